Context: an optimization exercise on an open-source flow, tuned for small area and a short achievable clock period. The choices shown serve that exercise and are no tape-out recipe.
RTL that was checked went through simulation tests only; none was proved equivalent to the original.
The runs stand in the order in which they began. Some may have run side by side, so a run need not build on the results above it, and the first need not be the original design.
The series may have gaps, and a smaller design here may also do less where the tests do not look.
For runs 5, 6, 9, 10, 19, 20, 25, 26 and 30 to 32, only the layout was checked, not whether the RTL still works.
Power figures rest on the tool's default switching activity, not on a simulated workload. The flow treats the clock pin as an ideal source, which a real chip does not have.

[design/flow/config.mk]
export PLATFORM = sky130hd
export DESIGN_NAME = shaping_v5
export DESIGN_NICKNAME = shaping_v5
export VERILOG_FILES = /design/flow/design.v
export SDC_FILE = /design/flow/constraint.sdc
export NUM_CORES = 4
export LEC_CHECK = 0
export CAP_MARGIN = 20
export CORE_MARGIN = 2
export CORE_UTILIZATION = 40
export SLEW_MARGIN = 20
[design/flow/design.v]
`timescale 1ns / 1ps
module shaping_v5(
inp,shapedout,conf,clk,count,rst
    ,r1,r2);
    input [13:0] inp;
	input [11:0] conf;
    input clk;
    input rst;
	output [13:0] shapedout;
    output[11:0] count;
    output r1;
    output r2;
    assign r1 = rst1;
    assign r2 = rst2;
    (* dont_touch = "true" *) wire signed[31:0] step0_0;
    (* dont_touch = "true" *) wire signed[31:0] step0;
    wire signed[31:0] step1;
    wire signed[31:0] step2;
    wire signed[63:0] step3;
    wire signed[63:0] step4;
    wire signed[63:0] step5;
    wire signed[63:0] step6;
    wire signed[63:0] step7;
    wire [1:0] sel;
    wire [4:0] m3;
    wire [4:0] tau;
    assign tau = conf[4:0];
    assign m3 = conf[9:5];
    assign sel = conf[11:10]; 
    reg [13:0] temp0;
	reg signed[31:0] temp1;
	reg signed[31:0] temp2;
	(* dont_touch = "true" *)reg signed[63:0] temp3;
	(* dont_touch = "true" *)reg signed[63:0] temp4;
	(* dont_touch = "true" *)reg signed[63:0] temp5;
	(* dont_touch = "true" *)reg signed[63:0] temp6;
	(* dont_touch = "true" *)reg signed[63:0] temp7;
	reg signed[63:0] temp8;
    reg signed[31:0]  data3;
    reg signed[31:0]  data4;
    reg [11:0] cnt;
    reg rst1;
    reg rst2;
    reg rst3;
    reg rst4;
    reg rst5;
    reg rst6;
    reg rst7;
    parameter k = 100;
    parameter l = 200;
	parameter TAUMAX = 8'hff;
    localparam depth = $clog2(k+1)-1;
    reg [14*(k+l+k+1)-1:0] dline;
    wire signed[31:0] data_k   = {{18{dline[14*k+13]}},dline[14*k+:14]};
    wire signed[31:0] data_kl  = {{18{dline[14*(k+l)+13]}},dline[14*(k+l)+:14]};
    wire signed[31:0] data_klk = {{18{dline[14*(k+l+k)+13]}},dline[14*(k+l+k)+:14]};
    integer i;
    always @(posedge clk)begin
    if(rst)
        cnt <= 12'h001;
    else if(|cnt)
            cnt <= cnt+1;
        else
            cnt <= 12'h000;
    end
    always@(posedge clk)begin
        temp0 <= inp;
    end
    always @(posedge clk)begin
        if(rst)
            rst1 <=1;
        else if(rst1 & cnt<k+l+k+1)
            rst1 <=1;
        else
            rst1 <=12'h000;
    end
    always @(posedge clk)begin
        if(rst)
            rst2 <=1;
        else if(rst1 & cnt<k+l+k+2)
            rst2 <=1;
        else
            rst2 <=12'h000;
    end
    always @(posedge clk)begin
        if(rst)
            rst3 <=1;
        else if(rst1 & cnt<k+l+k+3)
            rst3 <=1;
        else
            rst3 <=12'h000;
    end
    always @(posedge clk)begin
        if(rst)
            rst4 <=1;
        else if(rst1 & cnt<k+l+k+4)
            rst4 <=1;
        else
            rst4 <=12'h000;
    end
    always @(posedge clk)begin
        if(rst)
            rst5 <=1;
        else if(rst1 & cnt<k+l+k+5)
            rst5 <=1;
        else
            rst5 <=12'h000;
    end
    always @(posedge clk)begin
        if(rst)
            rst6 <=1;
        else if(rst1 & cnt<k+l+k+6)
            rst6 <=1;
        else
            rst6 <=12'h000;
    end
     always @(posedge clk)begin
        if(rst)
            rst7 <=1;
        else if(rst1 & cnt<k+l+k+7)
            rst7 <=1;
        else
            rst7 <=12'h000;
    end
    always @(posedge clk)begin
        dline <= {dline[14*(k+l+k)-1:0],step0[13:0]};
     end
	always @(posedge clk)begin
	   if(rst2)
	        temp1 <=  32'h0000_0000;
	   else 
			temp1 <= step1;
	end
	always @(posedge clk)begin
	   if(rst2)
			temp2 <=  32'h0000_0000;
	   else 
			temp2 <= step2;
	end
	always @(posedge clk)begin
	   if(rst3)
			temp3 <=  64'h0000_0000_0000_0000;
	   else 
			temp3 <= step3;
	end
	always @(posedge clk)begin
	   if(rst4)begin
			temp4 <=  64'h0000_0000_0000_0000;
	   end else begin
			temp4 <= step4;
	   end
	end
	always @(posedge clk)begin
	   if(rst5)
			temp5 <=  64'h0000_0000_0000_0000;
	   else
			case(tau)
			5'h00:temp5<=step4;				 
			5'h01:temp5<=temp3+step4;		 
			5'h02:temp5<=temp3+(step4>>>1);	 
			5'h03:temp5<=temp3+(step4>>>2);	 
			5'h04:temp5<=temp3+(step4>>>3);	 
			5'h05:temp5<=temp3+(step4>>>4);	 
			5'h06:temp5<=temp3+(step4>>>5);	 
			5'h07:temp5<=temp3+(step4>>>6);	 
			5'h08:temp5<=temp3+(step4>>>7);	 
			5'h09:temp5<=temp3+(step4>>>8);	 
			5'h0a:temp5<=temp3+(step4>>>9);	 
			5'h0b:temp5<=temp3+(step4>>>10);	 
			5'h0c:temp5<=temp3+(step4>>>11);	 
			5'h0d:temp5<=temp3+(step4>>>12);	 
			5'h0e:temp5<=temp3+(step4>>>13);	 
			5'h0f:temp5<=temp3+(step4>>>14);				 
			5'h10:temp5<=temp3+(step4>>>15);				 
			5'h11:temp5<=temp3+(step4>>>16);		 
			5'h12:temp5<=temp3+(step4>>>17);	 
			5'h13:temp5<=temp3+(step4>>>18);	 
			5'h14:temp5<=temp3+(step4>>>19);	 
			5'h15:temp5<=temp3+(step4>>>20);	 
			5'h16:temp5<=temp3+(step4>>>21);	 
			5'h17:temp5<=temp3+(step4>>>22);	 
			5'h18:temp5<=temp3+(step4>>>23);	 
			5'h19:temp5<=temp3+(step4>>>24);	 
			5'h1a:temp5<=temp3+(step4>>>25);	 
			5'h1b:temp5<=temp3+(step4>>>26);	 
			5'h1c:temp5<=temp3+(step4>>>27);	 
			5'h1d:temp5<=temp3+(step4>>>28);	 
			5'h1e:temp5<=temp3+(step4>>>29);	 
			5'h1f:temp5<=temp3;				 
			endcase
	end
	always @(posedge clk)begin
	   if(rst6)
			temp6 <=  64'h0000_0000_0000_0000;
	   else 
		    temp6 <= step6;
	end
	always @(posedge clk)begin
	   if(rst7)begin
			temp7 <=  64'h0000_0000_0000_0000;
	   end else begin
	   case(m3)
	   5'h00:temp7 <= step7;    
	   5'h01:temp7 <= step7>>>1;
	   5'h02:temp7 <= step7>>>2;
	   5'h03:temp7 <= step7>>>3;
	   5'h04:temp7 <= step7>>>4;
	   5'h05:temp7 <= step7>>>5;
	   5'h06:temp7 <= step7>>>6;
	   5'h07:temp7 <= step7>>>7;
	   5'h08:temp7 <= step7>>>8;
	   5'h09:temp7 <= step7>>>9;
	   5'h0a:temp7 <= step7>>>10;
	   5'h0b:temp7 <= step7>>>11;
	   5'h0c:temp7 <= step7>>>12;
	   5'h0d:temp7 <= step7>>>13;
	   5'h0e:temp7 <= step7>>>14;
	   5'h0f:temp7 <= step7>>>15;
	   5'h10:temp7 <= step7>>>16;
	   5'h11:temp7 <= step7>>>17;
	   5'h12:temp7 <= step7>>>18;
	   5'h13:temp7 <= step7>>>19;
	   5'h14:temp7 <= step7>>>20;
	   5'h15:temp7 <= step7>>>21;
	   5'h16:temp7 <= step7>>>22;
	   5'h17:temp7 <= step7>>>23;
	   5'h18:temp7 <= step7>>>24;
	   5'h19:temp7 <= step7>>>25;
	   5'h1a:temp7 <= step7>>>26;
	   5'h1b:temp7 <= step7>>>27;
	   5'h1c:temp7 <= step7>>>28;
	   5'h1d:temp7 <= step7>>>29;
	   5'h1e:temp7 <= step7>>>30;
	   5'h1f:temp7 <= step7>>>31;
	   endcase
	   end
	end
    assign step0_0 = {{19{inp[13]}},inp[12:0]};
    assign step0 =step0_0;
    assign step1 = step0 - data_k;          
    assign step2 = data_kl - data_klk;  
    assign step3 = {{49{temp1[15]}},temp1[14:0]} - {{49{temp2[15]}},temp2[14:0]};            
    assign step4 = temp3 + temp4;            
    assign step5 = temp5;
    assign step6 = temp6 + temp5;
    assign step7 = sel[1]? (sel[0]? temp6:step5):(sel[0]? temp3:{{51{inp[13]}},inp[12:0]}); 
	assign shapedout = temp7[13:0];
    assign count = cnt;
endmodule
[design/flow/constraint.sdc]
create_clock -name core_clock -period 11.0 [get_ports {clk}]
set_input_delay 2.2000 -clock core_clock [delete_from_list [all_inputs] [get_ports {clk}]]
set_output_delay 2.2000 -clock core_clock [all_outputs]
set_load 0.01 [all_outputs]
[design/flow/run.sh]
#!/bin/bash
# synth_recipe.tcl (not shown) runs the flow's synth.tcl, then flattens the netlist and writes it again
# the make line also repeats each setting of config.mk as NAME=value (left out here)
make -C /OpenROAD-flow-scripts/flow DESIGN_CONFIG=/design/flow/config.mk WORK_HOME=/design/flow/orfs CLKGATE_MAP_FILE= SYNTH_SCRIPT=/design/flow/synth_recipe.tcl finish
==> out/metrics.csv, run 1 <==
metric;value;unit
setup_viol;0;
power_leakage;86.5;nW
nNetsFinal;16900;
hold_viol_final;0;
pin_count;56;
setup_ws;0.840;ns
rsz0062_at_grt;no;
grt_pass1_wl;1080000;µm
outcome;timing/DRC/antenna clean;
cts_hold_buf;0;
ys.flop_type;dfxtp_1;
synth_area;177000;µm²
vias;129000;
cpMaxStageDelayCell;a21oi_1;
required;12.00;ns
dieWidth;669;µm
critical_path_class;flip-flop to flip-flop;
final_cell_mix;dfxtp_1, buf_4, a21oi_1, nor2_1, o21ai_0;
slew_headroom;7.50;%
drt_iter0_drc;17700;
path_max_fanout;15;
min_period;10.16;ns
die_h;669;µm
cap_violations;0;
drc_errors;0;
ys_seq_area_share;66.1;%
post-route-util;48.0;%
core_area;441000;µm²
first_pass_iters;10;
numCtsBuffers;528;
num_rows;244;
drive_gt1_share;14.7;%
dieArea;448000;µm²
synth_edf_count;0;
postCtsSetupBuffers;0;
cts_buffer_depth;4;
fin_tns_setup;0;ns
synth_cells;14900;
finalInstanceArea;212000;µm²
area_delta_synth_final;19.7;%
first_global_vias;119000;
highest_layer;met5;
dp.cells;21600;
cts_root_buf;clkbuf_16;
arrival;11.16;ns
wire_per_inst;36.2;µm
grt_usage;35.5;%
endpoint_kind;flip-flop;
yosysWarnings;1;
grt_max_degree;112;
layout_commonest_cell;dfxtp_1;
h-tree-depth;6;
async_reset_ff_share;0;%
avgViaCountPerCell;5.70;
timing.fmax;98.4;MHz
place_congestion;1.18;
fin_cells;22600;
cts_tree;done;
cpMostUsedCell;buf_4;
period_share;92.4;%
slowest_delay;0.82;ns
tightest_slew;1.38;ns
overflow;0;
dpl_cell_area;194000;µm²
wl_met1;341000;µm
pre_cts_slack;0.580;ns
cts.sinks;5847;
wl_met2;300000;µm
routed-wl-met3;91900;µm
finalClockSkew;0.131;ns
min_path_type;flip-flop to flip-flop;
clk_latency;1.11;ns
synth.distinct_cells;113;
cp-start-kind;flip-flop;
final_antenna_net_count;0;
dp_hpwl;611000;µm
p_per_area;189;nW/µm²
ys_ff_latch;5847;
vdd_drop_max;0.174;mV
syn_nets;15600;
avgSynthCellArea;11.9;µm²
antenna_found_initial;143;
wirelength;818000;µm
portBuffers;55;
path_clk_slew;0.07;ns
drv_slew;0;
start_util;40.1;%
cts-resized-gates;0;
path summary, 6_finish.rpt:
check,from,endpoint,slack (ns),depth (start not counted)
min reg2reg,dline[390],dline[404],0.23,0
min,dline[390],dline[404],0.23,0
max reg2reg,temp3[0],temp5[38],0.84,30
max,temp3[0],temp5[38],0.84,30
logic make-up after synthesis:
| group | synth area share (%) |
|---|---|
| adder cells (fa/ha/maj) | 5.12 |
| multiplexers | 0.992 |
| flip-flops | 66.1 |
| AO/OA/AOI/OAI | 13.7 |
| AND/OR/NAND/NOR | 7.43 |
| XOR/XNOR | 5.02 |
| buffers and inverters | 1.62 |
through the flow:
step                      hold WS [ns]  power (W)
after CTS                        0.239     0.0406
after global routing             0.258     0.0415
after detailed placement         0.312     0.0222
final                            0.230     0.0401
after floorplan                  0.310     0.0219
after global placement           0.309     0.0222
cell type report:
cell class	count	area, µm²
Sequential cell	5847	117000
Inverter	231	867
Clock buffer	732	15100
Fill cell	39700	229000
Multi-Input combinational cell	8330	58600
Clock inverter	197	2730
Timing Repair Buffer	1257	10100
Tap cell	5904	7390
Antenna cell	94	235
synth_stat cells (108+ instances only):
cell type | instances | area share (%)
nor3_1 | 270 | 0.76
dfxtp_1 | 5847 | 66
a211oi_1 | 146 | 0.62
nand3_1 | 215 | 0.61
inv_1 | 226 | 0.48
a21o_1 | 285 | 1.2
mux2i_1 | 110 | 0.62
a31oi_1 | 141 | 0.50
o22ai_1 | 263 | 0.93
o21a_1 | 138 | 0.58
a21oi_1 | 865 | 2.4
xor2_1 | 424 | 2.1
o21ai_0 | 765 | 2.2
nand2_1 | 719 | 1.5
nor2_1 | 770 | 1.6
ha_1 | 671 | 4.7
nand2b_1 | 108 | 0.38
nand4_1 | 153 | 0.54
a22oi_1 | 231 | 0.98
clkbuf_1 | 381 | 0.81
a221oi_1 | 119 | 0.59
xnor2_1 | 592 | 2.9
power breakdown:
part	switching (W)	total (W)	internal (W)	leakage [nW]
clock network	0.00793	0.0184	0.0104	8.70
registers	0.0000345	0.0213	0.0213	47.3
logic	0.000325	0.000404	0.0000787	30.5
layer usage:
layer,global-route usage (%),vias up
met5,0.244,-
met1,46.5,62600
met3,13.0,2565
met4,30.5,44
met2,45.5,8304
li1,-,55300
worst max-delay path, delay by kind of cell, from the launching register on:
family | cells | cell delay [ns]
DFF | 1 | 0.32
buffers and inverters | 5 | 1.06
AOI/OAI and AO/OA | 14 | 5.19
adders and majority gates | 3 | 1.34
muxes | 1 | 0.48
and+or+nand+nor | 6 | 1.34
xor gates and xnor gates | 1 | 0.39
registers in the layout, indices dropped and copies added, names as in the netlist:
name / flops
dline: 5614
temp4: 64
temp5: 45
temp6: 45
temp3: 16
temp1: 15
temp2: 15
temp7: 14
cnt: 12
rst1: 1
rst2: 1
rst3: 1
rst4: 1
rst5: 1
rst6: 1
rst7: 1
==> inputs of run 2 (changes only) <==
==> design/flow/design.v (replaced) <==
`timescale 1ns / 1ps
module shaping_v5(
inp,shapedout,conf,clk,count,rst
    ,r1,r2);
    input [13:0] inp;
    input [11:0] conf;
    input clk;
    input rst;
    output [13:0] shapedout;
    output [11:0] count;
    output r1;
    output r2;
    parameter k = 100;
    parameter l = 200;
    localparam N = k+l+k+2;           
    wire [4:0] tau = conf[4:0];
    wire [4:0] m3  = conf[9:5];
    wire [1:0] sel = conf[11:10];
    reg [11:0] cnt;
    reg rst1;
    reg rst2;      
    reg rst2d;     
    reg [14*N-1:0] dline;
    reg signed [15:0] temp3;
    reg signed [22:0] temp4;
    reg signed [22:0] tmpS;
    reg signed [15:0] tmpT;
    reg signed [44:0] temp6;
    reg [13:0] temp7;
    always @(posedge clk) begin
        if (rst)
            cnt <= 12'h001;
        else if (|cnt)
            cnt <= cnt + 1'b1;
        else
            cnt <= 12'h000;
    end
    always @(posedge clk) begin
        rst1  <= rst | (rst1 & (cnt < k+l+k+1));
        rst2  <= rst | rst1;
        rst2d <= rst2;
    end
    always @(posedge clk)
        dline <= {dline[14*(N-1)-1:0], inp};
    wire signed [15:0] d0   = {{2{dline[13]}}, dline[13:0]};
    wire signed [15:0] dk   = {{2{dline[14*(k+1)+13]}}, dline[14*(k+1)+:14]};
    wire signed [15:0] dkl  = {{2{dline[14*(k+l+1)+13]}}, dline[14*(k+l+1)+:14]};
    wire signed [15:0] dklk = {{2{dline[14*(k+l+k+1)+13]}}, dline[14*(k+l+k+1)+:14]};
    wire signed [22:0] step4 = temp4 + {{7{temp3[15]}}, temp3};
    wire signed [23:0] w4 = {step4, 1'b0};
    wire signed [23:0] w4s = w4 >>> tau;
    wire signed [22:0] temp5 = tmpS + {{7{tmpT[15]}}, tmpT};
    always @(posedge clk) begin
        if (rst2 | rst2d)
            temp3 <= 16'sd0;
        else
            temp3 <= (d0 - dk) - (dkl - dklk);
    end
    always @(posedge clk) begin
        if (rst2) begin
            temp4 <= 23'sd0;
            tmpS  <= 23'sd0;
            tmpT  <= 16'sd0;
            temp6 <= 45'sd0;
        end else begin
            temp4 <= step4;
            if (tau == 5'd0)
                tmpS <= step4;
            else if (tau == 5'd31)
                tmpS <= 23'sd0;
            else
                tmpS <= w4s[22:0];
            tmpT  <= (tau == 5'd0) ? 16'sd0 : temp3;
            temp6 <= temp6 + {{22{temp5[22]}}, temp5};
        end
    end
    wire signed [13:0] inps = inp;
    wire signed [13:0] sh0 = inps >>> m3;
    wire signed [15:0] sh1 = temp3 >>> m3;
    wire signed [22:0] sh2 = temp5 >>> m3;
    wire signed [44:0] sh3 = temp6 >>> m3;
    always @(posedge clk) begin
        if (rst2)
            temp7 <= 14'd0;
        else
            case (sel)
            2'd0: temp7 <= sh0;
            2'd1: temp7 <= sh1[13:0];
            2'd2: temp7 <= sh2[13:0];
            default: temp7 <= sh3[13:0];
            endcase
    end
    assign shapedout = temp7;
    assign count = cnt;
    assign r1 = rst1;
    assign r2 = rst2;
endmodule
==> run 2 against run 1 <==
Compared with the run above: still clean on timing, DRC and antenna; clock power barely moved; register-to-register slack gained 4.3 ns; critical path depth decreased by 9; largest cell class unchanged; core utilization shrank 0.42 points; clock-buffer cell count is 20 higher; flip-flop and latch count decreased by 67; sequential share of layout area is 21 points higher; routed wire length is 77% lower.
==> out/metrics.csv, run 2 <==
metric;value;unit;change
outcome;timing/DRC/antenna clean;;
wire_per_inst;14.8;µm;-59%
path_clk_slew;0.07;ns;about the same
power.switching;0.00780;W;-5.9%
cts_tree;done;;
yosys.area.top_type_share;90.9;%;+25 points
grt_pass1_wl;299000;µm;-72%
top_regs;dline: 5628 flops, temp6: 45 flops;;
crit_chain;ha_1 > fa_1 > a21o_1 > a32o_1 > a211o_1 > a21oi_1 > nand2_1 > xnor2_2 > buf_4 > ha_1 > a21o_1 > a21o_1 > a21o_1 > a21o_1 > a21oi_1 > o21ai_0 > a221o_1 > o21ba_2 > a311oi_1 > xor2_1 > nor2_1;;
ys_ff_latch;5780;;-1.1%
swShare;19.7;%;-0.97 points
setup_viol;0;;unchanged
avgSynthCellArea;17.1;µm²;+44%
cts_hold_buf;0;;unchanged
synthTopCellsByCount;dfxtp_1, nor2_1, nand2_1;;
first_global_vias;53000;;-56%
cts.sinks;5780;;-1.1%
ys.flop_type;dfxtp_1;;
avgViaCountPerCell;4.00;;-30%
synth_area_leaders;dfxtp_1, ha_1, nor2_1, fa_1, a21oi_1;;
rsz0062_at_grt;no;;
first_pass_iters;5;;-5
cts-resized-gates;0;;unchanged
pin_count;56;;unchanged
vdd_drop_max;0.153;mV;-12%
synth_cells;7450;;-50%
cpMostUsedCell;a21o_1;;
place_congestion;0.786;;-34%
final_cell_mix;dfxtp_1, clkbuf_16, nor2_1, nand2_1, a21oi_1;;
clk_latency;0.98;ns;-0.13 ns
portBuffers;55;;unchanged
slew_headroom;35.8;%;+28 points
drt_iter0_drc;2269;;-87%
antenna_found_initial;13;;-91%
internal_power;0.0318;W;about the same
timing.fmax;172;MHz;+74%
synth_edf_count;0;;unchanged
drv_slew;0;;unchanged
vias;50200;;-61%
numCtsBuffers;530;;+0.38%
drc_errors;0;;unchanged
synth_area;127000;µm²;-28%
power_leakage;61.0;nW;-29%
core_area;317000;µm²;-28%
yosysWarnings;1;;unchanged
p_clk_share;46.3;%;+0.5 points
synthMostInstantiatedCell;dfxtp_1;;
synth_largest_area_cell;dfxtp_1;;
largest_register_ffs;5628;;+0.25%
period_share;53.0;%;-39 points
min_period;5.82;ns;-4.33 ns
p_per_area;262;nW/µm²;+39%
seq_power_share;53.3;%;about the same
fill_cells;26400;;-34%
dieWidth;568;µm;-15%
dp_hpwl;104000;µm;-83%
hold_start;dline[528];;
synth.distinct_cells;92;;-19%
dp.cells;11600;;-46%
multiInputGateArea;10900;µm²;-81%
p_comb_share;0.5;%;-0.5 points
ys_seq_area_share;90.9;%;+25 points
async_reset_ff_share;0;%;unchanged
required;11.78;ns;-0.22 ns
regMostFlops;dline;;
start_util;40.1;%;about the same
cpMaxStageDelayCell;a21oi_1;;
cp-startpoint;tmpS[0];;
die_h;568;µm;-15%
cp-start-kind;flip-flop;;
hold_viol_final;0;;unchanged
arrival;6.61;ns;-4.55 ns
overflow;0;;unchanged
cap_violations;0;;unchanged
drive_gt1_share;11.4;%;-3.4 points
finalClockSkew;0.0769;ns;-0.0537 ns
path_max_fanout;27;;+12
postCtsSetupBuffers;0;;unchanged
dieArea;323000;µm²;-28%
cts_buffer_depth;4;;unchanged
wirelength;185000;µm;-77%
reg2reg_from;tmpS[0];;
critical_path_class;flip-flop to flip-flop;;
num_rows;207;;-15%
area_delta_synth_final;18.6;%;
final-seq-area;116000;µm²;-1.2%
cts_root_buf;clkbuf_16;;
grt_max_degree;56;;-50%
fin_tns_setup;0;ns;unchanged
min_path_type;flip-flop to flip-flop;;
h-tree-depth;6;;unchanged
slowest_delay;0.54;ns;-0.28 ns
layout_commonest_cell;dfxtp_1;;
syn_nets;7624;;-51%
tightest_slew;0.963;ns;-0.421 ns
final_antenna_net_count;0;;unchanged
nNetsFinal;8135;;-52%
fin_cells;12600;;-44%
grt_usage;11.5;%;-24 points
endpoint_kind;flip-flop;;
run 2: changes by cell type in the layout (fill, tap and decap cells not counted), sizes merged, moves of 373 or more:
cell,previous run,this run
ha,671,114
nor2,777,209
a21oi,888,127
xnor2,592,47
o21ai,818,93
nand2,722,130
xor2,424,51
buf,1205,29
run 2: power groups by stage:
| stage | clock [W] | sequential, W | combinational, W |
|---|---|---|---|
| 6_report | 0.0183 | 0.0211 | 0.000187 |
| 3_5_place_dp | 0 | 0.0216 | 0.000194 |
| 5_1_grt | 0.0198 | 0.0211 | 0.000207 |
| 3_3_place_gp | 0 | 0.0216 | 0.000197 |
| 4_1_cts | 0.0189 | 0.0211 | 0.000195 |
| 2_1_floorplan | 0 | 0.0216 | 0.000110 |
run 2: stage by stage:
| step | worst slack (ns) | utilization, % | power, W | cell area (µm²) | hold slack, ns |
|---|---|---|---|---|---|
| after floorplan | 4.97 | - | 0.0217 | 127000 | 0.310 |
| after global placement | 4.16 | 41.9 | 0.0218 | 133000 | 0.310 |
| after detailed placement | 4.19 | 41.9 | 0.0218 | 133000 | 0.312 |
| after CTS | 5.14 | 47.6 | 0.0402 | 151000 | 0.254 |
| after global routing | 4.76 | 47.6 | 0.0411 | 151000 | 0.276 |
| final | 5.18 | 47.6 | 0.0396 | 151000 | 0.265 |
run 2: metal layers:
metal	vias up	share of wire (%)	GRT usage, %
li1	25100	-	-
met1	23900	50	16.3
met2	866	41	16.8
met3	440	4.6	2.67
met4	6	3.8	5.11
met5	-	0.017	0
run 2: logic make-up after synthesis:
group                    Yosys count  synth area share, %
multiplexers                     108                 1.12
XOR/XNOR                          98                0.674
AND/OR/NAND/NOR                  597                 2.22
adder cells (fa/ha/maj)          146                 1.62
buffers and inverters            181                0.608
AO/OA/AOI/OAI                    540                 2.89
flip-flops                      5780                 90.9
run 2: critical path: cells and delay by family (launching register included):
kind,cells,cell delay [ns]
AOI/OAI and AO/OA,13,3.35
adders and majority gates,3,1.04
buffers and inverters,1,0.37
xor gates and xnor gates,2,0.36
DFF,1,0.30
and+or+nand+nor,2,0.24
run 2: area by class of cell:
class	count	area share (%)
diodes	1	0.00166
clock buffers	752	10.1
clock inverters	189	1.94
inverters	79	0.196
multi-input cells	1489	7.20
flip-flops and latches	5780	76.6
well taps	4180	3.46
repair buffers	81	0.484
run 2: worst paths after layout:
kind / cells after the start / end / slack [ns]
setup / recovery: 21 / temp6[37] / 5.18
hold / removal: 0 / dline[542] / 0.27
setup reg to reg: 21 / temp6[37] / 5.18
hold reg to reg: 0 / dline[542] / 0.27
==> inputs of run 3 (changes only) <==
--- a/design/flow/design.v
+++ b/design/flow/design.v
@@ -72,22 +72,22 @@
                 tmpS <= w4s[22:0];
             tmpT  <= (tau == 5'd0) ? 16'sd0 : temp3;
-            temp6 <= temp6 + {{22{temp5[22]}}, temp5};
+            temp6 <= temp6 + {{22{tmpS[22]}}, tmpS} + {{29{tmpT[15]}}, tmpT};
         end
     end
     wire signed [13:0] inps = inp;
-    wire signed [13:0] sh0 = inps >>> m3;
-    wire signed [15:0] sh1 = temp3 >>> m3;
-    wire signed [22:0] sh2 = temp5 >>> m3;
-    wire signed [44:0] sh3 = temp6 >>> m3;
+    reg signed [44:0] vsrc;
+    always @(*)
+        case (sel)
+        2'd0: vsrc = inps;
+        2'd1: vsrc = temp3;
+        2'd2: vsrc = temp5;
+        default: vsrc = temp6;
+        endcase
+    wire signed [44:0] vsh = vsrc >>> m3;
     always @(posedge clk) begin
         if (rst2)
             temp7 <= 14'd0;
         else
-            case (sel)
-            2'd0: temp7 <= sh0;
-            2'd1: temp7 <= sh1[13:0];
-            2'd2: temp7 <= sh2[13:0];
-            default: temp7 <= sh3[13:0];
-            endcase
+            temp7 <= vsh[13:0];
     end
     assign shapedout = temp7;
--- a/design/flow/config.mk
+++ b/design/flow/config.mk
@@ -8,4 +8,8 @@
 export CAP_MARGIN = 20
 export CORE_MARGIN = 2
-export CORE_UTILIZATION = 40
+export CORE_UTILIZATION = 55
+export CTS_BUF_LIST = sky130_fd_sc_hd__clkbuf_8
+export CTS_CLUSTER_DIAMETER = 45
+export CTS_CLUSTER_SIZE = 18
+export SETUP_SLACK_MARGIN = 5
 export SLEW_MARGIN = 20
==> run 3 against run 2 <==
Compared with the run above: core utilization rose by 14 points; largest cell class unchanged; critical path depth fell by 11; largest power group unchanged; setup slack improved by 0.79 ns; highest routed layer is now met4; design area fell by 5.8%; die area fell by 27%; hold slack got worse by 0.017 ns; still clean; cell count fell by 10%.
==> out/metrics.csv, run 3 <==
metric;value;unit;change
dp_hpwl;97500;µm;-6.3%
yosys.area.top_type_share;90.4;%;-0.49 points
portBuffers;55;;unchanged
start_util;55.2;%;+15 points
cp-start-kind;input port;;
hold_start;dline[47];;
dp.cells;10500;;-9.3%
synthMostInstantiatedCell;dfxtp_1;;
finalClockSkew;0.137;ns;+0.0603 ns
cts_tree;done;;
cts.sinks;5780;;unchanged
grt_max_degree;82;;+46%
antenna_found_initial;9;;-4
period_share;45.8;%;-7.2 points
postCtsSetupBuffers;0;;unchanged
r2r_slack;6.37;ns;+1.19 ns
min_path_type;flip-flop to flip-flop;;
nNetsFinal;8156;;+0.26%
ys_ff_latch;5780;;unchanged
final_antenna_net_count;0;;unchanged
vias;49600;;-1.2%
fin_cells;11300;;-10%
reg2reg_depth;10;;-52%
regMostFlops;dline;;
tightest_slew;1.04;ns;+0.0792 ns
grt_usage;14.6;%;+3.1 points
arrival;5.87;ns;-0.74 ns
critical_path_class;input port to flip-flop;;
hold_viol_final;0;;unchanged
path_clk_slew;0.10;ns;+0.03 ns
vdd_drop_max;0.198;mV;+30%
cts_root_buf;clkbuf_8;;
top_regs;dline: 5628 flops, temp6: 45 flops;;
hold-path-endpoint;dline[61];;
drt_iter0_drc;2332;;+2.8%
setup_ws;5.97;ns;+0.790 ns
pin_count;56;;unchanged
die_h;487;µm;-14%
avgSynthCellArea;17.1;µm²;-0.11%
synth_largest_area_cell;dfxtp_1;;
required;11.84;ns;+0.06 ns
reg2reg_from;temp3[15];;
path_max_fanout;24;;-11%
r2r-end;tmpS[3];;
final_cell_mix;dfxtp_1, clkbuf_8, nor2_1, nand2_1, inv_1;;
fin_tns_setup;0;ns;unchanged
cts_hold_buf;0;;unchanged
avgViaCountPerCell;4.39;;+9.8%
hold_depth;0;;unchanged
setup_viol;0;;unchanged
timing.fmax;199;MHz;+16%
first_pass_iters;5;;unchanged
power_leakage;57.7;nW;-5.4%
overflow;0;;unchanged
endpoint_kind;flip-flop;;
ys_seq_area_share;90.4;%;-0.49 points
wire_per_inst;15.1;µm;+2.0%
yosysWarnings;1;;unchanged
numCtsBuffers;452;;-15%
finalPower;0.0332;W;-16%
outcome;timing/DRC/antenna clean;;
synth_cells;7499;;+0.66%
slew_headroom;30.4;%;-5.4 points
ys.flop_type;dfxtp_1;;
first_global_vias;50400;;-4.7%
layout_commonest_cell;dfxtp_1;;
dieWidth;487;µm;-14%
synth_area;128000;µm²;+0.55%
dieArea;237000;µm²;-27%
area_delta_synth_final;11.0;%;
drv_slew;0;;unchanged
drc_errors;0;;unchanged
async_reset_ff_share;0;%;unchanged
core_area;232000;µm²;-27%
p_per_area;234;nW/µm²;-11%
cts_buffer_depth;4;;unchanged
clk_latency;1.09;ns;+0.11 ns
grt_pass1_wl;277000;µm;-7.4%
min_period;5.03;ns;-0.790 ns
synth_area_leaders;dfxtp_1, fa_1, ha_1, nor2_1, mux4_2;;
cts-resized-gates;0;;unchanged
h-tree-depth;5;;-1
synth_edf_count;0;;unchanged
rsz0062_at_grt;no;;
synth.distinct_cells;85;;-7.6%
cap_violations;0;;unchanged
pre_cts_slack;4.84;ns;+0.645 ns
place_congestion;0.802;;+2.0%
drive_gt1_share;10.1;%;-1.3 points
largest_register_ffs;5628;;unchanged
syn_nets;7710;;+1.1%
wirelength;170000;µm;-8.2%
num_rows;177;;-14%
synthTopCellsByCount;dfxtp_1, nor2_1, nand2_1;;
## run 3: power breakdown
group	switching, W	leakage [nW]	total (W)	internal, W
Clock	0.00648	5.10	0.0119	0.00545
Combinational	0.000124	5.80	0.000194	0.0000699
Sequential	0.0000385	46.8	0.0211	0.0210
Total	0.00665	57.7	0.0332	0.0266
## run 3: critical path, stage by stage
cell             delay, ns
clkdlybuf4s50_1       0.47
buf_4                 0.33
clkinv_1              0.38
nor2_2                0.88
a21oi_1               0.14
a41o_1                0.24
a31oi_1               0.28
nor4_1                0.10
a2111oi_0             0.63
o22ai_1               0.17
## run 3: kinds of logic after synthesis
| group | share of synthesized area [%] |
|---|---|
| mux | 1.07 |
| simple gates | 2.32 |
| flops | 90.4 |
| compound gates | 2.94 |
| fa+ha+maj | 2.23 |
| buf+inv | 0.538 |
| xor+xnor | 0.527 |
## run 3: how the worst max path moves through the flow
stage,slack (ns),end,startpoint
after global routing,5.63,temp7[4],conf[10]
after CTS,5.99,temp7[10],conf[10]
after floorplan,5.86,temp6[42],tmpT[15]
final,5.97,temp7[4],conf[10]
after detailed placement,4.84,temp7[10],conf[10]
after global placement,4.85,temp7[4],conf[10]
## run 3: through the flow
| stage | util (%) | instance area, µm² | hold WS (ns) |
|---|---|---|---|
| after CTS | 61.2 | 142000 | 0.227 |
| after global placement | 57.0 | 132000 | 0.309 |
| after global routing | 61.3 | 142000 | 0.235 |
| after detailed placement | 57.0 | 132000 | 0.312 |
| after floorplan | - | 128000 | 0.310 |
| final | 61.3 | 142000 | 0.248 |
## run 3: layer usage
metal  track usage (%)  vias up  routed length [µm]  part of all wire (%)
met2              20.0      774               66900                    39
met5                 0        -                   0                     0
met3              3.00      409                6610                   3.9
li1                  -    25000                   -                     -
met4              6.25        0                6260                   3.7
met1              22.3    23400               90300                    53
## run 3: area by class of cell
class / instances / area (µm²)
multi-input combinational: 1538 / 11700
inverter: 96 / 360
timing repair buffer: 77 / 738
fill: 17200 / 89900
tap: 3043 / 3810
clock buffer: 505 / 6950
clock inverter: 253 / 2950
antenna: 5 / 12.5
sequential: 5780 / 116000
==> inputs of run 4 (changes only) <==
==> design/flow/flow/run.sh (new file) <==
#!/bin/bash
# Standard synthesis, then the standard layout with a larger setup margin for
# timing repair (the clock period and constraints are unchanged).
set -euo pipefail
bash standard.sh synth > synth.log 2>&1
bash standard.sh SETUP_SLACK_MARGIN=7.6 finish > layout.log 2>&1
==> design/flow/standard.sh (new file) <==
#!/bin/bash
# synth_recipe.tcl (not shown) runs the flow's synth.tcl, then flattens the netlist and writes it again
# the make line also repeats each setting of config.mk as NAME=value (left out here)
make -C /OpenROAD-flow-scripts/flow DESIGN_CONFIG=/design/flow/config.mk WORK_HOME=/design/flow/orfs CLKGATE_MAP_FILE= SYNTH_SCRIPT=/design/flow/synth_recipe.tcl "${@:-finish}"
--- a/design/flow/config.mk
+++ b/design/flow/config.mk
@@ -12,4 +12,3 @@
 export CTS_CLUSTER_DIAMETER = 45
 export CTS_CLUSTER_SIZE = 18
-export SETUP_SLACK_MARGIN = 5
 export SLEW_MARGIN = 20
removed: design/flow/run.sh
==> run 4 against run 3 <==
Compared with the run above: flip-flop and latch count did not move; setup slack improved by 1.2 ns; clock skew fell by 0.022 ns; clock-buffer cell count rose by 4; hold slack improved by 0.017 ns; area after synthesis did not move; register-to-register slack improved by 0.83 ns; core utilization rose by 1.7 points; global-route usage rose by 0.43 points; sequential power barely moved; critical path type is now flip-flop to flip-flop; non-clock buffer count rose by 170; still clean; design area rose by 2.8%.
==> out/metrics.csv, run 4 <==
metric;value;unit;change
endpoint_kind;flip-flop;;
fill_cells;16800;;-2.4%
first_pass_iters;5;;unchanged
grt_max_degree;57;;-30%
start_util;55.2;%;unchanged
drive_gt1_share;16.6;%;+6.5 points
fin_tns_setup;0;ns;unchanged
pin_count;56;;unchanged
top_regs;dline: 5628 flops, temp6: 45 flops;;
regMostFlops;dline;;
final_cell_mix;dfxtp_1, clkbuf_8, nor2_1, nand2_1, buf_4;;
critical_path_class;flip-flop to flip-flop;;
setup_viol;0;;unchanged
wire_per_inst;15.4;µm;+2.0%
period_share;34.5;%;-11 points
synth.distinct_cells;85;;unchanged
vdd_drop_max;0.168;mV;-15%
rsz0062_at_grt;yes;;
cts_hold_buf;0;;unchanged
synthMostInstantiatedCell;dfxtp_1;;
p_per_area;227;nW/µm²;-3.0%
timing.fmax;263;MHz;+33%
ys.flop_type;dfxtp_1;;
drt_iter0_drc;2190;;-6.1%
drc_errors;0;;unchanged
async_reset_ff_share;0;%;unchanged
drv_slew;0;;unchanged
r2r_slack;7.20;ns;+0.83 ns
cts.sinks;5780;;unchanged
grt_pass1_wl;284000;µm;+2.9%
yosys.area.top_type_share;90.4;%;unchanged
fin_cells;11500;;+1.6%
synth_cells;7499;;unchanged
slew_headroom;32.0;%;+1.6 points
layout_commonest_cell;dfxtp_1;;
avgViaCountPerCell;4.42;;+0.53%
die_h;487;µm;unchanged
avgSynthCellArea;17.1;µm²;unchanged
ys_ff_latch;5780;;unchanged
area_delta_synth_final;14.1;%;
power_leakage;59.0;nW;+2.2%
min_path_type;flip-flop to flip-flop;;
h-tree-depth;5;;unchanged
grt_usage;15.0;%;+0.43 points
arrival;4.68;ns;-1.19 ns
path_max_fanout;2;;-92%
first_global_vias;51400;;+2.0%
clk_latency;1.02;ns;-0.07 ns
synth_area_leaders;dfxtp_1, fa_1, ha_1, nor2_1, mux4_2;;
synth_edf_count;0;;unchanged
hold_viol_final;0;;unchanged
path_clk_slew;0.10;ns;about the same
outcome;timing/DRC/antenna clean;;
vias;50700;;+2.1%
dp_hpwl;100000;µm;+2.5%
wirelength;176000;µm;+3.6%
cap_violations;0;;unchanged
num_rows;177;;unchanged
antenna_found_initial;7;;-2
dp.cells;10500;;-0.038%
synthTopCellsByCount;dfxtp_1, nor2_1, nand2_1;;
place_congestion;0.784;;-2.3%
dieArea;237000;µm²;unchanged
finalClockSkew;0.115;ns;-0.0219 ns
core_area;232000;µm²;unchanged
cts_root_buf;clkbuf_8;;
synth_largest_area_cell;dfxtp_1;;
largest_register_ffs;5628;;unchanged
syn_nets;7710;;unchanged
synth_area;128000;µm²;unchanged
portBuffers;55;;unchanged
tightest_slew;1.02;ns;-0.0267 ns
min_period;3.80;ns;-1.24 ns
nNetsFinal;8329;;+2.1%
cts_tree;done;;
cp-start-kind;flip-flop;;
yosysWarnings;1;;unchanged
numCtsBuffers;452;;unchanged
final_antenna_net_count;0;;unchanged
dieWidth;487;µm;unchanged
cts_buffer_depth;4;;unchanged
finalInstanceArea;146000;µm²;+2.8%
required;11.88;ns;+0.04 ns
dpl_cell_area;132000;µm²;+0.18%
ys_seq_area_share;90.4;%;unchanged
overflow;0;;unchanged
## run 4: cell counts after synthesis
No cell type changed its count.
## run 4: worst max-delay path, cell delays in order (launching register included)
cell	delay, ns
dfxtp_2	0.35
inv_2	0.04
fa_1	0.54
inv_2	0.05
fa_1	0.46
inv_2	0.08
ha_4	0.13
inv_2	0.03
fa_2	0.34
nor2b_2	0.15
o21ai_2	0.08
a21boi_2	0.18
o21ai_2	0.10
a21boi_2	0.20
o2111ai_2	0.20
a31oi_4	0.30
a221o_1	0.20
xnor2_1	0.12
nor2_1	0.07
## run 4: path summary, 6_finish.rpt
| path | from | to | depth (start not counted) |
|---|---|---|---|
| worst max-delay path | dline[1414] | temp3[14] | 18 |
| worst min-delay path | dline[782] | dline[796] | 0 |
| worst max register to register | dline[1414] | temp3[14] | 18 |
| worst min register to register | dline[782] | dline[796] | 0 |
## run 4: kinds of logic (layout without fill, tap and decap cells)
kind of cell | Yosys count | count (layout) | share of synthesized area (%)
buf+inv | 181 | 1109 | 0.538
other cells | 0 | 6 | 0
compound gates | 544 | 544 | 2.94
fa+ha+maj | 183 | 183 | 2.23
mux | 99 | 99 | 1.07
flops | 5780 | 5780 | 90.4
xor+xnor | 77 | 77 | 0.527
simple gates | 635 | 636 | 2.32
## run 4: layout make-up
class | count | area, µm² | share of cell area, %
multi-input cells | 1539 | 13700 | 9.40
inverters | 96 | 425 | 0.291
clock buffers | 509 | 7010 | 4.79
repair inverters | 2 | 15.0 | 0.0103
well taps | 3043 | 3810 | 2.61
clock inverters | 255 | 2770 | 1.89
repair buffers | 247 | 2440 | 1.67
diodes | 6 | 15.0 | 0.0103
flip-flops and latches | 5780 | 116000 | 79.3
## run 4: power breakdown
| group | internal, W | switching (W) |
|---|---|---|
| clock network | 0.00532 | 0.00647 |
| logic | 0.000104 | 0.000149 |
| registers | 0.0210 | 0.0000376 |
## run 4: layer usage
layer / track usage [%] / share of wire (%)
met5: 0 / 0.014
met3: 2.82 / 3.6
met2: 21.8 / 41
met4: 5.29 / 3.1
met1: 22.6 / 52
## run 4: timing repair
action	in CTS	in global routing
cloned	6	0
resized for setup	608	127
endpoints found under the setup margin	118	90
buffers inserted	134	38
pin swaps	134	138
## run 4: per-stage QoR
stage | worst slack (ns) | hold slack (ns) | total power [W] | utilization [%]
after floorplan | 6.88 | 0.310 | 0.0217 | -
after global placement | 5.20 | 0.310 | 0.0218 | 57.1
after detailed placement | 5.12 | 0.312 | 0.0218 | 57.1
after CTS | 7.07 | 0.251 | 0.0336 | 62.6
after global routing | 6.98 | 0.267 | 0.0344 | 63.0
final | 7.20 | 0.265 | 0.0331 | 63.0
==> inputs of run 5 (changes only) <==
==> design/flow/design.v (replaced) <==
`timescale 1ns / 1ps
module shaping_v5(
inp,shapedout,conf,clk,count,rst
    ,r1,r2);
    input [13:0] inp;
    input [11:0] conf;
    input clk;
    input rst;
    output [13:0] shapedout;
    output [11:0] count;
    output r1;
    output r2;
    parameter k = 100;
    parameter l = 200;
    localparam N = k+l+k+1;           
    wire [4:0] tau = conf[4:0];
    wire [4:0] m3  = conf[9:5];
    wire [1:0] sel = conf[11:10];
    reg [11:0] cnt;
    reg rst1;
    reg rst2;      
    reg rst2d;     
    reg [14*N-1:0] dline;
    reg signed [14:0] temp2;
    reg signed [15:0] temp3;
    reg signed [22:0] acc4;
    reg signed [22:0] tmpS;
    reg signed [15:0] tmpT;
    reg [22:0] t6lo;
    reg [21:0] t6hi;
    reg signed [2:0] c6;
    reg [13:0] temp7;
    always @(posedge clk) begin
        if (rst)
            cnt <= 12'h001;
        else if (|cnt)
            cnt <= cnt + 1'b1;
        else
            cnt <= 12'h000;
    end
    always @(posedge clk) begin
        rst1 <= rst | (rst1 & (cnt < k+l+k+1));
        rst2 <= rst | rst1;
        rst2d <= rst2;
    end
    always @(posedge clk)
        dline <= {dline[14*(N-1)-1:0], inp};
    wire signed [15:0] d0   = {{2{dline[13]}}, dline[13:0]};
    wire signed [15:0] dk1  = {{2{dline[14*(k+1)+13]}}, dline[14*(k+1)+:14]};
    wire signed [14:0] dkl  = {dline[14*(k+l)+13], dline[14*(k+l)+:14]};
    wire signed [14:0] dklk = {dline[14*(k+l+k)+13], dline[14*(k+l+k)+:14]};
    wire signed [23:0] w4 = {acc4, 1'b0};
    wire signed [23:0] w4s = w4 >>> tau;
    wire [24:0] lo_sum = t6lo + tmpS[22:0] + {{7{tmpT[15]}}, tmpT};
    wire [21:0] t6hi_now = t6hi + {{19{c6[2]}}, c6};
    wire signed [44:0] temp6 = {t6hi_now, t6lo};
    wire signed [22:0] temp5 = tmpS + {{7{tmpT[15]}}, tmpT};
    always @(posedge clk) begin
        if (rst2) begin
            temp2 <= 15'sd0;
            tmpS  <= 23'sd0;
            tmpT  <= 16'sd0;
            t6lo  <= 23'd0;
            t6hi  <= 22'd0;
            c6    <= 3'sd0;
        end else begin
            temp2 <= dkl - dklk;
            if (tau == 5'd0)
                tmpS <= acc4;
            else if (tau == 5'd31)
                tmpS <= 23'sd0;
            else
                tmpS <= w4s[22:0];
            tmpT  <= (tau == 5'd0) ? 16'sd0 : temp3;
            t6lo  <= lo_sum[22:0];
            t6hi  <= t6hi_now;
            c6    <= {1'b0, lo_sum[24:23]} - {2'b00, tmpS[22]} - {2'b00, tmpT[15]};
        end
    end
    always @(posedge clk) begin
        if (rst2 | rst2d) begin
            temp3 <= 16'sd0;
            acc4  <= 23'sd0;
        end else begin
            temp3 <= d0 - dk1 - {temp2[14], temp2};
            acc4  <= acc4 + {{7{d0[15]}}, d0} - {{7{dk1[15]}}, dk1} - {{8{temp2[14]}}, temp2};
        end
    end
    wire signed [13:0] inps = inp;
    reg signed [44:0] vsrc;
    always @(*)
        case (sel)
        2'd0: vsrc = inps;
        2'd1: vsrc = temp3;
        2'd2: vsrc = temp5;
        default: vsrc = temp6;
        endcase
    wire signed [44:0] vsh = vsrc >>> m3;
    always @(posedge clk) begin
        if (rst2)
            temp7 <= 14'd0;
        else
            temp7 <= vsh[13:0];
    end
    assign shapedout = temp7;
    assign count = cnt;
    assign r1 = rst1;
    assign r2 = rst2;
endmodule
--- a/design/flow/config.mk
+++ b/design/flow/config.mk
@@ -9,6 +9,6 @@
 export CORE_MARGIN = 2
 export CORE_UTILIZATION = 55
-export CTS_BUF_LIST = sky130_fd_sc_hd__clkbuf_8
-export CTS_CLUSTER_DIAMETER = 45
-export CTS_CLUSTER_SIZE = 18
+export CTS_BUF_LIST = sky130_fd_sc_hd__clkbuf_16
+export CTS_CLUSTER_DIAMETER = 55
+export CTS_CLUSTER_SIZE = 36
 export SLEW_MARGIN = 20
==> run 5 against run 4 <==
Compared with the run above: flip-flop and latch count is 4 higher; design area fell by 1.8%; via count down 4.6%; largest power group unchanged; sequential power about the same; critical endpoint is now c6[1]; power is 0.29% lower; first-iteration DRC count increased by 17%; routed wire length shrank 5.3%; still clean on timing, DRC and antenna; global-route usage decreased by 0.74 points.
==> out/metrics.csv, run 5 <==
metric;value;unit;change
wirelength;167000;µm;-5.3%
nNetsFinal;8026;;-3.6%
yosys.area.top_type_share;90.6;%;+0.25 points
regMostFlops;dline;;
syn_nets;7674;;-0.47%
final_antenna_net_count;0;;unchanged
overflow;0;;unchanged
ys_seq_area_share;90.6;%;+0.25 points
outcome;timing/DRC/antenna clean;;
cts_root_buf;clkbuf_16;;
avgSynthCellArea;17.1;µm²;+0.37%
die_h;486;µm;-0.10%
final_cell_mix;dfxtp_1, clkbuf_16, nor2_1, inv_1, nand2_1;;
min_path_type;flip-flop to flip-flop;;
period_share;37.8;%;+3.3 points
fill_cells;16800;;+0.15%
vdd_drop_max;0.184;mV;+9.4%
grt_max_degree;42;;-26%
drc_errors;0;;unchanged
grt_pass1_wl;269000;µm;-5.4%
drive_gt1_share;11.6;%;-5.1 points
wire_per_inst;15.1;µm;-1.5%
p_comb_share;1.1;%;+0.3 points
dp_hpwl;94500;µm;-5.5%
hold_viol_final;0;;unchanged
synthTopCellsByCount;dfxtp_1, nor2_1, inv_1;;
setup_viol;0;;unchanged
dieArea;236000;µm²;-0.21%
critical_path_class;flip-flop to flip-flop;;
arrival;4.94;ns;+0.26 ns
rsz0062_at_grt;yes;;
synth_cells;7456;;-0.57%
yosysWarnings;1;;unchanged
cp-start-kind;flip-flop;;
ys.flop_type;dfxtp_1;;
pre_cts_slack;4.96;ns;-0.157 ns
pin_count;56;;unchanged
p_clk_share;35.0;%;-0.6 points
portBuffers;55;;unchanged
final-seq-area;116000;µm²;about the same
place_congestion;0.797;;+1.7%
min_period;4.16;ns;+0.363 ns
required;11.78;ns;-0.10 ns
first_global_vias;48200;;-6.3%
vias;48400;;-4.6%
drt_iter0_drc;2559;;+17%
synth_area;128000;µm²;-0.21%
cts_tree;done;;
cts.sinks;5784;;+0.069%
antenna_found_initial;9;;+2
grt_usage;14.3;%;-0.74 points
path_clk_slew;0.12;ns;+0.02 ns
p_per_area;230;nW/µm²;+1.5%
start_util;55.4;%;+0.25 points
dp.cells;10500;;-0.59%
synthMostInstantiatedCell;dfxtp_1;;
synth_edf_count;0;;unchanged
first_pass_iters;5;;unchanged
area_delta_synth_final;12.3;%;
async_reset_ff_share;0;%;unchanged
power_leakage;57.6;nW;-2.4%
path_max_fanout;3;;+1
num_rows;176;;-0.56%
cts_buffer_depth;3;;-1
synth_largest_area_cell;dfxtp_1;;
dieWidth;486;µm;-0.10%
setup_ws;6.84;ns;-0.363 ns
fin_tns_setup;0;ns;unchanged
cts_hold_buf;0;;unchanged
drv_slew;0;;unchanged
synth.distinct_cells;78;;-8.2%
tightest_slew;0.827;ns;-0.188 ns
endpoint_kind;flip-flop;;
swShare;21.1;%;+1.0 points
timing.fmax;240;MHz;-8.7%
internal_power;0.0261;W;-1.5%
layout_commonest_cell;dfxtp_1;;
ys_ff_latch;5784;;+0.069%
seq_power_share;63.9;%;+0.3 points
numCtsBuffers;241;;-47%
largest_register_ffs;5614;;-0.25%
power.switching;0.00696;W;+4.7%
multiInputGateArea;12300;µm²;-10%
finalClockSkew;0.0811;ns;-0.0342 ns
avgViaCountPerCell;4.38;;-0.76%
core_area;231000;µm²;-0.66%
synth_area_leaders;dfxtp_1, ha_1, fa_1, nor2_1, mux4_2;;
cap_violations;0;;unchanged
h-tree-depth;4;;-1
fin_cells;11000;;-3.9%
slew_headroom;44.3;%;+12 points
clk_latency;0.90;ns;-0.12 ns
-- run 5: changes by cell type in the layout (fill, tap and decap cells not counted), sizes merged, moves of 13 or more --
cell      delta
buf         -54
bufinv      -24
inv         +62
clkinv      -25
and3        -14
clkinvlp    -35
nand2       -47
nand3       -19
xnor2       +13
o21ai       +39
ha          +17
clkbuf     -269
a21o        -30
o211ai      -19
-- run 5: layout make-up --
cell class              instances  share of cell area (%)
flip-flops and latches       5784                    80.8
multi-input cells            1457                    8.57
clock buffers                 241                    4.20
well taps                    3026                    2.64
clock inverters               201                    2.10
repair buffers                194                    1.36
inverters                     130                   0.356
diodes                          1                 0.00174
-- run 5: timing repair --
action | 4_1_cts | 5_1_grt
pin swaps | 80 | 77
endpoints found under the hold margin | 0 | 0
buffers inserted | 86 | 32
resized for setup | 451 | 103
setup endpoints to repair | 114 | 92
cloned | 6 | 0
-- run 5: worst paths after layout --
kind,depth (start not counted),start,endpoint,slack [ns]
min,0,dline[945],dline[959],0.28
min reg2reg,0,dline[945],dline[959],0.28
max reg2reg,19,t6lo[1],c6[1],6.84
max,19,t6lo[1],c6[1],6.84
-- run 5: per-stage QoR --
step | instance area (µm²) | utilization, % | total power [W] | hold slack [ns]
2_1_floorplan | 128000 | - | 0.0218 | 0.310
3_3_place_gp | 132000 | 57.3 | 0.0219 | 0.310
3_5_place_dp | 132000 | 57.3 | 0.0219 | 0.312
4_1_cts | 143000 | 62.0 | 0.0334 | 0.277
5_1_grt | 144000 | 62.2 | 0.0342 | 0.287
6_report | 144000 | 62.2 | 0.0330 | 0.282
-- run 5: routing by layer --
metal	global-route usage [%]	share of wire [%]	routed length, µm
met5	0	0.016	27
met4	4.67	2.8	4710
met3	2.90	4.3	7150
met2	19.5	39	64800
met1	22.6	54	90200
-- run 5: cells by family (layout without fill, tap and decap cells) --
group                      count (synthesis)  after routing  share of synthesized area (%)
and+or+nand+nor                          574            576                           2.12
xor gates and xnor gates                 101            101                          0.692
adders and majority gates                190            190                           2.25
AOI/OAI and AO/OA                        475            475                           2.44
muxes                                    115            115                           1.23
buffers and inverters                    217            766                          0.649
DFF                                     5784           5784                           90.6
other                                      0              1                              0
-- run 5: power groups by stage --
stage	registers [W]	logic [W]	clock network (W)
floorplan	0.0216	0.000208	0
global placement	0.0216	0.000283	0
detailed placement	0.0216	0.000283	0
CTS	0.0211	0.000347	0.0119
global route	0.0211	0.000402	0.0127
finish	0.0211	0.000369	0.0115
-- run 5: critical path, stage by stage (launching register included) --
cell	delay, ns
dfxtp_2	0.34
fa_1	0.58
ha_4	0.17
inv_2	0.04
fa_2	0.38
nor2b_4	0.13
o31a_1	0.17
o211ai_1	0.15
a21oi_2	0.24
nor2_4	0.09
a211oi_4	0.27
a2111oi_4	0.09
buf_6	0.15
o31ai_4	0.27
a21oi_2	0.08
o21bai_1	0.17
xnor2_1	0.11
fa_2	0.36
ha_4	0.26
nor2_1	0.03
==> inputs of run 6 (changes only) <==
--- a/design/flow/config.mk
+++ b/design/flow/config.mk
@@ -10,5 +10,5 @@
 export CORE_UTILIZATION = 55
 export CTS_BUF_LIST = sky130_fd_sc_hd__clkbuf_16
-export CTS_CLUSTER_DIAMETER = 55
-export CTS_CLUSTER_SIZE = 36
+export CTS_CLUSTER_DIAMETER = 60
+export CTS_CLUSTER_SIZE = 30
 export SLEW_MARGIN = 20
==> run 6 against run 5 <==
Compared with the run above: clock-buffer cell count shrank 6; largest power group unchanged; design area shrank 1.5%; largest cell class unchanged; fmax shrank 2.9%; still clean on timing, DRC and antenna; first-iteration DRC count shrank 6.6%; critical path type unchanged; core utilization shrank 0.93 points.
==> out/metrics.csv, run 6 <==
metric;value;unit;change
outcome;timing/DRC/antenna clean;;
fin_tns_setup;0;ns;unchanged
finalPower;0.0314;W;-4.8%
fin_hold_ws;0.286;ns;+0.00395 ns
yosys.area.top_type_share;90.6;%;unchanged
wirelength;166000;µm;-0.27%
setup_viol;0;;unchanged
synth_cells;7456;;unchanged
cp-start-kind;flip-flop;;
path_clk_slew;0.10;ns;-0.02 ns
drive_gt1_share;9.75;%;-1.8 points
internal_power;0.0253;W;-3.1%
overflow;0;;unchanged
numCtsBuffers;231;;-4.1%
h-tree-depth;4;;unchanged
endpoint_kind;flip-flop;;
hold-path-endpoint;dline[1702];;
cp.buffers_inverters;2;;unchanged
clk_latency;0.86;ns;-0.04 ns
final_cell_mix;dfxtp_1, clkbuf_16, nor2_1, inv_1, nand2_1;;
portBuffers;55;;unchanged
finalClockSkew;0.0666;ns;-0.0145 ns
timing.fmax;233;MHz;-2.9%
swShare;19.6;%;-1.4 points
grt_usage;14.2;%;-0.080 points
vdd_drop_max;0.179;mV;-3.0%
power.switching;0.00617;W;-11%
synthAdderAreaFrac;2.25;%;unchanged
multiInputGateArea;12300;µm²;-0.12%
synth_top_family_by_area;compound AO/OA/AOI/OAI gates;;
seq_power_share;67.1;%;+3.2 points
layout_commonest_cell;dfxtp_1;;
dp.cells;10500;;unchanged
reg2reg_depth;19;;unchanged
hold_depth;0;;unchanged
hold_start;dline[1688];;
die_h;486;µm;unchanged
cap_violations;0;;unchanged
fill_cells;17000;;+1.1%
vias;48000;;-0.76%
syn_nets;7674;;unchanged
cpLargestDelayFamily;adder cells;;
cts_buffer_depth;3;;unchanged
p_clk_share;31.7;%;-3.3 points
drt_iter0_drc;2390;;-6.6%
synth_area;128000;µm²;unchanged
synth.distinct_cells;78;;unchanged
fin_cells;10900;;-1.4%
period_share;39.0;%;+1.1 points
power_leakage;56.6;nW;-1.7%
synth_edf_count;0;;unchanged
core_area;231000;µm²;unchanged
tightest_slew;0.812;ns;-0.0153 ns
dieArea;236000;µm²;unchanged
cts_tree;done;;
wire_per_inst;15.3;µm;+1.1%
synthTopCellsByCount;dfxtp_1, nor2_1, inv_1;;
pin_count;56;;unchanged
path_max_fanout;3;;unchanged
cts.sinks;5784;;unchanged
antenna_found_initial;5;;-4
dp_hpwl;94500;µm;unchanged
min_period;4.29;ns;+0.126 ns
reg2reg_from;t6lo[1];;
slowest_delay;0.58;ns;about the same
avgViaCountPerCell;4.41;;+0.62%
p_per_area;222;nW/µm²;-3.4%
ys.flop_type;dfxtp_1;;
ys_seq_area_share;90.6;%;unchanged
place_congestion;0.797;;unchanged
slew_headroom;45.7;%;+1.4 points
grt_pass1_wl;269000;µm;about the same
dieWidth;486;µm;unchanged
drc_errors;0;;unchanged
synth_compound_area_share;2.44;%;unchanged
synth_area_leaders;dfxtp_1, ha_1, fa_1, nor2_1, mux4_2;;
cts_hold_buf;0;;unchanged
first_global_vias;48300;;+0.11%
final_antenna_net_count;0;;unchanged
ys_ff_latch;5784;;unchanged
area_delta_synth_final;10.7;%;
r2r-end;c6[1];;
arrival;5.02;ns;+0.08 ns
async_reset_ff_share;0;%;unchanged
yosys.area_share.simple;2.12;%;unchanged
regMostFlops;dline;;
cpMaxStageDelayCell;fa_1;;
largest_register_ffs;5614;;unchanged
nNetsFinal;8013;;-0.16%
grt_max_degree;42;;unchanged
required;11.73;ns;-0.05 ns
cts_root_buf;clkbuf_16;;
synth_mux_area_share;1.23;%;unchanged
crit_chain;fa_1 > ha_4 > inv_2 > fa_2 > nor2b_4 > o31a_1 > o211ai_1 > a21oi_2 > nor2_4 > a211oi_4 > a2111oi_4 > buf_4 > o31ai_4 > a21oi_2 > o21bai_1 > xnor2_1 > fa_2 > ha_4 > nor2_1;;
min_path_type;flip-flop to flip-flop;;
first_pass_iters;5;;unchanged
avgSynthCellArea;17.1;µm²;unchanged
rsz0062_at_grt;yes;;
r2r_slack;6.71;ns;-0.13 ns
critical_path_class;flip-flop to flip-flop;;
yosysWarnings;1;;unchanged
synthMostInstantiatedCell;dfxtp_1;;
hold_viol_final;0;;unchanged
synth-xor-area-share;0.692;%;unchanged
start_util;55.4;%;unchanged
num_rows;176;;unchanged
final-seq-area;116000;µm²;about the same
synth_largest_area_cell;dfxtp_1;;
p_comb_share;1.2;%;about the same
drv_slew;0;;unchanged
run 6: cell counts after synthesis:
Identical to the previous run, type by type.
run 6: cell families (layout without fill, tap and decap cells):
| logic type | Yosys count | in the layout |
|---|---|---|
| flip-flops | 5784 | 5784 |
| other | 0 | 2 |
| buffers and inverters | 217 | 613 |
| AO/OA/AOI/OAI | 475 | 475 |
| adder cells (fa/ha/maj) | 190 | 190 |
| AND/OR/NAND/NOR | 574 | 577 |
| XOR/XNOR | 101 | 101 |
| multiplexers | 115 | 115 |
run 6: metrics by stage:
step / setup slack (ns) / utilization (%) / cell area, µm²
detailed placement: 4.96 / 57.3 / 132000
global route: 6.54 / 61.3 / 141000
global placement: 4.97 / 57.3 / 132000
finish: 6.71 / 61.3 / 141000
CTS: 6.79 / 61.1 / 141000
floorplan: 6.48 / - / 128000
run 6: cell type report:
type                       count  share of cell area (%)
tap                         3026                    2.68
clock buffer                 235                    4.16
multi-input combinational   1458                    8.69
timing repair buffer         190                    1.44
clock inverter                58                   0.676
antenna                        2                 0.00354
inverter                     130                   0.361
sequential                  5784                    82.0
run 6: worst max-delay path by stage:
stage	start	end	slack (ns)	cells after the start
final	t6lo[1]	c6[1]	6.71	19
after global routing	t6lo[1]	c6[1]	6.54	19
after CTS	tmpS[1]	c6[1]	6.79	19
after detailed placement	conf[11]	temp7[2]	4.96	12
after global placement	conf[11]	temp7[2]	4.97	12
after floorplan	conf[10]	temp7[2]	6.48	12
run 6: metal layers:
| layer | global-route usage [%] | share of wire (%) | vias up |
|---|---|---|---|
| li1 | - | - | 24300 |
| met5 | 0 | 0 | - |
| met2 | 19.7 | 39 | 549 |
| met3 | 2.55 | 3.8 | 262 |
| met4 | 3.70 | 2.2 | 0 |
| met1 | 22.7 | 55 | 22900 |
run 6: power by group through the flow:
| stage | registers [W] | logic [W] | clock network, W |
|---|---|---|---|
| after floorplan | 0.0216 | 0.000208 | 0 |
| final | 0.0211 | 0.000379 | 0.00995 |
| after global placement | 0.0216 | 0.000283 | 0 |
| after CTS | 0.0211 | 0.000355 | 0.0103 |
| after global routing | 0.0211 | 0.000412 | 0.0111 |
| after detailed placement | 0.0216 | 0.000283 | 0 |
run 6: repair_timing:
item	in CTS	in global routing
endpoints found under the setup margin	115	94
gates cloned	8	2
pin swaps	90	70
setup buffers	86	25
gates resized for setup	480	81
==> inputs of run 7 (changes only) <==
==> design/flow/design.v: back to that of run 3 <==
==> run 7 against run 6 <==
Compared with the run above: fmax is 13% higher; flip-flop and latch count is 4 lower; design area is 1.5% higher; via count is 2.5% higher; register-to-register slack better by 0.50 ns; power is 0.42% lower; hold slack worse by 0.012 ns; first-iteration DRC count is 3.7% lower.
==> out/metrics.csv, run 7 <==
metric;value;unit;change
hold_start;dline[4200];;
dieWidth;487;µm;+0.10%
arrival;4.53;ns;-0.49 ns
largest_register_ffs;5628;;+0.25%
overflow;0;;unchanged
hold_viol_final;0;;unchanged
syn_nets;7710;;+0.47%
post-route-util;61.8;%;+0.50 points
drc_errors;0;;unchanged
cpLargestDelayFamily;compound AO/OA/AOI/OAI gates;;
avgSynthCellArea;17.1;µm²;-0.36%
power_leakage;57.5;nW;+1.6%
synth_largest_area_cell;dfxtp_1;;
p_clk_share;31.8;%;about the same
die_h;487;µm;+0.10%
synth_area;128000;µm²;+0.21%
swShare;19.6;%;-0.045 points
r2r_slack;7.22;ns;+0.50 ns
first_pass_iters;6;;+1
pin_count;56;;unchanged
synth_cells;7499;;+0.58%
path_clk_slew;0.10;ns;about the same
critical_path_class;flip-flop to flip-flop;;
antenna_found_initial;8;;+3
timing.fmax;264;MHz;+13%
multiInputGateArea;13700;µm²;+12%
cap_violations;0;;unchanged
grt_pass1_wl;278000;µm;+3.4%
wl_met1;92100;µm;+1.4%
min_path_type;flip-flop to flip-flop;;
reg2reg_depth;13;;-6
synthTopCellsByCount;dfxtp_1, nor2_1, nand2_1;;
path_max_fanout;5;;+2
cts_hold_buf;0;;unchanged
area_delta_synth_final;12.1;%;
drive_gt1_share;12.3;%;+2.5 points
num_rows;177;;+0.57%
p_per_area;218;nW/µm²;-1.9%
fin_tns_setup;0;ns;unchanged
hold_depth;0;;unchanged
cts.sinks;5780;;-0.069%
p_comb_share;0.9;%;-0.3 points
grt_usage;14.7;%;+0.53 points
grt_max_degree;37;;-12%
required;11.75;ns;+0.02 ns
power.switching;0.00613;W;-0.65%
period_share;34.4;%;-4.6 points
start_util;55.2;%;-0.25 points
h-tree-depth;4;;unchanged
fill_cells;16900;;-0.45%
yosys.area.top_type_share;90.4;%;-0.25 points
synth.distinct_cells;85;;+9.0%
synth_area_leaders;dfxtp_1, fa_1, ha_1, nor2_1, mux4_2;;
wl_met2;72300;µm;+10%
dp_hpwl;100000;µm;+5.8%
hold-path-endpoint;dline[4214];;
nNetsFinal;8133;;+1.5%
seq_power_share;67.4;%;+0.3 points
final_antenna_net_count;0;;unchanged
cts_buffer_depth;3;;unchanged
synthMostInstantiatedCell;dfxtp_1;;
yosysWarnings;1;;unchanged
setup_viol;0;;unchanged
crit_chain;buf_12 > fa_1 > ha_4 > a2111oi_4 > o21ai_1 > o21a_1 > a221o_1 > o21a_2 > o221a_4 > o211a_1 > o21a_4 > a221oi_2 > mux2_2;;
drt_iter0_drc;2302;;-3.7%
numCtsBuffers;231;;unchanged
endpoint_kind;flip-flop;;
cts_root_buf;clkbuf_16;;
ys_seq_area_share;90.4;%;-0.25 points
dieArea;237000;µm²;+0.21%
place_congestion;0.784;;-1.7%
ys.flop_type;dfxtp_1;;
synth_edf_count;0;;unchanged
r2r-end;temp6[42];;
portBuffers;55;;unchanged
slowest_delay;0.49;ns;-0.09 ns
finalClockSkew;0.105;ns;+0.0383 ns
min_period;3.78;ns;-0.504 ns
core_area;232000;µm²;+0.66%
reg2reg_from;tmpT[15];;
drv_slew;0;;unchanged
rsz0062_at_grt;yes;;
clk_latency;0.88;ns;+0.02 ns
outcome;timing/DRC/antenna clean;;
first_global_vias;49200;;+2.0%
cp.buffers_inverters;1;;-1
slew_headroom;28.7;%;-17 points
cp-start-kind;flip-flop;;
cts_tree;done;;
wirelength;174000;µm;+4.7%
vdd_drop_max;0.182;mV;+1.8%
internal_power;0.0252;W;-0.37%
final_cell_mix;dfxtp_1, clkbuf_16, nor2_1, buf_4, nand2_1;;
async_reset_ff_share;0;%;unchanged
avgViaCountPerCell;4.46;;+1.2%
layout_commonest_cell;dfxtp_1;;
top_regs;dline: 5628 flops, temp6: 45 flops;;
fin_hold_ws;0.274;ns;-0.0118 ns
wire_per_inst;15.8;µm;+3.4%
routed-wl-met3;5580;µm;-12%
cpMaxStageDelayCell;fa_1;;
vias;49200;;+2.5%
regMostFlops;dline;;
highest_layer;met5;;
tightest_slew;1.07;ns;+0.254 ns
final-seq-area;116000;µm²;about the same
ys_ff_latch;5780;;-0.069%
-- run 7: cell count changes after synthesis, sizes merged, moves of 13 or more --
| cell | change |
|---|---|
| a21o | +30 |
| nand3 | +19 |
| and3 | +14 |
| xnor2 | -13 |
| inv | -37 |
| ha | -17 |
| o211ai | +19 |
| nand2 | +47 |
| o21ai | -39 |
-- run 7: how the worst max path moves through the flow --
stage           endpoint         from  cells past startpoint  slack [ns]
2_1_floorplan   temp7[9]     conf[11]                      9        6.88
3_3_place_gp     tmpS[7]      conf[4]                      9        5.20
3_5_place_dp     tmpS[9]      conf[4]                      9        5.12
4_1_cts        temp6[42]     tmpT[15]                     13        7.17
5_1_grt        temp3[14]  dline[4214]                     18        7.02
6_report       temp6[42]     tmpT[15]                     13        7.22
-- run 7: cells by family after synthesis --
logic type,share of synthesized area [%]
buffers and inverters,0.538
adder cells (fa/ha/maj),2.23
AND/OR/NAND/NOR,2.32
multiplexers,1.07
flip-flops,90.4
XOR/XNOR,0.527
AO/OA/AOI/OAI,2.94
-- run 7: metrics by stage --
step	area, µm²	instances	worst slack, ns	total power [W]
after global placement	132000	10500	5.20	0.0218
after CTS	142000	11000	7.17	0.0317
after detailed placement	132000	10500	5.12	0.0218
after floorplan	129000	7499	6.88	0.0217
after global routing	143000	11000	7.02	0.0324
final	143000	11000	7.22	0.0313
-- run 7: area by class of cell --
cell class,instances,share of cell area [%]
clock inverters,60,0.736
diodes,5,0.00872
flip-flops and latches,5780,80.8
repair inverters,2,0.0105
multi-input cells,1539,9.58
clock buffers,231,4.03
inverters,96,0.303
repair buffers,272,1.91
well taps,3043,2.65
-- run 7: power by group through the flow --
stage / registers, W / clock network [W] / logic, W
2_1_floorplan: 0.0216 / 0 / 0.000131
3_3_place_gp: 0.0216 / 0 / 0.000198
3_5_place_dp: 0.0216 / 0 / 0.000196
4_1_cts: 0.0211 / 0.0103 / 0.000257
5_1_grt: 0.0211 / 0.0110 / 0.000292
6_report: 0.0211 / 0.00994 / 0.000272
-- run 7: what timing repair did --
action                     CTS  global route
gates resized for setup    620           145
pin swaps                  147           116
buffers inserted           147            46
setup endpoints to repair  119            91
gates cloned                 9             1
-- run 7: layer usage --
layer,up-vias,track usage [%]
met5,-,0
met4,4,4.11
met3,278,2.52
met2,520,21.7
met1,23600,22.5
li1,24800,-
-- run 7: worst reg2reg max path, delay by kind of cell, from the launching register on --
kind | cells | cell delay, ns
multiplexers | 1 | 0.36
flip-flops | 1 | 0.36
buffers and inverters | 1 | 0.14
AO/OA/AOI/OAI | 9 | 2.20
adder cells (fa/ha/maj) | 2 | 0.68
==> inputs of run 8 (changes only) <==
--- a/design/flow/flow/run.sh
+++ b/design/flow/flow/run.sh
@@ -4,3 +4,3 @@
 set -euo pipefail
 bash standard.sh synth > synth.log 2>&1
-bash standard.sh SETUP_SLACK_MARGIN=7.6 finish > layout.log 2>&1
+bash standard.sh SETUP_SLACK_MARGIN=8.2 finish > layout.log 2>&1
==> run 8 against run 7 <==
Compared with the run above: power rose by 0.73%; die area did not move; critical endpoint is now temp7[9]; highest routed layer unchanged; setup slack improved by 0.057 ns; sequential share of layout area fell by 0.68 points; routed wire length barely moved; critical path depth fell by 2; register-to-register slack improved by 0.11 ns; hold slack improved by 0.023 ns; area after synthesis did not move.
==> out/metrics.csv, run 8 <==
metric;value;unit;change
outcome;timing/DRC/antenna clean;;
core_area;232000;µm²;unchanged
power.switching;0.00618;W;+0.79%
internal_power;0.0253;W;+0.71%
drv_slew;0;;unchanged
fin_tns_setup;0;ns;unchanged
pre_cts_slack;5.14;ns;+0.0237 ns
drive_gt1_share;13.6;%;+1.4 points
synth_cells;7499;;unchanged
vdd_drop_max;0.180;mV;-1.1%
yosysWarnings;1;;unchanged
synth_area;128000;µm²;unchanged
clk_latency;0.88;ns;about the same
grt_pass1_wl;280000;µm;+0.72%
nNetsFinal;8183;;+0.61%
period_share;33.9;%;-0.52 points
p_per_area;218;nW/µm²;-0.11%
synth_largest_area_cell;dfxtp_1;;
die_h;487;µm;unchanged
area_delta_synth_final;13.0;%;
grt_usage;14.8;%;+0.055 points
grt_max_degree;41;;+11%
post-route-util;62.3;%;+0.52 points
cap_violations;0;;unchanged
avgViaCountPerCell;4.46;;about the same
ys_seq_area_share;90.4;%;unchanged
drc_errors;0;;unchanged
synth.distinct_cells;85;;unchanged
required;11.77;ns;+0.02 ns
pin_count;56;;unchanged
p_clk_share;32.2;%;+0.4 points
vias;49500;;+0.66%
dieArea;237000;µm²;unchanged
slew_headroom;28.8;%;+0.054 points
power_leakage;58.0;nW;+0.92%
setup_viol;0;;unchanged
cts_hold_buf;0;;unchanged
min_path_type;flip-flop to flip-flop;;
p_comb_share;0.9;%;about the same
cts_buffer_depth;3;;unchanged
final_antenna_net_count;0;;unchanged
regMostFlops;dline;;
h-tree-depth;4;;unchanged
ys_ff_latch;5780;;unchanged
overflow;0;;unchanged
yosys.area.top_type_share;90.4;%;unchanged
timing.fmax;268;MHz;+1.5%
tightest_slew;1.06;ns;-0.000812 ns
portBuffers;55;;unchanged
first_global_vias;49700;;+0.98%
cts_tree;done;;
fill_cells;16900;;-0.047%
drt_iter0_drc;2257;;-2.0%
finalClockSkew;0.0747;ns;-0.0302 ns
ys.flop_type;dfxtp_1;;
endpoint_kind;flip-flop;;
critical_path_class;input port to flip-flop;;
numCtsBuffers;233;;+0.87%
start_util;55.2;%;unchanged
num_rows;177;;unchanged
async_reset_ff_share;0;%;unchanged
path_clk_slew;0.09;ns;about the same
swShare;19.6;%;about the same
hold_viol_final;0;;unchanged
synth_edf_count;0;;unchanged
largest_register_ffs;5628;;unchanged
wire_per_inst;15.7;µm;-0.63%
arrival;4.50;ns;-0.03 ns
dieWidth;487;µm;unchanged
rsz0062_at_grt;yes;;
place_congestion;0.802;;+2.3%
path_max_fanout;6;;+1
top_regs;dline: 5628 flops, temp6: 45 flops;;
cp-start-kind;input port;;
cts_root_buf;clkbuf_16;;
dp_hpwl;96000;µm;-4.1%
antenna_found_initial;12;;+4
seq_power_share;66.9;%;-0.5 points
avgSynthCellArea;17.1;µm²;unchanged
synthMostInstantiatedCell;dfxtp_1;;
synth_area_leaders;dfxtp_1, fa_1, ha_1, nor2_1, mux4_2;;
syn_nets;7710;;unchanged
first_pass_iters;5;;-1
fin_cells;11100;;+0.58%
layout_commonest_cell;dfxtp_1;;
wirelength;174000;µm;about the same
synthTopCellsByCount;dfxtp_1, nor2_1, nand2_1;;
min_period;3.73;ns;-0.0572 ns
cts.sinks;5780;;unchanged
dp.cells;10500;;-0.019%
setup_ws;7.27;ns;+0.0572 ns
final_cell_mix;dfxtp_1, clkbuf_16, nor2_1, buf_4, nand2_1;;
[run 8: cell counts after synthesis]
Identical to the previous run, type by type.
[run 8: worst paths after layout]
check        cells past startpoint    endpoint  slack [ns]        from
min                              0  dline[707]        0.30  dline[693]
max reg2reg                     12   temp6[42]        7.33   temp6[15]
min reg2reg                      0  dline[707]        0.30  dline[693]
max                             11    temp7[9]        7.27    conf[10]
[run 8: layout make-up]
| type | count | area (µm²) | area share, % |
|---|---|---|---|
| diodes | 5 | 12.5 | 0.00865 |
| inverters | 96 | 427 | 0.295 |
| flip-flops and latches | 5780 | 116000 | 80.1 |
| clock buffers | 235 | 5880 | 4.06 |
| multi-input cells | 1539 | 14100 | 9.77 |
| well taps | 3043 | 3810 | 2.63 |
| repair buffers | 320 | 3390 | 2.34 |
| repair inverters | 2 | 13.8 | 0.00951 |
| clock inverters | 72 | 1150 | 0.796 |
[run 8: layer usage]
metal,global-route usage [%],vias to the layer above,wire [µm],share of wire [%]
met1,23.0,23700,93500,54
met2,21.2,564,70000,40
met3,2.57,335,5830,3.3
li1,-,24900,-,-
met5,0,-,38,0.022
met4,4.43,6,4890,2.8
[run 8: logic make-up (layout without fill, tap and decap cells)]
| kind of cell | after synthesis | after routing | share of synthesized area, % |
|---|---|---|---|
| compound gates | 544 | 544 | 2.94 |
| simple gates | 635 | 636 | 2.32 |
| mux | 99 | 99 | 1.07 |
| fa+ha+maj | 183 | 183 | 2.23 |
| other cells | 0 | 5 | 0 |
| xor+xnor | 77 | 77 | 0.527 |
| buf+inv | 181 | 725 | 0.538 |
| flops | 5780 | 5780 | 90.4 |
[run 8: repair_timing]
item,in CTS,in global routing
gates cloned,15,0
gates resized for setup,678,143
pin swaps,168,117
setup endpoints to repair,131,124
buffers inserted,181,57
[run 8: per-stage QoR]
stage	hold slack, ns	total power (W)	area (µm²)
after floorplan	0.310	0.0217	129000
after global placement	0.309	0.0218	133000
after detailed placement	0.312	0.0218	133000
after CTS	0.301	0.0319	144000
after global routing	0.299	0.0327	145000
final	0.297	0.0315	145000
[run 8: power groups by stage]
stage | logic, W | registers, W | clock network, W
2_1_floorplan | 0.000133 | 0.0216 | 0
3_3_place_gp | 0.000201 | 0.0216 | 0
3_5_place_dp | 0.000200 | 0.0216 | 0
4_1_cts | 0.000278 | 0.0211 | 0.0105
5_1_grt | 0.000315 | 0.0211 | 0.0113
6_report | 0.000295 | 0.0211 | 0.0101
[run 8: worst max-delay path, stage by stage]
cell       delay, ns
buf_12          0.12
buf_16          0.15
clkinv_16       0.06
nand2_8         0.05
or3_4           0.37
mux2i_4         0.20
nor3_2          0.08
a31o_2          0.26
mux4_2          0.51
mux2_4          0.28
a22o_1          0.19
==> inputs of run 9 (changes only) <==
--- a/design/flow/design.v
+++ b/design/flow/design.v
@@ -13,5 +13,5 @@
     parameter k = 100;
     parameter l = 200;
-    localparam N = k+l+k+2;           
+    localparam N = k+l+k+1;           
     wire [4:0] tau = conf[4:0];
     wire [4:0] m3  = conf[9:5];
@@ -23,5 +23,6 @@
     reg [14*N-1:0] dline;
     reg signed [15:0] temp3;
-    reg signed [22:0] temp4;
+    reg signed [22:0] acc4;
+    reg signed [15:0] q3;
     reg signed [22:0] tmpS;
     reg signed [15:0] tmpT;
@@ -44,34 +45,35 @@
         dline <= {dline[14*(N-1)-1:0], inp};
     wire signed [15:0] d0   = {{2{dline[13]}}, dline[13:0]};
-    wire signed [15:0] dk   = {{2{dline[14*(k+1)+13]}}, dline[14*(k+1)+:14]};
-    wire signed [15:0] dkl  = {{2{dline[14*(k+l+1)+13]}}, dline[14*(k+l+1)+:14]};
-    wire signed [15:0] dklk = {{2{dline[14*(k+l+k+1)+13]}}, dline[14*(k+l+k+1)+:14]};
-    wire signed [22:0] step4 = temp4 + {{7{temp3[15]}}, temp3};
-    wire signed [23:0] w4 = {step4, 1'b0};
+    wire signed [15:0] dk   = {{2{dline[14*k+13]}}, dline[14*k+:14]};
+    wire signed [15:0] dkl  = {{2{dline[14*(k+l)+13]}}, dline[14*(k+l)+:14]};
+    wire signed [15:0] dklk = {{2{dline[14*(k+l+k)+13]}}, dline[14*(k+l+k)+:14]};
+    wire signed [23:0] w4 = {acc4, 1'b0};
     wire signed [23:0] w4s = w4 >>> tau;
     wire signed [22:0] temp5 = tmpS + {{7{tmpT[15]}}, tmpT};
+    always @(posedge clk)
+        q3 <= dklk - dk - dkl;
     always @(posedge clk) begin
-        if (rst2 | rst2d)
+        if (rst2 | rst2d) begin
             temp3 <= 16'sd0;
-        else
-            temp3 <= (d0 - dk) - (dkl - dklk);
+            acc4  <= 23'sd0;
+        end else begin
+            temp3 <= d0 + q3;
+            acc4  <= acc4 + {{7{d0[15]}}, d0} + {{7{q3[15]}}, q3};
+        end
     end
     always @(posedge clk) begin
-        if (rst2) begin
-            temp4 <= 23'sd0;
-            tmpS  <= 23'sd0;
-            tmpT  <= 16'sd0;
+        if (tau == 5'd0)
+            tmpS <= acc4;
+        else if (tau == 5'd31)
+            tmpS <= 23'sd0;
+        else
+            tmpS <= w4s[22:0];
+        tmpT <= (tau == 5'd0) ? 16'sd0 : temp3;
+    end
+    always @(posedge clk) begin
+        if (rst2)
             temp6 <= 45'sd0;
-        end else begin
-            temp4 <= step4;
-            if (tau == 5'd0)
-                tmpS <= step4;
-            else if (tau == 5'd31)
-                tmpS <= 23'sd0;
-            else
-                tmpS <= w4s[22:0];
-            tmpT  <= (tau == 5'd0) ? 16'sd0 : temp3;
+        else
             temp6 <= temp6 + {{22{tmpS[22]}}, tmpS} + {{29{tmpT[15]}}, tmpT};
-        end
     end
     wire signed [13:0] inps = inp;
--- a/design/flow/flow/run.sh
+++ b/design/flow/flow/run.sh
@@ -4,3 +4,3 @@
 set -euo pipefail
 bash standard.sh synth > synth.log 2>&1
-bash standard.sh SETUP_SLACK_MARGIN=8.2 finish > layout.log 2>&1
+bash standard.sh SETUP_SLACK_MARGIN=7.6 finish > layout.log 2>&1
==> run 9 against run 8 <==
Compared with the run above: sequential share of layout area up 0.82 points; fmax down 3.0%; setup slack worse by 0.11 ns; global-route usage down 0.28 points; clock power about the same; area after synthesis up 0.52%; clock skew up 0.0068 ns; non-clock buffer count down 78; cell count down 0.65%; critical path type unchanged; critical endpoint is now temp7[2]; highest routed layer unchanged.
==> out/metrics.csv, run 9 <==
metric;value;unit;change
outcome;timing/DRC/antenna clean;;
rsz0062_at_grt;yes;;
internal_power;0.0253;W;-0.28%
synthTopCellsByCount;dfxtp_1, nor2_1, nand2_1;;
endpoint_kind;flip-flop;;
synth_largest_area_cell;dfxtp_1;;
cp-start-kind;input port;;
num_rows;177;;unchanged
cts_buffer_depth;3;;unchanged
drive_gt1_share;11.3;%;-2.3 points
grt_usage;14.5;%;-0.28 points
area_delta_synth_final;11.3;%;
synth_mux_area_share;1.16;%;+0.095 points
wire_per_inst;15.6;µm;-0.83%
synth_edf_count;0;;unchanged
final_antenna_net_count;0;;unchanged
arrival;4.50;ns;about the same
min_period;3.84;ns;+0.114 ns
dieArea;238000;µm²;+0.51%
finalClockSkew;0.0815;ns;+0.00684 ns
avgSynthCellArea;17.1;µm²;+0.21%
reg2reg_depth;12;;unchanged
synth_compound_area_share;3.06;%;+0.11 points
synth_area_leaders;dfxtp_1, fa_1, ha_1, nor2_1, a21oi_1;;
pre_cts_slack;5.16;ns;+0.0170 ns
yosys.area.top_type_share;89.9;%;-0.43 points
pin_count;56;;unchanged
grt_pass1_wl;275000;µm;-2.0%
die_h;488;µm;+0.26%
timing.fmax;260;MHz;-3.0%
synth.distinct_cells;100;;+18%
dpl_cell_area;133000;µm²;+0.27%
slew_headroom;37.6;%;+8.9 points
async_reset_ff_share;0;%;unchanged
cts.sinks;5782;;+0.035%
synthMostInstantiatedCell;dfxtp_1;;
cts_root_buf;clkbuf_16;;
path_clk_slew;0.10;ns;about the same
min_path_type;flip-flop to flip-flop;;
largest_register_ffs;5614;;-0.25%
reg2reg_from;tmpS[1];;
final_cell_mix;dfxtp_1, clkbuf_16, nor2_1, buf_4, nand2_1;;
clk_latency;0.87;ns;about the same
cp-startpoint;conf[10];;
synth_top_family_by_area;compound AO/OA/AOI/OAI gates;;
regMostFlops;dline;;
ys.flop_type;dfxtp_1;;
ys_seq_area_share;89.9;%;-0.43 points
first_global_vias;48800;;-1.9%
critical_path_class;input port to flip-flop;;
finalInstanceArea;143000;µm²;-0.98%
seq_power_share;67.3;%;+0.4 points
syn_nets;7756;;+0.60%
drc_errors;0;;unchanged
fin_tns_setup;0;ns;unchanged
synth_cells;7522;;+0.31%
p_comb_share;1.1;%;+0.2 points
h-tree-depth;4;;unchanged
nNetsFinal;8148;;-0.43%
required;11.66;ns;-0.11 ns
first_pass_iters;5;;unchanged
dp_hpwl;98200;µm;+2.4%
yosysWarnings;1;;unchanged
vias;49100;;-0.77%
cts_tree;done;;
p_per_area;219;nW/µm²;+0.53%
endpoint;temp7[2];;
overflow;0;;unchanged
grt_max_degree;65;;+59%
power_leakage;57.7;nW;-0.65%
top_regs;dline: 5614 flops, temp6: 45 flops;;
avgViaCountPerCell;4.46;;-0.12%
place_congestion;0.793;;-1.1%
r2r_slack;7.39;ns;+0.06 ns
path_max_fanout;6;;unchanged
numCtsBuffers;232;;-0.43%
p_clk_share;31.6;%;-0.6 points
setup_viol;0;;unchanged
power.switching;0.00611;W;-1.2%
layout_commonest_cell;dfxtp_1;;
ys_ff_latch;5782;;+0.035%
setup_ws;7.16;ns;-0.114 ns
swShare;19.5;%;-0.14 points
hold_viol_final;0;;unchanged
cap_violations;0;;unchanged
core_area;233000;µm²;+0.19%
vdd_drop_max;0.214;mV;+19%
r2r-end;temp7[0];;
dieWidth;488;µm;+0.26%
drt_iter0_drc;2470;;+9.4%
synthAdderAreaFrac;2.49;%;+0.26 points
period_share;34.9;%;+1.0 points
wirelength;172000;µm;-1.5%
synth_area;129000;µm²;+0.52%
yosys.area_share.simple;2.25;%;-0.069 points
synth-xor-area-share;0.558;%;+0.031 points
tightest_slew;0.936;ns;-0.129 ns
antenna_found_initial;8;;-4
start_util;55.3;%;+0.18 points
drv_slew;0;;unchanged
portBuffers;55;;unchanged
fill_cells;16900;;+0.041%
==> run 9: cell count changes after synthesis, moves of 12 or more <==
cell,before,now
clkbuf_1,73,53
and3_1,29,17
ha_1,107,122
nor3_1,38,52
nor2b_1,20,36
and2_1,40,15
o21ai_1,0,13
nand2_1,167,133
buf_2,2,16
a31oi_1,28,16
o21ai_0,82,94
nor2_1,207,193
==> run 9: worst max-delay path, cell delays in order <==
cell      delay, ns
buf_8          0.12
buf_12         0.14
a21o_4         0.22
or3_1          0.35
o211ai_1       0.18
buf_4          0.18
buf_12         0.11
nor4_4         0.03
a41oi_2        0.19
or4b_4         0.51
a31oi_1        0.15
o211ai_1       0.11
==> run 9: cell type report <==
type	instances	area (µm²)	area share, %
Sequential cell	5782	116000	80.9
Multi-Input combinational cell	1563	13900	9.68
Clock buffer	235	5880	4.10
Tap cell	3043	3810	2.66
Timing Repair Buffer	242	2540	1.78
Clock inverter	59	851	0.594
Inverter	91	385	0.269
Timing Repair inverter	2	16.3	0.0114
Antenna cell	3	7.51	0.00524
==> run 9: timing repair <==
item | 4_1_cts | 5_1_grt
cloned | 12 | 0
pin swaps | 95 | 85
gates resized for setup | 520 | 101
hold buffers | 0 | 0
setup buffers | 114 | 49
endpoints found under the setup margin | 120 | 82
==> run 9: worst min path at each step <==
stage                startpoint           to  slack (ns)  depth (start not counted)
floorplan            dline[986]  dline[1000]        0.31                          0
global placement    dline[1916]  dline[1930]        0.31                          0
detailed placement  dline[1169]  dline[1183]        0.31                          0
CTS                   dline[26]    dline[40]        0.26                          0
global route          dline[26]    dline[40]        0.27                          0
finish                dline[26]    dline[40]        0.28                          0
==> run 9: power by group through the flow <==
stage	Sequential, W	Combinational, W	Clock [W]
2_1_floorplan	0.0216	0.000174	0
3_3_place_gp	0.0216	0.000249	0
3_5_place_dp	0.0216	0.000248	0
4_1_cts	0.0211	0.000334	0.0103
5_1_grt	0.0211	0.000380	0.0110
6_report	0.0211	0.000354	0.00992
==> run 9: layer usage <==
layer | up-vias | global-route usage (%) | share of wire [%]
met5 | - | 0 | 0.0064
met1 | 23500 | 23.0 | 55
met2 | 553 | 20.4 | 39
li1 | 24800 | - | -
met4 | 2 | 3.93 | 2.7
met3 | 298 | 2.43 | 3.3
==> run 9: through the flow <==
stage	util [%]	hold slack, ns	instances	total power [W]
after floorplan	-	0.310	7522	0.0217
after global placement	57.2	0.310	10500	0.0218
after global routing	61.6	0.269	11000	0.0326
after CTS	61.3	0.257	11000	0.0317
after detailed placement	57.2	0.312	10500	0.0218
final	61.6	0.279	11000	0.0314
==> run 9: cell families (layout without fill, tap and decap cells) <==
| kind of cell | after synthesis | after routing |
|---|---|---|
| xor gates and xnor gates | 82 | 82 |
| DFF | 5782 | 5782 |
| AOI/OAI and AO/OA | 561 | 561 |
| and+or+nand+nor | 599 | 601 |
| buffers and inverters | 179 | 629 |
| other | 0 | 3 |
| muxes | 113 | 113 |
| adders and majority gates | 206 | 206 |
==> inputs of run 10 (changes only) <==
==> design/flow/flow/run.sh (replaced) <==
#!/bin/bash
# Standard synthesis, then the standard layout with a larger setup margin for
# timing repair and no dummy loads in clock tree synthesis (the clock period
# and constraints are unchanged).
set -euo pipefail
bash standard.sh synth > synth.log 2>&1
bash standard.sh SETUP_SLACK_MARGIN=7.6 \
  "CTS_ARGS=-sink_clustering_enable -repair_clock_nets -sink_clustering_size 30 -sink_clustering_max_diameter 60 -buf_list sky130_fd_sc_hd__clkbuf_16 -dont_use_dummy_load" \
  finish > layout.log 2>&1
==> run 10 against run 9 <==
Compared with the run above: critical path depth stayed put; area after synthesis stayed put; cell count is 0.81% lower; highest routed layer unchanged; combinational power decreased by 4%; first-iteration DRC count is 3.6% lower; power shrank 2.0%; non-clock buffer count down 25; sequential share of layout area is 0.72 points higher; still clean; die area is the same; global-route usage is 0.10 points lower; clock skew is 0.048 ns higher; clock-buffer cell count down 3.
==> out/metrics.csv, run 10 <==
metric;value;unit;change
avgViaCountPerCell;4.47;;+0.18%
arrival;4.46;ns;-0.04 ns
drc_errors;0;;unchanged
path_clk_slew;0.10;ns;about the same
h-tree-depth;4;;unchanged
first_pass_iters;5;;unchanged
drv_slew;0;;unchanged
cpMostUsedCell;o211ai_1;;
dp_hpwl;98200;µm;unchanged
overflow;0;;unchanged
fin_tns_setup;0;ns;unchanged
rsz0062_at_grt;yes;;
avgSynthCellArea;17.1;µm²;unchanged
drive_gt1_share;10.4;%;-0.92 points
layout_commonest_cell;dfxtp_1;;
min_path_type;flip-flop to flip-flop;;
wire_per_inst;15.6;µm;+0.28%
cap_violations;0;;unchanged
outcome;timing/DRC/antenna clean;;
period_share;34.8;%;-0.076 points
async_reset_ff_share;0;%;unchanged
cts_tree;done;;
synth_cells;7522;;unchanged
top_regs;dline: 5614 flops, temp6: 45 flops;;
nNetsFinal;8121;;-0.33%
timing.fmax;261;MHz;+0.22%
cts_hold_buf;0;;unchanged
crit_chain;buf_8 > buf_12 > inv_16 > a21o_4 > or3_1 > o211ai_1 > buf_4 > nor4_4 > a41oi_2 > or4b_4 > a31oi_1 > o211ai_1;;
dieWidth;488;µm;unchanged
vias;48800;;-0.63%
portBuffers;55;;unchanged
power_leakage;57.1;nW;-0.99%
multiInputGateArea;13700;µm²;-1.0%
synth_edf_count;0;;unchanged
antenna_found_initial;9;;+1
final_cell_mix;dfxtp_1, clkbuf_16, nor2_1, nand2_1, buf_4;;
num_rows;177;;unchanged
grt_pass1_wl;273000;µm;-0.73%
cpMaxStageDelayCell;or4b_4;;
cts_buffer_depth;3;;unchanged
critical_path_class;input port to flip-flop;;
path_max_fanout;7;;+1
fin_hold_ws;0.197;ns;-0.0825 ns
setup_viol;0;;unchanged
die_h;488;µm;unchanged
hold_viol_final;0;;unchanged
grt_max_degree;65;;unchanged
ys_ff_latch;5782;;unchanged
slew_headroom;38.9;%;+1.3 points
endpoint_kind;flip-flop;;
synth.distinct_cells;100;;unchanged
p_per_area;217;nW/µm²;-1.1%
slowest_delay;0.51;ns;about the same
drt_iter0_drc;2381;;-3.6%
synthMostInstantiatedCell;dfxtp_1;;
finalClockSkew;0.130;ns;+0.0482 ns
cp-start-kind;input port;;
start_util;55.3;%;unchanged
synth_area;129000;µm²;unchanged
yosys.area.top_type_share;89.9;%;unchanged
final-seq-area;116000;µm²;about the same
synth_area_leaders;dfxtp_1, fa_1, ha_1, nor2_1, a21oi_1;;
dieArea;238000;µm²;unchanged
clk_latency;0.88;ns;about the same
yosysWarnings;1;;unchanged
min_period;3.83;ns;-0.00839 ns
cp.buffers_inverters;4;;unchanged
largest_register_ffs;5614;;unchanged
tightest_slew;0.916;ns;-0.0195 ns
regMostFlops;dline;;
ys.flop_type;dfxtp_1;;
fill_cells;17000;;+0.43%
area_delta_synth_final;10.4;%;
numCtsBuffers;232;;unchanged
wirelength;171000;µm;-0.53%
final_antenna_net_count;0;;unchanged
place_congestion;0.793;;unchanged
syn_nets;7756;;unchanged
synthTopCellsByCount;dfxtp_1, nor2_1, nand2_1;;
cts.sinks;5782;;unchanged
vdd_drop_max;0.208;mV;-3.0%
first_global_vias;48500;;-0.61%
grt_usage;14.4;%;-0.10 points
required;11.63;ns;-0.03 ns
ys_seq_area_share;89.9;%;unchanged
cts_root_buf;clkbuf_16;;
cpLargestDelayFamily;compound AO/OA/AOI/OAI gates;;
core_area;233000;µm²;unchanged
synth_largest_area_cell;dfxtp_1;;
pin_count;56;;unchanged
## run 10: cell counts after synthesis
No cell type changed its count.
## run 10: cells by family after synthesis
| family | share of synthesized area (%) |
|---|---|
| and+or+nand+nor | 2.25 |
| buffers and inverters | 0.543 |
| muxes | 1.16 |
| adders and majority gates | 2.49 |
| AOI/OAI and AO/OA | 3.06 |
| DFF | 89.9 |
| xor gates and xnor gates | 0.558 |
## run 10: final cells by class
class / count / area share (%)
Clock buffer: 232 / 4.09
Timing Repair Buffer: 217 / 1.66
Antenna cell: 3 / 0.00529
Tap cell: 3043 / 2.68
Timing Repair inverter: 2 / 0.0115
Inverter: 91 / 0.264
Sequential cell: 5782 / 81.6
Multi-Input combinational cell: 1561 / 9.67
## run 10: power by group
group | total [W] | internal, W | switching, W | leakage, nW
sequential | 0.0211 | 0.0211 | 0.0000512 | 46.9
combinational | 0.000340 | 0.000152 | 0.000188 | 7.35
clock | 0.00931 | 0.00376 | 0.00555 | 2.86
## run 10: worst paths after layout
path / to / slack, ns / cells past startpoint / start
max: temp7[2] / 7.17 / 12 / conf[11]
max reg2reg: temp6[43] / 7.35 / 14 / tmpS[1]
min: dline[40] / 0.20 / 0 / dline[26]
min reg2reg: dline[40] / 0.20 / 0 / dline[26]
## run 10: per-stage QoR
| stage | setup slack (ns) | power (W) | utilization (%) | area (µm²) | instances |
|---|---|---|---|---|---|
| 5_1_grt | 7.13 | 0.0319 | 61.1 | 142000 | 10900 |
| 4_1_cts | 7.26 | 0.0311 | 60.7 | 141000 | 10900 |
| 2_1_floorplan | 6.71 | 0.0217 | - | 129000 | 7522 |
| 6_report | 7.17 | 0.0308 | 61.1 | 142000 | 10900 |
| 3_3_place_gp | 5.12 | 0.0218 | 57.2 | 133000 | 10500 |
| 3_5_place_dp | 5.16 | 0.0218 | 57.2 | 133000 | 10500 |
## run 10: metal layers
metal  vias up  global-route usage (%)  part of all wire [%]
met1     23300                    22.9                    55
met4         2                    3.84                   2.5
met2       554                    20.2                    39
met5         -                       0                0.0076
li1      24700                       -                     -
met3       312                    2.45                   3.3
## run 10: repair_timing
| action | 4_1_cts | 5_1_grt |
|---|---|---|
| pin swaps | 89 | 89 |
| endpoints found under the setup margin | 121 | 87 |
| gates resized for setup | 495 | 110 |
| cloned | 10 | 2 |
| setup buffers | 99 | 37 |
==> inputs of run 11 (changes only) <==
--- a/design/flow/design.v
+++ b/design/flow/design.v
@@ -63,17 +63,18 @@
     end
     always @(posedge clk) begin
-        if (tau == 5'd0)
-            tmpS <= acc4;
-        else if (tau == 5'd31)
-            tmpS <= 23'sd0;
-        else
-            tmpS <= w4s[22:0];
-        tmpT <= (tau == 5'd0) ? 16'sd0 : temp3;
-    end
-    always @(posedge clk) begin
-        if (rst2)
+        if (rst2) begin
+            tmpS  <= 23'sd0;
+            tmpT  <= 16'sd0;
             temp6 <= 45'sd0;
-        else
+        end else begin
+            if (tau == 5'd0)
+                tmpS <= acc4;
+            else if (tau == 5'd31)
+                tmpS <= 23'sd0;
+            else
+                tmpS <= w4s[22:0];
+            tmpT  <= (tau == 5'd0) ? 16'sd0 : temp3;
             temp6 <= temp6 + {{22{tmpS[22]}}, tmpS} + {{29{tmpT[15]}}, tmpT};
+        end
     end
     wire signed [13:0] inps = inp;
==> design/flow/flow/run.sh (replaced) <==
#!/bin/bash
# Standard synthesis, then the standard layout with a larger setup margin for
# timing repair (the clock period and constraints are unchanged).
set -euo pipefail
bash standard.sh synth > synth.log 2>&1
bash standard.sh SETUP_SLACK_MARGIN=7.6 finish > layout.log 2>&1
==> run 11 against run 10 <==
Compared with the run above: clock skew shrank 0.038 ns; critical path depth shrank 1; design area grew 0.72%; via count is essentially flat; clock power grew 8%; clock-buffer cell count grew 3; area after synthesis shrank 0.28%; core utilization grew 0.50 points; cell count grew 0.50%; critical path type unchanged; critical endpoint is now temp7[3]; largest power group unchanged.
==> out/metrics.csv, run 11 <==
metric;value;unit;change
endpoint;temp7[3];;
hold_viol_final;0;;unchanged
drv_slew;0;;unchanged
area_delta_synth_final;11.5;%;
wire_per_inst;15.7;µm;+0.52%
clk_latency;0.86;ns;-0.02 ns
dp_hpwl;97200;µm;-1.1%
synth_top_family_by_area;compound AO/OA/AOI/OAI gates;;
cap_violations;0;;unchanged
finalPower;0.0315;W;+2.4%
setup_viol;0;;unchanged
dpl_cell_area;133000;µm²;-0.18%
cpLargestDelayFamily;compound AO/OA/AOI/OAI gates;;
endpoint_kind;flip-flop;;
synth_area_leaders;dfxtp_1, fa_1, ha_1, nor2_1, mux2i_1;;
cts_buffer_depth;3;;unchanged
synth_compound_area_share;2.61;%;-0.45 points
portBuffers;55;;unchanged
grt_max_degree;57;;-12%
die_h;487;µm;-0.14%
synthAdderAreaFrac;2.50;%;+0.0070 points
power_leakage;57.6;nW;+0.88%
p_per_area;220;nW/µm²;+1.6%
nNetsFinal;8109;;-0.15%
antenna_found_initial;7;;-2
slew_headroom;48.4;%;+9.5 points
cts_tree;done;;
min_path_type;flip-flop to flip-flop;;
h-tree-depth;4;;unchanged
tightest_slew;0.773;ns;-0.143 ns
vias;48900;;+0.057%
core_area;232000;µm²;about the same
cts_hold_buf;0;;unchanged
first_global_vias;48700;;+0.45%
synth.distinct_cells;83;;-17%
cp.depth;11;;-1
arrival;4.36;ns;-0.10 ns
rsz0062_at_grt;yes;;
ys_seq_area_share;90.2;%;+0.25 points
overflow;0;;unchanged
wirelength;172000;µm;+1.0%
dieArea;237000;µm²;-0.28%
grt_usage;14.5;%;+0.072 points
drc_errors;0;;unchanged
num_rows;177;;unchanged
pre_cts_slack;5.23;ns;+0.0695 ns
cpMaxStageDelayCell;o311ai_4;;
ys.flop_type;dfxtp_1;;
yosysWarnings;1;;unchanged
period_share;33.8;%;-1.0 points
synth-xor-area-share;0.641;%;+0.083 points
numCtsBuffers;234;;+0.86%
min_period;3.72;ns;-0.112 ns
final_antenna_net_count;0;;unchanged
synth_area;128000;µm²;-0.28%
r2r_slack;7.31;ns;-0.04 ns
finalClockSkew;0.0916;ns;-0.0381 ns
setup_ws;7.28;ns;+0.112 ns
synth_mux_area_share;1.31;%;+0.15 points
final_cell_mix;dfxtp_1, clkbuf_16, nor2_1, nand2_1, buf_4;;
critical_path_class;input port to flip-flop;;
avgViaCountPerCell;4.45;;-0.44%
place_congestion;0.804;;+1.4%
avgSynthCellArea;17.1;µm²;about the same
fin_tns_setup;0;ns;unchanged
yosys.area.top_type_share;90.2;%;+0.25 points
synth_edf_count;0;;unchanged
synth_cells;7497;;-0.33%
cp-startpoint;conf[10];;
r2r-end;temp6[41];;
pin_count;56;;unchanged
outcome;timing/DRC/antenna clean;;
syn_nets;7731;;-0.32%
synth_largest_area_cell;dfxtp_1;;
crit_chain;buf_12 > buf_12 > buf_8 > a21o_4 > or3_1 > mux2_4 > and2_4 > a21o_4 > a2bb2oi_4 > o311ai_4 > a21oi_2;;
timing.fmax;269;MHz;+3.0%
required;11.65;ns;+0.02 ns
top_regs;dline: 5614 flops, temp6: 45 flops;;
drive_gt1_share;10.9;%;+0.52 points
drt_iter0_drc;2427;;+1.9%
finalInstanceArea;143000;µm²;+0.72%
cp.buffers_inverters;3;;-1
vdd_drop_max;0.185;mV;-11%
path_clk_slew;0.10;ns;about the same
grt_pass1_wl;273000;µm;+0.12%
cp-start-kind;input port;;
reg2reg_depth;14;;unchanged
synthTopCellsByCount;dfxtp_1, nor2_1, nand2_1;;
regMostFlops;dline;;
path_max_fanout;5;;-2
cts.sinks;5782;;unchanged
async_reset_ff_share;0;%;unchanged
layout_commonest_cell;dfxtp_1;;
yosys.area_share.simple;2.21;%;-0.039 points
reg2reg_from;temp6[1];;
ys_ff_latch;5782;;unchanged
synthMostInstantiatedCell;dfxtp_1;;
cts_root_buf;clkbuf_16;;
first_pass_iters;5;;unchanged
largest_register_ffs;5614;;unchanged
dieWidth;487;µm;-0.14%
slowest_delay;0.33;ns;-0.18 ns
start_util;55.2;%;-0.10 points
run 11: changes by cell type in the layout (fill, tap and decap cells not counted), sizes merged, moves of 8 or more:
cell and change:
a21o -9, a22o -12, a22oi +17, and2 +17, clkbuf +8, clkinv +36, inv +32, mux2i +13
nor2 +14, nor2b -19, o21a -9, xnor2 +8
run 11: report_power, final:
part	switching, W	internal [W]	total (W)
logic	0.000164	0.000127	0.000291
clock network	0.00596	0.00414	0.0101
registers	0.0000426	0.0210	0.0211
run 11: worst min-delay path by stage:
stage / start / endpoint / depth (start not counted) / slack [ns]
3_3_place_gp: dline[854] / dline[868] / 0 / 0.31
5_1_grt: dline[496] / dline[510] / 0 / 0.27
2_1_floorplan: dline[986] / dline[1000] / 0 / 0.31
6_report: dline[1098] / dline[1112] / 0 / 0.28
4_1_cts: dline[1321] / dline[1335] / 0 / 0.26
3_5_place_dp: dline[1322] / dline[1336] / 0 / 0.31
run 11: routing by layer:
metal	GRT usage, %	part of all wire, %	wire (µm)
met1	23.0	54	93900
met5	0	0	0
met2	20.3	40	68300
met3	2.55	3.7	6330
met4	3.90	2.3	3960
run 11: cell families after synthesis:
group	Yosys count
muxes	128
and+or+nand+nor	605
AOI/OAI and AO/OA	504
buffers and inverters	178
xor gates and xnor gates	94
adders and majority gates	206
DFF	5782
run 11: final cells by class:
class | instances | area, µm²
Sequential cell | 5782 | 116000
Fill cell | 17000 | 89200
Multi-Input combinational cell | 1540 | 13600
Clock buffer | 235 | 5880
Tap cell | 3043 | 3810
Timing Repair Buffer | 216 | 2300
Clock inverter | 66 | 1140
Inverter | 101 | 435
Antenna cell | 3 | 7.51
run 11: what timing repair did:
action / in CTS / in global routing
resized for setup: 475 / 154
setup buffers: 82 / 50
gates cloned: 10 / 4
setup endpoints to repair: 127 / 86
pin swaps: 77 / 89
run 11: through the flow:
step,hold slack (ns),utilization [%],std cells
floorplan,0.310,-,7497
global placement,0.310,57.1,10500
CTS,0.264,61.1,10900
finish,0.280,61.6,11000
detailed placement,0.312,57.1,10500
global route,0.275,61.6,11000
==> inputs of run 12 (changes only) <==
==> design/flow/flow/run.sh (replaced) <==
#!/bin/bash
# Standard synthesis, then the standard layout with a larger setup margin for
# timing repair and no dummy loads in clock tree synthesis (the clock period
# and constraints are unchanged).
set -euo pipefail
bash standard.sh synth > synth.log 2>&1
bash standard.sh SETUP_SLACK_MARGIN=7.6 \
  "CTS_ARGS=-sink_clustering_enable -repair_clock_nets -sink_clustering_size 40 -sink_clustering_max_diameter 50 -buf_list sky130_fd_sc_hd__clkbuf_16 -dont_use_dummy_load" \
  finish > layout.log 2>&1
--- a/design/flow/config.mk
+++ b/design/flow/config.mk
@@ -10,5 +10,5 @@
 export CORE_UTILIZATION = 55
 export CTS_BUF_LIST = sky130_fd_sc_hd__clkbuf_16
-export CTS_CLUSTER_DIAMETER = 60
-export CTS_CLUSTER_SIZE = 30
+export CTS_CLUSTER_DIAMETER = 50
+export CTS_CLUSTER_SIZE = 40
 export SLEW_MARGIN = 20
==> run 12 against run 11 <==
Compared with the run above: routed wire length grew 1.2%; fmax rose by 0.46%; global-route usage rose by 0.30 points; area after synthesis unchanged; sequential share of layout area is 0.92 points lower; setup slack improved by 0.017 ns; core utilization up 0.70 points; via count is 0.94% higher; largest cell class unchanged; largest power group unchanged.
==> out/metrics.csv, run 12 <==
metric;value;unit;change
cts_hold_buf;0;;unchanged
place_congestion;0.804;;unchanged
crit_chain;fa_1 > ha_4 > inv_2 > fa_2 > nor2b_4 > o2111ai_2 > and3_4 > nor3_4 > nor4_4 > or3_4 > o21ai_4 > a31oi_4 > o2bb2ai_2 > mux2_2;;
synthAdderAreaFrac;2.50;%;unchanged
top_regs;dline: 5614 flops, temp6: 45 flops;;
core_area;232000;µm²;unchanged
regMostFlops;dline;;
cp.buffers_inverters;1;;-2
yosys.area.top_type_share;90.2;%;unchanged
cpLargestDelayFamily;simple AND/OR/NAND/NOR gates;;
synth.distinct_cells;83;;unchanged
synth_cells;7497;;unchanged
die_h;487;µm;unchanged
hold_viol_final;0;;unchanged
fill_cells;16800;;-1.4%
synthTopCellsByCount;dfxtp_1, nor2_1, nand2_1;;
synth_area;128000;µm²;unchanged
hold_start;dline[5598];;
min_path_type;flip-flop to flip-flop;;
synth_mux_area_share;1.31;%;unchanged
critical_path_class;flip-flop to flip-flop;;
reg2reg_from;temp6[1];;
slew_headroom;48.7;%;+0.26 points
layout_commonest_cell;dfxtp_1;;
first_pass_iters;5;;unchanged
wirelength;175000;µm;+1.2%
synth_top_family_by_area;compound AO/OA/AOI/OAI gates;;
ys.flop_type;dfxtp_1;;
cpMaxStageDelayCell;fa_1;;
timing.fmax;270;MHz;+0.46%
cts.sinks;5782;;unchanged
setup_viol;0;;unchanged
nNetsFinal;8210;;+1.2%
cts_root_buf;clkbuf_16;;
cp-startpoint;temp6[1];;
grt_max_degree;57;;unchanged
path_clk_slew;0.11;ns;about the same
grt_pass1_wl;278000;µm;+2.0%
synth_edf_count;0;;unchanged
cts_tree;done;;
h-tree-depth;5;;+1
endpoint_kind;flip-flop;;
largest_register_ffs;5614;;unchanged
ys_seq_area_share;90.2;%;unchanged
tightest_slew;0.767;ns;-0.00668 ns
period_share;33.7;%;-0.16 points
outcome;timing/DRC/antenna clean;;
final_antenna_net_count;0;;unchanged
synth_compound_area_share;2.61;%;unchanged
yosysWarnings;1;;unchanged
overflow;0;;unchanged
slowest_delay;0.57;ns;+0.24 ns
drive_gt1_share;11.3;%;+0.33 points
required;11.73;ns;+0.08 ns
fin_hold_ws;0.228;ns;-0.0516 ns
vias;49300;;+0.94%
drv_slew;0;;unchanged
finalClockSkew;0.125;ns;+0.0333 ns
finalInstanceArea;145000;µm²;+1.1%
clk_latency;0.97;ns;+0.11 ns
min_period;3.70;ns;-0.0171 ns
rsz0062_at_grt;yes;;
vdd_drop_max;0.181;mV;-2.6%
final_cell_mix;dfxtp_1, clkbuf_16, nor2_1, nand2_1, a21oi_1;;
dpl_cell_area;133000;µm²;unchanged
cts_buffer_depth;4;;+1
synth_largest_area_cell;dfxtp_1;;
cp-start-kind;flip-flop;;
drt_iter0_drc;2469;;+1.7%
wire_per_inst;15.8;µm;+0.88%
power_leakage;58.4;nW;+1.5%
numCtsBuffers;354;;+51%
grt_usage;14.8;%;+0.30 points
area_delta_synth_final;12.7;%;
syn_nets;7731;;unchanged
avgSynthCellArea;17.1;µm²;unchanged
synth_area_leaders;dfxtp_1, fa_1, ha_1, nor2_1, mux2i_1;;
pin_count;56;;unchanged
synth-xor-area-share;0.641;%;unchanged
portBuffers;55;;unchanged
first_global_vias;49900;;+2.6%
yosys.area_share.simple;2.21;%;unchanged
arrival;4.43;ns;+0.07 ns
p_per_area;228;nW/µm²;+3.7%
dp_hpwl;97200;µm;unchanged
antenna_found_initial;6;;-1
cap_violations;0;;unchanged
fin_tns_setup;0;ns;unchanged
dieWidth;487;µm;unchanged
dieArea;237000;µm²;unchanged
avgViaCountPerCell;4.47;;+0.63%
synthMostInstantiatedCell;dfxtp_1;;
num_rows;177;;unchanged
async_reset_ff_share;0;%;unchanged
start_util;55.2;%;unchanged
drc_errors;0;;unchanged
path_max_fanout;3;;-2
ys_ff_latch;5782;;unchanged
## run 12: cell counts after synthesis
Identical to the previous run, type by type.
## run 12: logic make-up (layout without fill, tap and decap cells)
family | count (synthesis) | after routing
flip-flops | 5782 | 5782
AND/OR/NAND/NOR | 605 | 607
AO/OA/AOI/OAI | 504 | 504
adder cells (fa/ha/maj) | 206 | 206
buffers and inverters | 178 | 653
multiplexers | 128 | 128
XOR/XNOR | 94 | 94
other | 0 | 3
## run 12: worst reg2reg max path, cell delays in order, from the launching register on
cell	delay, ns
dfxtp_2	0.32
fa_1	0.57
ha_4	0.15
inv_2	0.04
fa_2	0.37
nor2b_4	0.20
o2111ai_2	0.18
and3_4	0.20
nor3_4	0.26
nor4_4	0.09
or3_4	0.39
o21ai_4	0.22
a31oi_4	0.13
o2bb2ai_2	0.16
mux2_2	0.27
## run 12: area by class of cell
cell class / count / area [µm²] / share of cell area, %
Multi-Input combinational cell: 1539 / 13500 / 9.34
Timing Repair Buffer: 198 / 2160 / 1.49
Clock buffer: 354 / 8860 / 6.12
Inverter: 101 / 433 / 0.299
Antenna cell: 3 / 7.51 / 0.00519
Sequential cell: 5782 / 116000 / 80.1
Tap cell: 3043 / 3810 / 2.63
## run 12: per-layer routing
metal	up-vias	share of wire (%)	track usage, %
met5	-	0	0
met4	0	2.9	5.05
met3	370	3.8	2.84
met2	715	40	20.6
met1	23500	54	23.0
li1	24800	-	-
## run 12: through the flow
| step | total power, W | setup WS, ns | std cells | util (%) |
|---|---|---|---|---|
| final | 0.0330 | 7.30 | 11000 | 62.3 |
| after global routing | 0.0342 | 7.21 | 11000 | 62.3 |
| after CTS | 0.0334 | 7.24 | 11000 | 61.9 |
| after detailed placement | 0.0218 | 5.23 | 10500 | 57.1 |
| after global placement | 0.0218 | 5.11 | 10500 | 57.1 |
| after floorplan | 0.0217 | 6.87 | 7497 | - |
## run 12: path summary, 6_finish.rpt
kind | slack (ns) | cells after the start | endpoint
setup / recovery | 7.30 | 14 | temp6[41]
hold / removal | 0.23 | 0 | dline[5612]
setup reg to reg | 7.30 | 14 | temp6[41]
hold reg to reg | 0.23 | 0 | dline[5612]
## run 12: repair_timing
| item | in CTS | in global routing |
|---|---|---|
| cloned | 10 | 2 |
| gates resized for setup | 461 | 138 |
| setup buffers | 79 | 36 |
| pin swaps | 74 | 69 |
| setup endpoints to repair | 125 | 98 |
## run 12: power breakdown
| group | total [W] | switching (W) | internal, W |
|---|---|---|---|
| combinational | 0.000289 | 0.000163 | 0.000126 |
| sequential | 0.0211 | 0.0000424 | 0.0211 |
| clock | 0.0116 | 0.00593 | 0.00569 |
| total | 0.0330 | 0.00614 | 0.0269 |
==> inputs of run 13 (changes only) <==
==> design/flow/flow/run.sh (replaced) <==
#!/bin/bash
# Standard synthesis, then the standard layout with a larger setup margin for
# timing repair and no dummy loads in clock tree synthesis (the clock period
# and constraints are unchanged).
set -euo pipefail
bash standard.sh synth > synth.log 2>&1
bash standard.sh SETUP_SLACK_MARGIN=7.6 \
  "CTS_ARGS=-sink_clustering_enable -repair_clock_nets -sink_clustering_size 30 -sink_clustering_max_diameter 80 -buf_list sky130_fd_sc_hd__clkbuf_16 -dont_use_dummy_load" \
  finish > layout.log 2>&1
--- a/design/flow/config.mk
+++ b/design/flow/config.mk
@@ -10,5 +10,5 @@
 export CORE_UTILIZATION = 55
 export CTS_BUF_LIST = sky130_fd_sc_hd__clkbuf_16
-export CTS_CLUSTER_DIAMETER = 50
-export CTS_CLUSTER_SIZE = 40
+export CTS_CLUSTER_DIAMETER = 80
+export CTS_CLUSTER_SIZE = 30
 export SLEW_MARGIN = 20
==> run 13 against run 12 <==
Compared with the run above: power is 7.4% lower; cell count decreased by 1.1%; setup slack got worse by 0.027 ns; largest cell class unchanged.
==> out/metrics.csv, run 13 <==
metric;value;unit;change
outcome;timing/DRC/antenna clean;;
num_rows;177;;unchanged
layout_commonest_cell;dfxtp_1;;
vdd_drop_max;0.167;mV;-7.7%
final_cell_mix;dfxtp_1, clkbuf_16, nor2_1, nand2_1, buf_4;;
cts_buffer_depth;3;;-1
pin_count;56;;unchanged
grt_pass1_wl;273000;µm;-2.1%
drc_errors;0;;unchanged
synth_edf_count;0;;unchanged
cts_hold_buf;0;;unchanged
first_global_vias;48300;;-3.2%
synthMostInstantiatedCell;dfxtp_1;;
synth.distinct_cells;83;;unchanged
dieWidth;487;µm;unchanged
ys_ff_latch;5782;;unchanged
h-tree-depth;4;;-1
largest_register_ffs;5614;;unchanged
path_max_fanout;8;;+5
async_reset_ff_share;0;%;unchanged
cp-start-kind;input port;;
yosys.area.top_type_share;90.2;%;unchanged
nNetsFinal;8089;;-1.5%
hold_viol_final;0;;unchanged
synth_largest_area_cell;dfxtp_1;;
min_period;3.73;ns;+0.0267 ns
start_util;55.2;%;unchanged
cts.sinks;5782;;unchanged
endpoint_kind;flip-flop;;
cap_violations;0;;unchanged
place_congestion;0.804;;unchanged
avgViaCountPerCell;4.45;;-0.44%
drive_gt1_share;9.97;%;-1.3 points
grt_usage;14.5;%;-0.32 points
ys.flop_type;dfxtp_1;;
overflow;0;;unchanged
yosysWarnings;1;;unchanged
slew_headroom;48.1;%;-0.60 points
period_share;33.9;%;+0.24 points
area_delta_synth_final;10.2;%;
finalClockSkew;0.138;ns;+0.0127 ns
tightest_slew;0.778;ns;+0.0118 ns
first_pass_iters;7;;+2
vias;48600;;-1.5%
core_area;232000;µm²;unchanged
arrival;4.34;ns;-0.09 ns
synth_cells;7497;;unchanged
p_per_area;216;nW/µm²;-5.3%
path_clk_slew;0.10;ns;about the same
drt_iter0_drc;2425;;-1.8%
setup_viol;0;;unchanged
regMostFlops;dline;;
syn_nets;7731;;unchanged
clk_latency;0.87;ns;-0.10 ns
synthTopCellsByCount;dfxtp_1, nor2_1, nand2_1;;
required;11.61;ns;-0.12 ns
cts_root_buf;clkbuf_16;;
wirelength;172000;µm;-1.7%
dp_hpwl;97200;µm;unchanged
grt_max_degree;57;;unchanged
timing.fmax;268;MHz;-0.72%
rsz0062_at_grt;yes;;
numCtsBuffers;224;;-37%
drv_slew;0;;unchanged
min_path_type;flip-flop to flip-flop;;
portBuffers;55;;unchanged
fill_cells;17100;;+2.1%
ys_seq_area_share;90.2;%;unchanged
avgSynthCellArea;17.1;µm²;unchanged
critical_path_class;input port to flip-flop;;
synth_area;128000;µm²;unchanged
power_leakage;56.8;nW;-2.7%
final_antenna_net_count;0;;unchanged
die_h;487;µm;unchanged
dieArea;237000;µm²;unchanged
fin_tns_setup;0;ns;unchanged
cts_tree;done;;
top_regs;dline: 5614 flops, temp6: 45 flops;;
synth_area_leaders;dfxtp_1, fa_1, ha_1, nor2_1, mux2i_1;;
antenna_found_initial;8;;+2
wire_per_inst;15.7;µm;-0.63%
fin_hold_ws;0.243;ns;+0.0151 ns
==> run 13: final timing paths <==
path	startpoint	end	slack [ns]	cells after the start
setup / recovery	conf[10]	temp7[3]	7.27	11
hold / removal	dline[359]	dline[373]	0.24	0
setup reg to reg	tmpS[1]	temp6[41]	7.34	14
hold reg to reg	dline[359]	dline[373]	0.24	0
==> run 13: timing repair <==
action,CTS,global route
endpoints found under the setup margin,126,92
pin swaps,74,81
resized for setup,459,137
cloned,9,3
setup buffers,88,36
==> run 13: final cells by class <==
cell class / count / area, µm² / share of cell area [%]
clock buffer: 224 / 5610 / 3.96
multi-input combinational: 1539 / 13500 / 9.53
timing repair buffer: 207 / 2210 / 1.56
tap: 3043 / 3810 / 2.69
inverter: 101 / 423 / 0.299
sequential: 5782 / 116000 / 81.9
antenna: 3 / 7.51 / 0.00531
==> run 13: per-layer routing <==
metal	global-route usage (%)	up-vias	routed length (µm)
met5	0	-	0
met4	4.05	0	4360
met3	2.48	286	5760
met2	20.2	534	67200
met1	23.0	23200	94200
li1	-	24500	-
==> run 13: cell families after synthesis <==
logic type,share of synthesized area [%]
buf+inv,0.537
fa+ha+maj,2.50
mux,1.31
flops,90.2
xor+xnor,0.641
simple gates,2.21
compound gates,2.61
==> run 13: where the power goes <==
part	leakage [nW]	switching, W	internal [W]
clock network	2.76	0.00554	0.00364
registers	46.9	0.0000425	0.0211
logic	7.22	0.000161	0.000124
==> run 13: worst max-delay path, stage by stage <==
cell       delay, ns
buf_12          0.10
buf_12          0.15
buf_8           0.13
a21o_4          0.19
or3_1           0.34
mux2_4          0.31
and2_4          0.17
a21o_4          0.23
a2bb2oi_4       0.18
o311ai_4        0.26
a21oi_2         0.05
==> run 13: through the flow <==
stage	instances	area (µm²)	util (%)	setup WS [ns]	total power, W
6_report	10900	141000	60.9	7.27	0.0306
5_1_grt	10900	141000	60.9	7.27	0.0317
4_1_cts	10900	141000	60.5	7.28	0.0309
3_5_place_dp	10500	133000	57.1	5.23	0.0218
3_3_place_gp	10500	133000	57.1	5.11	0.0218
2_1_floorplan	7497	129000	-	6.87	0.0217
==> inputs of run 14 (changes only) <==
==> design/flow/flow/run.sh (replaced) <==
#!/bin/bash
# Standard synthesis, then the standard layout with a larger setup margin for
# timing repair and no dummy loads in clock tree synthesis (the clock period
# and constraints are unchanged).
set -euo pipefail
bash standard.sh synth > synth.log 2>&1
bash standard.sh SETUP_SLACK_MARGIN=7.6 \
  "CTS_ARGS=-sink_clustering_enable -repair_clock_nets -sink_clustering_size 30 -sink_clustering_max_diameter 60 -buf_list sky130_fd_sc_hd__clkbuf_16 -dont_use_dummy_load" \
  finish > layout.log 2>&1
--- a/design/flow/config.mk
+++ b/design/flow/config.mk
@@ -8,7 +8,7 @@
 export CAP_MARGIN = 20
 export CORE_MARGIN = 2
-export CORE_UTILIZATION = 55
+export CORE_UTILIZATION = 70
 export CTS_BUF_LIST = sky130_fd_sc_hd__clkbuf_16
-export CTS_CLUSTER_DIAMETER = 80
+export CTS_CLUSTER_DIAMETER = 60
 export CTS_CLUSTER_SIZE = 30
 export SLEW_MARGIN = 20
==> run 14 against run 13 <==
Compared with the run above: synthesized cell count stayed put; area after synthesis did not move; the run now fails in detailed placement.
==> out/metrics.csv, run 14 <==
metric;value;unit;change
yosys.area.top_type_share;90.2;%;unchanged
synthTopCellsByCount;dfxtp_1, nor2_1, nand2_1;;
place_congestion;0.801;;-0.35%
synth_largest_area_cell;dfxtp_1;;
avgSynthCellArea;17.1;µm²;unchanged
async_reset_ff_share;0;%;unchanged
ys_ff_latch;5782;;unchanged
outcome;did not finish;;
synth_top_family_by_area;compound AO/OA/AOI/OAI gates;;
stop_stage;detailed placement;;
synth_area;128000;µm²;unchanged
yosys.area_share.simple;2.21;%;unchanged
num_rows;157;;-11%
syn_nets;7731;;unchanged
synth_compound_area_share;2.61;%;unchanged
yosysWarnings;1;;unchanged
start_util;70.3;%;+15 points
dieWidth;432;µm;-11%
toolErrorMsg;[ERROR DPL-0033] detailed placement checks failed during check placement.;;
synth.distinct_cells;83;;unchanged
ys_seq_area_share;90.2;%;unchanged
dp_hpwl;132000;µm;+36%
synth_area_leaders;dfxtp_1, fa_1, ha_1, nor2_1, mux2i_1;;
portBuffers;55;;unchanged
synthAdderAreaFrac;2.50;%;unchanged
die_h;432;µm;-11%
pin_count;56;;unchanged
synth_edf_count;0;;unchanged
synth_mux_area_share;1.31;%;unchanged
ys.flop_type;dfxtp_1;;
synthMostInstantiatedCell;dfxtp_1;;
synth_cells;7497;;unchanged
synth-xor-area-share;0.641;%;unchanged
==> run 14: cell counts after synthesis <==
Identical to the previous run, type by type.
==> run 14: logic make-up after synthesis <==
logic type / after synthesis
AOI/OAI and AO/OA: 504
xor gates and xnor gates: 94
adders and majority gates: 206
buffers and inverters: 178
DFF: 5782
muxes: 128
and+or+nand+nor: 605
==> run 14: power by group through the flow <==
stage / Clock (W) / Combinational, W / Sequential, W
2_1_floorplan: 0 / 0.000144 / 0.0216
3_3_place_gp: 0 / 0.000208 / 0.0216
==> run 14: per-stage QoR <==
step           area (µm²)  hold slack (ns)
2_1_floorplan      129000            0.310
3_3_place_gp       132000            0.310
==> run 14: how the worst min path moves through the flow <==
| stage | to | slack (ns) |
|---|---|---|
| global placement | dline[2056] | 0.31 |
| floorplan | dline[1000] | 0.31 |
==> inputs of run 15 (changes only) <==
==> design/flow/flow/run.sh (replaced) <==
#!/bin/bash
# Standard synthesis, then the standard layout with a larger setup margin for
# timing repair and no dummy loads in clock tree synthesis (the clock period
# and constraints are unchanged).
set -euo pipefail
bash standard.sh synth > synth.log 2>&1
bash standard.sh SETUP_SLACK_MARGIN=7.6 \
  "CTS_ARGS=-sink_clustering_enable -repair_clock_nets -sink_clustering_size 30 -sink_clustering_max_diameter 110 -buf_list sky130_fd_sc_hd__clkbuf_16 -dont_use_dummy_load" \
  finish > layout.log 2>&1
--- a/design/flow/config.mk
+++ b/design/flow/config.mk
@@ -8,7 +8,7 @@
 export CAP_MARGIN = 20
 export CORE_MARGIN = 2
-export CORE_UTILIZATION = 70
+export CORE_UTILIZATION = 55
 export CTS_BUF_LIST = sky130_fd_sc_hd__clkbuf_16
-export CTS_CLUSTER_DIAMETER = 60
+export CTS_CLUSTER_DIAMETER = 110
 export CTS_CLUSTER_SIZE = 30
 export SLEW_MARGIN = 20
==> run 15 against run 14 <==
Compared with the run above: the run now finishes clean; area after synthesis did not move; synthesized cell count stayed put.
==> out/metrics.csv, run 15 <==
metric;value;unit;change
dieWidth;487;µm;+13%
endpoint_kind;flip-flop;;
fin_tns_setup;0;ns;
path_clk_slew;0.10;ns;
cts_root_buf;clkbuf_16;;
period_share;33.5;%;
core_area;232000;µm²;
syn_nets;7731;;unchanged
pin_count;56;;unchanged
outcome;timing/DRC/antenna clean;;
synthMostInstantiatedCell;dfxtp_1;;
critical_path_class;input port to flip-flop;;
antenna_found_initial;7;;
highest_layer;met4;;
slowest_delay;0.55;ns;
dieArea;237000;µm²;
cap_violations;0;;
min_path_type;flip-flop to flip-flop;;
required;11.61;ns;
wire_per_inst;15.8;µm;
numCtsBuffers;216;;
avgViaCountPerCell;4.44;;
ys_ff_latch;5782;;unchanged
overflow;0;;
tightest_slew;0.755;ns;
crit_chain;buf_12 > buf_4 > buf_12 > buf_16 > a21oi_1 > a21oi_1 > buf_4 > o211a_1 > mux4_2 > or3_4 > o311ai_4 > a21oi_2;;
grt_usage;14.4;%;
h-tree-depth;4;;
power_leakage;56.9;nW;
yosysWarnings;1;;unchanged
regMostFlops;dline;;
num_rows;177;;+13%
avgSynthCellArea;17.1;µm²;unchanged
ys_seq_area_share;90.2;%;unchanged
grt_max_degree;57;;
p_per_area;215;nW/µm²;
vdd_drop_max;0.172;mV;
min_period;3.69;ns;
wl_met1;94100;µm;
hold_viol_final;0;;
path_max_fanout;12;;
arrival;4.30;ns;
die_h;487;µm;+13%
area_delta_synth_final;10.4;%;
cp.buffers_inverters;5;;
place_congestion;0.804;;+0.35%
top_regs;dline: 5614 flops, temp6: 45 flops;;
finalClockSkew;0.0987;ns;
grt_pass1_wl;272000;µm;
fill_cells;17100;;
synth.distinct_cells;83;;unchanged
cpMaxStageDelayCell;mux4_2;;
synth_largest_area_cell;dfxtp_1;;
synth_cells;7497;;unchanged
async_reset_ff_share;0;%;unchanged
largest_register_ffs;5614;;
clk_latency;0.85;ns;
final_antenna_net_count;0;;
rsz0062_at_grt;yes;;
first_pass_iters;5;;
first_global_vias;48200;;
drc_errors;0;;
cpLargestDelayFamily;buffers and inverters;;
cts_tree;done;;
routed-wl-met3;5990;µm;
synth_area;128000;µm²;unchanged
dp.cells;10500;;
nNetsFinal;8099;;
cp-start-kind;input port;;
wirelength;172000;µm;
layout_commonest_cell;dfxtp_1;;
vias;48400;;
fin_cells;10900;;
synth_area_leaders;dfxtp_1, fa_1, ha_1, nor2_1, mux2i_1;;
ys.flop_type;dfxtp_1;;
drt_iter0_drc;2471;;
final_cell_mix;dfxtp_1, clkbuf_16, nor2_1, nand2_1, buf_4;;
cts_buffer_depth;3;;
slew_headroom;49.7;%;
dp_hpwl;97200;µm;-26%
synth_edf_count;0;;unchanged
yosys.area.top_type_share;90.2;%;unchanged
timing.fmax;271;MHz;
wl_met2;68000;µm;
drive_gt1_share;10.3;%;
setup_viol;0;;
synthTopCellsByCount;dfxtp_1, nor2_1, nand2_1;;
start_util;55.2;%;-15 points
drv_slew;0;;
cts_hold_buf;0;;
cts.sinks;5782;;
portBuffers;55;;unchanged
[run 15: stage by stage]
stage | hold slack [ns] | instance area, µm² | setup WS (ns) | utilization (%) | total power [W]
after global placement | 0.310 | 133000 | 5.11 | 57.1 | 0.0218
after global routing | 0.248 | 142000 | 7.24 | 61.0 | 0.0315
final | 0.246 | 142000 | 7.31 | 61.0 | 0.0304
after detailed placement | 0.312 | 133000 | 5.23 | 57.1 | 0.0218
after floorplan | 0.310 | 129000 | 6.87 | - | 0.0217
after CTS | 0.239 | 141000 | 7.24 | 60.5 | 0.0308
[run 15: layout make-up]
| type | count | area (µm²) | share of cell area [%] |
|---|---|---|---|
| antenna | 1 | 2.50 | 0.00177 |
| clock buffer | 216 | 5410 | 3.82 |
| inverter | 101 | 423 | 0.299 |
| multi-input combinational | 1539 | 13700 | 9.65 |
| sequential | 5782 | 116000 | 81.8 |
| tap | 3043 | 3810 | 2.69 |
| timing repair buffer | 225 | 2450 | 1.73 |
[run 15: worst paths after layout]
path | start | to | slack, ns | cells after the start
setup / recovery | conf[10] | temp7[3] | 7.31 | 12
hold / removal | dline[2253] | dline[2267] | 0.25 | 0
setup reg to reg | temp6[1] | temp6[37] | 7.35 | 14
hold reg to reg | dline[2253] | dline[2267] | 0.25 | 0
[run 15: logic make-up (layout without fill, tap and decap cells)]
family / after synthesis / in the layout / synth area share (%)
AND/OR/NAND/NOR: 605 / 607 / 2.21
AO/OA/AOI/OAI: 504 / 504 / 2.61
other: 0 / 1 / 0
buffers and inverters: 178 / 542 / 0.537
multiplexers: 128 / 128 / 1.31
adder cells (fa/ha/maj): 206 / 206 / 2.50
XOR/XNOR: 94 / 94 / 0.641
flip-flops: 5782 / 5782 / 90.2
[run 15: timing repair]
action | 4_1_cts | 5_1_grt
endpoints found under the hold margin | 0 | 0
buffers inserted | 99 | 41
resized for setup | 501 | 154
pin swaps | 90 | 81
gates cloned | 9 | 5
endpoints found under the setup margin | 126 | 97
[run 15: routing by layer]
layer	global-route usage [%]	up-vias
met5	0	-
met4	3.99	0
met2	20.2	517
li1	-	24500
met3	2.48	271
met1	23.0	23100
[run 15: power breakdown]
group	switching [W]	internal, W
Sequential	0.0000422	0.0210
Combinational	0.000167	0.000135
Clock	0.00552	0.00352
==> inputs of run 16 (changes only) <==
==> design/flow/flow/run.sh (replaced) <==
#!/bin/bash
# Standard synthesis, then the standard layout with a larger setup margin for
# timing repair and no dummy loads in clock tree synthesis (the clock period
# and constraints are unchanged).
set -euo pipefail
bash standard.sh synth > synth.log 2>&1
bash standard.sh SETUP_SLACK_MARGIN=7.6 \
  "CTS_ARGS=-sink_clustering_enable -repair_clock_nets -sink_clustering_size 30 -sink_clustering_max_diameter 80 -buf_list sky130_fd_sc_hd__clkbuf_16 -dont_use_dummy_load" \
  finish > layout.log 2>&1
--- a/design/flow/config.mk
+++ b/design/flow/config.mk
@@ -8,7 +8,7 @@
 export CAP_MARGIN = 20
 export CORE_MARGIN = 2
-export CORE_UTILIZATION = 55
+export CORE_UTILIZATION = 63
 export CTS_BUF_LIST = sky130_fd_sc_hd__clkbuf_16
-export CTS_CLUSTER_DIAMETER = 110
+export CTS_CLUSTER_DIAMETER = 80
 export CTS_CLUSTER_SIZE = 30
 export SLEW_MARGIN = 20
==> run 16 against run 15 <==
Compared with the run above: core utilization is 8.7 points higher; sequential power barely moved; register-to-register slack got worse by 0.19 ns; die area is 13% lower; sequential share of layout area up 0.41 points; global-route usage increased by 2.4 points; critical path depth up 3; fmax down 4.1%; clock skew shrank 0.0048 ns; cell count shrank 3.4%; area after synthesis did not move; highest routed layer is now met5.
==> out/metrics.csv, run 16 <==
metric;value;unit;change
cts.sinks;5782;;unchanged
yosys.area_share.simple;2.21;%;unchanged
num_rows;165;;-6.8%
fin_hold_ws;0.258;ns;+0.0119 ns
vdd_drop_max;0.178;mV;+3.0%
clk_latency;0.85;ns;about the same
rsz0062_at_grt;yes;;
first_pass_iters;5;;unchanged
min_path_type;flip-flop to flip-flop;;
cts_tree;done;;
grt_usage;16.8;%;+2.4 points
outcome;timing/DRC/antenna clean;;
multiInputGateArea;13500;µm²;-1.6%
synthTopCellsByCount;dfxtp_1, nor2_1, nand2_1;;
pin_count;56;;unchanged
setup_viol;0;;unchanged
fill_cells;12900;;-25%
dp.cells;10200;;-3.5%
yosys.area.top_type_share;90.2;%;unchanged
wire_per_inst;16.6;µm;+5.0%
core_area;202000;µm²;-13%
final_cell_mix;dfxtp_1, clkbuf_16, nor2_1, nand2_1, buf_4;;
cts_root_buf;clkbuf_16;;
numCtsBuffers;220;;+1.9%
synth-xor-area-share;0.641;%;unchanged
final_antenna_net_count;0;;unchanged
avgViaCountPerCell;4.60;;+3.6%
drc_errors;0;;unchanged
grt_max_degree;50;;-12%
critical_path_class;flip-flop to flip-flop;;
p_comb_share;0.9;%;about the same
p_per_area;217;nW/µm²;+0.84%
drv_slew;0;;unchanged
power_leakage;56.9;nW;about the same
largest_register_ffs;5614;;unchanged
regMostFlops;dline;;
period_share;34.9;%;+1.4 points
tightest_slew;0.790;ns;+0.0352 ns
cap_violations;0;;unchanged
timing.fmax;260;MHz;-4.1%
h-tree-depth;4;;unchanged
swShare;18.9;%;+0.071 points
finalPower;0.0305;W;+0.32%
first_global_vias;48700;;+1.0%
finalClockSkew;0.0939;ns;-0.00480 ns
cts_hold_buf;0;;unchanged
ys.flop_type;dfxtp_1;;
internal_power;0.0248;W;+0.23%
dieWidth;455;µm;-6.5%
nNetsFinal;8097;;-0.025%
place_congestion;0.857;;+6.6%
synth.distinct_cells;83;;unchanged
dp_hpwl;96700;µm;-0.46%
overflow;0;;unchanged
dpl_cell_area;132000;µm²;-0.35%
start_util;63.4;%;+8.2 points
ys_seq_area_share;90.2;%;unchanged
drt_iter0_drc;2728;;+10%
synthAdderAreaFrac;2.50;%;unchanged
synth_area_leaders;dfxtp_1, fa_1, ha_1, nor2_1, mux2i_1;;
power.switching;0.00577;W;+0.70%
yosysWarnings;1;;unchanged
seq_power_share;69.1;%;-0.2 points
async_reset_ff_share;0;%;unchanged
endpoint_kind;flip-flop;;
path_max_fanout;3;;-9
vias;48500;;+0.12%
synth_compound_area_share;2.61;%;unchanged
required;11.66;ns;+0.05 ns
synth_largest_area_cell;dfxtp_1;;
layout_commonest_cell;dfxtp_1;;
area_delta_synth_final;9.82;%;
synth_cells;7497;;unchanged
path_clk_slew;0.10;ns;about the same
p_clk_share;30.0;%;+0.3 points
arrival;4.50;ns;+0.20 ns
top_regs;dline: 5614 flops, temp6: 45 flops;;
antenna_found_initial;10;;+3
final-seq-area;116000;µm²;about the same
min_period;3.84;ns;+0.156 ns
cp-start-kind;flip-flop;;
die_h;455;µm;-6.5%
ys_ff_latch;5782;;unchanged
fin_tns_setup;0;ns;unchanged
synth_mux_area_share;1.31;%;unchanged
fin_cells;10500;;-3.4%
synth_top_family_by_area;compound AO/OA/AOI/OAI gates;;
grt_pass1_wl;274000;µm;+0.89%
hold_viol_final;0;;unchanged
wirelength;175000;µm;+1.4%
slew_headroom;47.3;%;-2.3 points
syn_nets;7731;;unchanged
synth_area;128000;µm²;unchanged
portBuffers;55;;unchanged
synthMostInstantiatedCell;dfxtp_1;;
synth_edf_count;0;;unchanged
cts_buffer_depth;3;;unchanged
finalInstanceArea;141000;µm²;-0.52%
drive_gt1_share;9.82;%;-0.52 points
avgSynthCellArea;17.1;µm²;unchanged
dieArea;207000;µm²;-13%
-- run 16: cell counts after synthesis --
Identical to the previous run, type by type.
-- run 16: layout make-up --
class                           count  share of cell area [%]
Sequential cell                  5782                    82.2
Antenna cell                        5                 0.00888
Clock buffer                      220                    3.91
Tap cell                         2672                    2.37
Timing Repair inverter              1                 0.00799
Inverter                          101                   0.298
Multi-Input combinational cell   1538                    9.54
Timing Repair Buffer              219                    1.63
-- run 16: cells by family after synthesis --
| logic type | after synthesis |
|---|---|
| buffers and inverters | 178 |
| AO/OA/AOI/OAI | 504 |
| multiplexers | 128 |
| flip-flops | 5782 |
| AND/OR/NAND/NOR | 605 |
| XOR/XNOR | 94 |
| adder cells (fa/ha/maj) | 206 |
-- run 16: final timing paths --
| path | start | endpoint | slack, ns | cells past startpoint |
|---|---|---|---|---|
| setup reg to reg | tmpS[1] | temp6[41] | 7.16 | 15 |
| hold reg to reg | dline[1109] | dline[1123] | 0.26 | 0 |
| hold / removal | dline[1109] | dline[1123] | 0.26 | 0 |
| setup / recovery | tmpS[1] | temp6[41] | 7.16 | 15 |
-- run 16: repair_timing --
item	4_1_cts	5_1_grt
endpoints found under the setup margin	121	100
cloned	7	1
setup buffers	102	38
pin swaps	69	81
gates resized for setup	473	129
-- run 16: worst max-delay path, stage by stage, from the launching register on --
cell and delay, ns:
dfxtp_4 0.35, fa_1 0.54, ha_2 0.19, inv_2 0.04, fa_2 0.41, nor2b_4 0.14, o2111ai_2 0.13, and3_4 0.22
nor3_4 0.26, nor4_2 0.07, buf_4 0.17, or3_4 0.36, o21ai_4 0.28, a31oi_4 0.13, o2bb2ai_2 0.15, mux2_2 0.27
-- run 16: routing by layer --
metal	vias up	GRT usage (%)	share of wire [%]
li1	24500	-	-
met1	23100	25.9	52
met2	558	24.7	42
met3	299	2.98	3.7
met4	2	4.44	2.4
met5	-	0	0.0063
-- run 16: power by group through the flow --
stage                     Sequential (W)  Combinational (W)  Clock (W)
after floorplan                   0.0216           0.000144          0
after global placement            0.0216           0.000208          0
after detailed placement          0.0216           0.000207          0
after CTS                         0.0211           0.000262    0.00942
after global routing              0.0211           0.000306     0.0101
final                             0.0211           0.000285    0.00915
-- run 16: through the flow --
stage               setup WS, ns  util, %
floorplan                   6.87        -
global placement            5.39     65.4
detailed placement          5.39     65.4
CTS                         7.20     69.2
global route                7.05     69.7
finish                      7.16     69.7
==> inputs of run 17 (changes only) <==
==> design/flow/flow/run.sh (replaced) <==
#!/bin/bash
# Standard synthesis, then the standard layout with a larger setup margin for
# timing repair and no dummy loads in clock tree synthesis (the clock period
# and constraints are unchanged).
set -euo pipefail
bash standard.sh synth > synth.log 2>&1
bash standard.sh SETUP_SLACK_MARGIN=7.35 \
  "CTS_ARGS=-sink_clustering_enable -repair_clock_nets -sink_clustering_size 30 -sink_clustering_max_diameter 110 -buf_list sky130_fd_sc_hd__clkbuf_16 -dont_use_dummy_load" \
  finish > layout.log 2>&1
--- a/design/flow/config.mk
+++ b/design/flow/config.mk
@@ -8,7 +8,7 @@
 export CAP_MARGIN = 20
 export CORE_MARGIN = 2
-export CORE_UTILIZATION = 63
+export CORE_UTILIZATION = 55
 export CTS_BUF_LIST = sky130_fd_sc_hd__clkbuf_16
-export CTS_CLUSTER_DIAMETER = 80
+export CTS_CLUSTER_DIAMETER = 110
 export CTS_CLUSTER_SIZE = 30
 export SLEW_MARGIN = 20
==> run 17 against run 16 <==
Compared with the run above: still clean on timing, DRC and antenna; sequential power is essentially flat; sequential share of layout area grew 0.43 points; flip-flop and latch count is the same; cell count grew 2.9%; area after synthesis is the same; die area grew 14%; global-route usage shrank 2.3 points; setup slack gained 0.13 ns; clock-buffer cell count shrank 7; first-iteration DRC count shrank 14%; largest power group unchanged.
==> out/metrics.csv, run 17 <==
metric;value;unit;change
synth_edf_count;0;;unchanged
tightest_slew;0.879;ns;+0.0882 ns
num_rows;177;;+7.3%
nNetsFinal;8031;;-0.82%
reg2reg_from;tmpS[1];;
first_pass_iters;5;;unchanged
grt_max_degree;56;;+12%
hold_start;dline[398];;
outcome;timing/DRC/antenna clean;;
hold-path-endpoint;dline[412];;
largest_register_ffs;5614;;unchanged
rsz0062_at_grt;yes;;
dieArea;237000;µm²;+14%
synth.distinct_cells;83;;unchanged
drc_errors;0;;unchanged
synth_area;128000;µm²;unchanged
period_share;33.8;%;-1.1 points
async_reset_ff_share;0;%;unchanged
pre_cts_slack;5.37;ns;-0.0183 ns
regMostFlops;dline;;
required;11.63;ns;-0.03 ns
setup_viol;0;;unchanged
clk_latency;0.86;ns;about the same
drt_iter0_drc;2355;;-14%
top_regs;dline: 5614 flops, temp6: 45 flops;;
synth_largest_area_cell;dfxtp_1;;
slew_headroom;41.4;%;-5.9 points
fin_tns_setup;0;ns;unchanged
ys.flop_type;dfxtp_1;;
critical_path_class;input port to flip-flop;;
dp_hpwl;98900;µm;+2.3%
die_h;487;µm;+7.0%
hold_viol_final;0;;unchanged
pin_count;56;;unchanged
core_area;232000;µm²;+15%
synth_cells;7497;;unchanged
portBuffers;55;;unchanged
first_global_vias;48200;;-0.96%
final_antenna_net_count;0;;unchanged
p_per_area;216;nW/µm²;-0.14%
start_util;55.2;%;-8.2 points
syn_nets;7731;;unchanged
yosys.area.top_type_share;90.2;%;unchanged
power_leakage;56.4;nW;-0.89%
cts_root_buf;clkbuf_16;;
wirelength;170000;µm;-2.5%
place_congestion;0.773;;-9.8%
r2r_slack;7.31;ns;+0.15 ns
hold_depth;0;;unchanged
overflow;0;;unchanged
antenna_found_initial;6;;-4
drive_gt1_share;8.35;%;-1.5 points
grt_usage;14.5;%;-2.3 points
reg2reg_depth;14;;-1
area_delta_synth_final;9.25;%;
cts_buffer_depth;3;;unchanged
timing.fmax;269;MHz;+3.4%
cp-start-kind;input port;;
r2r-end;temp6[41];;
avgViaCountPerCell;4.43;;-3.7%
ys_seq_area_share;90.2;%;unchanged
ys_ff_latch;5782;;unchanged
layout_commonest_cell;dfxtp_1;;
drv_slew;0;;unchanged
wire_per_inst;15.7;µm;-5.3%
finalInstanceArea;140000;µm²;-0.52%
arrival;4.34;ns;-0.16 ns
numCtsBuffers;213;;-3.2%
cts.sinks;5782;;unchanged
dieWidth;487;µm;+7.0%
synth_area_leaders;dfxtp_1, fa_1, ha_1, nor2_1, mux2i_1;;
dp.cells;10500;;+3.7%
final_cell_mix;dfxtp_1, clkbuf_16, nor2_1, nand2_1, a21oi_1;;
dpl_cell_area;133000;µm²;+0.28%
path_clk_slew;0.11;ns;about the same
finalClockSkew;0.0989;ns;+0.00497 ns
vias;48000;;-0.88%
cts_tree;done;;
fin_cells;10800;;+2.9%
grt_pass1_wl;273000;µm;-0.56%
vdd_drop_max;0.180;mV;+1.2%
min_path_type;flip-flop to flip-flop;;
synthTopCellsByCount;dfxtp_1, nor2_1, nand2_1;;
path_max_fanout;15;;+12
avgSynthCellArea;17.1;µm²;unchanged
setup_ws;7.28;ns;+0.126 ns
cap_violations;0;;unchanged
endpoint_kind;flip-flop;;
min_period;3.72;ns;-0.126 ns
cts_hold_buf;0;;unchanged
synthMostInstantiatedCell;dfxtp_1;;
yosysWarnings;1;;unchanged
h-tree-depth;4;;unchanged
==> run 17: cell counts after synthesis <==
No cell type changed its count.
==> run 17: cells by family (layout without fill, tap and decap cells) <==
family	Yosys count	in the layout	share of synthesized area [%]
simple gates	605	606	2.21
flops	5782	5782	90.2
compound gates	504	504	2.61
fa+ha+maj	206	206	2.50
mux	128	128	1.31
buf+inv	178	475	0.537
other cells	0	6	0
xor+xnor	94	94	0.641
==> run 17: cell type report <==
class	instances	area, µm²
sequential	5782	116000
fill	17100	92100
multi-input combinational	1538	13000
clock buffer	213	5330
tap	3043	3810
timing repair buffer	161	1710
inverter	101	423
antenna	6	15.0
==> run 17: worst max-delay path by stage <==
stage | startpoint | cells past startpoint | slack [ns] | to
after global routing | tmpS[1] | 15 | 7.19 | temp6[37]
final | conf[10] | 11 | 7.28 | temp7[3]
after CTS | tmpS[0] | 16 | 7.24 | temp6[41]
after detailed placement | conf[10] | 11 | 5.37 | temp7[0]
after floorplan | conf[11] | 11 | 6.87 | temp7[10]
after global placement | conf[10] | 11 | 5.33 | temp7[0]
==> run 17: repair_timing <==
item / in CTS / in global routing
setup endpoints to repair: 115 / 54
buffers inserted: 62 / 20
gates cloned: 5 / 1
resized for setup: 326 / 128
pin swaps: 38 / 48
==> run 17: stage by stage <==
stage	utilization (%)	hold slack [ns]	power, W
2_1_floorplan	-	0.310	0.0217
3_3_place_gp	57.1	0.310	0.0218
3_5_place_dp	57.1	0.312	0.0218
4_1_cts	60.1	0.234	0.0307
5_1_grt	60.4	0.249	0.0315
6_report	60.4	0.241	0.0303
==> run 17: power breakdown <==
group          internal (W)  total [W]  switching (W)
combinational      0.000114   0.000261       0.000147
sequential           0.0211     0.0211      0.0000420
clock               0.00347    0.00897        0.00550
total                0.0246     0.0303        0.00569
==> run 17: worst max-delay path, cell delays in order <==
cell and delay (ns):
buf_8 0.11, buf_12 0.15, inv_16 0.08, nand2_8 0.09, or4_4 0.44, o2111ai_4 0.14, nor2_1 0.06, mux4_2 0.56
or3_1 0.34, o311ai_1 0.09, a21oi_1 0.07
==> run 17: routing by layer <==
metal	vias up	GRT usage [%]	routed length (µm)
li1	24400	-	-
met1	22900	22.9	93100
met2	503	20.4	67400
met3	261	2.54	5700
met4	2	3.89	4200
met5	-	0	8
==> inputs of run 18 (changes only) <==
==> design/flow/flow/run.sh (replaced) <==
#!/bin/bash
# Standard synthesis, then the standard layout with a larger setup margin for
# timing repair and no dummy loads in clock tree synthesis (the clock period
# and constraints are unchanged).
set -euo pipefail
bash standard.sh synth > synth.log 2>&1
bash standard.sh SETUP_SLACK_MARGIN=7.6 \
  "CTS_ARGS=-sink_clustering_enable -repair_clock_nets -sink_clustering_size 34 -sink_clustering_max_diameter 110 -buf_list sky130_fd_sc_hd__clkbuf_16 -dont_use_dummy_load" \
  finish > layout.log 2>&1
--- a/design/flow/config.mk
+++ b/design/flow/config.mk
@@ -11,4 +11,4 @@
 export CTS_BUF_LIST = sky130_fd_sc_hd__clkbuf_16
 export CTS_CLUSTER_DIAMETER = 110
-export CTS_CLUSTER_SIZE = 30
+export CTS_CLUSTER_SIZE = 34
 export SLEW_MARGIN = 20
==> run 18 against run 17 <==
Compared with the run above: critical endpoint is now temp7[2]; routed wire length increased by 0.21%; still clean on timing, DRC and antenna; critical path depth up 1; register-to-register slack gained 0.04 ns; fmax shrank 1.7%; design area increased by 0.32%; clock-buffer cell count shrank 19; synthesized cell count is the same; non-clock buffer count grew 42; clock skew rose by 0.029 ns; power decreased by 0.99%; via count up 0.37%.
==> out/metrics.csv, run 18 <==
metric;value;unit;change
cts_hold_buf;0;;unchanged
outcome;timing/DRC/antenna clean;;
dieArea;237000;µm²;unchanged
cts_buffer_depth;3;;unchanged
gr-max-usage-layer;met1;;
period_share;34.4;%;+0.58 points
regMostFlops;dline;;
h-tree-depth;4;;unchanged
syn_nets;7731;;unchanged
path_max_fanout;10;;-5
wirelength;171000;µm;+0.21%
synth_edf_count;0;;unchanged
pin_count;56;;unchanged
yosysWarnings;1;;unchanged
min_path_type;flip-flop to flip-flop;;
synth_area_leaders;dfxtp_1, fa_1, ha_1, nor2_1, mux2i_1;;
crit_chain;buf_12 > buf_12 > buf_6 > buf_8 > buf_4 > nand2_8 > o22ai_1 > or3_4 > mux4_2 > a21oi_2 > o221ai_2 > o21ba_2;;
synth.distinct_cells;83;;unchanged
post-route-util;60.5;%;+0.19 points
synthTopCellsByCount;dfxtp_1, nor2_1, nand2_1;;
largest_register_ffs;5614;;unchanged
start_util;55.2;%;unchanged
drt_iter0_drc;2503;;+6.3%
drv_slew;0;;unchanged
top_regs;dline: 5614 flops, temp6: 45 flops;;
min_period;3.78;ns;+0.0639 ns
critical_path_class;input port to flip-flop;;
drc_errors;0;;unchanged
place_congestion;0.804;;+4.0%
nNetsFinal;8055;;+0.30%
grt_max_degree;57;;+1.8%
ys_seq_area_share;90.2;%;unchanged
dpl_cell_area;133000;µm²;about the same
portBuffers;55;;unchanged
fill_cells;17200;;+0.55%
avgSynthCellArea;17.1;µm²;unchanged
grt_use_met1;23.0;%;+0.051 points
met3_usage;2.44;%;-0.10 points
cpMostUsedCell;buf_12;;
arrival;4.54;ns;+0.20 ns
timing.fmax;265;MHz;-1.7%
dieWidth;487;µm;unchanged
slew_headroom;49.3;%;+7.9 points
vias;48200;;+0.37%
cts_root_buf;clkbuf_16;;
first_global_vias;48000;;-0.45%
ys.flop_type;dfxtp_1;;
finalClockSkew;0.128;ns;+0.0290 ns
slowest_delay;0.58;ns;+0.02 ns
ys_ff_latch;5782;;unchanged
yosys.area.top_type_share;90.2;%;unchanged
synth_largest_area_cell;dfxtp_1;;
wire_per_inst;15.7;µm;about the same
dp_hpwl;97200;µm;-1.8%
fin_tns_setup;0;ns;unchanged
cpMaxStageDelayCell;mux4_2;;
hold_viol_final;0;;unchanged
die_h;487;µm;unchanged
overflow;0;;unchanged
use_met2;20.1;%;-0.30 points
required;11.76;ns;+0.13 ns
antenna_found_initial;7;;+1
finalInstanceArea;141000;µm²;+0.32%
first_pass_iters;5;;unchanged
numCtsBuffers;194;;-8.9%
setup_viol;0;;unchanged
cts_tree;done;;
avgViaCountPerCell;4.44;;+0.17%
core_area;232000;µm²;unchanged
cp-start-kind;input port;;
grt_usage;14.4;%;-0.076 points
vdd_drop_max;0.170;mV;-5.2%
async_reset_ff_share;0;%;unchanged
synthMostInstantiatedCell;dfxtp_1;;
cap_violations;0;;unchanged
num_rows;177;;unchanged
grt_pass1_wl;271000;µm;-0.64%
area_delta_synth_final;9.60;%;
drive_gt1_share;9.32;%;+0.97 points
layout_commonest_cell;dfxtp_1;;
multiInputGateArea;13500;µm²;+3.2%
endpoint_kind;flip-flop;;
synth_area;128000;µm²;unchanged
fin_hold_ws;0.247;ns;+0.00656 ns
cts.sinks;5782;;unchanged
path_clk_slew;0.11;ns;about the same
clk_latency;0.89;ns;+0.03 ns
synth_cells;7497;;unchanged
tightest_slew;0.760;ns;-0.119 ns
p_per_area;213;nW/µm²;-1.3%
final_cell_mix;dfxtp_1, nor2_1, clkbuf_16, nand2_1, a21oi_1;;
final-seq-area;116000;µm²;about the same
power_leakage;56.4;nW;+0.15%
rsz0062_at_grt;yes;;
final_antenna_net_count;0;;unchanged
[run 18: critical path: cells and delay by family]
family,cells,cell delay [ns]
compound gates,4,0.63
mux,1,0.58
simple gates,2,0.49
buf+inv,5,0.63
[run 18: final cells by class]
| type | count | area share [%] |
|---|---|---|
| tap | 3043 | 2.71 |
| inverter | 101 | 0.296 |
| multi-input combinational | 1539 | 9.56 |
| antenna | 4 | 0.00712 |
| sequential | 5782 | 82.4 |
| clock buffer | 194 | 3.45 |
| timing repair buffer | 203 | 1.58 |
[run 18: path summary, 6_finish.rpt]
kind | startpoint | end | slack (ns) | depth (start not counted)
setup / recovery | conf[10] | temp7[2] | 7.22 | 12
hold / removal | dline[31] | dline[45] | 0.25 | 0
setup reg to reg | tmpS[3] | temp7[2] | 7.35 | 13
hold reg to reg | dline[31] | dline[45] | 0.25 | 0
[run 18: through the flow]
step           power (W)  cells  setup WS [ns]
2_1_floorplan     0.0217   7497           6.87
3_3_place_gp      0.0218  10500           5.11
3_5_place_dp      0.0218  10500           5.23
4_1_cts           0.0303  10800           7.30
5_1_grt           0.0311  10900           7.22
6_report          0.0300  10900           7.22
[run 18: report_power, final]
group          switching, W  internal, W
Clock               0.00545      0.00319
Combinational      0.000159     0.000126
Sequential        0.0000423       0.0211
Total               0.00565       0.0244
[run 18: layer usage]
metal	vias up	wire [µm]
li1	24400	-
met1	23100	94500
met2	471	66800
met3	270	5260
met4	0	4200
met5	-	0
[run 18: repair_timing]
| action | 4_1_cts | 5_1_grt |
|---|---|---|
| pin swaps | 74 | 64 |
| buffers inserted | 86 | 35 |
| resized for setup | 482 | 106 |
| cloned | 8 | 3 |
| setup endpoints to repair | 126 | 96 |
| endpoints found under the hold margin | 0 | 0 |
[run 18: cells by family (layout without fill, tap and decap cells)]
| kind of cell | Yosys count | after routing | share of synthesized area, % |
|---|---|---|---|
| buffers and inverters | 178 | 498 | 0.537 |
| adder cells (fa/ha/maj) | 206 | 206 | 2.50 |
| XOR/XNOR | 94 | 94 | 0.641 |
| multiplexers | 128 | 128 | 1.31 |
| flip-flops | 5782 | 5782 | 90.2 |
| other | 0 | 4 | 0 |
| AO/OA/AOI/OAI | 504 | 504 | 2.61 |
| AND/OR/NAND/NOR | 605 | 607 | 2.21 |
==> inputs of run 19 (changes only) <==
--- a/design/flow/design.v
+++ b/design/flow/design.v
@@ -63,18 +63,17 @@
     end
     always @(posedge clk) begin
-        if (rst2) begin
-            tmpS  <= 23'sd0;
-            tmpT  <= 16'sd0;
+        if (tau == 5'd0)
+            tmpS <= acc4;
+        else if (tau == 5'd31)
+            tmpS <= 23'sd0;
+        else
+            tmpS <= w4s[22:0];
+        tmpT <= (tau == 5'd0) ? 16'sd0 : temp3;
+    end
+    always @(posedge clk) begin
+        if (rst2)
             temp6 <= 45'sd0;
-        end else begin
-            if (tau == 5'd0)
-                tmpS <= acc4;
-            else if (tau == 5'd31)
-                tmpS <= 23'sd0;
-            else
-                tmpS <= w4s[22:0];
-            tmpT  <= (tau == 5'd0) ? 16'sd0 : temp3;
+        else
             temp6 <= temp6 + {{22{tmpS[22]}}, tmpS} + {{29{tmpT[15]}}, tmpT};
-        end
     end
     wire signed [13:0] inps = inp;
==> design/flow/flow/run.sh (replaced) <==
#!/bin/bash
# Standard synthesis, then the standard layout with a larger setup margin for
# timing repair and no dummy loads in clock tree synthesis (the clock period
# and constraints are unchanged).
set -euo pipefail
bash standard.sh synth > synth.log 2>&1
bash standard.sh SETUP_SLACK_MARGIN=7.6 \
  "CTS_ARGS=-sink_clustering_enable -repair_clock_nets -sink_clustering_size 30 -sink_clustering_max_diameter 110 -buf_list sky130_fd_sc_hd__clkbuf_16 -dont_use_dummy_load" \
  finish > layout.log 2>&1
--- a/design/flow/config.mk
+++ b/design/flow/config.mk
@@ -11,4 +11,4 @@
 export CTS_BUF_LIST = sky130_fd_sc_hd__clkbuf_16
 export CTS_CLUSTER_DIAMETER = 110
-export CTS_CLUSTER_SIZE = 34
+export CTS_CLUSTER_SIZE = 30
 export SLEW_MARGIN = 20
==> run 19 against run 18 <==
Compared with the run above: still clean; register-to-register slack better by 0.02 ns; sequential power about the same; sequential share of layout area down 0.52 points; via count up 0.82%; clock power up 4.1%; largest cell class unchanged.
==> out/metrics.csv, run 19 <==
metric;value;unit;change
drv_slew;0;;unchanged
slowest_delay;0.53;ns;-0.05 ns
finalClockSkew;0.106;ns;-0.0221 ns
slew_headroom;38.1;%;-11 points
antenna_found_initial;9;;+2
hold_start;dline[385];;
pre_cts_slack;5.16;ns;-0.0695 ns
overflow;0;;unchanged
async_reset_ff_share;0;%;unchanged
p_per_area;215;nW/µm²;+0.71%
path_max_fanout;6;;-4
hold_depth;0;;unchanged
dieWidth;488;µm;+0.14%
reg2reg_depth;14;;+1
wire_per_inst;15.6;µm;-0.55%
top_regs;dline: 5614 flops, temp6: 45 flops;;
cts_root_buf;clkbuf_16;;
outcome;timing/DRC/antenna clean;;
cap_violations;0;;unchanged
clk_latency;0.87;ns;-0.02 ns
first_global_vias;48200;;+0.44%
nNetsFinal;8107;;+0.65%
fill_cells;17100;;-0.74%
dp_hpwl;98200;µm;+1.1%
synthMostInstantiatedCell;dfxtp_1;;
place_congestion;0.793;;-1.4%
pin_count;56;;unchanged
first_pass_iters;5;;unchanged
synthTopCellsByCount;dfxtp_1, nor2_1, nand2_1;;
avgViaCountPerCell;4.45;;+0.35%
cpMaxStageDelayCell;or4b_4;;
crit_chain;buf_12 > buf_12 > a21o_4 > buf_4 > or3_4 > a211oi_4 > a211oi_4 > and2_4 > or4b_4 > a31oi_1 > o211ai_1;;
min_period;3.93;ns;+0.154 ns
critical_path_class;input port to flip-flop;;
numCtsBuffers;214;;+10%
layout_commonest_cell;dfxtp_1;;
grt_pass1_wl;272000;µm;+0.35%
h-tree-depth;4;;unchanged
portBuffers;55;;unchanged
finalPower;0.0304;W;+1.4%
arrival;4.58;ns;+0.04 ns
syn_nets;7756;;+0.32%
grt_max_degree;65;;+14%
min_path_type;flip-flop to flip-flop;;
cp-start-kind;input port;;
ys_ff_latch;5782;;unchanged
yosysWarnings;1;;unchanged
drive_gt1_share;10.3;%;+0.93 points
ys_seq_area_share;89.9;%;-0.25 points
yosys.area.top_type_share;89.9;%;-0.25 points
cts_tree;done;;
r2r_slack;7.37;ns;+0.02 ns
power_leakage;56.8;nW;+0.68%
ys.flop_type;dfxtp_1;;
dp.cells;10500;;+0.11%
cts_buffer_depth;3;;unchanged
die_h;488;µm;+0.14%
start_util;55.3;%;+0.10 points
cp.buffers_inverters;3;;-2
period_share;35.8;%;+1.4 points
timing.fmax;254;MHz;-3.9%
hold_viol_final;0;;unchanged
core_area;233000;µm²;about the same
fin_cells;10900;;+0.47%
largest_register_ffs;5614;;unchanged
synth_largest_area_cell;dfxtp_1;;
hold-path-endpoint;dline[399];;
synth.distinct_cells;100;;+20%
grt_usage;14.4;%;-0.021 points
synth_edf_count;0;;unchanged
drc_errors;0;;unchanged
synth_cells;7522;;+0.33%
fin_tns_setup;0;ns;unchanged
vias;48600;;+0.82%
multiInputGateArea;13800;µm²;+2.4%
dieArea;238000;µm²;+0.28%
vdd_drop_max;0.163;mV;-4.2%
drt_iter0_drc;2488;;-0.60%
cp.depth;11;;-1
endpoint_kind;flip-flop;;
wirelength;171000;µm;about the same
synth_area;129000;µm²;+0.28%
final_cell_mix;dfxtp_1, clkbuf_16, nor2_1, nand2_1, buf_4;;
tightest_slew;0.929;ns;+0.169 ns
area_delta_synth_final;10.0;%;
regMostFlops;dline;;
rsz0062_at_grt;yes;;
setup_viol;0;;unchanged
final_antenna_net_count;0;;unchanged
avgSynthCellArea;17.1;µm²;about the same
setup_ws;7.07;ns;-0.154 ns
cts.sinks;5782;;unchanged
synth_area_leaders;dfxtp_1, fa_1, ha_1, nor2_1, a21oi_1;;
num_rows;177;;unchanged
reg2reg_from;temp6[1];;
path_clk_slew;0.10;ns;about the same
cpLargestDelayFamily;simple AND/OR/NAND/NOR gates;;
r2r-end;temp6[43];;
final-seq-area;116000;µm²;about the same
required;11.65;ns;-0.11 ns
-- run 19: cell types whose count changed in the layout (fill, tap and decap cells not counted), moves of 12 or more --
cell / change
and2_1: -15
clkbuf_16: +20
a22o_1: +12
a22oi_1: -12
ha_1: -13
nor2b_1: +19
nor2_1: -14
buf_4: +17
-- run 19: power breakdown --
part           internal [W]  switching [W]  leakage [nW]
Clock               0.00349        0.00550          2.64
Combinational      0.000150       0.000186          7.32
Sequential           0.0211      0.0000512          46.9
-- run 19: kinds of logic (layout without fill, tap and decap cells) --
| logic type | after synthesis | in the layout | synth area share (%) |
|---|---|---|---|
| compound gates | 561 | 561 | 3.06 |
| xor+xnor | 82 | 82 | 0.558 |
| fa+ha+maj | 206 | 206 | 2.49 |
| buf+inv | 179 | 528 | 0.543 |
| flops | 5782 | 5782 | 89.9 |
| mux | 113 | 113 | 1.16 |
| other cells | 0 | 3 | 0 |
| simple gates | 599 | 599 | 2.25 |
-- run 19: what timing repair did --
item                                    4_1_cts  5_1_grt
gates resized for setup                     494      112
setup buffers                                99       43
cloned                                        8        2
hold buffers                                  0        0
pin swaps                                    86       89
endpoints found under the setup margin      121       82
-- run 19: final cells by class --
class | count | share of cell area [%]
Multi-Input combinational cell | 1561 | 9.73
Clock buffer | 214 | 3.78
Antenna cell | 3 | 0.00530
Tap cell | 3043 | 2.69
Sequential cell | 5782 | 81.9
Timing Repair inverter | 2 | 0.0115
Inverter | 91 | 0.265
Timing Repair Buffer | 221 | 1.65
-- run 19: worst max-delay path by stage --
stage,start,end,slack (ns)
after floorplan,conf[11],temp7[2],6.71
after global placement,conf[10],temp7[3],5.12
after detailed placement,conf[10],temp7[3],5.16
after CTS,conf[11],temp7[7],7.29
after global routing,conf[11],temp7[7],7.04
final,conf[10],temp7[2],7.07
-- run 19: layer usage --
metal | part of all wire [%] | track usage [%]
met5 | 0.0076 | 0
met4 | 2.4 | 3.65
met3 | 2.9 | 2.35
met2 | 39 | 20.2
met1 | 55 | 22.9
-- run 19: stage by stage --
step / cell area (µm²) / hold WS [ns] / utilization (%)
floorplan: 129000 / 0.310 / -
global placement: 133000 / 0.310 / 57.2
detailed placement: 133000 / 0.312 / 57.2
CTS: 141000 / 0.223 / 60.5
global route: 142000 / 0.238 / 60.9
finish: 142000 / 0.240 / 60.9
==> inputs of run 20 (changes only) <==
--- a/design/flow/design.v
+++ b/design/flow/design.v
@@ -20,4 +20,5 @@
     reg rst1;
     reg rst2;      
+    reg rst7;      
     reg rst2d;     
     reg [14*N-1:0] dline;
@@ -39,6 +40,7 @@
     always @(posedge clk) begin
         rst1  <= rst | (rst1 & (cnt < k+l+k+1));
-        rst2  <= rst | rst1;
-        rst2d <= rst2;
+        rst2  <= rst | (rst1 & (cnt < k+l+k+2));
+        rst7  <= rst | (rst1 & (cnt < k+l+k+7));
+        rst2d <= rst7;
     end
     always @(posedge clk)
@@ -54,5 +56,5 @@
         q3 <= dklk - dk - dkl;
     always @(posedge clk) begin
-        if (rst2 | rst2d) begin
+        if (rst7 | rst2d) begin
             temp3 <= 16'sd0;
             acc4  <= 23'sd0;
@@ -63,17 +65,18 @@
     end
     always @(posedge clk) begin
-        if (tau == 5'd0)
-            tmpS <= acc4;
-        else if (tau == 5'd31)
-            tmpS <= 23'sd0;
-        else
-            tmpS <= w4s[22:0];
-        tmpT <= (tau == 5'd0) ? 16'sd0 : temp3;
-    end
-    always @(posedge clk) begin
-        if (rst2)
+        if (rst7) begin
+            tmpS  <= 23'sd0;
+            tmpT  <= 16'sd0;
             temp6 <= 45'sd0;
-        else
+        end else begin
+            if (tau == 5'd0)
+                tmpS <= acc4;
+            else if (tau == 5'd31)
+                tmpS <= 23'sd0;
+            else
+                tmpS <= w4s[22:0];
+            tmpT  <= (tau == 5'd0) ? 16'sd0 : temp3;
             temp6 <= temp6 + {{22{tmpS[22]}}, tmpS} + {{29{tmpT[15]}}, tmpT};
+        end
     end
     wire signed [13:0] inps = inp;
@@ -88,5 +91,5 @@
     wire signed [44:0] vsh = vsrc >>> m3;
     always @(posedge clk) begin
-        if (rst2)
+        if (rst7)
             temp7 <= 14'd0;
         else
==> run 20 against run 19 <==
Compared with the run above: flip-flop and latch count grew 1; cell count shrank 0.38%; non-clock buffer count shrank 10; critical endpoint is now temp6[43]; critical path depth grew 4; global-route usage grew 0.73 points; area after synthesis shrank 0.19%; via count shrank 0.19%; core utilization is essentially flat; power is essentially flat; setup slack lost 0.16 ns; die area shrank 0.19%; largest power group unchanged; clock-buffer cell count grew 1.
==> out/metrics.csv, run 20 <==
metric;value;unit;change
drc_errors;0;;unchanged
cts_root_buf;clkbuf_16;;
nNetsFinal;8066;;-0.51%
cts_tree;done;;
cts_buffer_depth;3;;unchanged
final-seq-area;116000;µm²;about the same
reg2reg_depth;15;;+1
hold-path-endpoint;dline[4043];;
first_global_vias;49300;;+2.3%
dpl_cell_area;133000;µm²;about the same
min_path_type;flip-flop to flip-flop;;
synth_mux_area_share;1.35;%;+0.18 points
async_reset_ff_share;0;%;unchanged
final_antenna_net_count;0;;unchanged
synth_edf_count;0;;unchanged
clk_latency;0.89;ns;+0.02 ns
timing.fmax;244;MHz;-3.9%
synth_largest_area_cell;dfxtp_1;;
slew_headroom;41.4;%;+3.3 points
pin_count;56;;unchanged
overflow;0;;unchanged
critical_path_class;flip-flop to flip-flop;;
yosysWarnings;1;;unchanged
rsz0062_at_grt;yes;;
path_clk_slew;0.10;ns;about the same
cp.buffers_inverters;2;;-1
layout_commonest_cell;dfxtp_1;;
vias;48500;;-0.19%
fill_cells;17100;;+0.16%
largest_register_ffs;5614;;unchanged
dieWidth;487;µm;about the same
avgSynthCellArea;17.1;µm²;+0.22%
h-tree-depth;4;;unchanged
finalInstanceArea;141000;µm²;-0.12%
outcome;timing/DRC/antenna clean;;
synth-xor-area-share;0.641;%;+0.083 points
synth_area_leaders;dfxtp_1, fa_1, ha_1, nor2_1, mux2i_1;;
hold_viol_final;0;;unchanged
power_leakage;56.9;nW;about the same
place_congestion;0.778;;-1.9%
start_util;55.3;%;about the same
top_regs;dline: 5614 flops, temp6: 45 flops;;
synth_compound_area_share;2.81;%;-0.24 points
post-route-util;60.9;%;about the same
synth_cells;7491;;-0.41%
drt_iter0_drc;2264;;-9.0%
dp.cells;10500;;-0.25%
hold_start;dline[4029];;
multiInputGateArea;13600;µm²;-1.5%
syn_nets;7725;;-0.40%
crit_chain;fa_1 > ha_4 > inv_2 > fa_2 > and2b_2 > o31a_1 > buf_6 > o2111ai_4 > a211oi_4 > o22ai_4 > o31ai_4 > o41ai_4 > o41a_1 > o21ai_2 > mux2_4;;
wirelength;178000;µm;+4.5%
grt_max_degree;49;;-25%
ys_seq_area_share;90.1;%;+0.19 points
path_max_fanout;3;;-3
first_pass_iters;5;;unchanged
cp-start-kind;flip-flop;;
min_period;4.09;ns;+0.160 ns
synth.distinct_cells;88;;-12%
portBuffers;55;;unchanged
die_h;487;µm;about the same
synthTopCellsByCount;dfxtp_1, nor2_1, a21oi_1;;
period_share;37.2;%;+1.5 points
fin_tns_setup;0;ns;unchanged
synthAdderAreaFrac;2.50;%;+0.0047 points
vdd_drop_max;0.177;mV;+8.7%
tightest_slew;0.873;ns;-0.0555 ns
synthMostInstantiatedCell;dfxtp_1;;
synth_top_family_by_area;compound AO/OA/AOI/OAI gates;;
required;11.70;ns;+0.05 ns
grt_pass1_wl;281000;µm;+3.4%
area_delta_synth_final;10.1;%;about the same
cap_violations;0;;unchanged
cpLargestDelayFamily;compound AO/OA/AOI/OAI gates;;
num_rows;177;;unchanged
finalClockSkew;0.126;ns;+0.0201 ns
yosys.area_share.simple;2.03;%;-0.22 points
arrival;4.79;ns;+0.21 ns
endpoint_kind;flip-flop;;
antenna_found_initial;6;;-3
setup_viol;0;;unchanged
core_area;232000;µm²;about the same
wire_per_inst;16.4;µm;+4.9%
regMostFlops;dline;;
grt_usage;15.1;%;+0.73 points
avgViaCountPerCell;4.46;;+0.19%
r2r_slack;6.91;ns;-0.46 ns
cpMaxStageDelayCell;fa_1;;
fin_hold_ws;0.210;ns;-0.0296 ns
final_cell_mix;dfxtp_1, clkbuf_16, nor2_1, nand2_1, a21oi_1;;
ys.flop_type;dfxtp_1;;
dieArea;237000;µm²;-0.19%
r2r-end;temp6[43];;
cts.sinks;5783;;+0.017%
slowest_delay;0.58;ns;+0.05 ns
numCtsBuffers;215;;+0.47%
ys_ff_latch;5783;;+0.017%
fin_cells;10900;;-0.38%
drv_slew;0;;unchanged
synth_area;128000;µm²;-0.19%
drive_gt1_share;9.92;%;-0.33 points
reg2reg_from;temp6[1];;
yosys.area.top_type_share;90.1;%;+0.19 points
dp_hpwl;104000;µm;+5.8%
hold_depth;0;;unchanged
p_per_area;215;nW/µm²;about the same
## run 20: timing repair
action,CTS,global route
setup buffers,96,27
hold buffers,0,0
resized for setup,486,113
pin swaps,86,60
gates cloned,13,0
endpoints found under the setup margin,115,92
## run 20: cell families after synthesis
logic type	Yosys count
and+or+nand+nor	560
buffers and inverters	185
adders and majority gates	206
xor gates and xnor gates	94
muxes	134
AOI/OAI and AO/OA	529
DFF	5783
## run 20: worst max-delay path by stage
stage | startpoint | end | slack (ns) | cells past startpoint
floorplan | conf[11] | temp7[9] | 6.82 | 11
global placement | conf[10] | temp7[6] | 5.34 | 11
detailed placement | conf[10] | temp7[6] | 5.39 | 11
CTS | temp6[1] | temp6[43] | 6.94 | 15
global route | temp6[1] | temp6[43] | 6.82 | 15
finish | temp6[1] | temp6[43] | 6.91 | 15
## run 20: through the flow
step | power, W | setup slack, ns
global placement | 0.0218 | 5.34
finish | 0.0304 | 6.91
floorplan | 0.0217 | 6.82
global route | 0.0315 | 6.82
detailed placement | 0.0218 | 5.39
CTS | 0.0307 | 6.94
## run 20: worst reg2reg max path: cells and delay by family (launching register included)
kind / cells / cell delay [ns]
compound gates: 8 / 1.87
fa+ha+maj: 3 / 1.04
buf+inv: 2 / 0.17
flops: 1 / 0.36
mux: 1 / 0.31
simple gates: 1 / 0.25
## run 20: power breakdown
| group | internal, W | switching (W) |
|---|---|---|
| combinational | 0.000132 | 0.000164 |
| clock | 0.00350 | 0.00551 |
| sequential | 0.0211 | 0.0000427 |
| total | 0.0247 | 0.00571 |
## run 20: layout make-up
type	instances	share of cell area (%)
Sequential cell	5783	82.0
Multi-Input combinational cell	1524	9.60
Clock buffer	215	3.80
Tap cell	3043	2.69
Timing Repair Buffer	211	1.66
Inverter	97	0.271
Antenna cell	2	0.00354
## run 20: routing by layer
metal / global-route usage, % / share of wire (%)
met3: 2.57 / 3.2
met4: 5.21 / 3.4
met5: 0 / 0.0073
met2: 22.6 / 42
met1: 22.2 / 52
==> inputs of run 21 (changes only) <==
--- a/design/flow/design.v
+++ b/design/flow/design.v
@@ -20,5 +20,4 @@
     reg rst1;
     reg rst2;      
-    reg rst7;      
     reg rst2d;     
     reg [14*N-1:0] dline;
@@ -28,5 +27,7 @@
     reg signed [22:0] tmpS;
     reg signed [15:0] tmpT;
-    reg signed [44:0] temp6;
+    reg [22:0] t6lo;
+    reg [21:0] t6hi;
+    reg signed [1:0] c6;
     reg [13:0] temp7;
     always @(posedge clk) begin
@@ -40,7 +41,6 @@
     always @(posedge clk) begin
         rst1  <= rst | (rst1 & (cnt < k+l+k+1));
-        rst2  <= rst | (rst1 & (cnt < k+l+k+2));
-        rst7  <= rst | (rst1 & (cnt < k+l+k+7));
-        rst2d <= rst7;
+        rst2  <= rst | rst1;
+        rst2d <= rst2;
     end
     always @(posedge clk)
@@ -53,8 +53,11 @@
     wire signed [23:0] w4s = w4 >>> tau;
     wire signed [22:0] temp5 = tmpS + {{7{tmpT[15]}}, tmpT};
+    wire [24:0] lo_sum = {2'b00, t6lo} + {{2{tmpS[22]}}, tmpS} + {{9{tmpT[15]}}, tmpT};
+    wire [21:0] t6hi_now = t6hi + {{20{c6[1]}}, c6};
+    wire signed [44:0] temp6 = {t6hi_now, t6lo};
     always @(posedge clk)
         q3 <= dklk - dk - dkl;
     always @(posedge clk) begin
-        if (rst7 | rst2d) begin
+        if (rst2 | rst2d) begin
             temp3 <= 16'sd0;
             acc4  <= 23'sd0;
@@ -65,8 +68,10 @@
     end
     always @(posedge clk) begin
-        if (rst7) begin
+        if (rst2) begin
             tmpS  <= 23'sd0;
             tmpT  <= 16'sd0;
-            temp6 <= 45'sd0;
+            t6lo  <= 23'd0;
+            t6hi  <= 22'd0;
+            c6    <= 2'sd0;
         end else begin
             if (tau == 5'd0)
@@ -77,5 +82,7 @@
                 tmpS <= w4s[22:0];
             tmpT  <= (tau == 5'd0) ? 16'sd0 : temp3;
-            temp6 <= temp6 + {{22{tmpS[22]}}, tmpS} + {{29{tmpT[15]}}, tmpT};
+            t6lo  <= lo_sum[22:0];
+            t6hi  <= t6hi_now;
+            c6    <= lo_sum[24:23];
         end
     end
@@ -91,5 +98,5 @@
     wire signed [44:0] vsh = vsrc >>> m3;
     always @(posedge clk) begin
-        if (rst7)
+        if (rst2)
             temp7 <= 14'd0;
         else
--- a/design/flow/flow/run.sh
+++ b/design/flow/flow/run.sh
@@ -5,5 +5,5 @@
 set -euo pipefail
 bash standard.sh synth > synth.log 2>&1
-bash standard.sh SETUP_SLACK_MARGIN=7.6 \
+bash standard.sh SETUP_SLACK_MARGIN=7.35 \
   "CTS_ARGS=-sink_clustering_enable -repair_clock_nets -sink_clustering_size 30 -sink_clustering_max_diameter 110 -buf_list sky130_fd_sc_hd__clkbuf_16 -dont_use_dummy_load" \
   finish > layout.log 2>&1
==> run 21 against run 20 <==
Compared with the run above: clock power about the same; synthesized cell count grew 0.16%; sequential power hardly changed; routed wire length down 4.1%; power down 0.13%; largest power group unchanged; setup slack better by 0.38 ns; largest cell class unchanged.
==> out/metrics.csv, run 21 <==
metric;value;unit;change
outcome;timing/DRC/antenna clean;;
synth.distinct_cells;98;;+11%
power.switching;0.00569;W;-0.39%
ys_seq_area_share;90.3;%;+0.18 points
cp-start-kind;input port;;
required;11.65;ns;-0.05 ns
area_delta_synth_final;9.25;%;
regMostFlops;dline;;
min_path_type;flip-flop to flip-flop;;
numCtsBuffers;215;;unchanged
hold_depth;0;;unchanged
grt_max_degree;55;;+12%
avgViaCountPerCell;4.44;;-0.40%
antenna_found_initial;5;;-1
syn_nets;7719;;-0.078%
grt_pass1_wl;273000;µm;-2.8%
reg2reg_from;c6[1];;
core_area;232000;µm²;unchanged
fin_cells;10800;;-0.45%
pin_count;56;;unchanged
cap_violations;0;;unchanged
die_h;487;µm;about the same
final_antenna_net_count;0;;unchanged
synth_cells;7503;;+0.16%
vdd_drop_max;0.176;mV;-0.92%
seq_power_share;69.5;%;about the same
wire_per_inst;15.8;µm;-3.6%
r2r_slack;7.43;ns;+0.52 ns
final_cell_mix;dfxtp_1, clkbuf_16, nor2_1, ha_1, nand2_1;;
path_clk_slew;0.10;ns;about the same
dpl_cell_area;132000;µm²;-0.32%
nNetsFinal;7999;;-0.83%
fill_cells;17100;;+0.13%
portBuffers;55;;unchanged
hold_viol_final;0;;unchanged
cts.sinks;5784;;+0.017%
setup_ws;7.29;ns;+0.382 ns
async_reset_ff_share;0;%;unchanged
timing.fmax;269;MHz;+10%
num_rows;177;;unchanged
dp.cells;10500;;+0.076%
path_max_fanout;4;;+1
cts_buffer_depth;3;;unchanged
largest_register_ffs;5614;;unchanged
fin_tns_setup;0;ns;unchanged
synth_area;128000;µm²;-0.18%
dieWidth;487;µm;about the same
vias;48100;;-0.85%
first_pass_iters;5;;unchanged
p_clk_share;29.6;%;about the same
min_period;3.71;ns;-0.382 ns
start_util;55.2;%;-0.099 points
setup_viol;0;;unchanged
period_share;33.7;%;-3.5 points
place_congestion;0.775;;-0.48%
layout_commonest_cell;dfxtp_1;;
grt_usage;14.5;%;-0.58 points
dp_hpwl;99000;µm;-4.8%
first_global_vias;48300;;-2.0%
ys_ff_latch;5784;;+0.017%
overflow;0;;unchanged
drive_gt1_share;8.25;%;-1.7 points
yosys.area.top_type_share;90.3;%;+0.18 points
synth_largest_area_cell;dfxtp_1;;
rsz0062_at_grt;yes;;
clk_latency;0.90;ns;about the same
wirelength;171000;µm;-4.1%
pre_cts_slack;5.33;ns;-0.0666 ns
power_leakage;55.8;nW;-1.9%
finalInstanceArea;140000;µm²;-0.93%
slew_headroom;40.0;%;-1.4 points
synth_edf_count;0;;unchanged
critical_path_class;input port to flip-flop;;
drt_iter0_drc;2080;;-8.1%
internal_power;0.0247;W;about the same
synthMostInstantiatedCell;dfxtp_1;;
yosysWarnings;1;;unchanged
endpoint_kind;flip-flop;;
tightest_slew;0.891;ns;+0.0178 ns
ys.flop_type;dfxtp_1;;
drc_errors;0;;unchanged
synthTopCellsByCount;dfxtp_1, nor2_1, ha_1;;
hold_start;dline[3702];;
p_comb_share;0.9;%;about the same
drv_slew;0;;unchanged
cts_root_buf;clkbuf_16;;
finalClockSkew;0.108;ns;-0.0176 ns
synth_area_leaders;dfxtp_1, ha_1, fa_1, nor2_1, o21ai_0;;
cts_tree;done;;
reg2reg_depth;10;;-5
p_per_area;217;nW/µm²;+0.81%
hold-path-endpoint;dline[3716];;
swShare;18.7;%;-0.048 points
cts_hold_buf;0;;unchanged
dieArea;237000;µm²;-0.18%
r2r-end;temp7[7];;
arrival;4.36;ns;-0.43 ns
avgSynthCellArea;17.1;µm²;-0.34%
h-tree-depth;4;;unchanged
==> run 21: kinds of logic after synthesis <==
family,share of synthesized area (%)
AO/OA/AOI/OAI,3.03
XOR/XNOR,0.627
buffers and inverters,0.571
AND/OR/NAND/NOR,2.24
flip-flops,90.3
multiplexers,1.02
adder cells (fa/ha/maj),2.21
==> run 21: worst max-delay path, stage by stage <==
cell             delay, ns
clkdlybuf4s50_1       0.48
inv_1                 0.07
mux4_2                0.51
mux4_2                0.53
nand2_2               0.13
a31oi_2               0.11
a2111oi_2             0.34
==> run 21: power by group through the flow <==
stage / sequential, W / combinational [W] / clock [W]
2_1_floorplan: 0.0216 / 0.000140 / 0
3_3_place_gp: 0.0216 / 0.000208 / 0
3_5_place_dp: 0.0216 / 0.000206 / 0
4_1_cts: 0.0211 / 0.000247 / 0.00936
5_1_grt: 0.0211 / 0.000283 / 0.0101
6_report: 0.0211 / 0.000263 / 0.00900
==> run 21: worst max path at each step <==
stage | endpoint | slack (ns) | cells past startpoint | from
finish | temp7[7] | 7.29 | 7 | inp[8]
global route | temp7[7] | 7.24 | 11 | c6[1]
floorplan | temp7[10] | 7.09 | 8 | conf[11]
global placement | tmpS[19] | 5.34 | 7 | conf[4]
detailed placement | tmpS[17] | 5.33 | 7 | conf[4]
CTS | temp7[7] | 7.35 | 10 | c6[1]
==> run 21: cell type report <==
| class | instances | area [µm²] | share of cell area [%] |
|---|---|---|---|
| diodes | 2 | 5.00 | 0.00357 |
| clock buffers | 215 | 5380 | 3.84 |
| inverters | 99 | 410 | 0.293 |
| multi-input cells | 1530 | 12900 | 9.22 |
| flip-flops and latches | 5784 | 116000 | 82.7 |
| well taps | 3043 | 3810 | 2.72 |
| repair buffers | 152 | 1690 | 1.21 |
| repair inverters | 1 | 5.00 | 0.00357 |
==> run 21: timing repair <==
action                     4_1_cts  5_1_grt
resized for setup              288      150
setup endpoints to repair       94       48
buffers inserted                44       24
cloned                          10        1
pin swaps                       32       56
==> run 21: layer usage <==
layer	track usage [%]	routed length [µm]	up-vias	share of wire, %
met3	2.66	6490	288	3.8
met2	20.3	67200	517	39
met4	4.46	4820	0	2.8
met1	22.8	92500	22900	54
li1	-	-	24400	-
met5	0	0	-	0
==> run 21: stage by stage <==
| stage | hold slack [ns] | util, % | total power [W] |
|---|---|---|---|
| after floorplan | 0.310 | - | 0.0217 |
| after global placement | 0.310 | 57.0 | 0.0218 |
| after detailed placement | 0.312 | 57.0 | 0.0218 |
| after CTS | 0.228 | 59.9 | 0.0307 |
| after global routing | 0.244 | 60.3 | 0.0315 |
| final | 0.230 | 60.3 | 0.0304 |
==> inputs of run 22 (changes only) <==
--- a/design/flow/flow/run.sh
+++ b/design/flow/flow/run.sh
@@ -5,5 +5,5 @@
 set -euo pipefail
 bash standard.sh synth > synth.log 2>&1
-bash standard.sh SETUP_SLACK_MARGIN=7.35 \
+bash standard.sh SETUP_SLACK_MARGIN=7.6 \
   "CTS_ARGS=-sink_clustering_enable -repair_clock_nets -sink_clustering_size 30 -sink_clustering_max_diameter 110 -buf_list sky130_fd_sc_hd__clkbuf_16 -dont_use_dummy_load" \
   finish > layout.log 2>&1
==> run 22 against run 21 <==
Compared with the run above: still clean on timing, DRC and antenna; via count is 1.3% higher; routed wire length is 1.3% higher; power is 0.20% higher; synthesized cell count stayed put; clock-buffer cell count is the same; largest power group unchanged; highest routed layer unchanged.
==> out/metrics.csv, run 22 <==
metric;value;unit;change
outcome;timing/DRC/antenna clean;;
fin_tns_setup;0;ns;unchanged
tightest_slew;0.875;ns;-0.0157 ns
start_util;55.2;%;unchanged
fill_cells;17100;;-0.41%
synth_area;128000;µm²;unchanged
wire_per_inst;15.9;µm;+0.55%
async_reset_ff_share;0;%;unchanged
ys_ff_latch;5784;;unchanged
period_share;34.0;%;+0.24 points
crit_chain;buf_12 > buf_12 > buf_8 > nor2b_4 > buf_12 > nand3b_1 > mux2i_2 > or2_4 > o221a_1 > a211oi_4 > nor4b_4 > a311o_1;;
fin_hold_ws;0.239;ns;+0.00976 ns
arrival;4.42;ns;+0.06 ns
internal_power;0.0247;W;about the same
cpMostUsedCell;buf_12;;
place_congestion;0.782;;+0.94%
synth_largest_area_cell;dfxtp_1;;
vias;48700;;+1.3%
area_delta_synth_final;10.3;%;
hold_viol_final;0;;unchanged
p_clk_share;29.7;%;about the same
portBuffers;55;;unchanged
cts_tree;done;;
path_max_fanout;7;;+3
grt_max_degree;52;;-5.5%
synth_edf_count;0;;unchanged
grt_pass1_wl;275000;µm;+0.66%
slowest_delay;0.40;ns;-0.13 ns
drive_gt1_share;10.3;%;+2.1 points
required;11.68;ns;+0.03 ns
seq_power_share;69.3;%;-0.2 points
synthMostInstantiatedCell;dfxtp_1;;
grt_usage;14.7;%;+0.13 points
cts_buffer_depth;3;;unchanged
cp.depth;12;;+5
yosys.area.top_type_share;90.3;%;unchanged
first_global_vias;48700;;+0.71%
timing.fmax;268;MHz;-0.70%
regMostFlops;dline;;
swShare;18.8;%;+0.086 points
pin_count;56;;unchanged
reg2reg_from;tmpS[1];;
cpLargestDelayFamily;simple AND/OR/NAND/NOR gates;;
r2r_slack;7.43;ns;about the same
drt_iter0_drc;2227;;+7.1%
reg2reg_depth;15;;+5
drc_errors;0;;unchanged
rsz0062_at_grt;yes;;
cts_root_buf;clkbuf_16;;
dieWidth;487;µm;unchanged
synthTopCellsByCount;dfxtp_1, nor2_1, ha_1;;
min_path_type;flip-flop to flip-flop;;
endpoint_kind;flip-flop;;
power_leakage;56.4;nW;+1.1%
largest_register_ffs;5614;;unchanged
final_cell_mix;dfxtp_1, clkbuf_16, nor2_1, buf_4, nand2_1;;
ys_seq_area_share;90.3;%;unchanged
synth_area_leaders;dfxtp_1, ha_1, fa_1, nor2_1, o21ai_0;;
path_clk_slew;0.10;ns;about the same
r2r-end;c6[0];;
h-tree-depth;4;;unchanged
nNetsFinal;8077;;+0.98%
core_area;232000;µm²;unchanged
hold-path-endpoint;dline[33];;
avgViaCountPerCell;4.47;;+0.54%
synth_cells;7503;;unchanged
slew_headroom;41.0;%;+1.1 points
overflow;0;;unchanged
setup_viol;0;;unchanged
cp-start-kind;input port;;
dp_hpwl;97500;µm;-1.5%
power.switching;0.00573;W;+0.66%
hold_start;dline[19];;
p_per_area;215;nW/µm²;-0.79%
clk_latency;0.88;ns;-0.02 ns
critical_path_class;input port to flip-flop;;
antenna_found_initial;6;;+1
hold_depth;0;;unchanged
cap_violations;0;;unchanged
finalClockSkew;0.114;ns;+0.00580 ns
avgSynthCellArea;17.1;µm²;unchanged
cp.buffers_inverters;4;;+2
syn_nets;7719;;unchanged
layout_commonest_cell;dfxtp_1;;
vdd_drop_max;0.190;mV;+7.9%
num_rows;177;;unchanged
ys.flop_type;dfxtp_1;;
cts.sinks;5784;;unchanged
numCtsBuffers;215;;unchanged
final_antenna_net_count;0;;unchanged
first_pass_iters;5;;unchanged
cts_hold_buf;0;;unchanged
synth.distinct_cells;98;;unchanged
p_comb_share;1.0;%;about the same
die_h;487;µm;unchanged
dieArea;237000;µm²;unchanged
min_period;3.74;ns;+0.0263 ns
yosysWarnings;1;;unchanged
fin_cells;10900;;+0.73%
wirelength;173000;µm;+1.3%
drv_slew;0;;unchanged
cpMaxStageDelayCell;nor4b_4;;
dp.cells;10500;;+0.0095%
run 22: cell counts after synthesis:
No cell type changed its count.
run 22: worst max-delay path by stage:
stage / slack [ns] / to / from
floorplan: 7.09 / temp7[10] / conf[11]
global placement: 5.43 / temp7[7] / conf[11]
detailed placement: 5.43 / temp7[12] / conf[11]
CTS: 7.33 / r2 / rst2
global route: 7.27 / temp7[0] / conf[10]
finish: 7.26 / temp7[0] / conf[10]
run 22: layout make-up:
| cell class | instances | area, µm² | area share, % |
|---|---|---|---|
| inverters | 99 | 420 | 0.297 |
| repair buffers | 229 | 2510 | 1.77 |
| multi-input cells | 1531 | 13400 | 9.50 |
| well taps | 3043 | 3810 | 2.69 |
| repair inverters | 1 | 7.51 | 0.00531 |
| diodes | 3 | 7.51 | 0.00531 |
| clock buffers | 215 | 5380 | 3.80 |
| flip-flops and latches | 5784 | 116000 | 81.9 |
run 22: cells by family (layout without fill, tap and decap cells):
family | Yosys count | count (layout) | share of synthesized area, %
flip-flops | 5784 | 5784 | 90.3
AND/OR/NAND/NOR | 598 | 600 | 2.24
AO/OA/AOI/OAI | 551 | 551 | 3.03
buffers and inverters | 190 | 544 | 0.571
adder cells (fa/ha/maj) | 188 | 188 | 2.21
multiplexers | 101 | 101 | 1.02
XOR/XNOR | 91 | 91 | 0.627
other | 0 | 3 | 0
run 22: worst register-to-register path: cells and delay by family (launching register included):
family,cells,cell delay (ns)
AOI/OAI and AO/OA,5,1.06
xor gates and xnor gates,1,0.14
adders and majority gates,3,1.13
buffers and inverters,2,0.24
DFF,1,0.38
and+or+nand+nor,4,0.50
run 22: timing repair:
item | CTS | global route
pin swaps | 111 | 71
setup endpoints to repair | 105 | 81
cloned | 17 | 0
setup buffers | 105 | 34
gates resized for setup | 533 | 112
run 22: power groups by stage:
stage | logic, W | clock network, W | registers, W
final | 0.000305 | 0.00902 | 0.0211
after global routing | 0.000326 | 0.0101 | 0.0211
after CTS | 0.000292 | 0.00937 | 0.0211
after detailed placement | 0.000207 | 0 | 0.0216
after global placement | 0.000209 | 0 | 0.0216
after floorplan | 0.000142 | 0 | 0.0216
run 22: layer usage:
metal | track usage [%] | routed length, µm | vias to the layer above | part of all wire (%)
li1 | - | - | 24600 | -
met1 | 22.6 | 92800 | 23300 | 54
met2 | 20.6 | 68900 | 495 | 40
met3 | 2.71 | 6300 | 312 | 3.6
met4 | 4.96 | 5250 | 0 | 3.0
met5 | 0 | 0 | - | 0
run 22: metrics by stage:
| step | utilization, % | setup slack [ns] | cell area, µm² | total power (W) |
|---|---|---|---|---|
| 4_1_cts | 60.6 | 7.33 | 141000 | 0.0308 |
| 2_1_floorplan | - | 7.09 | 129000 | 0.0217 |
| 3_5_place_dp | 57.0 | 5.43 | 133000 | 0.0218 |
| 3_3_place_gp | 57.0 | 5.43 | 133000 | 0.0218 |
| 6_report | 60.9 | 7.26 | 142000 | 0.0304 |
| 5_1_grt | 60.9 | 7.27 | 141000 | 0.0315 |
==> inputs of run 23 (changes only) <==
==> design/flow/flow/run.sh (replaced) <==
#!/bin/bash
# Standard synthesis, then the standard layout with: a larger setup margin
# for timing repair, plain buffers (buf_4) on the ports instead of delay
# cells, and no dummy loads in clock tree synthesis. The clock period and
# constraints are unchanged.
set -euo pipefail
bash standard.sh synth > synth.log 2>&1
bash standard.sh SETUP_SLACK_MARGIN=7.35 \
  "BUFFER_PORTS_ARGS=-buffer_cell sky130_fd_sc_hd__buf_4" \
  "CTS_ARGS=-sink_clustering_enable -repair_clock_nets -sink_clustering_size 30 -sink_clustering_max_diameter 110 -buf_list sky130_fd_sc_hd__clkbuf_16 -dont_use_dummy_load" \
  MATCH_CELL_FOOTPRINT=0 \
  finish > layout.log 2>&1
==> run 23 against run 22 <==
Compared with the run above: flip-flop and latch count stayed put; global-route usage shrank 0.48 points; via count fell by 0.98%.
==> out/metrics.csv, run 23 <==
metric;value;unit;change
area_delta_synth_final;8.54;%;
finalPower;0.0303;W;-0.32%
reg2reg_depth;15;;unchanged
ys_seq_area_share;90.3;%;unchanged
pin_count;56;;unchanged
hold_viol_final;0;;unchanged
swShare;18.7;%;-0.10 points
clk_latency;0.82;ns;-0.06 ns
synth_area;128000;µm²;unchanged
cts_hold_buf;0;;unchanged
grt_pass1_wl;268000;µm;-2.4%
dp_hpwl;97100;µm;-0.44%
path_max_fanout;12;;+5
antenna_found_initial;7;;+1
hold_start;dline[49];;
min_path_type;flip-flop to flip-flop;;
grt_max_degree;64;;+23%
reg2reg_from;tmpS[1];;
cap_violations;0;;unchanged
synth.distinct_cells;98;;unchanged
p_clk_share;29.7;%;about the same
synth_area_leaders;dfxtp_1, ha_1, fa_1, nor2_1, o21ai_0;;
cp-startpoint;conf[10];;
outcome;timing/DRC/antenna clean;;
path_clk_slew;0.10;ns;about the same
dieArea;237000;µm²;unchanged
min_period;3.62;ns;-0.117 ns
wl_met2;65900;µm;-4.4%
avgSynthCellArea;17.1;µm²;unchanged
die_h;487;µm;unchanged
cts_root_buf;clkbuf_16;;
slew_headroom;35.3;%;-5.8 points
multiInputGateArea;12700;µm²;-5.4%
synth_largest_area_cell;dfxtp_1;;
rsz0062_at_grt;yes;;
cpMaxStageDelayCell;a311o_2;;
dieWidth;487;µm;unchanged
synth_edf_count;0;;unchanged
syn_nets;7719;;unchanged
final-seq-area;116000;µm²;about the same
synthMostInstantiatedCell;dfxtp_1;;
drive_gt1_share;7.81;%;-2.5 points
setup_viol;0;;unchanged
synthTopCellsByCount;dfxtp_1, nor2_1, ha_1;;
place_congestion;0.769;;-1.6%
overflow;0;;unchanged
regMostFlops;dline;;
cp-start-kind;input port;;
cp.depth;10;;-2
grt_usage;14.2;%;-0.48 points
avgViaCountPerCell;4.47;;about the same
pre_cts_slack;5.84;ns;+0.406 ns
period_share;32.9;%;-1.1 points
vdd_drop_max;0.166;mV;-12%
dpl_cell_area;132000;µm²;-0.15%
cts_buffer_depth;3;;unchanged
cts_tree;done;;
power_leakage;55.5;nW;-1.6%
setup_ws;7.38;ns;+0.117 ns
p_comb_share;0.7;%;-0.3 points
ys_ff_latch;5784;;unchanged
nNetsFinal;7965;;-1.4%
final_cell_mix;dfxtp_1, clkbuf_16, nor2_1, nand2_1, buf_4;;
first_global_vias;48100;;-1.2%
cpMostUsedCell;buf_4;;
yosys.area.top_type_share;90.3;%;unchanged
finalClockSkew;0.0997;ns;-0.0144 ns
core_area;232000;µm²;unchanged
tightest_slew;0.970;ns;+0.0950 ns
wl_met1;92200;µm;-0.59%
final_antenna_net_count;0;;unchanged
synth_cells;7503;;unchanged
cts.sinks;5784;;unchanged
crit_chain;buf_16 > nand2b_4 > buf_4 > a21oi_4 > a311o_2 > o21a_2 > buf_4 > a211oi_2 > nor2_1 > o311a_1;;
timing.fmax;276;MHz;+3.2%
layout_commonest_cell;dfxtp_1;;
required;11.68;ns;about the same
start_util;55.2;%;unchanged
fill_cells;17400;;+1.7%
async_reset_ff_share;0;%;unchanged
hold_depth;0;;unchanged
fin_cells;10800;;-0.97%
portBuffers;55;;unchanged
critical_path_class;input port to flip-flop;;
first_pass_iters;5;;unchanged
arrival;4.30;ns;-0.12 ns
largest_register_ffs;5614;;unchanged
drv_slew;0;;unchanged
drt_iter0_drc;2287;;+2.7%
endpoint_kind;flip-flop;;
yosysWarnings;1;;unchanged
slowest_delay;0.39;ns;about the same
routed-wl-met3;5700;µm;-9.5%
internal_power;0.0246;W;-0.19%
h-tree-depth;4;;unchanged
seq_power_share;69.6;%;+0.3 points
fin_tns_setup;0;ns;unchanged
numCtsBuffers;215;;unchanged
wire_per_inst;15.6;µm;-1.8%
dp.cells;10500;;-0.085%
vias;48200;;-0.98%
ys.flop_type;dfxtp_1;;
num_rows;177;;unchanged
p_per_area;218;nW/µm²;+1.3%
finalInstanceArea;139000;µm²;-1.6%
cp.buffers_inverters;3;;-1
wirelength;168000;µm;-2.8%
power.switching;0.00568;W;-0.87%
cpLargestDelayFamily;compound AO/OA/AOI/OAI gates;;
drc_errors;0;;unchanged
highest_layer;met5;;
==> run 23: worst paths after layout <==
check                                 end  slack [ns]
worst max-delay path             temp7[1]        7.38
worst min-delay path            dline[63]        0.24
worst max register to register   temp7[3]        7.41
worst min register to register  dline[63]        0.24
==> run 23: area by class of cell <==
| class | count | share of cell area [%] |
|---|---|---|
| antenna | 9 | 0.0162 |
| clock buffer | 215 | 3.87 |
| inverter | 99 | 0.287 |
| multi-input combinational | 1531 | 9.13 |
| sequential | 5784 | 83.2 |
| tap | 3043 | 2.74 |
| timing repair buffer | 118 | 0.726 |
==> run 23: power groups by stage <==
stage	clock network, W	logic (W)	registers (W)
after floorplan	0	0.000142	0.0216
after global placement	0	0.000206	0.0216
after detailed placement	0	0.000205	0.0216
after CTS	0.00936	0.000213	0.0211
after global routing	0.0101	0.000247	0.0211
final	0.00900	0.000227	0.0211
==> run 23: metal layers <==
metal  vias to the layer above  GRT usage (%)
li1                      24300              -
met1                     23100           22.5
met2                       505           19.6
met3                       299           2.48
met4                         2           4.34
met5                         -              0
==> run 23: logic make-up after synthesis <==
kind of cell	after synthesis	share of synthesized area (%)
fa+ha+maj	188	2.21
buf+inv	190	0.571
xor+xnor	91	0.627
flops	5784	90.3
mux	101	1.02
compound gates	551	3.03
simple gates	598	2.24
==> run 23: metrics by stage <==
step | hold slack (ns) | utilization (%)
6_report | 0.245 | 59.9
5_1_grt | 0.241 | 59.9
4_1_cts | 0.246 | 59.5
3_5_place_dp | 0.312 | 57.0
3_3_place_gp | 0.309 | 57.0
2_1_floorplan | 0.310 | -
==> run 23: repair_timing <==
action                                 in CTS  in global routing
endpoints found under the hold margin       0                  0
pin swaps                                  17                 56
resized for setup                         101                147
cloned                                      0                  4
buffers inserted                           22                 27
setup endpoints to repair                  48                 32
==> inputs of run 24 (changes only) <==
--- a/design/flow/flow/run.sh
+++ b/design/flow/flow/run.sh
@@ -9,4 +9,3 @@
   "BUFFER_PORTS_ARGS=-buffer_cell sky130_fd_sc_hd__buf_4" \
   "CTS_ARGS=-sink_clustering_enable -repair_clock_nets -sink_clustering_size 30 -sink_clustering_max_diameter 110 -buf_list sky130_fd_sc_hd__clkbuf_16 -dont_use_dummy_load" \
-  MATCH_CELL_FOOTPRINT=0 \
   finish > layout.log 2>&1
==> run 24 against run 23 <==
Compared with the run above: still clean on timing, DRC and antenna; design area decreased by 0.21%; synthesized cell count unchanged; via count decreased by 0.32%; sequential share of layout area increased by 0.16 points; clock power about the same; global-route usage decreased by 0.23 points; clock skew decreased by 0.0076 ns; die area unchanged; routed wire length decreased by 1.5%; critical endpoint is now temp7[4]; largest power group unchanged.
==> out/metrics.csv, run 24 <==
metric;value;unit;change
hold_viol_final;0;;unchanged
required;11.70;ns;+0.02 ns
drv_slew;0;;unchanged
final_cell_mix;dfxtp_1, clkbuf_16, nor2_1, nand2_1, ha_1;;
regMostFlops;dline;;
power_leakage;55.4;nW;-0.18%
clk_latency;0.85;ns;+0.03 ns
met3_usage;2.37;%;-0.11 points
num_rows;177;;unchanged
numCtsBuffers;214;;-0.47%
setup_viol;0;;unchanged
swShare;18.7;%;-0.058 points
ys_seq_area_share;90.3;%;unchanged
synthMostInstantiatedCell;dfxtp_1;;
finalPower;0.0303;W;-0.14%
wirelength;166000;µm;-1.5%
layout_commonest_cell;dfxtp_1;;
path_max_fanout;14;;+2
seq_power_share;69.7;%;about the same
avgViaCountPerCell;4.46;;-0.16%
use_met2;19.2;%;-0.38 points
fin_tns_setup;0;ns;unchanged
period_share;32.9;%;-0.035 points
place_congestion;0.798;;+3.7%
cts_buffer_depth;3;;unchanged
rsz0062_at_grt;yes;;
pre_cts_slack;5.70;ns;-0.131 ns
critical_path_class;input port to flip-flop;;
cap_violations;0;;unchanged
endpoint_kind;flip-flop;;
drc_errors;0;;unchanged
cts_root_buf;clkbuf_16;;
synth_area;128000;µm²;unchanged
yosys.area.top_type_share;90.3;%;unchanged
fin_cells;10800;;-0.17%
final_antenna_net_count;0;;unchanged
dieArea;237000;µm²;unchanged
r2r_slack;7.43;ns;+0.02 ns
avgSynthCellArea;17.1;µm²;unchanged
hold_start;dline[674];;
arrival;4.32;ns;+0.02 ns
setup_ws;7.38;ns;+0.00384 ns
dieWidth;487;µm;unchanged
synth_largest_area_cell;dfxtp_1;;
internal_power;0.0246;W;about the same
portBuffers;55;;unchanged
ys.flop_type;dfxtp_1;;
ys_ff_latch;5784;;unchanged
vias;48100;;-0.32%
cts.sinks;5784;;unchanged
synth_edf_count;0;;unchanged
drive_gt1_share;7.42;%;-0.39 points
grt_pass1_wl;265000;µm;-1.4%
min_period;3.62;ns;-0.00384 ns
r2r-end;temp7[3];;
finalInstanceArea;139000;µm²;-0.21%
grt_usage;13.9;%;-0.23 points
p_clk_share;29.6;%;about the same
fill_cells;17400;;+0.017%
p_per_area;218;nW/µm²;about the same
overflow;0;;unchanged
wire_per_inst;15.4;µm;-1.4%
h-tree-depth;4;;unchanged
timing.fmax;276;MHz;+0.11%
dp_hpwl;96400;µm;-0.69%
gr-max-usage-layer;met1;;
cts_tree;done;;
vdd_drop_max;0.180;mV;+8.5%
slew_headroom;34.8;%;-0.41 points
core_area;232000;µm²;unchanged
antenna_found_initial;3;;-4
outcome;timing/DRC/antenna clean;;
grt_max_degree;65;;+1.6%
first_pass_iters;5;;unchanged
synth.distinct_cells;98;;unchanged
reg2reg_from;tmpS[14];;
synthTopCellsByCount;dfxtp_1, nor2_1, ha_1;;
pin_count;56;;unchanged
path_clk_slew;0.10;ns;about the same
die_h;487;µm;unchanged
min_path_type;flip-flop to flip-flop;;
async_reset_ff_share;0;%;unchanged
hold_depth;0;;unchanged
yosysWarnings;1;;unchanged
drt_iter0_drc;2375;;+3.8%
hold-path-endpoint;dline[688];;
finalClockSkew;0.0921;ns;-0.00761 ns
dpl_cell_area;132000;µm²;about the same
start_util;55.2;%;unchanged
first_global_vias;47700;;-0.70%
grt_use_met1;22.4;%;-0.085 points
area_delta_synth_final;8.32;%;
syn_nets;7719;;unchanged
p_comb_share;0.7;%;about the same
nNetsFinal;7952;;-0.16%
reg2reg_depth;12;;-3
tightest_slew;0.976;ns;+0.00619 ns
synth_area_leaders;dfxtp_1, ha_1, fa_1, nor2_1, o21ai_0;;
synth_cells;7503;;unchanged
power.switching;0.00565;W;-0.45%
largest_register_ffs;5614;;unchanged
cp-start-kind;input port;;
dp.cells;10500;;-0.038%
-- run 24: cell count changes in the layout (fill, tap and decap cells not counted), sizes merged --
cell    delta
clkinv     -1
buf       -10
o21a       -1
inv        +1
clkbuf     -2
diode      -5
-- run 24: area by class of cell --
type | count | area [µm²] | share of cell area [%]
Antenna cell | 4 | 10.0 | 0.00721
Clock buffer | 214 | 5360 | 3.86
Timing Repair Buffer | 107 | 918 | 0.661
Inverter | 99 | 387 | 0.278
Multi-Input combinational cell | 1530 | 12600 | 9.06
Sequential cell | 5784 | 116000 | 83.4
Tap cell | 3043 | 3810 | 2.74
-- run 24: cells by family (layout without fill, tap and decap cells) --
logic type | count (synthesis) | count (layout) | synth area share (%)
other | 0 | 4 | 0
multiplexers | 101 | 101 | 1.02
adder cells (fa/ha/maj) | 188 | 188 | 2.21
AND/OR/NAND/NOR | 598 | 599 | 2.24
XOR/XNOR | 91 | 91 | 0.627
buffers and inverters | 190 | 420 | 0.571
flip-flops | 5784 | 5784 | 90.3
AO/OA/AOI/OAI | 551 | 551 | 3.03
-- run 24: power by group through the flow --
stage                     Clock, W  Sequential (W)  Combinational (W)
after detailed placement         0          0.0216           0.000200
after floorplan                  0          0.0216           0.000140
after CTS                  0.00932          0.0211           0.000210
after global placement           0          0.0216           0.000201
final                      0.00897          0.0211           0.000221
after global routing        0.0101          0.0211           0.000241
-- run 24: worst max-delay path, stage by stage --
cell and delay [ns]:
buf_16 0.14, inv_6 0.14, nand2_8 0.12, o31ai_2 0.44
inv_1 0.13, mux4_2 0.51, o211ai_1 0.35, o21ai_0 0.12
o21ai_0 0.16
-- run 24: what timing repair did --
item	CTS	global route
pin swaps	17	42
resized for setup	93	124
buffers inserted	15	28
gates cloned	0	2
hold buffers	0	0
setup endpoints to repair	51	25
-- run 24: worst max path at each step --
stage                           start        end  cells after the start
after global placement        conf[5]   temp7[5]                      9
after global routing         conf[11]  temp7[11]                     10
after floorplan              conf[11]  temp7[10]                      8
after CTS                 dline[1402]     q3[14]                     13
after detailed placement      conf[5]   temp7[5]                      9
final                        conf[10]   temp7[4]                      9
-- run 24: per-stage QoR --
stage	hold slack, ns	util (%)
after CTS	0.238	59.4
after detailed placement	0.312	56.9
after global placement	0.309	56.9
after global routing	0.250	59.8
after floorplan	0.310	-
final	0.249	59.8
-- run 24: per-layer routing --
layer  wire length, µm  part of all wire [%]
met1             92200                    56
met2             64200                    39
met3              5480                   3.3
met4              3920                   2.4
met5                 0                     0
==> inputs of run 25 (changes only) <==
--- a/design/flow/design.v
+++ b/design/flow/design.v
@@ -53,9 +53,10 @@
     wire signed [23:0] w4s = w4 >>> tau;
     wire signed [22:0] temp5 = tmpS + {{7{tmpT[15]}}, tmpT};
-    wire [24:0] lo_sum = {2'b00, t6lo} + {{2{tmpS[22]}}, tmpS} + {{9{tmpT[15]}}, tmpT};
+    wire [24:0] lo_sum = {2'b00, t6lo} + {{2{temp5[22]}}, temp5};
     wire [21:0] t6hi_now = t6hi + {{20{c6[1]}}, c6};
     wire signed [44:0] temp6 = {t6hi_now, t6lo};
     always @(posedge clk)
         q3 <= dklk - dk - dkl;
+    wire signed [15:0] t3next = d0 + q3;
     always @(posedge clk) begin
         if (rst2 | rst2d) begin
@@ -63,6 +64,6 @@
             acc4  <= 23'sd0;
         end else begin
-            temp3 <= d0 + q3;
-            acc4  <= acc4 + {{7{d0[15]}}, d0} + {{7{q3[15]}}, q3};
+            temp3 <= t3next;
+            acc4  <= acc4 + {{7{t3next[15]}}, t3next};
         end
     end
--- a/design/flow/flow/run.sh
+++ b/design/flow/flow/run.sh
@@ -6,5 +6,5 @@
 set -euo pipefail
 bash standard.sh synth > synth.log 2>&1
-bash standard.sh SETUP_SLACK_MARGIN=7.35 \
+bash standard.sh SETUP_SLACK_MARGIN=7.6 \
   "BUFFER_PORTS_ARGS=-buffer_cell sky130_fd_sc_hd__buf_4" \
   "CTS_ARGS=-sink_clustering_enable -repair_clock_nets -sink_clustering_size 30 -sink_clustering_max_diameter 110 -buf_list sky130_fd_sc_hd__clkbuf_16 -dont_use_dummy_load" \
==> run 25 against run 24 <==
Compared with the run above: setup slack lost 0.41 ns; non-clock buffer count rose by 71; hold slack lost 0.0043 ns; clock-buffer cell count did not move; die area down 1.2%; highest routed layer is now met5; design area barely moved; critical endpoint is now acc4[21].
==> out/metrics.csv, run 25 <==
metric;value;unit;change
avgViaCountPerCell;4.40;;-1.3%
critical_path_class;flip-flop to flip-flop;;
path_max_fanout;3;;-11
cts.sinks;5784;;unchanged
grt_max_degree;53;;-18%
post-route-util;60.5;%;+0.73 points
ys.flop_type;dfxtp_1;;
cp.buffers_inverters;0;;-3
syn_nets;7528;;-2.5%
grt_usage;13.6;%;-0.36 points
outcome;timing/DRC/antenna clean;;
regMostFlops;dline;;
die_h;484;µm;-0.61%
overflow;0;;unchanged
cpLargestDelayFamily;compound AO/OA/AOI/OAI gates;;
pin_count;56;;unchanged
cp-start-kind;flip-flop;;
crit_chain;ha_4 > fa_2 > a21o_1 > a21oi_2 > o21bai_1 > a21oi_2 > o21bai_2 > a211oi_2 > o21bai_1 > a21oi_2 > o21ai_2 > xor2_2 > ha_4 > a21o_1 > a21o_1 > a21oi_2 > o21ai_2 > a2111oi_2 > o21bai_1 > xnor2_1 > nor2_1;;
finalPower;0.0303;W;+0.12%
nNetsFinal;7833;;-1.5%
dp_hpwl;88700;µm;-8.1%
area_delta_synth_final;9.64;%;
finalClockSkew;0.0903;ns;-0.00177 ns
yosysWarnings;1;;unchanged
grt_pass1_wl;258000;µm;-2.4%
power_leakage;55.4;nW;+0.11%
cp.depth;21;;+12
rsz0062_at_grt;yes;;
cts_root_buf;clkbuf_16;;
arrival;4.71;ns;+0.39 ns
synth.distinct_cells;76;;-22%
num_rows;176;;-0.56%
endpoint_kind;flip-flop;;
synth_area_leaders;dfxtp_1, ha_1, nor2_1, a21oi_1, xnor2_1;;
numCtsBuffers;214;;unchanged
first_pass_iters;6;;+1
fin_tns_setup;0;ns;unchanged
dieArea;234000;µm²;-1.2%
synth_cells;7356;;-2.0%
ys_ff_latch;5784;;unchanged
tightest_slew;0.806;ns;-0.171 ns
cap_violations;0;;unchanged
start_util;55.2;%;about the same
largest_register_ffs;5614;;unchanged
fin_hold_ws;0.245;ns;-0.00433 ns
final_antenna_net_count;0;;unchanged
avgSynthCellArea;17.2;µm²;+0.75%
synthTopCellsByCount;dfxtp_1, nor2_1, a21oi_1;;
cpMaxStageDelayCell;fa_2;;
p_per_area;218;nW/µm²;+0.14%
vias;47000;;-2.2%
drt_iter0_drc;2162;;-9.0%
layout_commonest_cell;dfxtp_1;;
synth_largest_area_cell;dfxtp_1;;
cts_tree;done;;
min_path_type;flip-flop to flip-flop;;
finalInstanceArea;139000;µm²;about the same
ys_seq_area_share;91.4;%;+1.1 points
hold_depth;0;;unchanged
cts_buffer_depth;3;;unchanged
cpMostUsedCell;a21oi_2;;
antenna_found_initial;3;;unchanged
async_reset_ff_share;0;%;unchanged
synthMostInstantiatedCell;dfxtp_1;;
hold_viol_final;0;;unchanged
period_share;36.6;%;+3.7 points
setup_viol;0;;unchanged
required;11.69;ns;about the same
timing.fmax;248;MHz;-10%
drv_slew;0;;unchanged
wire_per_inst;14.8;µm;-4.0%
dpl_cell_area;131000;µm²;-1.1%
vdd_drop_max;0.160;mV;-11%
wirelength;158000;µm;-4.8%
h-tree-depth;4;;unchanged
reg2reg_depth;21;;+9
clk_latency;0.86;ns;about the same
synth_edf_count;0;;unchanged
core_area;229000;µm²;-1.2%
first_global_vias;47300;;-0.96%
yosys.area.top_type_share;91.4;%;+1.1 points
drive_gt1_share;9.47;%;+2.0 points
slew_headroom;46.2;%;+11 points
portBuffers;55;;unchanged
drc_errors;0;;unchanged
min_period;4.03;ns;+0.409 ns
place_congestion;0.761;;-4.7%
synth_area;127000;µm²;-1.2%
slowest_delay;0.37;ns;-0.14 ns
path_clk_slew;0.11;ns;about the same
final_cell_mix;dfxtp_1, clkbuf_16, nor2_1, buf_4, nand2_1;;
fill_cells;17000;;-2.3%
dieWidth;484;µm;-0.61%
==> run 25: logic make-up after synthesis <==
kind of cell | share of synthesized area (%)
mux | 1.05
xor+xnor | 0.801
buf+inv | 0.508
flops | 91.4
simple gates | 1.94
compound gates | 2.75
fa+ha+maj | 1.54
==> run 25: area by class of cell <==
cell class	count	area, µm²	area share (%)
multi-input combinational	1403	11900	8.58
timing repair buffer	178	1640	1.18
tap	3026	3790	2.73
antenna	1	2.50	0.00180
inverter	80	312	0.224
sequential	5784	116000	83.4
clock buffer	214	5360	3.86
==> run 25: worst paths after layout <==
path | startpoint | endpoint | slack, ns
worst max-delay path | dline[0] | acc4[21] | 6.97
worst min-delay path | dline[1789] | dline[1803] | 0.24
worst max register to register | dline[0] | acc4[21] | 6.97
worst min register to register | dline[1789] | dline[1803] | 0.24
==> run 25: through the flow <==
step | std cells | setup slack (ns)
after global routing | 10700 | 6.70
after global placement | 10400 | 6.01
after floorplan | 7356 | 6.84
final | 10700 | 6.97
after CTS | 10700 | 6.94
after detailed placement | 10400 | 5.96
==> run 25: routing by layer <==
| layer | vias up | part of all wire (%) | GRT usage (%) |
|---|---|---|---|
| met1 | 22400 | 54 | 21.1 |
| met3 | 287 | 3.2 | 2.33 |
| li1 | 23900 | - | - |
| met2 | 490 | 40 | 19.6 |
| met4 | 2 | 2.5 | 3.68 |
| met5 | - | 0.0051 | 0 |
==> run 25: worst register-to-register path: cells and delay by family (launching register included) <==
kind	cells	cell delay [ns]
flip-flops	1	0.34
XOR/XNOR	2	0.42
AO/OA/AOI/OAI	15	2.36
adder cells (fa/ha/maj)	3	0.79
AND/OR/NAND/NOR	1	0.06
==> run 25: timing repair <==
item / in CTS / in global routing
pin swaps: 71 / 66
gates cloned: 1 / 0
hold buffers: 0 / 0
resized for setup: 265 / 109
setup buffers: 82 / 32
endpoints found under the setup margin: 78 / 75
==> run 25: power by group <==
part | total (W) | switching (W) | internal (W)
sequential | 0.0211 | 0.0000381 | 0.0211
clock | 0.00898 | 0.00549 | 0.00349
combinational | 0.000246 | 0.000144 | 0.000102
==> inputs of run 26 (changes only) <==
--- a/design/flow/design.v
+++ b/design/flow/design.v
@@ -58,5 +58,4 @@
     always @(posedge clk)
         q3 <= dklk - dk - dkl;
-    wire signed [15:0] t3next = d0 + q3;
     always @(posedge clk) begin
         if (rst2 | rst2d) begin
@@ -64,6 +63,6 @@
             acc4  <= 23'sd0;
         end else begin
-            temp3 <= t3next;
-            acc4  <= acc4 + {{7{t3next[15]}}, t3next};
+            temp3 <= d0 + q3;
+            acc4  <= acc4 + {{7{d0[15]}}, d0} + {{7{q3[15]}}, q3};
         end
     end
==> run 26 against run 25 <==
Compared with the run above: still clean on timing, DRC and antenna; register-to-register slack got worse by 0.13 ns; cell count increased by 1.1%; via count increased by 1.5%; critical endpoint is now t6lo[21]; highest routed layer is now met4.
==> out/metrics.csv, run 26 <==
metric;value;unit;change
vias;47700;;+1.5%
setup_viol;0;;unchanged
area_delta_synth_final;9.09;%;
avgSynthCellArea;17.0;µm²;-1.3%
portBuffers;55;;unchanged
start_util;55.4;%;+0.19 points
wire_per_inst;14.6;µm;-1.3%
fin_cells;10800;;+1.1%
path_clk_slew;0.10;ns;about the same
wirelength;158000;µm;-0.23%
drive_gt1_share;8.53;%;-0.94 points
synth_edf_count;0;;unchanged
dp_hpwl;87500;µm;-1.3%
vdd_drop_max;0.166;mV;+3.4%
place_congestion;0.785;;+3.2%
synthAdderAreaFrac;1.86;%;+0.32 points
cpMaxStageDelayCell;a211o_4;;
reg2reg_depth;18;;-14%
min_period;4.15;ns;+0.129 ns
crit_chain;ha_4 > fa_2 > a211oi_4 > o21bai_1 > a21oi_1 > xnor2_1 > ha_2 > or3_1 > a21oi_2 > o21ai_2 > a211o_4 > a41oi_4 > a21oi_2 > a221o_1 > o41ai_4 > buf_4 > xor2_1 > nor2_1;;
hold_viol_final;0;;unchanged
cts_tree;done;;
synth_mux_area_share;1.12;%;+0.075 points
yosys.area_share.simple;2.25;%;+0.31 points
dpl_cell_area;132000;µm²;+0.77%
period_share;37.8;%;+1.2 points
final-seq-area;116000;µm²;about the same
finalInstanceArea;139000;µm²;+0.22%
required;11.65;ns;-0.04 ns
cts_buffer_depth;3;;unchanged
synth.distinct_cells;84;;+11%
cpMostUsedCell;a21oi_2;;
endpoint_kind;flip-flop;;
ys_ff_latch;5784;;unchanged
path_max_fanout;3;;unchanged
cts_hold_buf;0;;unchanged
slowest_delay;0.39;ns;+0.02 ns
synth_area_leaders;dfxtp_1, ha_1, nor2_1, fa_1, a21oi_1;;
cp-start-kind;flip-flop;;
layout_commonest_cell;dfxtp_1;;
synthTopCellsByCount;dfxtp_1, nor2_1, nand2_1;;
regMostFlops;dline;;
synth_largest_area_cell;dfxtp_1;;
numCtsBuffers;213;;-0.47%
critical_path_class;flip-flop to flip-flop;;
grt_usage;13.4;%;-0.17 points
finalClockSkew;0.103;ns;+0.0130 ns
drt_iter0_drc;2149;;-0.60%
drc_errors;0;;unchanged
finalPower;0.0303;W;about the same
synth_compound_area_share;2.73;%;-0.016 points
ys.flop_type;dfxtp_1;;
clk_latency;0.84;ns;-0.02 ns
drv_slew;0;;unchanged
fin_tns_setup;0;ns;unchanged
async_reset_ff_share;0;%;unchanged
overflow;0;;unchanged
grt_pass1_wl;258000;µm;-0.11%
timing.fmax;241;MHz;-3.1%
tightest_slew;0.789;ns;-0.0163 ns
final_cell_mix;dfxtp_1, nor2_1, clkbuf_16, nand2_1, ha_1;;
final_antenna_net_count;0;;unchanged
h-tree-depth;4;;unchanged
synth_top_family_by_area;compound AO/OA/AOI/OAI gates;;
cts_root_buf;clkbuf_16;;
syn_nets;7698;;+2.3%
synthMostInstantiatedCell;dfxtp_1;;
fill_cells;17100;;+0.91%
antenna_found_initial;4;;+1
synth_area;128000;µm²;+0.73%
num_rows;176;;unchanged
dieWidth;486;µm;+0.36%
cap_violations;0;;unchanged
yosys.area.top_type_share;90.8;%;-0.66 points
dp.cells;10500;;+1.4%
dieArea;236000;µm²;+0.73%
outcome;timing/DRC/antenna clean;;
slew_headroom;47.2;%;+0.95 points
first_pass_iters;5;;-1
die_h;486;µm;+0.36%
grt_max_degree;54;;+1.9%
core_area;230000;µm²;+0.38%
pin_count;56;;unchanged
rsz0062_at_grt;yes;;
avgViaCountPerCell;4.42;;+0.37%
multiInputGateArea;12200;µm²;+2.8%
synth-xor-area-share;0.700;%;-0.10 points
min_path_type;flip-flop to flip-flop;;
cts.sinks;5784;;unchanged
arrival;4.80;ns;+0.09 ns
synth_cells;7505;;+2.0%
first_global_vias;47900;;+1.4%
ys_seq_area_share;90.8;%;-0.66 points
yosysWarnings;1;;unchanged
largest_register_ffs;5614;;unchanged
nNetsFinal;7968;;+1.7%
p_per_area;218;nW/µm²;-0.20%
power_leakage;55.7;nW;+0.55%
hold_depth;0;;unchanged
run 26: cell count changes in the layout (fill, tap and decap cells not counted), sizes merged, moves of 10 or more:
| cell | previous run | this run |
|---|---|---|
| a211oi | 26 | 37 |
| a21o | 35 | 50 |
| and2 | 44 | 29 |
| buf | 178 | 147 |
| fa | 19 | 41 |
| inv | 77 | 95 |
| nand2 | 111 | 139 |
| nor2 | 188 | 232 |
| nor3 | 46 | 58 |
| xnor2 | 66 | 56 |
run 26: final cells by class:
cell class | instances | share of cell area, %
tap | 3026 | 2.72
inverter | 98 | 0.280
multi-input combinational | 1525 | 8.80
sequential | 5784 | 83.3
timing repair inverter | 1 | 0.00539
clock buffer | 213 | 3.83
timing repair buffer | 152 | 1.09
antenna | 5 | 0.00899
run 26: path summary, 6_finish.rpt:
path | start | to | slack (ns)
max | tmpT[0] | t6lo[21] | 6.85
max reg2reg | tmpT[0] | t6lo[21] | 6.85
min reg2reg | dline[2084] | dline[2098] | 0.25
min | dline[2084] | dline[2098] | 0.25
run 26: what timing repair did:
item,in CTS,in global routing
setup buffers,61,22
resized for setup,191,141
pin swaps,42,64
gates cloned,2,4
endpoints found under the hold margin,0,0
setup endpoints to repair,85,79
run 26: worst max-delay path, delay by kind of cell, from the launching register on:
kind	cells	cell delay (ns)
AOI/OAI and AO/OA	10	2.13
xor gates and xnor gates	2	0.25
adders and majority gates	3	0.73
buffers and inverters	1	0.17
DFF	1	0.33
and+or+nand+nor	2	0.43
run 26: cells by family (layout without fill, tap and decap cells):
kind of cell / after synthesis / in the layout
compound gates: 531 / 531
mux: 109 / 109
flops: 5784 / 5784
fa+ha+maj: 165 / 165
xor+xnor: 102 / 102
other cells: 0 / 5
buf+inv: 196 / 464
simple gates: 618 / 618
run 26: metal layers:
| metal | GRT usage [%] | up-vias | wire, µm |
|---|---|---|---|
| li1 | - | 24300 | - |
| met1 | 21.5 | 22600 | 87600 |
| met2 | 18.3 | 534 | 60100 |
| met3 | 2.49 | 269 | 5690 |
| met4 | 3.97 | 0 | 4050 |
| met5 | 0 | - | 0 |
run 26: per-stage QoR:
step / hold slack, ns / worst slack [ns] / utilization [%]
floorplan: 0.310 / 6.79 / -
global placement: 0.310 / 5.49 / 57.2
detailed placement: 0.312 / 5.48 / 57.2
CTS: 0.248 / 6.81 / 60.0
global route: 0.255 / 6.70 / 60.4
finish: 0.253 / 6.85 / 60.4
run 26: report_power, final:
part	switching, W	total (W)	internal [W]
registers	0.0000371	0.0211	0.0211
logic	0.000155	0.000264	0.000110
clock network	0.00549	0.00897	0.00347
total	0.00568	0.0303	0.0246
==> inputs of run 27 (changes only) <==
--- a/design/flow/design.v
+++ b/design/flow/design.v
@@ -53,5 +53,5 @@
     wire signed [23:0] w4s = w4 >>> tau;
     wire signed [22:0] temp5 = tmpS + {{7{tmpT[15]}}, tmpT};
-    wire [24:0] lo_sum = {2'b00, t6lo} + {{2{temp5[22]}}, temp5};
+    wire [24:0] lo_sum = {2'b00, t6lo} + {{2{tmpS[22]}}, tmpS} + {{9{tmpT[15]}}, tmpT};
     wire [21:0] t6hi_now = t6hi + {{20{c6[1]}}, c6};
     wire signed [44:0] temp6 = {t6hi_now, t6lo};
--- a/design/flow/flow/run.sh
+++ b/design/flow/flow/run.sh
@@ -6,5 +6,5 @@
 set -euo pipefail
 bash standard.sh synth > synth.log 2>&1
-bash standard.sh SETUP_SLACK_MARGIN=7.6 \
+bash standard.sh SETUP_SLACK_MARGIN=7.9 \
   "BUFFER_PORTS_ARGS=-buffer_cell sky130_fd_sc_hd__buf_4" \
   "CTS_ARGS=-sink_clustering_enable -repair_clock_nets -sink_clustering_size 30 -sink_clustering_max_diameter 110 -buf_list sky130_fd_sc_hd__clkbuf_16 -dont_use_dummy_load" \
==> run 27 against run 26 <==
Compared with the run above: power grew 0.18%; critical path type is now input port to flip-flop; non-clock buffer count grew 50; clock skew shrank 0.014 ns; largest power group unchanged; critical path depth shrank 9; die area grew 0.50%; cell count grew 0.68%.
==> out/metrics.csv, run 27 <==
metric;value;unit;change
finalPower;0.0304;W;+0.18%
crit_chain;buf_16 > buf_4 > nand2_8 > o22ai_1 > a31oi_2 > nand3_2 > mux4_2 > o221a_1 > nor4_1;;
hold_viol_final;0;;unchanged
num_rows;177;;+0.57%
ys_seq_area_share;90.3;%;-0.46 points
synth_cells;7503;;-0.027%
synth_largest_area_cell;dfxtp_1;;
tightest_slew;1.12;ns;+0.335 ns
min_path_type;flip-flop to flip-flop;;
slew_headroom;25.0;%;-22 points
cpMaxStageDelayCell;mux4_2;;
cts_root_buf;clkbuf_16;;
portBuffers;55;;unchanged
path_clk_slew;0.10;ns;about the same
cts_buffer_depth;3;;unchanged
ys.flop_type;dfxtp_1;;
layout_commonest_cell;dfxtp_1;;
first_pass_iters;5;;unchanged
numCtsBuffers;215;;+0.94%
wire_per_inst;15.8;µm;+8.2%
core_area;232000;µm²;+0.86%
syn_nets;7719;;+0.27%
synthMostInstantiatedCell;dfxtp_1;;
wirelength;172000;µm;+8.9%
cap_violations;0;;unchanged
area_delta_synth_final;10.3;%;
nNetsFinal;8050;;+1.0%
pin_count;56;;unchanged
timing.fmax;278;MHz;+16%
synth_area;128000;µm²;+0.51%
cts.sinks;5784;;unchanged
slowest_delay;0.58;ns;+0.19 ns
place_congestion;0.777;;-0.98%
drt_iter0_drc;2348;;+9.3%
arrival;4.26;ns;-0.54 ns
yosys.area.top_type_share;90.3;%;-0.46 points
async_reset_ff_share;0;%;unchanged
drive_gt1_share;11.1;%;+2.6 points
synth_area_leaders;dfxtp_1, ha_1, fa_1, nor2_1, o21ai_0;;
p_per_area;215;nW/µm²;-1.5%
overflow;0;;unchanged
largest_register_ffs;5614;;unchanged
die_h;487;µm;+0.25%
first_global_vias;49000;;+2.2%
drc_errors;0;;unchanged
synthTopCellsByCount;dfxtp_1, nor2_1, ha_1;;
grt_max_degree;55;;+1.9%
dp_hpwl;98200;µm;+12%
dieWidth;487;µm;+0.25%
vias;48500;;+1.6%
dpl_cell_area;132000;µm²;+0.40%
yosysWarnings;1;;unchanged
period_share;32.7;%;-5.1 points
required;11.66;ns;about the same
drv_slew;0;;unchanged
endpoint_kind;flip-flop;;
start_util;55.2;%;-0.19 points
final_cell_mix;dfxtp_1, clkbuf_16, nor2_1, buf_4, nand2_1;;
synth_edf_count;0;;unchanged
cts_tree;done;;
avgSynthCellArea;17.1;µm²;+0.53%
min_period;3.60;ns;-0.558 ns
vdd_drop_max;0.179;mV;+8.1%
regMostFlops;dline;;
antenna_found_initial;4;;unchanged
rsz0062_at_grt;yes;;
critical_path_class;input port to flip-flop;;
finalClockSkew;0.0890;ns;-0.0143 ns
ys_ff_latch;5784;;unchanged
synth.distinct_cells;98;;+17%
final_antenna_net_count;0;;unchanged
h-tree-depth;4;;unchanged
grt_pass1_wl;274000;µm;+6.2%
finalInstanceArea;141000;µm²;+1.7%
cts_hold_buf;0;;unchanged
cp-start-kind;input port;;
path_max_fanout;13;;+10
power_leakage;56.2;nW;+0.83%
outcome;timing/DRC/antenna clean;;
fin_tns_setup;0;ns;unchanged
grt_usage;14.5;%;+1.1 points
avgViaCountPerCell;4.46;;+0.93%
dieArea;237000;µm²;+0.50%
post-route-util;60.9;%;+0.48 points
clk_latency;0.86;ns;+0.02 ns
setup_viol;0;;unchanged
-- run 27: changes by cell type after synthesis, sizes merged, moves of 12 or more --
cell / before / now
a21o: 50 / 37
nand2: 139 / 112
clkbuf: 83 / 69
a21oi: 137 / 97
o31ai: 7 / 19
nor2: 232 / 213
fa: 41 / 65
-- run 27: repair_timing --
action | in CTS | in global routing
gates resized for setup | 417 | 155
setup buffers | 92 | 37
cloned | 11 | 0
hold endpoints to repair | 0 | 0
pin swaps | 121 | 100
endpoints found under the setup margin | 104 | 87
-- run 27: final timing paths --
| path | startpoint | endpoint | slack, ns | cells after the start |
|---|---|---|---|---|
| max | conf[10] | temp7[10] | 7.40 | 9 |
| min | dline[192] | dline[206] | 0.25 | 0 |
| max reg2reg | tmpS[1] | c6[0] | 7.44 | 14 |
| min reg2reg | dline[192] | dline[206] | 0.25 | 0 |
-- run 27: cell families after synthesis --
logic type	count (synthesis)	synth area share, %
flip-flops	5784	90.3
AND/OR/NAND/NOR	598	2.24
AO/OA/AOI/OAI	551	3.03
buffers and inverters	190	0.571
adder cells (fa/ha/maj)	188	2.21
multiplexers	101	1.02
XOR/XNOR	91	0.627
-- run 27: critical path, delay by kind of cell --
| kind | cells | cell delay, ns |
|---|---|---|
| compound gates | 3 | 0.63 |
| mux | 1 | 0.58 |
| simple gates | 3 | 0.56 |
| buf+inv | 2 | 0.27 |
-- run 27: metrics by stage --
step                setup slack [ns]  hold slack (ns)  instances
floorplan                       7.09            0.310       7503
global placement                5.82            0.310      10500
detailed placement              5.84            0.312      10500
CTS                             7.40            0.235      10800
global route                    7.31            0.236      10900
finish                          7.40            0.251      10900
-- run 27: area by class of cell --
class	instances	area, µm²
well taps	3043	3810
repair buffers	202	2120
inverters	99	420
flip-flops and latches	5784	116000
fillers	17200	90800
multi-input cells	1532	13800
diodes	2	5.00
clock buffers	215	5380
-- run 27: routing by layer --
metal  global-route usage, %  vias to the layer above  wire length [µm]
met1                    23.0                    23200             93800
met5                       0                        -                 0
met3                    2.32                      285              5490
met4                    4.25                        0              4570
met2                    20.5                      524             67700
li1                        -                    24500                 -
-- run 27: power breakdown --
part,switching [W],internal (W)
logic,0.000164,0.000117
clock network,0.00550,0.00351
registers,0.0000387,0.0211
==> inputs of run 28 (changes only) <==
--- a/design/flow/flow/run.sh
+++ b/design/flow/flow/run.sh
@@ -6,5 +6,5 @@
 set -euo pipefail
 bash standard.sh synth > synth.log 2>&1
-bash standard.sh SETUP_SLACK_MARGIN=7.9 \
+bash standard.sh SETUP_SLACK_MARGIN=7.6 \
   "BUFFER_PORTS_ARGS=-buffer_cell sky130_fd_sc_hd__buf_4" \
   "CTS_ARGS=-sink_clustering_enable -repair_clock_nets -sink_clustering_size 30 -sink_clustering_max_diameter 110 -buf_list sky130_fd_sc_hd__clkbuf_16 -dont_use_dummy_load" \
==> run 28 against run 27 <==
Compared with the run above: still clean; via count about the same; clock-buffer cell count is 2 lower; die area is the same; global-route usage is 0.54 points lower; sequential power about the same; clock skew rose by 0.0011 ns; clock power hardly changed; register-to-register slack better by 0.13 ns; critical path depth decreased by 7; hold slack worse by 0.0010 ns; largest cell class unchanged.
==> out/metrics.csv, run 28 <==
metric;value;unit;change
outcome;timing/DRC/antenna clean;;
required;8.80;ns;-2.86 ns
antenna_found_initial;5;;+1
tightest_slew;0.884;ns;-0.240 ns
largest_register_ffs;5614;;unchanged
drv_slew;0;;unchanged
avgSynthCellArea;17.1;µm²;unchanged
power_leakage;56.0;nW;-0.24%
crit_chain;buf_12 > buf_6;;
slew_headroom;41.1;%;+16 points
arrival;1.42;ns;-2.84 ns
cts_tree;done;;
grt_pass1_wl;267000;µm;-2.5%
rsz0062_at_grt;yes;;
final-seq-area;116000;µm²;unchanged
async_reset_ff_share;0;%;unchanged
overflow;0;;unchanged
cpMaxStageDelayCell;dfxtp_4;;
yosysWarnings;1;;unchanged
synth.distinct_cells;98;;unchanged
wirelength;168000;µm;-2.3%
min_period;3.62;ns;+0.0232 ns
hold_viol_final;0;;unchanged
ys_seq_area_share;90.3;%;unchanged
fin_tns_setup;0;ns;unchanged
synthMostInstantiatedCell;dfxtp_1;;
synth_edf_count;0;;unchanged
place_congestion;0.791;;+1.8%
cts.sinks;5784;;unchanged
routed-wl-met3;5900;µm;+7.5%
ys_ff_latch;5784;;unchanged
vias;48500;;+0.087%
yosys.area.top_type_share;90.3;%;unchanged
slowest_delay;0.37;ns;-0.21 ns
first_pass_iters;5;;unchanged
synthTopCellsByCount;dfxtp_1, nor2_1, ha_1;;
synth_largest_area_cell;dfxtp_1;;
cp-start-kind;flip-flop;;
cpLargestDelayFamily;flip-flops;;
fill_cells;17200;;-0.23%
grt_usage;14.0;%;-0.54 points
multiInputGateArea;13700;µm²;-1.2%
numCtsBuffers;213;;-0.93%
critical_path_class;flip-flop to primary output;;
layout_commonest_cell;dfxtp_1;;
ys.flop_type;dfxtp_1;;
pin_count;56;;unchanged
path_clk_slew;0.11;ns;about the same
drc_errors;0;;unchanged
cts_root_buf;clkbuf_16;;
core_area;232000;µm²;unchanged
final_antenna_net_count;0;;unchanged
wl_met1;92500;µm;-1.4%
synth_area;128000;µm²;unchanged
path_max_fanout;2;;-11
num_rows;177;;unchanged
cts_buffer_depth;3;;unchanged
area_delta_synth_final;10.0;%;
dieWidth;487;µm;unchanged
p_per_area;215;nW/µm²;+0.14%
pre_cts_slack;5.81;ns;-0.0299 ns
setup_ws;7.38;ns;-0.0232 ns
avgViaCountPerCell;4.47;;+0.25%
wl_met2;65300;µm;-3.5%
die_h;487;µm;unchanged
setup_viol;0;;unchanged
highest_layer;met4;;
final_cell_mix;dfxtp_1, clkbuf_16, nor2_1, buf_4, nand2_1;;
endpoint_kind;primary output;;
cts_hold_buf;0;;unchanged
finalClockSkew;0.0901;ns;+0.00111 ns
vdd_drop_max;0.214;mV;+19%
dp_hpwl;94600;µm;-3.7%
wire_per_inst;15.4;µm;-2.1%
start_util;55.2;%;unchanged
min_path_type;flip-flop to flip-flop;;
clk_latency;0.85;ns;about the same
regMostFlops;dline;;
drt_iter0_drc;2371;;+0.98%
first_global_vias;48300;;-1.5%
drive_gt1_share;10.2;%;-0.90 points
syn_nets;7719;;unchanged
h-tree-depth;4;;unchanged
nNetsFinal;8033;;-0.21%
grt_max_degree;55;;unchanged
portBuffers;55;;unchanged
cap_violations;0;;unchanged
cp.buffers_inverters;2;;unchanged
synth_cells;7503;;unchanged
dieArea;237000;µm²;unchanged
synth_area_leaders;dfxtp_1, ha_1, fa_1, nor2_1, o21ai_0;;
period_share;32.9;%;+0.21 points
timing.fmax;276;MHz;-0.64%
-- run 28: layout make-up --
type,instances,share of cell area (%)
inverters,99,0.296
well taps,3043,2.70
clock buffers,213,3.78
multi-input cells,1532,9.70
flip-flops and latches,5784,82.2
diodes,1,0.00177
repair buffers,187,1.36
-- run 28: stage by stage --
step           area [µm²]  total power, W  hold slack (ns)  util (%)  cells
6_report           141000          0.0303            0.250      60.7  10900
5_1_grt            141000          0.0315            0.247      60.7  10900
4_1_cts            140000          0.0307            0.244      60.1  10800
3_5_place_dp       132000          0.0218            0.312      57.0  10500
3_3_place_gp       132000          0.0218            0.309      57.0  10500
2_1_floorplan      129000          0.0217            0.310         -   7503
-- run 28: what timing repair did --
item / 4_1_cts / 5_1_grt
cloned: 5 / 6
buffers inserted: 71 / 43
resized for setup: 306 / 206
pin swaps: 74 / 102
endpoints found under the setup margin: 81 / 64
-- run 28: worst paths after layout --
check             slack, ns     endpoint   startpoint  cells past startpoint
setup / recovery       7.38           r2         rst2                      2
hold reg to reg        0.25  dline[1312]  dline[1298]                      0
hold / removal         0.25  dline[1312]  dline[1298]                      0
setup reg to reg       7.57        c6[1]      tmpS[2]                     13
-- run 28: logic make-up (layout without fill, tap and decap cells) --
| logic type | count (synthesis) | count (layout) | share of synthesized area [%] |
|---|---|---|---|
| AOI/OAI and AO/OA | 551 | 552 | 3.03 |
| xor gates and xnor gates | 91 | 91 | 0.627 |
| adders and majority gates | 188 | 188 | 2.21 |
| buffers and inverters | 190 | 499 | 0.571 |
| DFF | 5784 | 5784 | 90.3 |
| muxes | 101 | 101 | 1.02 |
| other | 0 | 1 | 0 |
| and+or+nand+nor | 598 | 600 | 2.24 |
-- run 28: worst reg2reg max path, cell delays in order, from the launching register on --
cell       delay (ns)
dfxtp_4          0.38
fa_2             0.57
ha_4             0.21
a211o_4          0.36
a2111oi_4        0.37
buf_4            0.19
o211ai_1         0.14
nand3_2          0.17
o21ai_4          0.08
a221oi_4         0.27
a21boi_2         0.12
a31oi_2          0.23
xnor2_1          0.14
nor2_1           0.07
-- run 28: where the power goes --
group	total, W	switching [W]	internal [W]
registers	0.0211	0.0000379	0.0211
logic	0.000274	0.000163	0.000111
clock network	0.00897	0.00549	0.00347
-- run 28: metal layers --
metal	GRT usage, %	up-vias
met1	22.4	23300
met2	19.5	527
met4	3.71	0
met3	2.41	262
li1	-	24500
met5	0	-
==> inputs of run 29 (changes only) <==
--- a/design/flow/config.mk
+++ b/design/flow/config.mk
@@ -13,2 +13,3 @@
 export CTS_CLUSTER_SIZE = 30
 export SLEW_MARGIN = 20
+export TNS_END_PERCENT = 10
==> run 29 against run 28 <==
Compared with the run above: power about the same; area after synthesis unchanged; critical path type unchanged; sequential share of layout area is 0.92 points higher; clock skew up 0.0042 ns; global-route usage rose by 0.18 points; via count is 1.1% lower; die area did not move; still clean on timing, DRC and antenna; setup slack worse by 0.00098 ns; fmax hardly changed.
==> out/metrics.csv, run 29 <==
metric;value;unit;change
outcome;timing/DRC/antenna clean;;
timing.fmax;276;MHz;about the same
dp_hpwl;95700;µm;+1.2%
start_util;55.2;%;unchanged
final_antenna_net_count;0;;unchanged
grt_pass1_wl;269000;µm;+0.59%
cap_violations;0;;unchanged
cts.sinks;5784;;unchanged
regMostFlops;dline;;
pin_count;56;;unchanged
min_period;3.62;ns;+0.000980 ns
grt_max_degree;55;;unchanged
cp-start-kind;flip-flop;;
ys_seq_area_share;90.3;%;unchanged
synth_area;128000;µm²;unchanged
arrival;1.42;ns;about the same
cts_hold_buf;0;;unchanged
critical_path_class;flip-flop to primary output;;
drive_gt1_share;8.04;%;-2.1 points
synth_mux_area_share;1.02;%;unchanged
clk_latency;0.87;ns;+0.02 ns
yosys.area.top_type_share;90.3;%;unchanged
vdd_drop_max;0.177;mV;-17%
nNetsFinal;7970;;-0.78%
required;8.80;ns;about the same
ys_ff_latch;5784;;unchanged
largest_register_ffs;5614;;unchanged
avgViaCountPerCell;4.45;;-0.54%
cts_root_buf;clkbuf_16;;
synth_largest_area_cell;dfxtp_1;;
vias;48000;;-1.1%
drt_iter0_drc;2241;;-5.5%
slowest_delay;0.36;ns;about the same
syn_nets;7719;;unchanged
p_per_area;218;nW/µm²;+1.2%
multiInputGateArea;12900;µm²;-6.0%
period_share;32.9;%;about the same
synth_compound_area_share;3.03;%;unchanged
place_congestion;0.783;;-1.0%
cts_buffer_depth;3;;unchanged
synthTopCellsByCount;dfxtp_1, nor2_1, ha_1;;
cpMaxStageDelayCell;dfxtp_4;;
cp.buffers_inverters;2;;unchanged
cts_tree;done;;
yosysWarnings;1;;unchanged
power_leakage;55.5;nW;-0.90%
synthMostInstantiatedCell;dfxtp_1;;
finalInstanceArea;139000;µm²;-1.2%
dieWidth;487;µm;unchanged
core_area;232000;µm²;unchanged
synth_top_family_by_area;compound AO/OA/AOI/OAI gates;;
path_clk_slew;0.10;ns;about the same
portBuffers;55;;unchanged
endpoint_kind;primary output;;
dpl_cell_area;132000;µm²;about the same
grt_usage;14.2;%;+0.18 points
setup_viol;0;;unchanged
synth_area_leaders;dfxtp_1, ha_1, fa_1, nor2_1, o21ai_0;;
num_rows;177;;unchanged
synth-xor-area-share;0.627;%;unchanged
h-tree-depth;4;;unchanged
wire_per_inst;15.5;µm;+0.52%
dieArea;237000;µm²;unchanged
final_cell_mix;dfxtp_1, clkbuf_16, nor2_1, nand2_1, buf_4;;
antenna_found_initial;3;;-2
rsz0062_at_grt;yes;;
synth_edf_count;0;;unchanged
cpLargestDelayFamily;flip-flops;;
synth.distinct_cells;98;;unchanged
first_global_vias;48100;;-0.44%
drv_slew;0;;unchanged
slew_headroom;38.3;%;-2.8 points
synthAdderAreaFrac;2.21;%;unchanged
min_path_type;flip-flop to flip-flop;;
path_max_fanout;2;;unchanged
first_pass_iters;5;;unchanged
numCtsBuffers;215;;+0.94%
yosys.area_share.simple;2.24;%;unchanged
avgSynthCellArea;17.1;µm²;unchanged
overflow;0;;unchanged
finalClockSkew;0.0944;ns;+0.00425 ns
die_h;487;µm;unchanged
tightest_slew;0.917;ns;+0.0336 ns
pre_cts_slack;5.57;ns;-0.240 ns
fill_cells;17300;;+0.47%
crit_chain;buf_12 > buf_6;;
area_delta_synth_final;8.74;%;
ys.flop_type;dfxtp_1;;
final-seq-area;116000;µm²;about the same
drc_errors;0;;unchanged
wirelength;168000;µm;about the same
setup_ws;7.38;ns;-0.000980 ns
synth_cells;7503;;unchanged
fin_tns_setup;0;ns;unchanged
async_reset_ff_share;0;%;unchanged
hold_viol_final;0;;unchanged
layout_commonest_cell;dfxtp_1;;
run 29: cell counts after synthesis:
Identical to the previous run, type by type.
run 29: stage by stage:
stage / utilization, % / hold slack (ns) / total power (W) / cells
floorplan: - / 0.310 / 0.0217 / 7503
global placement: 56.9 / 0.310 / 0.0218 / 10500
detailed placement: 56.9 / 0.312 / 0.0218 / 10500
CTS: 59.8 / 0.223 / 0.0307 / 10800
global route: 60.0 / 0.239 / 0.0315 / 10800
finish: 60.0 / 0.243 / 0.0303 / 10800
run 29: cell type report:
cell class                      instances  area share (%)
Tap cell                             3043            2.73
Clock buffer                          215            3.86
Multi-Input combinational cell       1531            9.23
Antenna cell                            4         0.00718
Inverter                               99           0.279
Sequential cell                      5784            83.1
Timing Repair Buffer                  123           0.819
run 29: per-layer routing:
| layer | vias up | GRT usage [%] | share of wire (%) |
|---|---|---|---|
| met5 | - | 0 | 0 |
| li1 | 24400 | - | - |
| met1 | 22900 | 22.6 | 55 |
| met2 | 513 | 19.4 | 39 |
| met4 | 0 | 4.27 | 2.8 |
| met3 | 281 | 2.66 | 3.6 |
run 29: power by group:
| part | internal, W | switching (W) | leakage, nW |
|---|---|---|---|
| clock network | 0.00350 | 0.00551 | 2.65 |
| registers | 0.0211 | 0.0000382 | 46.9 |
| logic | 0.0000885 | 0.000146 | 6.03 |
| total | 0.0247 | 0.00570 | 55.5 |
run 29: final timing paths:
path / cells after the start / start / slack, ns / to
setup reg to reg: 15 / tmpS[1] / 7.43 / c6[0]
setup / recovery: 2 / rst2 / 7.38 / r2
hold / removal: 0 / dline[5059] / 0.24 / dline[5073]
hold reg to reg: 0 / dline[5059] / 0.24 / dline[5073]
run 29: repair_timing:
action	CTS	global route
cloned	6	0
pin swaps	56	46
endpoints found under the setup margin	78	77
setup buffers	39	13
resized for setup	204	84
run 29: worst register-to-register path: stages, from the launching register on:
cell	delay, ns
dfxtp_4	0.37
fa_1	0.49
ha_2	0.20
inv_2	0.04
fa_2	0.37
nor2b_4	0.19
o31ai_4	0.11
a2111oi_4	0.30
buf_4	0.18
nor3_2	0.05
o41a_1	0.46
nor2b_4	0.18
o31ai_4	0.09
a31oi_2	0.17
xnor2_1	0.13
nor2_1	0.06
run 29: cell families after synthesis:
| family | count (synthesis) |
|---|---|
| simple gates | 598 |
| flops | 5784 |
| fa+ha+maj | 188 |
| xor+xnor | 91 |
| compound gates | 551 |
| buf+inv | 190 |
| mux | 101 |
==> inputs of run 30 (changes only) <==
--- a/design/flow/design.v
+++ b/design/flow/design.v
@@ -20,4 +20,5 @@
     reg rst1;
     reg rst2;      
+    reg rst7;      
     reg rst2d;     
     reg [14*N-1:0] dline;
@@ -41,6 +42,7 @@
     always @(posedge clk) begin
         rst1  <= rst | (rst1 & (cnt < k+l+k+1));
-        rst2  <= rst | rst1;
-        rst2d <= rst2;
+        rst2  <= rst | (rst1 & (cnt < k+l+k+2));
+        rst7  <= rst | (rst1 & (cnt < k+l+k+7));
+        rst2d <= rst7;
     end
     always @(posedge clk)
@@ -59,5 +61,5 @@
         q3 <= dklk - dk - dkl;
     always @(posedge clk) begin
-        if (rst2 | rst2d) begin
+        if (rst7 | rst2d) begin
             temp3 <= 16'sd0;
             acc4  <= 23'sd0;
@@ -68,5 +70,5 @@
     end
     always @(posedge clk) begin
-        if (rst2) begin
+        if (rst7) begin
             tmpS  <= 23'sd0;
             tmpT  <= 16'sd0;
@@ -98,5 +100,5 @@
     wire signed [44:0] vsh = vsrc >>> m3;
     always @(posedge clk) begin
-        if (rst2)
+        if (rst7)
             temp7 <= 14'd0;
         else
--- a/design/flow/config.mk
+++ b/design/flow/config.mk
@@ -13,3 +13,2 @@
 export CTS_CLUSTER_SIZE = 30
 export SLEW_MARGIN = 20
-export TNS_END_PERCENT = 10
==> run 30 against run 29 <==
Compared with the run above: cell count is 0.27% lower; flip-flop and latch count increased by 1; routed wire length down 3.8%; first-iteration DRC count is 3.3% lower; clock skew increased by 0.010 ns; fmax fell by 8.6%.
==> out/metrics.csv, run 30 <==
metric;value;unit;change
dp_hpwl;90700;µm;-5.2%
seq_power_share;69.5;%;about the same
wirelength;161000;µm;-3.8%
place_congestion;0.766;;-2.2%
grt_max_degree;48;;-13%
swShare;18.8;%;about the same
regMostFlops;dline;;
drv_slew;0;;unchanged
vdd_drop_max;0.178;mV;+0.26%
dieWidth;486;µm;-0.20%
synth_compound_area_share;2.73;%;-0.30 points
grt_usage;13.7;%;-0.47 points
synth.distinct_cells;86;;-12%
async_reset_ff_share;0;%;unchanged
yosys.area.top_type_share;90.7;%;+0.38 points
cts_tree;done;;
vias;47500;;-1.1%
clk_latency;0.88;ns;about the same
synth_cells;7438;;-0.87%
avgSynthCellArea;17.2;µm²;+0.47%
largest_register_ffs;5614;;unchanged
cts_hold_buf;0;;unchanged
power.switching;0.00569;W;about the same
nNetsFinal;7961;;-0.11%
fill_cells;17000;;-1.2%
numCtsBuffers;215;;unchanged
synthAdderAreaFrac;2.22;%;+0.0090 points
final-seq-area;116000;µm²;about the same
wire_per_inst;15.0;µm;-3.6%
cts_root_buf;clkbuf_16;;
path_clk_slew;0.11;ns;about the same
syn_nets;7654;;-0.84%
grt_pass1_wl;262000;µm;-2.5%
synth_edf_count;0;;unchanged
drive_gt1_share;9.23;%;+1.2 points
core_area;230000;µm²;-0.85%
internal_power;0.0247;W;about the same
cts.sinks;5785;;+0.017%
cts_buffer_depth;3;;unchanged
finalPower;0.0304;W;about the same
fin_tns_setup;0;ns;unchanged
p_comb_share;0.8;%;about the same
ys_seq_area_share;90.7;%;+0.38 points
die_h;486;µm;-0.20%
multiInputGateArea;12600;µm²;-2.1%
yosys.area_share.simple;2.11;%;-0.13 points
h-tree-depth;4;;unchanged
layout_commonest_cell;dfxtp_1;;
yosysWarnings;1;;unchanged
synth_mux_area_share;1.03;%;+0.0071 points
final_cell_mix;dfxtp_1, clkbuf_16, nor2_1, nand2_1, buf_4;;
slew_headroom;38.3;%;about the same
first_pass_iters;5;;unchanged
final_antenna_net_count;0;;unchanged
p_clk_share;29.7;%;about the same
outcome;timing/DRC/antenna clean;;
portBuffers;55;;unchanged
dieArea;236000;µm²;-0.40%
power_leakage;56.1;nW;+0.94%
p_per_area;217;nW/µm²;-0.13%
setup_viol;0;;unchanged
dpl_cell_area;132000;µm²;-0.32%
hold_viol_final;0;;unchanged
drc_errors;0;;unchanged
antenna_found_initial;6;;+3
synth_area;128000;µm²;-0.40%
drt_iter0_drc;2167;;-3.3%
period_share;36.0;%;+3.1 points
synthMostInstantiatedCell;dfxtp_1;;
finalInstanceArea;140000;µm²;+0.17%
synth_largest_area_cell;dfxtp_1;;
tightest_slew;0.922;ns;+0.00435 ns
cp-start-kind;flip-flop;;
critical_path_class;flip-flop to flip-flop;;
synthTopCellsByCount;dfxtp_1, nor2_1, ha_1;;
endpoint_kind;flip-flop;;
start_util;55.4;%;+0.25 points
rsz0062_at_grt;yes;;
area_delta_synth_final;9.37;%;
synth-xor-area-share;0.686;%;+0.058 points
cap_violations;0;;unchanged
finalClockSkew;0.104;ns;+0.00999 ns
num_rows;176;;-0.56%
ys.flop_type;dfxtp_1;;
synth_area_leaders;dfxtp_1, ha_1, fa_1, nor2_1, a21oi_1;;
min_period;3.96;ns;+0.340 ns
required;11.63;ns;+2.83 ns
ys_ff_latch;5785;;+0.017%
path_max_fanout;3;;+1
overflow;0;;unchanged
synth_top_family_by_area;compound AO/OA/AOI/OAI gates;;
arrival;4.59;ns;+3.17 ns
avgViaCountPerCell;4.41;;-0.87%
first_global_vias;47700;;-0.78%
min_path_type;flip-flop to flip-flop;;
timing.fmax;252;MHz;-8.6%
pin_count;56;;unchanged
-- run 30: cell count changes in the layout (fill, tap and decap cells not counted), sizes merged, moves of 14 or more --
cell / before / now
a211oi: 46 / 32
a21oi: 97 / 121
buf: 119 / 169
xnor2: 47 / 66
-- run 30: layout make-up --
| type | instances | area share, % |
|---|---|---|
| repair buffers | 170 | 1.13 |
| flip-flops and latches | 5785 | 83.0 |
| inverters | 101 | 0.293 |
| diodes | 1 | 0.00179 |
| multi-input cells | 1472 | 9.02 |
| clock buffers | 215 | 3.85 |
| well taps | 3026 | 2.71 |
-- run 30: metrics by stage --
step | cells | setup slack, ns | hold slack (ns) | utilization, %
3_3_place_gp | 10400 | 5.77 | 0.309 | 57.2
4_1_cts | 10700 | 7.01 | 0.246 | 60.3
6_report | 10800 | 7.04 | 0.249 | 60.6
3_5_place_dp | 10400 | 5.80 | 0.312 | 57.2
5_1_grt | 10800 | 6.89 | 0.247 | 60.6
2_1_floorplan | 7438 | 7.02 | 0.310 | -
-- run 30: power by group through the flow --
stage	sequential [W]	clock [W]	combinational, W
2_1_floorplan	0.0216	0	0.000140
4_1_cts	0.0211	0.00937	0.000224
5_1_grt	0.0211	0.0101	0.000263
3_3_place_gp	0.0216	0	0.000196
3_5_place_dp	0.0216	0	0.000195
6_report	0.0211	0.00902	0.000241
-- run 30: cell families after synthesis --
kind of cell / count (synthesis)
multiplexers: 99
XOR/XNOR: 100
buffers and inverters: 182
AO/OA/AOI/OAI: 513
flip-flops: 5785
AND/OR/NAND/NOR: 571
adder cells (fa/ha/maj): 188
-- run 30: layer usage --
metal	track usage [%]	part of all wire [%]	wire length, µm	vias up
met4	4.12	2.7	4390	2
met3	2.58	3.4	5560	275
li1	-	-	-	24100
met1	21.9	55	89100	22600
met2	18.7	39	62100	464
met5	0	0.0081	13	-
-- run 30: final timing paths --
path                                start   endpoint  slack [ns]  cells after the start
worst max-delay path              tmpT[2]      c6[1]        7.04                     13
worst min-delay path            dline[36]  dline[50]        0.25                      0
worst max register to register    tmpT[2]      c6[1]        7.04                     13
worst min register to register  dline[36]  dline[50]        0.25                      0
-- run 30: critical path: stages (launching register included) --
cell	delay (ns)
dfxtp_2	0.35
fa_1	0.60
ha_4	0.22
a211o_1	0.29
o211ai_1	0.17
a21oi_4	0.16
a221o_1	0.37
a41o_1	0.24
o41ai_4	0.41
o21ai_2	0.10
or4_4	0.44
a31oi_4	0.20
xnor2_2	0.16
nor2_2	0.07
-- run 30: repair_timing --
item | in CTS | in global routing
buffers inserted | 68 | 41
setup endpoints to repair | 73 | 72
cloned | 2 | 0
pin swaps | 81 | 110
gates resized for setup | 285 | 125
==> inputs of run 31 (changes only) <==
--- a/design/flow/flow/run.sh
+++ b/design/flow/flow/run.sh
@@ -6,5 +6,5 @@
 set -euo pipefail
 bash standard.sh synth > synth.log 2>&1
-bash standard.sh SETUP_SLACK_MARGIN=7.6 \
+bash standard.sh SETUP_SLACK_MARGIN=7.35 \
   "BUFFER_PORTS_ARGS=-buffer_cell sky130_fd_sc_hd__buf_4" \
   "CTS_ARGS=-sink_clustering_enable -repair_clock_nets -sink_clustering_size 30 -sink_clustering_max_diameter 110 -buf_list sky130_fd_sc_hd__clkbuf_16 -dont_use_dummy_load" \
==> run 31 against run 30 <==
Compared with the run above: clock power is 0.6% lower; flip-flop and latch count stayed put; clock-buffer cell count is 2 lower; core utilization is 0.57 points lower; non-clock buffer count is 62 lower; cell count is 0.58% lower; global-route usage is 0.14 points higher; critical endpoint unchanged; largest cell class unchanged; highest routed layer unchanged.
==> out/metrics.csv, run 31 <==
metric;value;unit;change
critical_path_class;flip-flop to flip-flop;;
yosys.area_share.simple;2.11;%;unchanged
cts_tree;done;;
min_period;3.89;ns;-0.0753 ns
cts_hold_buf;0;;unchanged
vias;47200;;-0.56%
period_share;35.3;%;-0.68 points
synthMostInstantiatedCell;dfxtp_1;;
first_global_vias;47200;;-0.98%
async_reset_ff_share;0;%;unchanged
ys_ff_latch;5785;;unchanged
timing.fmax;257;MHz;+1.9%
ys_seq_area_share;90.7;%;unchanged
synth_largest_area_cell;dfxtp_1;;
min_path_type;flip-flop to flip-flop;;
outcome;timing/DRC/antenna clean;;
avgSynthCellArea;17.2;µm²;unchanged
cts.sinks;5785;;unchanged
synth_cells;7438;;unchanged
r2r-end;c6[1];;
layout_commonest_cell;dfxtp_1;;
synth_area_leaders;dfxtp_1, ha_1, fa_1, nor2_1, a21oi_1;;
final_antenna_net_count;0;;unchanged
syn_nets;7654;;unchanged
drt_iter0_drc;2178;;+0.51%
tightest_slew;0.909;ns;-0.0129 ns
first_pass_iters;5;;unchanged
synthAdderAreaFrac;2.22;%;unchanged
final_cell_mix;dfxtp_1, clkbuf_16, nor2_1, nand2_1, ha_1;;
dieArea;236000;µm²;unchanged
clk_latency;0.86;ns;-0.02 ns
path_max_fanout;3;;unchanged
synth_edf_count;0;;unchanged
pin_count;56;;unchanged
p_comb_share;0.7;%;about the same
cts_root_buf;clkbuf_16;;
swShare;18.7;%;-0.033 points
ys.flop_type;dfxtp_1;;
cp-start-kind;flip-flop;;
vdd_drop_max;0.158;mV;-11%
synthTopCellsByCount;dfxtp_1, nor2_1, ha_1;;
hold_viol_final;0;;unchanged
area_delta_synth_final;8.33;%;
cp-startpoint;t6lo[2];;
fin_tns_setup;0;ns;unchanged
nNetsFinal;7897;;-0.80%
core_area;230000;µm²;unchanged
setup_ws;7.11;ns;+0.0753 ns
synth-xor-area-share;0.686;%;unchanged
grt_max_degree;52;;+8.3%
cpMaxStageDelayCell;fa_1;;
wirelength;162000;µm;+0.83%
dpl_cell_area;132000;µm²;about the same
endpoint_kind;flip-flop;;
slew_headroom;39.2;%;+0.87 points
finalInstanceArea;138000;µm²;-0.95%
rsz0062_at_grt;yes;;
pre_cts_slack;5.74;ns;-0.0616 ns
overflow;0;;unchanged
drc_errors;0;;unchanged
cap_violations;0;;unchanged
grt_pass1_wl;262000;µm;about the same
p_per_area;219;nW/µm²;+0.73%
synth.distinct_cells;86;;unchanged
numCtsBuffers;213;;-0.93%
crit_chain;fa_1 > ha_1 > a211o_1 > o211ai_1 > a21oi_2 > a221o_1 > a41o_1 > o41ai_4 > o21ai_2 > or4_4 > a31oi_4 > xnor2_2 > nor2_1;;
die_h;486;µm;unchanged
synth_compound_area_share;2.73;%;unchanged
place_congestion;0.765;;about the same
drv_slew;0;;unchanged
seq_power_share;69.7;%;+0.2 points
arrival;4.57;ns;-0.02 ns
power_leakage;55.5;nW;-0.93%
slowest_delay;0.56;ns;-0.04 ns
wire_per_inst;15.2;µm;+1.4%
synth_area;128000;µm²;unchanged
reg2reg_from;t6lo[2];;
yosysWarnings;1;;unchanged
p_clk_share;29.6;%;about the same
power.switching;0.00567;W;-0.40%
post-route-util;60.1;%;-0.57 points
dp_hpwl;94200;µm;+3.8%
finalClockSkew;0.100;ns;-0.00437 ns
path_clk_slew;0.10;ns;about the same
r2r_slack;7.11;ns;+0.08 ns
grt_usage;13.9;%;+0.14 points
synth_top_family_by_area;compound AO/OA/AOI/OAI gates;;
portBuffers;55;;unchanged
finalPower;0.0303;W;-0.22%
internal_power;0.0246;W;-0.18%
yosys.area.top_type_share;90.7;%;unchanged
dieWidth;486;µm;unchanged
cts_buffer_depth;3;;unchanged
avgViaCountPerCell;4.41;;about the same
endpoint;c6[1];;
setup_viol;0;;unchanged
drive_gt1_share;7.38;%;-1.9 points
h-tree-depth;4;;unchanged
required;11.69;ns;+0.06 ns
regMostFlops;dline;;
antenna_found_initial;11;;+5
synth_mux_area_share;1.03;%;unchanged
num_rows;176;;unchanged
reg2reg_depth;13;;unchanged
largest_register_ffs;5614;;unchanged
start_util;55.4;%;unchanged
## run 31: cell counts after synthesis
Identical to the previous run, type by type.
## run 31: routing by layer
metal  up-vias  wire, µm  track usage, %
met4         2      4020            3.99
met2       461     62400            19.0
li1      24000         -               -
met1     22500     90700            22.3
met5         -        13               0
met3       248      5360            2.40
## run 31: per-stage QoR
stage / hold slack (ns) / instances
floorplan: 0.310 / 7438
global placement: 0.309 / 10400
detailed placement: 0.312 / 10400
CTS: 0.228 / 10700
global route: 0.246 / 10700
finish: 0.248 / 10700
## run 31: critical path, delay by kind of cell (launching register included)
kind	cells	cell delay [ns]
AO/OA/AOI/OAI	8	1.96
XOR/XNOR	1	0.16
adder cells (fa/ha/maj)	2	0.81
flip-flops	1	0.34
AND/OR/NAND/NOR	2	0.50
## run 31: final cells by class
class                      instances  area, µm²
antenna                            3       7.51
inverter                         101        409
multi-input combinational       1472      12100
timing repair buffer             108        886
sequential                      5785     116000
fill                           17100      92000
tap                             3026       3790
clock buffer                     213       5330
## run 31: worst min-delay path by stage
stage	end	start	slack [ns]	cells past startpoint
2_1_floorplan	dline[1000]	dline[986]	0.31	0
3_3_place_gp	dline[1647]	dline[1633]	0.31	0
3_5_place_dp	dline[1016]	dline[1002]	0.31	0
4_1_cts	dline[1198]	dline[1184]	0.23	0
5_1_grt	dline[598]	dline[584]	0.25	0
6_report	dline[1198]	dline[1184]	0.25	0
## run 31: logic make-up (layout without fill, tap and decap cells)
family | count (synthesis) | after routing
flops | 5785 | 5785
simple gates | 571 | 572
compound gates | 513 | 513
fa+ha+maj | 188 | 188
buf+inv | 182 | 422
xor+xnor | 100 | 100
mux | 99 | 99
other cells | 0 | 3
## run 31: timing repair
action	4_1_cts	5_1_grt
resized for setup	111	118
pin swaps	30	62
setup endpoints to repair	41	34
buffers inserted	18	29
gates cloned	1	0
## run 31: power groups by stage
stage          clock network [W]  registers [W]  logic, W
4_1_cts                  0.00931         0.0211  0.000210
2_1_floorplan                  0         0.0216  0.000138
3_5_place_dp                   0         0.0216  0.000200
6_report                 0.00897         0.0211  0.000220
3_3_place_gp                   0         0.0216  0.000201
5_1_grt                   0.0100         0.0211  0.000239
==> inputs of run 32 (changes only) <==
--- a/design/flow/design.v
+++ b/design/flow/design.v
@@ -70,18 +70,18 @@
     end
     always @(posedge clk) begin
+        if (tau == 5'd0)
+            tmpS <= acc4;
+        else if (tau == 5'd31)
+            tmpS <= 23'sd0;
+        else
+            tmpS <= w4s[22:0];
+        tmpT <= (tau == 5'd0) ? 16'sd0 : temp3;
+    end
+    always @(posedge clk) begin
         if (rst7) begin
-            tmpS  <= 23'sd0;
-            tmpT  <= 16'sd0;
             t6lo  <= 23'd0;
             t6hi  <= 22'd0;
             c6    <= 2'sd0;
         end else begin
-            if (tau == 5'd0)
-                tmpS <= acc4;
-            else if (tau == 5'd31)
-                tmpS <= 23'sd0;
-            else
-                tmpS <= w4s[22:0];
-            tmpT  <= (tau == 5'd0) ? 16'sd0 : temp3;
             t6lo  <= lo_sum[22:0];
             t6hi  <= t6hi_now;
--- a/design/flow/flow/run.sh
+++ b/design/flow/flow/run.sh
@@ -6,5 +6,5 @@
 set -euo pipefail
 bash standard.sh synth > synth.log 2>&1
-bash standard.sh SETUP_SLACK_MARGIN=7.35 \
+bash standard.sh SETUP_SLACK_MARGIN=7.6 \
   "BUFFER_PORTS_ARGS=-buffer_cell sky130_fd_sc_hd__buf_4" \
   "CTS_ARGS=-sink_clustering_enable -repair_clock_nets -sink_clustering_size 30 -sink_clustering_max_diameter 110 -buf_list sky130_fd_sc_hd__clkbuf_16 -dont_use_dummy_load" \
==> run 32 against run 31 <==
Compared with the run above: still clean; via count up 1.7%; setup slack improved by 0.20 ns; power rose by 0.35%; flip-flop and latch count unchanged; routed wire length grew 0.73%; synthesized cell count up 0.35%; clock skew rose by 0.014 ns; cell count grew 0.85%; critical path type is now input port to flip-flop; critical endpoint is now temp7[0]; highest routed layer unchanged.
==> out/metrics.csv, run 32 <==
metric;value;unit;change
outcome;timing/DRC/antenna clean;;
start_util;55.2;%;-0.26 points
first_global_vias;47600;;+0.71%
finalClockSkew;0.114;ns;+0.0136 ns
cts_root_buf;clkbuf_16;;
grt_pass1_wl;263000;µm;+0.36%
avgViaCountPerCell;4.44;;+0.83%
setup_viol;0;;unchanged
drc_errors;0;;unchanged
cpMaxStageDelayCell;mux4_2;;
avgSynthCellArea;17.2;µm²;about the same
yosysWarnings;1;;unchanged
die_h;487;µm;+0.14%
cts_hold_buf;0;;unchanged
synth_area;128000;µm²;+0.28%
fin_cells;10800;;+0.85%
rsz0062_at_grt;yes;;
finalInstanceArea;140000;µm²;+1.2%
dieWidth;487;µm;+0.14%
reg2reg_from;tmpS[0];;
ys_ff_latch;5785;;unchanged
vdd_drop_max;0.171;mV;+8.3%
cap_violations;0;;unchanged
synth_largest_area_cell;dfxtp_1;;
cts.sinks;5785;;unchanged
finalPower;0.0304;W;+0.35%
synth.distinct_cells;87;;+1.2%
hold-path-endpoint;dline[4518];;
cpMostUsedCell;mux2_4;;
final_cell_mix;dfxtp_1, clkbuf_16, nor2_1, buf_4, nand2_1;;
synthTopCellsByCount;dfxtp_1, nor2_1, ha_1;;
async_reset_ff_share;0;%;unchanged
h-tree-depth;4;;unchanged
slew_headroom;20.5;%;-19 points
cp-start-kind;input port;;
r2r-end;temp7[10];;
overflow;0;;unchanged
synth_area_leaders;dfxtp_1, ha_1, fa_1, nor2_1, mux4_2;;
period_share;33.5;%;-1.8 points
endpoint_kind;flip-flop;;
crit_chain;buf_16 > inv_16 > nand2_8 > o21ai_4 > a21oi_1 > mux2_4 > o21bai_4 > mux4_2 > mux2_4 > mux2_4 > o22ai_2;;
drive_gt1_share;9.29;%;+1.9 points
largest_register_ffs;5614;;unchanged
slowest_delay;0.51;ns;-0.05 ns
drv_slew;0;;unchanged
path_clk_slew;0.10;ns;about the same
num_rows;177;;+0.57%
first_pass_iters;6;;+1
final_antenna_net_count;0;;unchanged
layout_commonest_cell;dfxtp_1;;
min_path_type;flip-flop to flip-flop;;
vias;48000;;+1.7%
final-seq-area;116000;µm²;about the same
critical_path_class;input port to flip-flop;;
antenna_found_initial;6;;-5
cts_buffer_depth;3;;unchanged
fill_cells;17300;;+1.1%
min_period;3.68;ns;-0.203 ns
synth_cells;7464;;+0.35%
grt_max_degree;57;;+9.6%
core_area;232000;µm²;+0.76%
arrival;4.37;ns;-0.20 ns
hold_viol_final;0;;unchanged
synthMostInstantiatedCell;dfxtp_1;;
multiInputGateArea;12800;µm²;+6.2%
ys_seq_area_share;90.4;%;-0.25 points
power_leakage;56.1;nW;+0.92%
ys.flop_type;dfxtp_1;;
place_congestion;0.800;;+4.6%
dpl_cell_area;132000;µm²;+0.24%
portBuffers;55;;unchanged
clk_latency;0.89;ns;+0.03 ns
grt_usage;13.8;%;-0.033 points
synth_edf_count;0;;unchanged
required;11.69;ns;about the same
path_max_fanout;6;;+3
area_delta_synth_final;9.28;%;
dieArea;237000;µm²;+0.28%
syn_nets;7680;;+0.34%
drt_iter0_drc;2295;;+5.4%
regMostFlops;dline;;
p_per_area;217;nW/µm²;-0.80%
tightest_slew;1.19;ns;+0.279 ns
yosys.area.top_type_share;90.4;%;-0.25 points
reg2reg_depth;13;;unchanged
hold_depth;0;;unchanged
timing.fmax;272;MHz;+5.5%
r2r_slack;7.41;ns;+0.30 ns
nNetsFinal;7972;;+0.95%
numCtsBuffers;215;;+0.94%
pin_count;56;;unchanged
fin_tns_setup;0;ns;unchanged
hold_start;dline[4504];;
wire_per_inst;15.2;µm;-0.12%
dp.cells;10500;;+0.41%
dp_hpwl;93900;µm;-0.35%
cts_tree;done;;
wirelength;164000;µm;+0.73%
==> run 32: cell types whose count changed after synthesis, sizes merged, moves of 10 or more <==
cell	before	now
nor2b	24	38
or2	18	8
nand4	8	24
mux2	20	30
xnor2	66	54
a22o	2	14
and2	31	21
a22oi	18	2
==> run 32: layout make-up <==
type / count / share of cell area (%)
Antenna cell: 2 / 0.00358
Clock buffer: 215 / 3.84
Inverter: 110 / 0.314
Multi-Input combinational cell: 1487 / 9.16
Sequential cell: 5785 / 82.9
Tap cell: 3043 / 2.72
Timing Repair Buffer: 157 / 1.09
==> run 32: how the worst max path moves through the flow <==
stage | from | end | cells past startpoint
3_3_place_gp | conf[11] | temp7[1] | 9
3_5_place_dp | conf[11] | temp7[1] | 9
5_1_grt | tmpS[0] | temp7[10] | 13
6_report | conf[10] | temp7[0] | 11
2_1_floorplan | conf[10] | temp7[0] | 11
4_1_cts | tmpS[0] | temp7[5] | 14
==> run 32: repair_timing <==
action	4_1_cts	5_1_grt
buffers inserted	51	37
pin swaps	62	66
gates resized for setup	290	138
endpoints found under the hold margin	0	0
setup endpoints to repair	86	80
cloned	2	5
==> run 32: per-layer routing <==
layer  track usage (%)  up-vias  routed length [µm]
met2              19.3      502               64400
met1              21.9    23000               89300
met5                 0        -                  16
met3              2.58      236                6160
li1                  -    24200                   -
met4              3.67        2                3720
==> run 32: logic make-up (layout without fill, tap and decap cells) <==
logic type               after synthesis  after routing  share of synthesized area (%)
AO/OA/AOI/OAI                        531            531                           2.77
flip-flops                          5785           5785                           90.4
adder cells (fa/ha/maj)              188            188                           2.22
multiplexers                         113            113                           1.21
XOR/XNOR                              95             95                          0.650
buffers and inverters                194            482                          0.648
AND/OR/NAND/NOR                      558            560                           2.08
other                                  0              2                              0
==> run 32: metrics by stage <==
stage / util [%] / hold WS [ns] / worst slack (ns)
finish: 60.3 / 0.228 / 7.32
global route: 60.3 / 0.225 / 7.33
CTS: 59.9 / 0.212 / 7.38
detailed placement: 56.9 / 0.312 / 5.71
global placement: 56.9 / 0.309 / 5.81
floorplan: - / 0.310 / 6.63
==> run 32: power breakdown <==
| group | switching, W | internal [W] |
|---|---|---|
| Clock | 0.00549 | 0.00351 |
| Sequential | 0.0000482 | 0.0211 |
| Combinational | 0.000164 | 0.000121 |
==> run 32: critical path, delay by kind of cell <==
kind            cells  cell delay (ns)
simple gates        1             0.06
buf+inv             2             0.21
compound gates      4             0.52
mux                 4             1.36
==> inputs of run 33 (changes only) <==
--- a/design/flow/design.v
+++ b/design/flow/design.v
@@ -20,5 +20,4 @@
     reg rst1;
     reg rst2;      
-    reg rst7;      
     reg rst2d;     
     reg [14*N-1:0] dline;
@@ -42,7 +41,6 @@
     always @(posedge clk) begin
         rst1  <= rst | (rst1 & (cnt < k+l+k+1));
-        rst2  <= rst | (rst1 & (cnt < k+l+k+2));
-        rst7  <= rst | (rst1 & (cnt < k+l+k+7));
-        rst2d <= rst7;
+        rst2  <= rst | rst1;
+        rst2d <= rst2;
     end
     always @(posedge clk)
@@ -61,5 +59,5 @@
         q3 <= dklk - dk - dkl;
     always @(posedge clk) begin
-        if (rst7 | rst2d) begin
+        if (rst2 | rst2d) begin
             temp3 <= 16'sd0;
             acc4  <= 23'sd0;
@@ -70,18 +68,18 @@
     end
     always @(posedge clk) begin
-        if (tau == 5'd0)
-            tmpS <= acc4;
-        else if (tau == 5'd31)
-            tmpS <= 23'sd0;
-        else
-            tmpS <= w4s[22:0];
-        tmpT <= (tau == 5'd0) ? 16'sd0 : temp3;
-    end
-    always @(posedge clk) begin
-        if (rst7) begin
+        if (rst2) begin
+            tmpS  <= 23'sd0;
+            tmpT  <= 16'sd0;
             t6lo  <= 23'd0;
             t6hi  <= 22'd0;
             c6    <= 2'sd0;
         end else begin
+            if (tau == 5'd0)
+                tmpS <= acc4;
+            else if (tau == 5'd31)
+                tmpS <= 23'sd0;
+            else
+                tmpS <= w4s[22:0];
+            tmpT  <= (tau == 5'd0) ? 16'sd0 : temp3;
             t6lo  <= lo_sum[22:0];
             t6hi  <= t6hi_now;
@@ -100,5 +98,5 @@
     wire signed [44:0] vsh = vsrc >>> m3;
     always @(posedge clk) begin
-        if (rst7)
+        if (rst2)
             temp7 <= 14'd0;
         else
--- a/design/flow/config.mk
+++ b/design/flow/config.mk
@@ -8,5 +8,5 @@
 export CAP_MARGIN = 20
 export CORE_MARGIN = 2
-export CORE_UTILIZATION = 55
+export CORE_UTILIZATION = 48
 export CTS_BUF_LIST = sky130_fd_sc_hd__clkbuf_16
 export CTS_CLUSTER_DIAMETER = 110
==> run 33 against run 32 <==
Compared with the run above: clock-buffer cell count up 1; die area up 15%; routed wire length up 5.4%; core utilization down 7.2 points; first-iteration DRC count down 4.1%; power about the same; largest power group unchanged; highest routed layer is now met4.
==> out/metrics.csv, run 33 <==
metric;value;unit;change
outcome;timing/DRC/antenna clean;;
drv_slew;0;;unchanged
cts_root_buf;clkbuf_16;;
internal_power;0.0247;W;about the same
p_comb_share;0.8;%;about the same
rsz0062_at_grt;yes;;
reg2reg_from;tmpS[0];;
reg2reg_depth;17;;+4
p_per_area;216;nW/µm²;-0.73%
hold_depth;0;;unchanged
dp_hpwl;98800;µm;+5.2%
path_max_fanout;13;;+7
p_clk_share;29.8;%;+0.2 points
finalClockSkew;0.0925;ns;-0.0211 ns
seq_power_share;69.4;%;about the same
synth_area;128000;µm²;+0.12%
avgSynthCellArea;17.1;µm²;-0.40%
r2r-end;c6[0];;
finalPower;0.0304;W;about the same
dieWidth;521;µm;+7.1%
nNetsFinal;8005;;+0.41%
drt_iter0_drc;2201;;-4.1%
cp-startpoint;conf[10];;
dieArea;271000;µm²;+15%
fin_tns_setup;0;ns;unchanged
endpoint_kind;flip-flop;;
cts_tree;done;;
r2r_slack;7.46;ns;+0.05 ns
path_clk_slew;0.11;ns;about the same
tightest_slew;1.05;ns;-0.137 ns
cpMaxStageDelayCell;o22ai_2;;
cp-start-kind;input port;;
crit_chain;buf_16 > nand2b_4 > nand2_1 > o22ai_2 > nor3_1 > a211o_1 > or2_1 > mux2i_4 > o211ai_1 > a32o_1;;
async_reset_ff_share;0;%;unchanged
synth_edf_count;0;;unchanged
min_path_type;flip-flop to flip-flop;;
final_antenna_net_count;0;;unchanged
hold_viol_final;0;;unchanged
num_rows;189;;+6.8%
post-route-util;53.2;%;-7.2 points
syn_nets;7719;;+0.51%
required;11.68;ns;about the same
synthMostInstantiatedCell;dfxtp_1;;
fill_cells;21300;;+23%
timing.fmax;274;MHz;+0.90%
hold_start;dline[1169];;
regMostFlops;dline;;
synth.distinct_cells;98;;+13%
final_cell_mix;dfxtp_1, clkbuf_16, nor2_1, nand2_1, buf_4;;
grt_usage;12.8;%;-1.1 points
grt_pass1_wl;277000;µm;+5.3%
overflow;0;;unchanged
slew_headroom;29.7;%;+9.2 points
cts_hold_buf;0;;unchanged
h-tree-depth;4;;unchanged
synth_largest_area_cell;dfxtp_1;;
ys.flop_type;dfxtp_1;;
vias;48400;;+0.87%
avgViaCountPerCell;4.27;;-3.8%
setup_viol;0;;unchanged
first_pass_iters;5;;-1
min_period;3.65;ns;-0.0329 ns
core_area;265000;µm²;+14%
pin_count;56;;unchanged
cts_buffer_depth;3;;unchanged
drive_gt1_share;9.64;%;+0.36 points
hold-path-endpoint;dline[1183];;
setup_ws;7.35;ns;+0.0329 ns
cap_violations;0;;unchanged
numCtsBuffers;216;;+0.47%
synthTopCellsByCount;dfxtp_1, nor2_1, ha_1;;
layout_commonest_cell;dfxtp_1;;
start_util;48.3;%;-6.9 points
critical_path_class;input port to flip-flop;;
pre_cts_slack;5.74;ns;+0.0260 ns
synth_cells;7503;;+0.52%
antenna_found_initial;6;;unchanged
clk_latency;0.86;ns;-0.03 ns
power_leakage;55.8;nW;-0.40%
power.switching;0.00573;W;+0.45%
place_congestion;0.760;;-5.0%
swShare;18.9;%;+0.078 points
vdd_drop_max;0.145;mV;-15%
first_global_vias;48800;;+2.6%
area_delta_synth_final;9.97;%;
wire_per_inst;15.2;µm;+0.54%
arrival;4.33;ns;-0.04 ns
drc_errors;0;;unchanged
ys_ff_latch;5784;;-0.017%
die_h;521;µm;+7.1%
ys_seq_area_share;90.3;%;-0.13 points
slowest_delay;0.33;ns;-0.18 ns
portBuffers;55;;unchanged
grt_max_degree;55;;-3.5%
period_share;33.2;%;-0.30 points
yosysWarnings;1;;unchanged
wirelength;173000;µm;+5.4%
synth_area_leaders;dfxtp_1, ha_1, fa_1, nor2_1, o21ai_0;;
largest_register_ffs;5614;;unchanged
yosys.area.top_type_share;90.3;%;-0.13 points
cts.sinks;5784;;-0.017%
==> run 33: cell count changes in the layout (fill, tap and decap cells not counted), sizes merged, moves of 11 or more <==
cell / before / now
a211oi: 28 / 46
a21oi: 113 / 97
a22o: 14 / 3
a22oi: 2 / 19
a31oi: 26 / 14
and2: 21 / 40
nand3: 36 / 47
nor2: 202 / 213
nor2b: 38 / 26
nor3: 38 / 51
o31ai: 8 / 19
==> run 33: metrics by stage <==
| step | std cells | hold slack (ns) | instance area (µm²) |
|---|---|---|---|
| 6_report | 11300 | 0.248 | 141000 |
| 5_1_grt | 11300 | 0.249 | 141000 |
| 4_1_cts | 11300 | 0.244 | 140000 |
| 3_5_place_dp | 11000 | 0.312 | 133000 |
| 3_3_place_gp | 11000 | 0.310 | 133000 |
| 2_1_floorplan | 7503 | 0.310 | 129000 |
==> run 33: layout make-up <==
class                   count  area, µm²  share of cell area (%)
repair buffers            156       1560                    1.11
diodes                      6       15.0                  0.0106
clock buffers             216       5410                    3.83
well taps                3533       4420                    3.13
multi-input cells        1532      13300                    9.44
inverters                  99        394                   0.279
flip-flops and latches   5784     116000                    82.2
==> run 33: critical path, delay by kind of cell <==
kind | cells | cell delay, ns
buffers and inverters | 1 | 0.14
muxes | 1 | 0.25
AOI/OAI and AO/OA | 4 | 1.11
and+or+nand+nor | 4 | 0.61
==> run 33: worst max path at each step <==
| stage | to | depth (start not counted) | slack [ns] |
|---|---|---|---|
| after floorplan | temp7[10] | 8 | 7.09 |
| after global placement | temp7[12] | 9 | 5.71 |
| after detailed placement | temp7[12] | 9 | 5.74 |
| after CTS | count[5] | 1 | 7.40 |
| after global routing | c6[0] | 17 | 7.33 |
| final | temp7[2] | 10 | 7.35 |
==> run 33: routing by layer <==
| metal | GRT usage [%] | up-vias | wire length, µm |
|---|---|---|---|
| met3 | 2.13 | 304 | 5070 |
| met4 | 4.04 | 0 | 5310 |
| met1 | 20.2 | 23200 | 95400 |
| li1 | - | 24400 | - |
| met5 | 0 | - | 0 |
| met2 | 17.7 | 449 | 66800 |
==> run 33: repair_timing <==
item / in CTS / in global routing
pin swaps: 86 / 88
resized for setup: 339 / 98
cloned: 7 / 0
buffers inserted: 61 / 27
endpoints found under the setup margin: 77 / 72
==> run 33: logic make-up (layout without fill, tap and decap cells) <==
kind of cell / Yosys count / in the layout / synth area share (%)
XOR/XNOR: 91 / 91 / 0.627
multiplexers: 101 / 101 / 1.02
AND/OR/NAND/NOR: 598 / 600 / 2.24
adder cells (fa/ha/maj): 188 / 188 / 2.21
buffers and inverters: 190 / 471 / 0.571
AO/OA/AOI/OAI: 551 / 552 / 3.03
flip-flops: 5784 / 5784 / 90.3
other: 0 / 6 / 0
==> run 33: power by group through the flow <==
stage	sequential, W	combinational, W	clock (W)
after floorplan	0.0216	0.000142	0
after global placement	0.0216	0.000206	0
after detailed placement	0.0216	0.000204	0
after CTS	0.0211	0.000242	0.00945
after global routing	0.0211	0.000272	0.0102
final	0.0211	0.000250	0.00906

[static timing again, ports no longer ideal]
How much do the figures lean on ideal ports? The routed layouts below were timed once more, with nothing changed but the port constraints.
Step 1 (the two cells are an assumption about what drives the block):
set clk [get_ports {clk}]
set_driving_cell -lib_cell sky130_fd_sc_hd__clkbuf_16 $clk
set_driving_cell -lib_cell sky130_fd_sc_hd__buf_2 [delete_from_list [all_inputs] $clk]
Step 2 moves the port delays by t, midway between the first and last clock arrival at a register: inputs arrive t later, outputs are due t later. That takes back most of the time a late clock gives input paths.
Slacks: ideal / step 1 / step 2; pairs: ideal / step 1.
| run | shift t [ns] | slack for setup (ns) | worst setup path after step 2 | worst register clock-pin slew, ns | cell pins on the clock port's net |
|---|---|---|---|---|---|
| run 1 | 1.159 | 0.840 / 0.840 / 0.651 | input to register | 0.09 / 0.09 | 1 |
| run 2 | 1.028 | 5.175 / 5.175 / 4.480 | input to register | 0.07 / 0.07 | 1 |
| run 3 | 1.100 | 5.966 / 6.024 / 4.924 | input to register | 0.10 / 0.10 | 1 |
| run 4 | 1.080 | 7.203 / 7.139 / 6.262 | input to register | 0.10 / 0.10 | 1 |
| run 5 | 0.956 | 6.840 / 6.840 / 6.119 | input to register | 0.12 / 0.12 | 1 |
| run 6 | 0.927 | 6.714 / 6.714 / 6.020 | input to register | 0.10 / 0.10 | 1 |
| run 7 | 0.921 | 7.218 / 7.218 / 6.446 | input to register | 0.11 / 0.11 | 1 |
| run 8 | 0.938 | 7.275 / 7.243 / 6.379 | input to register | 0.11 / 0.11 | 1 |
| run 9 | 0.916 | 7.161 / 7.195 / 6.278 | input to register | 0.11 / 0.11 | 1 |
| run 10 | 0.898 | 7.169 / 7.200 / 6.302 | input to register | 0.11 / 0.11 | 1 |
| run 11 | 0.912 | 7.281 / 7.275 / 6.408 | input to register | 0.11 / 0.11 | 1 |
| run 12 | 0.975 | 7.298 / 7.256 / 6.398 | input to register | 0.12 / 0.12 | 1 |
| run 13 | 0.897 | 7.272 / 7.313 / 6.416 | input to register | 0.10 / 0.10 | 1 |
| run 15 | 0.907 | 7.314 / 7.318 / 6.445 | input to register | 0.12 / 0.12 | 1 |
| run 16 | 0.890 | 7.158 / 7.158 / 6.387 | input to register | 0.11 / 0.11 | 1 |
| run 17 | 0.908 | 7.284 / 7.314 / 6.415 | input to register | 0.12 / 0.12 | 1 |
| run 18 | 0.917 | 7.220 / 7.265 / 6.347 | input to register | 0.12 / 0.12 | 1 |
| run 19 | 0.920 | 7.066 / 7.100 / 6.179 | input to register | 0.11 / 0.11 | 1 |
| run 20 | 0.904 | 6.906 / 6.906 / 6.456 | input to register | 0.12 / 0.12 | 1 |
| run 21 | 0.890 | 7.288 / 7.332 / 6.442 | input to register | 0.12 / 0.12 | 1 |
| run 22 | 0.908 | 7.262 / 7.305 / 6.397 | input to register | 0.12 / 0.12 | 1 |
| run 23 | 0.899 | 7.379 / 7.275 / 6.376 | input to register | 0.11 / 0.11 | 1 |
| run 24 | 0.890 | 7.383 / 7.342 / 6.452 | input to register | 0.11 / 0.11 | 1 |
| run 25 | 0.902 | 6.974 / 6.974 / 6.435 | input to register | 0.11 / 0.11 | 1 |
| run 26 | 0.897 | 6.845 / 6.845 / 6.201 | input to register | 0.12 / 0.12 | 1 |
| run 27 | 0.894 | 7.403 / 7.295 / 6.400 | input to register | 0.11 / 0.11 | 1 |
| run 28 | 0.888 | 7.380 / 7.294 / 6.511 | input to register | 0.12 / 0.12 | 1 |
| run 29 | 0.915 | 7.379 / 7.291 / 6.412 | input to register | 0.11 / 0.11 | 1 |
| run 30 | 0.881 | 7.039 / 7.039 / 6.485 | input to register | 0.11 / 0.11 | 1 |
| run 31 | 0.906 | 7.114 / 7.114 / 6.430 | input to register | 0.11 / 0.11 | 1 |
| run 32 | 0.906 | 7.317 / 7.282 / 6.375 | input to register | 0.11 / 0.11 | 1 |
| run 33 | 0.905 | 7.350 / 7.294 / 6.389 | input to register | 0.12 / 0.12 | 1 |
After both steps setup and hold are still met in every run listed. For run 3, which loses most, drivers alone change the setup slack by +0.058 ns; drivers and shift together by -1.042 ns.
